From an optimization exercise on the open Yosys and OpenROAD flow, aimed at small area and a short achievable clock period; shortcuts taken in it are not production practice. Where RTL was checked, it was by simulation tests only, not by an equivalence proof against the original. The runs stand in the order in which they began. Some may have run side by side, so a run need not build on the results above it, and the first need not be the original design. Not every run is shown, and edits may drop behaviour that the tests do not exercise. The RTL of runs 2 and 4 to 6 was laid out without a check of its function. No activity file was given, so power comes from the tool's default toggle rates.

==> flow/design.v <==
`timescale 1ns / 1ps
module full_adder(i_x1,i_x2,i_cin,o_sum,o_carry);
  input  i_x1;                
  input  i_x2;                
  input  i_cin;             
  output o_sum;
  output o_carry;
  wire   w_WIRE_1;
  wire   w_WIRE_2;
  wire   w_WIRE_3;
  assign w_WIRE_1 =  i_x1 ^ i_x2;
  assign w_WIRE_2 =   w_WIRE_1  & i_cin;
  assign w_WIRE_3 = (!w_WIRE_1) & i_x1;
  assign o_sum   =  w_WIRE_1 ^ i_cin;
  assign o_carry =  w_WIRE_2 | w_WIRE_3;
endmodule  
`timescale 1ns / 1ps
module ripple_carry_adder 
  #(parameter WIDTH = 2)
  (
   input [WIDTH-1:0] i_add_term1,
   input [WIDTH-1:0] i_add_term2,
   input                      i_carry_in,
   output [WIDTH:0]  o_result
   );
  wire [WIDTH:0]     w_CARRY;
  wire [WIDTH-1:0]   w_SUM;
   assign w_CARRY[0] = i_carry_in;
  genvar             ii;
  generate 
    for (ii=0; ii<WIDTH; ii=ii+1) 
      begin
        full_adder FA_rca( 
                          .i_x1     (i_add_term1[ii]),
                          .i_x2     (i_add_term2[ii]),
                          .i_cin    (w_CARRY[ii]),
                          .o_sum    (w_SUM[ii]),
                          .o_carry  (w_CARRY[ii+1])
                         );
      end
  endgenerate
  assign o_result = {w_CARRY[WIDTH], w_SUM};    
endmodule  
module compressor_4_2(a,b,c,d,cin,sum,carry,cout);
input	a;
input	b;
input	c;
input	d;
input	cin;				 
output	sum;
output	carry;
output	cout;				 
assign s1  = a  ^ b;
assign s2  = c  ^ d;
assign s3  = s1 ^ s2;
assign sum   = s3 ^ cin;
assign carry = s3 ? cin : d;
assign cout  = s1 ? c : a;
endmodule
`timescale 1ns / 1ps
module compressor_82_42(A,B,C,D,E,F,G,H,Cin0,Cin1,Cin2,Cin3,Cin4,
                        Sum,Carry,Cout0,Cout1,Cout2,Cout3,Cout4);
 input	A;
 input	B;
 input	C;
 input	D;
 input	E;
 input	F;
 input	G;
 input	H;
 input	Cin0;				 
 input	Cin1;				 
 input	Cin2;				 
 input	Cin3;				 
 input	Cin4;				 
 output	Sum;
 output	Carry;
 output	Cout0;				 
 output	Cout1;				 
 output	Cout2;				 
 output	Cout3;				 
 output	Cout4;				 
compressor_4_2	COMP_4_2_0(
                           .a			(E),
                           .b			(F),
                           .c			(G),
                           .d			(H),
                           .cin		    (Cin0),
                           .sum			(Sum_4_2_0),
                           .carry		(Cout3),
                           .cout		(Cout2)
                          );
compressor_4_2	COMP_4_2_1(
                           .a			(A),
                           .b			(B),
                           .c			(C),
                           .d			(D),
                           .cin		    (Cin1),
                           .sum			(Sum_4_2_1),
                           .carry		(Cout1),
                           .cout		(Cout0)
                          );
compressor_4_2	COMP_4_2_2(
                           .a			(Cin2),
                           .b			(Sum_4_2_1),
                           .c			(Cin3),
                           .d			(Sum_4_2_0),
                           .cin		    (Cin4),
                           .sum			(Sum),
                           .carry		(Carry),
                           .cout		(Cout4)
                          );						  
endmodule  
`timescale 1ns / 1ps
module compressor_array_82_42(P0,P1,P2,P3,P4,P5,P6,P7,Sum);
input	[7:0] P0,P1,P2,P3,P4,P5,P6,P7;
output	[10:0] Sum;
wire    [7:0]  S,Carry,Cout0,Cout1,Cout2,Cout3,Cout4;
wire    [10:0] C;
wire    [2:0]  c_sum;
 compressor_82_42 COMPRESSOR_82_42_I0(
								      .A(P0[0]),
								      .B(P1[0]),
								      .C(P2[0]),
								      .D(P3[0]),
								      .E(P4[0]),
								      .F(P5[0]),
								      .G(P6[0]),
									  .H(P7[0]),
								      .Cin0(1'b0),
								      .Cin1(1'b0),
								      .Cin2(1'b0),
								      .Cin3(1'b0),
								      .Cin4(1'b0),
								      .Sum(S[0]),
								      .Carry(Carry[0]),
								      .Cout0(Cout0[0]),
								      .Cout1(Cout1[0]),
								      .Cout2(Cout2[0]),
								      .Cout3(Cout3[0]),
								      .Cout4(Cout4[0])
								    );
genvar i;
generate
begin
 	for(i=1; i<=7; i=i+1) begin 
	compressor_82_42 COMPRESSOR_82_42_I(
  							            .A(P0[i]),
								        .B(P1[i]),
								        .C(P2[i]),
								        .D(P3[i]),
										.E(P4[i]),
										.F(P5[i]),
										.G(P6[i]),
										.H(P7[i]),
										.Cin0(Cout0[i-1]),
										.Cin1(Cout1[i-1]),
										.Cin2(Cout2[i-1]),
										.Cin3(Cout3[i-1]),
										.Cin4(Cout4[i-1]),
										.Sum(S[i]),
										.Carry(Carry[i]),
										.Cout0(Cout0[i]),
										.Cout1(Cout1[i]),
										.Cout2(Cout2[i]),
										.Cout3(Cout3[i]),
										.Cout4(Cout4[i])
										);
	end
end	
endgenerate
full_adder FULL_ADDER_0(
						.i_x1		(Carry[0]),
						.i_x2		(S[1]),
						.i_cin		(1'b0),
						.o_sum		(Sum[1]),
						.o_carry	(C[0])
					   ); 
full_adder FULL_ADDER_1(
						.i_x1		(Carry[1]),
						.i_x2		(S[2]),
						.i_cin		(C[0]),
						.o_sum		(Sum[2]),
						.o_carry	(C[1])
					   );
full_adder FULL_ADDER_2(
						.i_x1		(Carry[2]),
						.i_x2		(S[3]),
						.i_cin		(C[1]),
						.o_sum		(Sum[3]),
						.o_carry	(C[2])
					   );
full_adder FULL_ADDER_3(
						.i_x1		(Carry[3]),
						.i_x2		(S[4]),
						.i_cin		(C[2]),
						.o_sum		(Sum[4]),
						.o_carry	(C[3])
					   );
full_adder FULL_ADDER_4(
						.i_x1		(Carry[4]),
						.i_x2		(S[5]),
						.i_cin		(C[3]),
						.o_sum		(Sum[5]),
						.o_carry	(C[4])
					   );
full_adder FULL_ADDER_5(
						.i_x1		(Carry[5]),
						.i_x2		(S[6]),
						.i_cin		(C[4]),
						.o_sum		(Sum[6]),
						.o_carry	(C[5])
					   );
full_adder FULL_ADDER_6(
						.i_x1		(Carry[6]),
						.i_x2		(S[7]),
						.i_cin		(C[5]),
						.o_sum		(Sum[7]),
						.o_carry	(C[6])
					   ); 
full_adder FULL_ADDER_8(
						.i_x1		(C[6]),
						.i_x2		(Cout0[7]),
						.i_cin		(Cout1[7]),
						.o_sum		(c_sum[0]),
						.o_carry	(C[7])
					   );
full_adder FULL_ADDER_9(
						.i_x1		(Cout2[7]),
						.i_x2		(Cout3[7]),
						.i_cin		(Cout4[7]),
						.o_sum		(c_sum[1]),
						.o_carry	(C[8])
					   );
full_adder FULL_ADDER_10(
						.i_x1		(c_sum[0]),
						.i_x2		(c_sum[1]),
						.i_cin		(Carry[7]),
						.o_sum		(Sum[8]),
						.o_carry	(C[9])
					   );
full_adder FULL_ADDER_11(
						.i_x1		(C[7]),
						.i_x2		(C[9]),
						.i_cin		(C[8]),
						.o_sum		(c_sum[2]),
						.o_carry	(C[10])
					   );
assign Sum[9]  = c_sum[2];
assign Sum[10] = C[10];
assign Sum[0]  = S[0];
endmodule
`timescale 1ns / 1ps
module sad_8_2_arch1(clk,reset,org0,org1,org2,org3,org4,org5,org6,org7,
                               ref0,ref1,ref2,ref3,ref4,ref5,ref6,ref7,final_sum);
input          clk,reset; 
input	[7:0]  ref0,ref1,ref2,ref3,ref4,ref5,ref6,ref7;
input	[7:0]  org0,org1,org2,org3,org4,org5,org6,org7;
output	[15:0] final_sum;
wire	[10:0] sad_sum;
wire    [15:0]  rca_sum;
reg     [15:0]  sum_reg;
reg     [7:0]   sad_0,sad_1,sad_2,sad_3,sad_4,sad_5,sad_6,sad_7;
always @(posedge clk)
begin
  if(reset)
	sad_0 <= 8'd0;  
  else if (org0 > ref0)
	sad_0 <= org0 - ref0;
  else  
	sad_0 <= ref0 - org0;
end      
always @(posedge clk)
begin
  if(reset)
	sad_1 <= 8'd0;  
  else if (org1 > ref1)
	sad_1 <= org1 - ref1;
  else  
	sad_1 <= ref1 - org1;
end      
always @(posedge clk)
begin
  if(reset)
	sad_2 <= 8'd0;  
  else if (org2 > ref2)
	sad_2 <= org2 - ref2;
  else  
	sad_2 <= ref2 - org2;
end      
always @(posedge clk)
begin
  if(reset)
	sad_3 <= 8'd0;  
  else if (org3 > ref3)
	sad_3 <= org3 - ref3;
  else  
	sad_3 <= ref3 - org3;
end      
always @(posedge clk)
begin
  if(reset)
	sad_4 <= 8'd0;  
  else if (org4 > ref4)
	sad_4 <= org4 - ref4;
  else  
	sad_4 <= ref4 - org4;
end      
always @(posedge clk)
begin
  if(reset)
	sad_5 <= 8'd0;  
  else if (org5 > ref5)
	sad_5 <= org5 - ref5;
  else  
	sad_5 <= ref5 - org5;
end      
always @(posedge clk)
begin
  if(reset)
	sad_6 <= 8'd0;  
  else if (org6 > ref6)
	sad_6 <= org6 - ref6;
  else  
	sad_6 <= ref6 - org6;
end      
always @(posedge clk)
begin
  if(reset)
	sad_7 <= 8'd0;  
  else if (org7 > ref7)
	sad_7 <= org7 - ref7;
  else  
	sad_7 <= ref7 - org7;
end    
compressor_array_82_42 COMPRESSOR_ARRAY_82_42(
											  .P0		(sad_0),
											  .P1		(sad_1),
											  .P2		(sad_2),
											  .P3		(sad_3),
											  .P4		(sad_4),
											  .P5		(sad_5),
											  .P6		(sad_6),
											  .P7		(sad_7),
											  .Sum		(sad_sum)
											 ); 
ripple_carry_adder #(.WIDTH(15)) RCA_inst_1_1(
                                              .i_add_term1   ({4'd0,sad_sum}),
                                              .i_add_term2   (sum_reg[14:0]),
   											  .i_carry_in    (1'b0),   
                                              .o_result      (rca_sum)
                                             );	
reg reset_l;											 
always @ (posedge clk)
begin
	reset_l <= reset;
end
always @(posedge clk)
begin
	if(reset_l)
		sum_reg <= 16'd0;
	else
		sum_reg <= rca_sum[15:0];
end
assign final_sum = sum_reg[15:0];
endmodule  
==> flow/run.sh <==
#!/bin/bash
# synth_recipe.tcl (not shown) runs the flow's synth.tcl, then flattens the netlist and writes it again
# the make line also repeats each setting of config.mk as NAME=value (left out here)
make -C /OpenROAD-flow-scripts/flow DESIGN_CONFIG=/design/flow/config.mk WORK_HOME=/design/flow/orfs CLKGATE_MAP_FILE= SYNTH_SCRIPT=/design/flow/synth_recipe.tcl finish
==> flow/config.mk <==
export PLATFORM = sky130hd
export DESIGN_NAME = sad_8_2_arch1
export DESIGN_NICKNAME = sad_8_2_arch1
export VERILOG_FILES = /design/flow/design.v
export SDC_FILE = /design/flow/constraint.sdc
export NUM_CORES = 4
export LEC_CHECK = 0
export CAP_MARGIN = 20
export CORE_MARGIN = 2
export CORE_UTILIZATION = 40
export SLEW_MARGIN = 20
==> flow/constraint.sdc <==
create_clock -name core_clock -period 6.5 [get_ports {clk}]
set_input_delay 1.3000 -clock core_clock [delete_from_list [all_inputs] [get_ports {clk}]]
set_output_delay 1.3000 -clock core_clock [all_outputs]
set_load 0.01 [all_outputs]
==> run notes, run 1 <==
- Status: no timing/DRC/antenna violations
- Longest Clk Path Bufs: 2
- Final Critical Period: 6.00 ns
- Top_reg_cell synth: dfxtp_1
- Post-route cell area: 12100 um^2
- Buf/Inv on CP: 0
- Hold Fails Final Rpt: 0
- Layout cells sized above 1: 0.0553
- Area contributors post-synth: dfxtp_1, ha_1, xnor2_1
- Skew-Pair Late Insertion Delay: about 0.35 ns
- MaxCap Viol Count: 0
- CP required: 6.72 ns
- Critical path's largest stage delay: 0.69 ns
- First-pass GRT wire length: 37500 um
- Hold Crit Start: sum_reg[0]$_SDFF_PP0_
- Comb power frac: 0.778
- 1st-iter DRT viols: 367
- N_diodes: 0
- Root buffer cell: clkbuf_16
- Initial Util: 0.404
- Dpl cells: 1653
- Synthesized cell area: 10100 um^2
- Crit path cell chain: xor3_1 > o22ai_1 > nor3_2 > o211a_1 > o31a_1 > o2111ai_1 > o211ai_1 > or4b_1 > or2_0 > or4_1 > o311a_1 > nand2_1 > a21oi_1 > xnor2_1 > maj3_2 > maj3_1 > ha_1 > ha_1 > ha_1 > ha_1 > nor2b_1
- Synth Register Bits: 81
- Antenna viol nets, final: 0
- Post-synthesis cell type count: 80
- CP arrival: 6.22 ns
- Most used cell, CP: ha_1
- DP Worst Slack: ~0.56 ns
- Reg2reg end: sum_reg[14]$_SDFF_PP0_
- Hold EP: sum_reg[0]$_SDFF_PP0_
- Setup crit end kind: flip-flop
- Slowest CP cell: or4b_1
- Grt total ovfl: 0
- Setup crit start kind: flip-flop
- Global Route Usage Sum: 0.171
- TritonCTS clock tree: done
- Switching Fraction: 0.457
- Hold path depth: 2
- Net count after synthesis: between 1000 and 1500
- FF-to-FF Start: sad_1[3]$_SDFF_PP0_
- Area Overhead vs Synth: 19.8%
- Nets: 1607
- Post-Route WL: 22200 um
- Post-detail-place hpwl: between 15000 and 20000 um
- Port buffer count: 145
- RSZ-0062 raised after global routing: false
- Die H: ~160 um
- FFs w/ async S/R, synth: 0
- Worst rel slew slack: 0.549
- Yosys top cell area share: 0.160
- CP max FO: 10
- F_max: roughly 0.17 GHz
- Average size of a mapped cell: 8.33 um^2
- VDD IR-drop max: approximately 0.65 mV
- Chip width: ~160 um
- Num CTS Buffers: 9
- Placed inst area: 11800 um^2
- Sw power: 0.00260 W
- Vias in the first global route: 8037
- Fin crit share: 0.924
- Sinks on Clock Net: 81
- # rows: 58
- R2R cell count: 21
- CP top delay family: simple AND/OR/NAND/NOR gates
- Leak: between 5 and 6 nW
- WP depth: 21
- CORE AREA: 25000 um^2
- Pwr/cell area: 469 nW/um^2
- Yosys top cell by area: dfxtp_1
- Setup ws final: slightly below 0.5 ns
- Antenna violations before repair: 0
- Residual DRC: 0
- Clk pwr share: 0.095
- Final setup viols: 0
- I/O Pins: between 100 and 150
- Reg clk slew, reported paths: 0.07 ns
- Vias: 8428
- # H-tree levels: 3
- 1st-pass router iterations: 5
- Pin count of the biggest net entering global routing: 66
- Hold-fix buffers at CTS: 0
- R2R Setup Slk: 0.50 ns
- Hold crit path type: reg -> reg
- Max reg flops: 16
- Seq pwr share: 0.128
- WHS: 0.585 ns
- Worst Max-Slew Pin Slew: 0.675 ns
- Kind of critical path: reg -> reg
- Max-slew violations: 0
- Synth warn: 6
- Drt wl/cell: 13.3 um
- Sequential-to-total area share from yosys stat: 0.160
- Number of synthesized flops with an enable pin: 0
- Final TNS setup: 0 ns
- Vias per cell: between 5 and 6
- Worst Skew: about 0.0057 ns
- RD Place Congestion: between 0.8 and 0.9
- Syn Inst Count: 1216
- Pint: 0.00309 W
- Die ar.: 26600 um^2
- Final non-filler cell total: 1669
-- how the worst max path moves through the flow --
stage	from	to	slack [ns]
2_1_floorplan	sad_1[0]$_SDFF_PP0_	sum_reg[14]$_SDFF_PP0_	0.91
3_3_place_gp	sad_1[0]$_SDFF_PP0_	sum_reg[14]$_SDFF_PP0_	0.62
3_5_place_dp	sad_1[0]$_SDFF_PP0_	sum_reg[14]$_SDFF_PP0_	0.56
4_1_cts	sad_1[1]$_SDFF_PP0_	sum_reg[14]$_SDFF_PP0_	0.53
5_1_grt	sad_1[1]$_SDFF_PP0_	sum_reg[14]$_SDFF_PP0_	0.03
6_report	sad_1[3]$_SDFF_PP0_	sum_reg[14]$_SDFF_PP0_	0.50
-- layout make-up --
class	instances	area, um^2
clock buffers	9	225
clock inverters	7	90.1
fillers	2417	12900
inverters	150	563
multi-input cells	940	7720
flip-flops and latches	81	1620
well taps	330	413
repair buffers	152	1500
-- Yosys cell counts, types with 4 or more instances --
cell      instances
o21a_1           12
and4_1            8
a31oi_1           9
inv_1           150
o21bai_1         12
o221ai_1          5
clkbuf_1         24
ha_1            127
xor3_1            6
a21o_1           39
or2_2             6
mux2_2           18
xnor2_1          96
a221o_1           4
maj3_1           25
buf_1             5
nand4_1          11
nand3_1          12
o22ai_1           8
fa_1             16
xor2_1           42
or3_1             8
dfxtp_1          81
buf_4            15
a211oi_1         14
nand3b_1          4
o21ai_0          36
nand2_1          35
o211ai_1          8
a21oi_1          72
nand2b_1          6
o31a_1            5
and2_1            9
nor2_1          109
a221oi_1         16
mux2i_1          35
and3_1            8
o31ai_1           8
nor3_1            9
nor2b_1          36
-- worst min-delay path, delay by kind of cell, from the launching register on --
kind	cells	cell delay (ns)
adders and majority gates	1	0.11
and+or+nand+nor	1	0.10
DFF	1	0.33
-- layout by cell type (no fill, tap or decap), drive strengths merged, types with 10 or more instances in the layout --
cell           netlist  routed
o21bai              13      13
dfxtp               81      81
maj3                28      28
clkdlybuf4s50        0     144
ha                 127     127
a21o                39      39
nor2               109     109
o21ai               38      38
nand2               35      35
a31oi               12      12
mux2i               35      35
mux2                19      19
a211oi              16      16
inv                150     156
nor2b               36      36
nor3                11      11
nand3               12      12
xor2                43      43
o31ai               10      10
nand4               11      11
fa                  16      16
a21oi               74      74
xnor2               99      99
o21a                12      12
a221oi              16      16
-- power by group through the flow --
| stage | clock network, W | registers [W] | logic [W] |
|---|---|---|---|
| 5_1_grt | 0.000574 | 0.000741 | 0.00500 |
| 2_1_floorplan | 0 | 0.000690 | 0.00378 |
| 3_3_place_gp | 0 | 0.000734 | 0.00439 |
| 4_1_cts | 0.000556 | 0.000726 | 0.00444 |
| 6_report | 0.000539 | 0.000726 | 0.00443 |
| 3_5_place_dp | 0 | 0.000737 | 0.00442 |
-- cell families (layout without fill, tap and decap cells) --
logic type / Yosys count / count (layout) / synth area share
AO/OA/AOI/OAI: 286 / 286 / 0.197
AND/OR/NAND/NOR: 275 / 275 / 0.137
buffers and inverters: 195 / 318 / 0.0780
adder cells (fa/ha/maj): 171 / 171 / 0.217
XOR/XNOR: 154 / 154 / 0.155
flip-flops: 81 / 81 / 0.160
multiplexers: 54 / 54 / 0.0561
-- per-layer routing --
metal	track usage	share of wire	vias up
met5	0	0	-
met4	0.0334	0.0070	0
met3	0.0203	0.030	9
met2	0.295	0.47	139
met1	0.230	0.50	3851
li1	-	-	4429
-- what timing repair did --
item / in CTS / in global routing
setup endpoints to repair: 0 / 1
setup buffers: 0 / 0
resized for setup: 0 / 1
-- stage by stage --
stage | util | total power [W]
floorplan | - | 0.00447
global placement | 0.472 | 0.00512
detailed placement | 0.472 | 0.00516
CTS | 0.484 | 0.00572
global route | 0.484 | 0.00632
finish | 0.484 | 0.00569
==> inputs of run 2 (changes only) <==
==> flow/design.v (replaced) <==
module sad_8_2_arch1(clk,reset,org0,org1,org2,org3,org4,org5,org6,org7,
                               ref0,ref1,ref2,ref3,ref4,ref5,ref6,ref7,final_sum);
input          clk,reset;
input   [7:0]  ref0,ref1,ref2,ref3,ref4,ref5,ref6,ref7;
input   [7:0]  org0,org1,org2,org3,org4,org5,org6,org7;
output  [15:0] final_sum;
  wire [7:0] t0, x0; wire c0;
  wire [8:0] k0;
  assign k0[0] = 1'b0;
  genvar j0;
  generate for (j0 = 0; j0 < 8; j0 = j0 + 1) begin : rc0
    assign t0[j0] = org0[j0] ^ ~ref0[j0] ^ k0[j0];
    assign k0[j0+1] = (org0[j0] & ~ref0[j0]) | (k0[j0] & (org0[j0] ^ ~ref0[j0]));
  end endgenerate
  assign c0 = k0[8];
  assign x0 = t0 ^ {8{~c0}};
  wire [7:0] t1, x1; wire c1;
  wire [8:0] k1;
  assign k1[0] = 1'b0;
  genvar j1;
  generate for (j1 = 0; j1 < 8; j1 = j1 + 1) begin : rc1
    assign t1[j1] = org1[j1] ^ ~ref1[j1] ^ k1[j1];
    assign k1[j1+1] = (org1[j1] & ~ref1[j1]) | (k1[j1] & (org1[j1] ^ ~ref1[j1]));
  end endgenerate
  assign c1 = k1[8];
  assign x1 = t1 ^ {8{~c1}};
  wire [7:0] t2, x2; wire c2;
  wire [8:0] k2;
  assign k2[0] = 1'b0;
  genvar j2;
  generate for (j2 = 0; j2 < 8; j2 = j2 + 1) begin : rc2
    assign t2[j2] = org2[j2] ^ ~ref2[j2] ^ k2[j2];
    assign k2[j2+1] = (org2[j2] & ~ref2[j2]) | (k2[j2] & (org2[j2] ^ ~ref2[j2]));
  end endgenerate
  assign c2 = k2[8];
  assign x2 = t2 ^ {8{~c2}};
  wire [7:0] t3, x3; wire c3;
  wire [8:0] k3;
  assign k3[0] = 1'b0;
  genvar j3;
  generate for (j3 = 0; j3 < 8; j3 = j3 + 1) begin : rc3
    assign t3[j3] = org3[j3] ^ ~ref3[j3] ^ k3[j3];
    assign k3[j3+1] = (org3[j3] & ~ref3[j3]) | (k3[j3] & (org3[j3] ^ ~ref3[j3]));
  end endgenerate
  assign c3 = k3[8];
  assign x3 = t3 ^ {8{~c3}};
  wire [7:0] t4, x4; wire c4;
  wire [8:0] k4;
  assign k4[0] = 1'b0;
  genvar j4;
  generate for (j4 = 0; j4 < 8; j4 = j4 + 1) begin : rc4
    assign t4[j4] = org4[j4] ^ ~ref4[j4] ^ k4[j4];
    assign k4[j4+1] = (org4[j4] & ~ref4[j4]) | (k4[j4] & (org4[j4] ^ ~ref4[j4]));
  end endgenerate
  assign c4 = k4[8];
  assign x4 = t4 ^ {8{~c4}};
  wire [7:0] t5, x5; wire c5;
  wire [8:0] k5;
  assign k5[0] = 1'b0;
  genvar j5;
  generate for (j5 = 0; j5 < 8; j5 = j5 + 1) begin : rc5
    assign t5[j5] = org5[j5] ^ ~ref5[j5] ^ k5[j5];
    assign k5[j5+1] = (org5[j5] & ~ref5[j5]) | (k5[j5] & (org5[j5] ^ ~ref5[j5]));
  end endgenerate
  assign c5 = k5[8];
  assign x5 = t5 ^ {8{~c5}};
  wire [7:0] t6, x6; wire c6;
  wire [8:0] k6;
  assign k6[0] = 1'b0;
  genvar j6;
  generate for (j6 = 0; j6 < 8; j6 = j6 + 1) begin : rc6
    assign t6[j6] = org6[j6] ^ ~ref6[j6] ^ k6[j6];
    assign k6[j6+1] = (org6[j6] & ~ref6[j6]) | (k6[j6] & (org6[j6] ^ ~ref6[j6]));
  end endgenerate
  assign c6 = k6[8];
  assign x6 = t6 ^ {8{~c6}};
  wire [7:0] t7, x7; wire c7;
  wire [8:0] k7;
  assign k7[0] = 1'b0;
  genvar j7;
  generate for (j7 = 0; j7 < 8; j7 = j7 + 1) begin : rc7
    assign t7[j7] = org7[j7] ^ ~ref7[j7] ^ k7[j7];
    assign k7[j7+1] = (org7[j7] & ~ref7[j7]) | (k7[j7] & (org7[j7] ^ ~ref7[j7]));
  end endgenerate
  assign c7 = k7[8];
  assign x7 = t7 ^ {8{~c7}};
  wire as1, ac2;
  assign as1 = c0 ^ c1 ^ c2;
  assign ac2 = (c0 & c1) | (c2 & (c0 ^ c1));
  wire as3, ac4;
  assign as3 = c3 ^ c4 ^ c5;
  assign ac4 = (c3 & c4) | (c5 & (c3 ^ c4));
  wire as5, ac6;
  assign as5 = c6 ^ c7 ^ x0[0];
  assign ac6 = (c6 & c7) | (x0[0] & (c6 ^ c7));
  wire as7, ac8;
  assign as7 = x1[0] ^ x2[0] ^ x3[0];
  assign ac8 = (x1[0] & x2[0]) | (x3[0] & (x1[0] ^ x2[0]));
  wire as9, ac10;
  assign as9 = x4[0] ^ x5[0] ^ x6[0];
  assign ac10 = (x4[0] & x5[0]) | (x6[0] & (x4[0] ^ x5[0]));
  wire as11, ac12;
  assign as11 = x7[0] ^ as1 ^ as3;
  assign ac12 = (x7[0] & as1) | (as3 & (x7[0] ^ as1));
  wire as13, ac14;
  assign as13 = as5 ^ as7 ^ as9;
  assign ac14 = (as5 & as7) | (as9 & (as5 ^ as7));
  wire as15, ac16;
  assign as15 = x0[1] ^ x1[1] ^ x2[1];
  assign ac16 = (x0[1] & x1[1]) | (x2[1] & (x0[1] ^ x1[1]));
  wire as17, ac18;
  assign as17 = x3[1] ^ x4[1] ^ x5[1];
  assign ac18 = (x3[1] & x4[1]) | (x5[1] & (x3[1] ^ x4[1]));
  wire as19, ac20;
  assign as19 = x6[1] ^ x7[1] ^ ac2;
  assign ac20 = (x6[1] & x7[1]) | (ac2 & (x6[1] ^ x7[1]));
  wire as21, ac22;
  assign as21 = ac4 ^ ac10 ^ ac6;
  assign ac22 = (ac4 & ac10) | (ac6 & (ac4 ^ ac10));
  wire as23, ac24;
  assign as23 = ac8 ^ as15 ^ as17;
  assign ac24 = (ac8 & as15) | (as17 & (ac8 ^ as15));
  wire as25, ac26;
  assign as25 = ac12 ^ as19 ^ as21;
  assign ac26 = (ac12 & as19) | (as21 & (ac12 ^ as19));
  wire as27, ac28;
  assign as27 = x0[2] ^ x1[2] ^ x2[2];
  assign ac28 = (x0[2] & x1[2]) | (x2[2] & (x0[2] ^ x1[2]));
  wire as29, ac30;
  assign as29 = x3[2] ^ x4[2] ^ x5[2];
  assign ac30 = (x3[2] & x4[2]) | (x5[2] & (x3[2] ^ x4[2]));
  wire as31, ac32;
  assign as31 = x6[2] ^ x7[2] ^ ac16;
  assign ac32 = (x6[2] & x7[2]) | (ac16 & (x6[2] ^ x7[2]));
  wire as33, ac34;
  assign as33 = ac18 ^ as27 ^ as29;
  assign ac34 = (ac18 & as27) | (as29 & (ac18 ^ as27));
  wire as35, ac36;
  assign as35 = ac20 ^ ac22 ^ as31;
  assign ac36 = (ac20 & ac22) | (as31 & (ac20 ^ ac22));
  wire as37, ac38;
  assign as37 = ac24 ^ as33 ^ ac26;
  assign ac38 = (ac24 & as33) | (ac26 & (ac24 ^ as33));
  wire as39, ac40;
  assign as39 = x0[3] ^ x1[3] ^ x2[3];
  assign ac40 = (x0[3] & x1[3]) | (x2[3] & (x0[3] ^ x1[3]));
  wire as41, ac42;
  assign as41 = x3[3] ^ x4[3] ^ x5[3];
  assign ac42 = (x3[3] & x4[3]) | (x5[3] & (x3[3] ^ x4[3]));
  wire as43, ac44;
  assign as43 = x6[3] ^ x7[3] ^ ac28;
  assign ac44 = (x6[3] & x7[3]) | (ac28 & (x6[3] ^ x7[3]));
  wire as45, ac46;
  assign as45 = ac30 ^ as39 ^ as41;
  assign ac46 = (ac30 & as39) | (as41 & (ac30 ^ as39));
  wire as47, ac48;
  assign as47 = ac32 ^ as43 ^ ac34;
  assign ac48 = (ac32 & as43) | (ac34 & (ac32 ^ as43));
  wire as49, ac50;
  assign as49 = as45 ^ ac36 ^ as47;
  assign ac50 = (as45 & ac36) | (as47 & (as45 ^ ac36));
  wire as51, ac52;
  assign as51 = x0[4] ^ x1[4] ^ x2[4];
  assign ac52 = (x0[4] & x1[4]) | (x2[4] & (x0[4] ^ x1[4]));
  wire as53, ac54;
  assign as53 = x3[4] ^ x4[4] ^ x5[4];
  assign ac54 = (x3[4] & x4[4]) | (x5[4] & (x3[4] ^ x4[4]));
  wire as55, ac56;
  assign as55 = x6[4] ^ x7[4] ^ ac40;
  assign ac56 = (x6[4] & x7[4]) | (ac40 & (x6[4] ^ x7[4]));
  wire as57, ac58;
  assign as57 = ac42 ^ as51 ^ as53;
  assign ac58 = (ac42 & as51) | (as53 & (ac42 ^ as51));
  wire as59, ac60;
  assign as59 = ac44 ^ as55 ^ ac46;
  assign ac60 = (ac44 & as55) | (ac46 & (ac44 ^ as55));
  wire as61, ac62;
  assign as61 = as57 ^ ac48 ^ as59;
  assign ac62 = (as57 & ac48) | (as59 & (as57 ^ ac48));
  wire as63, ac64;
  assign as63 = x0[5] ^ x1[5] ^ x2[5];
  assign ac64 = (x0[5] & x1[5]) | (x2[5] & (x0[5] ^ x1[5]));
  wire as65, ac66;
  assign as65 = x3[5] ^ x4[5] ^ x5[5];
  assign ac66 = (x3[5] & x4[5]) | (x5[5] & (x3[5] ^ x4[5]));
  wire as67, ac68;
  assign as67 = x6[5] ^ x7[5] ^ ac52;
  assign ac68 = (x6[5] & x7[5]) | (ac52 & (x6[5] ^ x7[5]));
  wire as69, ac70;
  assign as69 = ac54 ^ as63 ^ as65;
  assign ac70 = (ac54 & as63) | (as65 & (ac54 ^ as63));
  wire as71, ac72;
  assign as71 = ac56 ^ as67 ^ ac58;
  assign ac72 = (ac56 & as67) | (ac58 & (ac56 ^ as67));
  wire as73, ac74;
  assign as73 = as69 ^ ac60 ^ as71;
  assign ac74 = (as69 & ac60) | (as71 & (as69 ^ ac60));
  wire as75, ac76;
  assign as75 = x0[6] ^ x1[6] ^ x2[6];
  assign ac76 = (x0[6] & x1[6]) | (x2[6] & (x0[6] ^ x1[6]));
  wire as77, ac78;
  assign as77 = x3[6] ^ x4[6] ^ x5[6];
  assign ac78 = (x3[6] & x4[6]) | (x5[6] & (x3[6] ^ x4[6]));
  wire as79, ac80;
  assign as79 = x6[6] ^ x7[6] ^ ac64;
  assign ac80 = (x6[6] & x7[6]) | (ac64 & (x6[6] ^ x7[6]));
  wire as81, ac82;
  assign as81 = ac66 ^ as75 ^ as77;
  assign ac82 = (ac66 & as75) | (as77 & (ac66 ^ as75));
  wire as83, ac84;
  assign as83 = ac68 ^ as79 ^ ac70;
  assign ac84 = (ac68 & as79) | (ac70 & (ac68 ^ as79));
  wire as85, ac86;
  assign as85 = as81 ^ ac72 ^ as83;
  assign ac86 = (as81 & ac72) | (as83 & (as81 ^ ac72));
  wire as87, ac88;
  assign as87 = x0[7] ^ x1[7] ^ x2[7];
  assign ac88 = (x0[7] & x1[7]) | (x2[7] & (x0[7] ^ x1[7]));
  wire as89, ac90;
  assign as89 = x3[7] ^ x4[7] ^ x5[7];
  assign ac90 = (x3[7] & x4[7]) | (x5[7] & (x3[7] ^ x4[7]));
  wire as91, ac92;
  assign as91 = x6[7] ^ x7[7] ^ ac76;
  assign ac92 = (x6[7] & x7[7]) | (ac76 & (x6[7] ^ x7[7]));
  wire as93, ac94;
  assign as93 = ac78 ^ as87 ^ as89;
  assign ac94 = (ac78 & as87) | (as89 & (ac78 ^ as87));
  wire as95, ac96;
  assign as95 = ac80 ^ as91 ^ ac82;
  assign ac96 = (ac80 & as91) | (ac82 & (ac80 ^ as91));
  wire as97, ac98;
  assign as97 = as93 ^ ac84 ^ as95;
  assign ac98 = (as93 & ac84) | (as95 & (as93 ^ ac84));
  wire as99, ac100;
  assign as99 = ac88 ^ ac90 ^ ac92;
  assign ac100 = (ac88 & ac90) | (ac92 & (ac88 ^ ac90));
  wire as101, ac102;
  assign as101 = ac94 ^ ac96 ^ as99;
  assign ac102 = (ac94 & ac96) | (as99 & (ac94 ^ ac96));
  reg p0_0, p0_1, p1_0, p1_1, p1_2, p2_0, p2_1, p3_0, p3_1, p4_0, p4_1, p5_0, p5_1, p6_0, p6_1, p7_0, p7_1, p8_0, p8_1, p9_0, p9_1;
  reg reset_l;
  always @(posedge clk) begin
    p0_0 <= as11;
    p0_1 <= as13;
    p1_0 <= ac14;
    p1_1 <= as23;
    p1_2 <= as25;
    p2_0 <= as35;
    p2_1 <= as37;
    p3_0 <= ac38;
    p3_1 <= as49;
    p4_0 <= ac50;
    p4_1 <= as61;
    p5_0 <= ac62;
    p5_1 <= as73;
    p6_0 <= ac74;
    p6_1 <= as85;
    p7_0 <= ac86;
    p7_1 <= as97;
    p8_0 <= ac98;
    p8_1 <= as101;
    p9_0 <= ac100;
    p9_1 <= ac102;
    reset_l <= reset;
  end
  reg [15:0] sum_reg;
  wire bs103, bc104;
  assign bs103 = p0_0 ^ p0_1 ^ sum_reg[0];
  assign bc104 = (p0_0 & p0_1) | (sum_reg[0] & (p0_0 ^ p0_1));
  wire bs105, bc106;
  assign bs105 = p1_0 ^ p1_1 ^ p1_2;
  assign bc106 = (p1_0 & p1_1) | (p1_2 & (p1_0 ^ p1_1));
  wire bs107, bc108;
  assign bs107 = sum_reg[1] ^ bc104 ^ bs105;
  assign bc108 = (sum_reg[1] & bc104) | (bs105 & (sum_reg[1] ^ bc104));
  wire bs109, bc110;
  assign bs109 = p2_0 ^ p2_1 ^ sum_reg[2];
  assign bc110 = (p2_0 & p2_1) | (sum_reg[2] & (p2_0 ^ p2_1));
  wire bs111, bc112;
  assign bs111 = bc106 ^ bs109 ^ bc108;
  assign bc112 = (bc106 & bs109) | (bc108 & (bc106 ^ bs109));
  wire bs113, bc114;
  assign bs113 = p3_0 ^ p3_1 ^ sum_reg[3];
  assign bc114 = (p3_0 & p3_1) | (sum_reg[3] & (p3_0 ^ p3_1));
  wire bs115, bc116;
  assign bs115 = bc110 ^ bs113 ^ bc112;
  assign bc116 = (bc110 & bs113) | (bc112 & (bc110 ^ bs113));
  wire bs117, bc118;
  assign bs117 = p4_0 ^ p4_1 ^ sum_reg[4];
  assign bc118 = (p4_0 & p4_1) | (sum_reg[4] & (p4_0 ^ p4_1));
  wire bs119, bc120;
  assign bs119 = bc114 ^ bs117 ^ bc116;
  assign bc120 = (bc114 & bs117) | (bc116 & (bc114 ^ bs117));
  wire bs121, bc122;
  assign bs121 = p5_0 ^ p5_1 ^ sum_reg[5];
  assign bc122 = (p5_0 & p5_1) | (sum_reg[5] & (p5_0 ^ p5_1));
  wire bs123, bc124;
  assign bs123 = bc118 ^ bs121 ^ bc120;
  assign bc124 = (bc118 & bs121) | (bc120 & (bc118 ^ bs121));
  wire bs125, bc126;
  assign bs125 = p6_0 ^ p6_1 ^ sum_reg[6];
  assign bc126 = (p6_0 & p6_1) | (sum_reg[6] & (p6_0 ^ p6_1));
  wire bs127, bc128;
  assign bs127 = bc122 ^ bs125 ^ bc124;
  assign bc128 = (bc122 & bs125) | (bc124 & (bc122 ^ bs125));
  wire bs129, bc130;
  assign bs129 = p7_0 ^ p7_1 ^ sum_reg[7];
  assign bc130 = (p7_0 & p7_1) | (sum_reg[7] & (p7_0 ^ p7_1));
  wire bs131, bc132;
  assign bs131 = bc126 ^ bs129 ^ bc128;
  assign bc132 = (bc126 & bs129) | (bc128 & (bc126 ^ bs129));
  wire bs133, bc134;
  assign bs133 = p8_0 ^ p8_1 ^ sum_reg[8];
  assign bc134 = (p8_0 & p8_1) | (sum_reg[8] & (p8_0 ^ p8_1));
  wire bs135, bc136;
  assign bs135 = bc130 ^ bs133 ^ bc132;
  assign bc136 = (bc130 & bs133) | (bc132 & (bc130 ^ bs133));
  wire bs137, bc138;
  assign bs137 = p9_0 ^ p9_1 ^ sum_reg[9];
  assign bc138 = (p9_0 & p9_1) | (sum_reg[9] & (p9_0 ^ p9_1));
  wire bs139, bc140;
  assign bs139 = bc134 ^ bs137 ^ bc136;
  assign bc140 = (bc134 & bs137) | (bc136 & (bc134 ^ bs137));
  wire bs141, bc142;
  assign bs141 = sum_reg[10] ^ bc138 ^ bc140;
  assign bc142 = (sum_reg[10] & bc138) | (bc140 & (sum_reg[10] ^ bc138));
  wire [15:0] ra = {1'b0, sum_reg[14], sum_reg[13], sum_reg[12], sum_reg[11], bs141, bs139, bs135, bs131, bs127, bs123, bs119, bs115, bs111, bs107, bs103};
  wire [15:0] rb = {1'b0, 1'b0, 1'b0, 1'b0, bc142, 1'b0, 1'b0, 1'b0, 1'b0, 1'b0, 1'b0, 1'b0, 1'b0, 1'b0, 1'b0, 1'b0};
  wire [15:0] nsum = ra + rb;
  always @(posedge clk)
    if (reset_l) sum_reg <= 16'd0;
    else         sum_reg <= nsum;
  assign final_sum = sum_reg;
endmodule
==> run 2 against run 1 <==
Effect of this change:
- final cell count down 57%
- final area down 43%
- setup slack worse by 0.36 ns
- synthesized cell count down 67%
- flip-flop and latch count down 43
- sequential share of layout area down 2.4 points
- sequential power down 38%
- hold slack worse by 0.032 ns
- largest power group unchanged
==> run notes, run 2 <==
- Pwr/cell area: 366 nW/um^2 (-22%)
- Num CTS Buffers: 5 (-4)
- Register area: 761 um^2 (-53%)
- Antenna violations before repair: 0 (unchanged)
- CP max FO: 8 (-2)
- Number of fill cells in the layout: 993 (-59%)
- Post-Route WL: 9970 um (-55%)
- Net count after synthesis: 671 (-55%)
- Synth cell count leaders: inv_1, fa_1, xnor2_1, dfxtp_1, xor2_1
- Yosys top cell area share: 0.538 (+0.378)
- MaxCap Viol Count: 0 (unchanged)
- Port buffer count: 145 (unchanged)
- Synth warn: 1 (-5)
- Most used cell, CP: fa_2
- Max-slew violations: 0 (unchanged)
- Fin crit share: 0.979 (+0.0557)
- Die ar.: 12600 um^2 (-53%)
- Worst Max-Slew Pin Slew: 0.594 ns (-0.0812 ns)
- CP top delay family: adder cells
- Placed inst area: 6460 um^2 (-45%)
- F_max: 0.157 GHz (-5.7%)
- Critical path's largest stage delay: 0.54 ns (-0.15 ns)
- Post-synthesis cell type count: 15 (-81%)
- Post-detail-place hpwl: 9300 um (-50%)
- Skew-Pair Late Insertion Delay: 0.28 ns (-0.07 ns)
- Average size of a mapped cell: 11.6 um^2 (+39%)
- Synthesized cell area: 4690 um^2 (-54%)
- Commonest non-fill, non-tap cell in the layout: clkdlybuf4s50_1
- Root buffer cell: clkbuf_16
- Setup crit end kind: flip-flop
- Longest Clk Path Bufs: 2 (unchanged)
- Layout cells sized above 1: 0.193 (+0.137)
- I/O Pins: 146 (unchanged)
- Residual DRC: 0 (unchanged)
- Setup crit start kind: input pin
- R2R Setup Slk: 1.44 ns (+0.94 ns)
- Number of synthesized flops with an enable pin: 0 (unchanged)
- Antenna viol nets, final: 0 (unchanged)
- WHS: 0.554 ns (-0.0316 ns)
- Slowest CP cell: fa_1
- Synth Register Bits: 38 (-53%)
- Post-route cell area: 6950 um^2 (-43%)
- Hold crit path type: reg -> reg
- Max reg flops: 16 (unchanged)
- CP arrival: 6.52 ns (+0.30 ns)
- N_diodes: 0 (unchanged)
- Global Route Usage Sum: 0.167 (-0.00404)
- TritonCTS clock tree: done
- Crit path cell chain: clkbuf_2 > inv_2 > ha_4 > fa_2 > fa_2 > fa_2 > fa_2 > fa_2 > fa_2 > fa_2 > buf_8 > xor2_1 > fa_1 > inv_1 > fa_1 > inv_1 > fa_1 > inv_1 > fa_1
- Most frequent cells in the layout: clkdlybuf4s50_1, inv_1, fa_1
- RD Place Congestion: 0.805 (-0.96%)
- Buf/Inv on CP: 6 (+6)
- Sinks on Clock Net: 38 (-53%)
- Yosys top cell by area: fa_1
- Worst Skew: 0.00502 ns (-0.000649 ns)
- # H-tree levels: 2 (-1)
- Status: no timing/DRC/antenna violations
- Vias: 3028 (-64%)
- Nets: 837 (-48%)
- Hold Fails Final Rpt: 0 (unchanged)
- Vias per cell: 4.24 (-16%)
- # rows: 39 (-33%)
- Initial Util: 0.411 (+0.00631)
- Syn Inst Count: 404 (-67%)
- Reg clk slew, reported paths: 0.06 ns (about the same)
- Grt total ovfl: 0 (unchanged)
- RSZ-0062 raised after global routing: true
- Leak: 3.14 nW (-44%)
- Hold-fix buffers at CTS: 0 (unchanged)
- Top-count cell post-synth: inv_1
- 1st-iter DRT viols: 50 (-86%)
- Dpl cells: 700 (-58%)
- Sequential-to-total area share from yosys stat: 0.162 (+0.00206)
- Kind of critical path: in -> reg
- 1st-pass router iterations: 4 (-1)
- Setup ws final: 0.134 ns (-0.362 ns)
- First-pass GRT wire length: 16400 um (-56%)
- CORE AREA: 11400 um^2 (-54%)
- Final setup viols: 0 (unchanged)
- Final Critical Period: 6.37 ns (+0.362 ns)
- VDD IR-drop max: 0.225 mV (-65%)
- DP Worst Slack: -0.731 ns (-1.29 ns)
- Vias in the first global route: 3534 (-56%)
- Die H: 112 um (-31%)
- CP required: 6.65 ns (-0.07 ns)
- Chip width: 112 um (-31%)
- Worst rel slew slack: 0.604 (+0.0545)
- Area of the multi-input gates: 3600 um^2 (-53%)
- Final non-filler cell total: 714 (-57%)
- Area contributors post-synth: fa_1, dfxtp_1, inv_1
- Drt wl/cell: 14.0 um (+4.8%)
- Pin count of the biggest net entering global routing: 17 (-74%)
- Area Overhead vs Synth: 48.1%
- Top_reg_cell synth: dfxtp_1
- FFs w/ async S/R, synth: 0 (unchanged)
## run 2: timing repair
action / in CTS / in global routing
pin swaps: 8 / 30
setup endpoints to repair: 14 / 13
setup buffers: 3 / 3
gates resized for setup: 48 / 48
## run 2: where the power goes
| group | total (W) | switching, W | internal [W] |
|---|---|---|---|
| clock | 0.000269 | 0.0000882 | 0.000181 |
| sequential | 0.000447 | 0.0000595 | 0.000387 |
| combinational | 0.00183 | 0.000894 | 0.000931 |
## run 2: cell type report
class,instances,share of cell area
Clock buffer,6,0.0185
Timing Repair Buffer,168,0.250
Clock inverter,2,0.00540
Tap cell,143,0.0258
Sequential cell,38,0.109
Inverter,134,0.0724
Multi-Input combinational cell,223,0.519
## run 2: layer usage
| metal | global-route usage | vias up | part of all wire |
|---|---|---|---|
| met3 | 0.0302 | 8 | 0.048 |
| met5 | 0 | - | 0 |
| li1 | - | 1416 | - |
| met4 | 0.0260 | 0 | 0.0092 |
| met2 | 0.322 | 78 | 0.58 |
| met1 | 0.196 | 1526 | 0.36 |
## run 2: path summary, 6_finish.rpt
path	start	endpoint	cells past startpoint
worst min-delay path	sum_reg[13]$_SDFF_PP0_	sum_reg[15]$_SDFF_PP0_	1
worst min register to register	sum_reg[13]$_SDFF_PP0_	sum_reg[15]$_SDFF_PP0_	1
worst max register to register	p1_0$_DFF_P_	sum_reg[12]$_SDFF_PP0_	16
worst max-delay path	ref3[0]	p4_1$_DFF_P_	19
## run 2: logic make-up after synthesis
logic type	after synthesis	share of synthesized area
AOI/OAI and AO/OA	1	0.00160
muxes	1	0.00320
adders and majority gates	137	0.567
xor gates and xnor gates	66	0.123
buffers and inverters	143	0.121
and+or+nand+nor	18	0.0216
DFF	38	0.162
## run 2: metrics by stage
stage / power [W] / util / TNS [ns]
floorplan: 0.00171 / - / 0
global placement: 0.00221 / 0.566 / -6.49
detailed placement: 0.00227 / 0.566 / -8.56
CTS: 0.00259 / 0.592 / 0
global route: 0.00294 / 0.608 / -0.189
finish: 0.00254 / 0.608 / 0
## run 2: worst register-to-register path, stage by stage, from the launching register on
cell and delay [ns]:
dfxtp_1 0.31, fa_1 0.47, inv_1 0.08, fa_1 0.17, fa_1 0.16, inv_1 0.05, fa_1 0.37, fa_1 0.38
fa_1 0.39, fa_1 0.38, fa_1 0.39, fa_1 0.40, fa_1 0.40, fa_1 0.38, ha_1 0.21, ha_1 0.27
nor2b_1 0.12
==> inputs of run 3 (changes only) <==
==> flow/design.v (replaced) <==
module sad_8_2_arch1(clk,reset,org0,org1,org2,org3,org4,org5,org6,org7,
                               ref0,ref1,ref2,ref3,ref4,ref5,ref6,ref7,final_sum);
input          clk,reset;
input   [7:0]  ref0,ref1,ref2,ref3,ref4,ref5,ref6,ref7;
input   [7:0]  org0,org1,org2,org3,org4,org5,org6,org7;
output  [15:0] final_sum;
  wire [7:0] x0; wire B0;
  wire [7:0] p0;
  assign p0 = org0 ^ ref0;
  wire q0_G1, q0_P2;
  assign q0_G1 = (~org0[1] & ref0[1]) | (~p0[1] & (~org0[0] & ref0[0]));
  assign q0_P2 = ~p0[1] & ~p0[0];
  wire q0_G3, q0_P4;
  assign q0_G3 = (~org0[3] & ref0[3]) | (~p0[3] & (~org0[2] & ref0[2]));
  assign q0_P4 = ~p0[3] & ~p0[2];
  wire q0_G5, q0_P6;
  assign q0_G5 = (~org0[5] & ref0[5]) | (~p0[5] & (~org0[4] & ref0[4]));
  assign q0_P6 = ~p0[5] & ~p0[4];
  wire q0_G7, q0_P8;
  assign q0_G7 = (~org0[7] & ref0[7]) | (~p0[7] & (~org0[6] & ref0[6]));
  assign q0_P8 = ~p0[7] & ~p0[6];
  wire q0_G9, q0_P10;
  assign q0_G9 = (~org0[2] & ref0[2]) | (~p0[2] & q0_G1);
  assign q0_P10 = ~p0[2] & q0_P2;
  wire q0_G11, q0_P12;
  assign q0_G11 = q0_G3 | (q0_P4 & q0_G1);
  assign q0_P12 = q0_P4 & q0_P2;
  wire q0_G13, q0_P14;
  assign q0_G13 = (~org0[6] & ref0[6]) | (~p0[6] & q0_G5);
  assign q0_P14 = ~p0[6] & q0_P6;
  wire q0_G15, q0_P16;
  assign q0_G15 = q0_G7 | (q0_P8 & q0_G5);
  assign q0_P16 = q0_P8 & q0_P6;
  wire q0_G17, q0_P18;
  assign q0_G17 = (~org0[4] & ref0[4]) | (~p0[4] & q0_G11);
  assign q0_P18 = ~p0[4] & q0_P12;
  wire q0_G19, q0_P20;
  assign q0_G19 = q0_G5 | (q0_P6 & q0_G11);
  assign q0_P20 = q0_P6 & q0_P12;
  wire q0_G21, q0_P22;
  assign q0_G21 = q0_G13 | (q0_P14 & q0_G11);
  assign q0_P22 = q0_P14 & q0_P12;
  wire q0_G23, q0_P24;
  assign q0_G23 = q0_G15 | (q0_P16 & q0_G11);
  assign q0_P24 = q0_P16 & q0_P12;
  wire [8:0] b0 = {q0_G23, q0_G21, q0_G19, q0_G17, q0_G11, q0_G9, q0_G1, (~org0[0] & ref0[0]), 1'b0};
  assign B0 = b0[8];
  assign x0 = p0 ^ b0[7:0] ^ {8{B0}};
  wire [7:0] x1; wire B1;
  wire [7:0] p1;
  assign p1 = org1 ^ ref1;
  wire q1_G25, q1_P26;
  assign q1_G25 = (~org1[1] & ref1[1]) | (~p1[1] & (~org1[0] & ref1[0]));
  assign q1_P26 = ~p1[1] & ~p1[0];
  wire q1_G27, q1_P28;
  assign q1_G27 = (~org1[3] & ref1[3]) | (~p1[3] & (~org1[2] & ref1[2]));
  assign q1_P28 = ~p1[3] & ~p1[2];
  wire q1_G29, q1_P30;
  assign q1_G29 = (~org1[5] & ref1[5]) | (~p1[5] & (~org1[4] & ref1[4]));
  assign q1_P30 = ~p1[5] & ~p1[4];
  wire q1_G31, q1_P32;
  assign q1_G31 = (~org1[7] & ref1[7]) | (~p1[7] & (~org1[6] & ref1[6]));
  assign q1_P32 = ~p1[7] & ~p1[6];
  wire q1_G33, q1_P34;
  assign q1_G33 = (~org1[2] & ref1[2]) | (~p1[2] & q1_G25);
  assign q1_P34 = ~p1[2] & q1_P26;
  wire q1_G35, q1_P36;
  assign q1_G35 = q1_G27 | (q1_P28 & q1_G25);
  assign q1_P36 = q1_P28 & q1_P26;
  wire q1_G37, q1_P38;
  assign q1_G37 = (~org1[6] & ref1[6]) | (~p1[6] & q1_G29);
  assign q1_P38 = ~p1[6] & q1_P30;
  wire q1_G39, q1_P40;
  assign q1_G39 = q1_G31 | (q1_P32 & q1_G29);
  assign q1_P40 = q1_P32 & q1_P30;
  wire q1_G41, q1_P42;
  assign q1_G41 = (~org1[4] & ref1[4]) | (~p1[4] & q1_G35);
  assign q1_P42 = ~p1[4] & q1_P36;
  wire q1_G43, q1_P44;
  assign q1_G43 = q1_G29 | (q1_P30 & q1_G35);
  assign q1_P44 = q1_P30 & q1_P36;
  wire q1_G45, q1_P46;
  assign q1_G45 = q1_G37 | (q1_P38 & q1_G35);
  assign q1_P46 = q1_P38 & q1_P36;
  wire q1_G47, q1_P48;
  assign q1_G47 = q1_G39 | (q1_P40 & q1_G35);
  assign q1_P48 = q1_P40 & q1_P36;
  wire [8:0] b1 = {q1_G47, q1_G45, q1_G43, q1_G41, q1_G35, q1_G33, q1_G25, (~org1[0] & ref1[0]), 1'b0};
  assign B1 = b1[8];
  assign x1 = p1 ^ b1[7:0] ^ {8{B1}};
  wire [7:0] x2; wire B2;
  wire [7:0] p2;
  assign p2 = org2 ^ ref2;
  wire q2_G49, q2_P50;
  assign q2_G49 = (~org2[1] & ref2[1]) | (~p2[1] & (~org2[0] & ref2[0]));
  assign q2_P50 = ~p2[1] & ~p2[0];
  wire q2_G51, q2_P52;
  assign q2_G51 = (~org2[3] & ref2[3]) | (~p2[3] & (~org2[2] & ref2[2]));
  assign q2_P52 = ~p2[3] & ~p2[2];
  wire q2_G53, q2_P54;
  assign q2_G53 = (~org2[5] & ref2[5]) | (~p2[5] & (~org2[4] & ref2[4]));
  assign q2_P54 = ~p2[5] & ~p2[4];
  wire q2_G55, q2_P56;
  assign q2_G55 = (~org2[7] & ref2[7]) | (~p2[7] & (~org2[6] & ref2[6]));
  assign q2_P56 = ~p2[7] & ~p2[6];
  wire q2_G57, q2_P58;
  assign q2_G57 = (~org2[2] & ref2[2]) | (~p2[2] & q2_G49);
  assign q2_P58 = ~p2[2] & q2_P50;
  wire q2_G59, q2_P60;
  assign q2_G59 = q2_G51 | (q2_P52 & q2_G49);
  assign q2_P60 = q2_P52 & q2_P50;
  wire q2_G61, q2_P62;
  assign q2_G61 = (~org2[6] & ref2[6]) | (~p2[6] & q2_G53);
  assign q2_P62 = ~p2[6] & q2_P54;
  wire q2_G63, q2_P64;
  assign q2_G63 = q2_G55 | (q2_P56 & q2_G53);
  assign q2_P64 = q2_P56 & q2_P54;
  wire q2_G65, q2_P66;
  assign q2_G65 = (~org2[4] & ref2[4]) | (~p2[4] & q2_G59);
  assign q2_P66 = ~p2[4] & q2_P60;
  wire q2_G67, q2_P68;
  assign q2_G67 = q2_G53 | (q2_P54 & q2_G59);
  assign q2_P68 = q2_P54 & q2_P60;
  wire q2_G69, q2_P70;
  assign q2_G69 = q2_G61 | (q2_P62 & q2_G59);
  assign q2_P70 = q2_P62 & q2_P60;
  wire q2_G71, q2_P72;
  assign q2_G71 = q2_G63 | (q2_P64 & q2_G59);
  assign q2_P72 = q2_P64 & q2_P60;
  wire [8:0] b2 = {q2_G71, q2_G69, q2_G67, q2_G65, q2_G59, q2_G57, q2_G49, (~org2[0] & ref2[0]), 1'b0};
  assign B2 = b2[8];
  assign x2 = p2 ^ b2[7:0] ^ {8{B2}};
  wire [7:0] x3; wire B3;
  wire [7:0] p3;
  assign p3 = org3 ^ ref3;
  wire q3_G73, q3_P74;
  assign q3_G73 = (~org3[1] & ref3[1]) | (~p3[1] & (~org3[0] & ref3[0]));
  assign q3_P74 = ~p3[1] & ~p3[0];
  wire q3_G75, q3_P76;
  assign q3_G75 = (~org3[3] & ref3[3]) | (~p3[3] & (~org3[2] & ref3[2]));
  assign q3_P76 = ~p3[3] & ~p3[2];
  wire q3_G77, q3_P78;
  assign q3_G77 = (~org3[5] & ref3[5]) | (~p3[5] & (~org3[4] & ref3[4]));
  assign q3_P78 = ~p3[5] & ~p3[4];
  wire q3_G79, q3_P80;
  assign q3_G79 = (~org3[7] & ref3[7]) | (~p3[7] & (~org3[6] & ref3[6]));
  assign q3_P80 = ~p3[7] & ~p3[6];
  wire q3_G81, q3_P82;
  assign q3_G81 = (~org3[2] & ref3[2]) | (~p3[2] & q3_G73);
  assign q3_P82 = ~p3[2] & q3_P74;
  wire q3_G83, q3_P84;
  assign q3_G83 = q3_G75 | (q3_P76 & q3_G73);
  assign q3_P84 = q3_P76 & q3_P74;
  wire q3_G85, q3_P86;
  assign q3_G85 = (~org3[6] & ref3[6]) | (~p3[6] & q3_G77);
  assign q3_P86 = ~p3[6] & q3_P78;
  wire q3_G87, q3_P88;
  assign q3_G87 = q3_G79 | (q3_P80 & q3_G77);
  assign q3_P88 = q3_P80 & q3_P78;
  wire q3_G89, q3_P90;
  assign q3_G89 = (~org3[4] & ref3[4]) | (~p3[4] & q3_G83);
  assign q3_P90 = ~p3[4] & q3_P84;
  wire q3_G91, q3_P92;
  assign q3_G91 = q3_G77 | (q3_P78 & q3_G83);
  assign q3_P92 = q3_P78 & q3_P84;
  wire q3_G93, q3_P94;
  assign q3_G93 = q3_G85 | (q3_P86 & q3_G83);
  assign q3_P94 = q3_P86 & q3_P84;
  wire q3_G95, q3_P96;
  assign q3_G95 = q3_G87 | (q3_P88 & q3_G83);
  assign q3_P96 = q3_P88 & q3_P84;
  wire [8:0] b3 = {q3_G95, q3_G93, q3_G91, q3_G89, q3_G83, q3_G81, q3_G73, (~org3[0] & ref3[0]), 1'b0};
  assign B3 = b3[8];
  assign x3 = p3 ^ b3[7:0] ^ {8{B3}};
  wire [7:0] x4; wire B4;
  wire [7:0] p4;
  assign p4 = org4 ^ ref4;
  wire q4_G97, q4_P98;
  assign q4_G97 = (~org4[1] & ref4[1]) | (~p4[1] & (~org4[0] & ref4[0]));
  assign q4_P98 = ~p4[1] & ~p4[0];
  wire q4_G99, q4_P100;
  assign q4_G99 = (~org4[3] & ref4[3]) | (~p4[3] & (~org4[2] & ref4[2]));
  assign q4_P100 = ~p4[3] & ~p4[2];
  wire q4_G101, q4_P102;
  assign q4_G101 = (~org4[5] & ref4[5]) | (~p4[5] & (~org4[4] & ref4[4]));
  assign q4_P102 = ~p4[5] & ~p4[4];
  wire q4_G103, q4_P104;
  assign q4_G103 = (~org4[7] & ref4[7]) | (~p4[7] & (~org4[6] & ref4[6]));
  assign q4_P104 = ~p4[7] & ~p4[6];
  wire q4_G105, q4_P106;
  assign q4_G105 = (~org4[2] & ref4[2]) | (~p4[2] & q4_G97);
  assign q4_P106 = ~p4[2] & q4_P98;
  wire q4_G107, q4_P108;
  assign q4_G107 = q4_G99 | (q4_P100 & q4_G97);
  assign q4_P108 = q4_P100 & q4_P98;
  wire q4_G109, q4_P110;
  assign q4_G109 = (~org4[6] & ref4[6]) | (~p4[6] & q4_G101);
  assign q4_P110 = ~p4[6] & q4_P102;
  wire q4_G111, q4_P112;
  assign q4_G111 = q4_G103 | (q4_P104 & q4_G101);
  assign q4_P112 = q4_P104 & q4_P102;
  wire q4_G113, q4_P114;
  assign q4_G113 = (~org4[4] & ref4[4]) | (~p4[4] & q4_G107);
  assign q4_P114 = ~p4[4] & q4_P108;
  wire q4_G115, q4_P116;
  assign q4_G115 = q4_G101 | (q4_P102 & q4_G107);
  assign q4_P116 = q4_P102 & q4_P108;
  wire q4_G117, q4_P118;
  assign q4_G117 = q4_G109 | (q4_P110 & q4_G107);
  assign q4_P118 = q4_P110 & q4_P108;
  wire q4_G119, q4_P120;
  assign q4_G119 = q4_G111 | (q4_P112 & q4_G107);
  assign q4_P120 = q4_P112 & q4_P108;
  wire [8:0] b4 = {q4_G119, q4_G117, q4_G115, q4_G113, q4_G107, q4_G105, q4_G97, (~org4[0] & ref4[0]), 1'b0};
  assign B4 = b4[8];
  assign x4 = p4 ^ b4[7:0] ^ {8{B4}};
  wire [7:0] x5; wire B5;
  wire [7:0] p5;
  assign p5 = org5 ^ ref5;
  wire q5_G121, q5_P122;
  assign q5_G121 = (~org5[1] & ref5[1]) | (~p5[1] & (~org5[0] & ref5[0]));
  assign q5_P122 = ~p5[1] & ~p5[0];
  wire q5_G123, q5_P124;
  assign q5_G123 = (~org5[3] & ref5[3]) | (~p5[3] & (~org5[2] & ref5[2]));
  assign q5_P124 = ~p5[3] & ~p5[2];
  wire q5_G125, q5_P126;
  assign q5_G125 = (~org5[5] & ref5[5]) | (~p5[5] & (~org5[4] & ref5[4]));
  assign q5_P126 = ~p5[5] & ~p5[4];
  wire q5_G127, q5_P128;
  assign q5_G127 = (~org5[7] & ref5[7]) | (~p5[7] & (~org5[6] & ref5[6]));
  assign q5_P128 = ~p5[7] & ~p5[6];
  wire q5_G129, q5_P130;
  assign q5_G129 = (~org5[2] & ref5[2]) | (~p5[2] & q5_G121);
  assign q5_P130 = ~p5[2] & q5_P122;
  wire q5_G131, q5_P132;
  assign q5_G131 = q5_G123 | (q5_P124 & q5_G121);
  assign q5_P132 = q5_P124 & q5_P122;
  wire q5_G133, q5_P134;
  assign q5_G133 = (~org5[6] & ref5[6]) | (~p5[6] & q5_G125);
  assign q5_P134 = ~p5[6] & q5_P126;
  wire q5_G135, q5_P136;
  assign q5_G135 = q5_G127 | (q5_P128 & q5_G125);
  assign q5_P136 = q5_P128 & q5_P126;
  wire q5_G137, q5_P138;
  assign q5_G137 = (~org5[4] & ref5[4]) | (~p5[4] & q5_G131);
  assign q5_P138 = ~p5[4] & q5_P132;
  wire q5_G139, q5_P140;
  assign q5_G139 = q5_G125 | (q5_P126 & q5_G131);
  assign q5_P140 = q5_P126 & q5_P132;
  wire q5_G141, q5_P142;
  assign q5_G141 = q5_G133 | (q5_P134 & q5_G131);
  assign q5_P142 = q5_P134 & q5_P132;
  wire q5_G143, q5_P144;
  assign q5_G143 = q5_G135 | (q5_P136 & q5_G131);
  assign q5_P144 = q5_P136 & q5_P132;
  wire [8:0] b5 = {q5_G143, q5_G141, q5_G139, q5_G137, q5_G131, q5_G129, q5_G121, (~org5[0] & ref5[0]), 1'b0};
  assign B5 = b5[8];
  assign x5 = p5 ^ b5[7:0] ^ {8{B5}};
  wire [7:0] x6; wire B6;
  wire [7:0] p6;
  assign p6 = org6 ^ ref6;
  wire q6_G145, q6_P146;
  assign q6_G145 = (~org6[1] & ref6[1]) | (~p6[1] & (~org6[0] & ref6[0]));
  assign q6_P146 = ~p6[1] & ~p6[0];
  wire q6_G147, q6_P148;
  assign q6_G147 = (~org6[3] & ref6[3]) | (~p6[3] & (~org6[2] & ref6[2]));
  assign q6_P148 = ~p6[3] & ~p6[2];
  wire q6_G149, q6_P150;
  assign q6_G149 = (~org6[5] & ref6[5]) | (~p6[5] & (~org6[4] & ref6[4]));
  assign q6_P150 = ~p6[5] & ~p6[4];
  wire q6_G151, q6_P152;
  assign q6_G151 = (~org6[7] & ref6[7]) | (~p6[7] & (~org6[6] & ref6[6]));
  assign q6_P152 = ~p6[7] & ~p6[6];
  wire q6_G153, q6_P154;
  assign q6_G153 = (~org6[2] & ref6[2]) | (~p6[2] & q6_G145);
  assign q6_P154 = ~p6[2] & q6_P146;
  wire q6_G155, q6_P156;
  assign q6_G155 = q6_G147 | (q6_P148 & q6_G145);
  assign q6_P156 = q6_P148 & q6_P146;
  wire q6_G157, q6_P158;
  assign q6_G157 = (~org6[6] & ref6[6]) | (~p6[6] & q6_G149);
  assign q6_P158 = ~p6[6] & q6_P150;
  wire q6_G159, q6_P160;
  assign q6_G159 = q6_G151 | (q6_P152 & q6_G149);
  assign q6_P160 = q6_P152 & q6_P150;
  wire q6_G161, q6_P162;
  assign q6_G161 = (~org6[4] & ref6[4]) | (~p6[4] & q6_G155);
  assign q6_P162 = ~p6[4] & q6_P156;
  wire q6_G163, q6_P164;
  assign q6_G163 = q6_G149 | (q6_P150 & q6_G155);
  assign q6_P164 = q6_P150 & q6_P156;
  wire q6_G165, q6_P166;
  assign q6_G165 = q6_G157 | (q6_P158 & q6_G155);
  assign q6_P166 = q6_P158 & q6_P156;
  wire q6_G167, q6_P168;
  assign q6_G167 = q6_G159 | (q6_P160 & q6_G155);
  assign q6_P168 = q6_P160 & q6_P156;
  wire [8:0] b6 = {q6_G167, q6_G165, q6_G163, q6_G161, q6_G155, q6_G153, q6_G145, (~org6[0] & ref6[0]), 1'b0};
  assign B6 = b6[8];
  assign x6 = p6 ^ b6[7:0] ^ {8{B6}};
  wire [7:0] x7; wire B7;
  wire [7:0] p7;
  assign p7 = org7 ^ ref7;
  wire q7_G169, q7_P170;
  assign q7_G169 = (~org7[1] & ref7[1]) | (~p7[1] & (~org7[0] & ref7[0]));
  assign q7_P170 = ~p7[1] & ~p7[0];
  wire q7_G171, q7_P172;
  assign q7_G171 = (~org7[3] & ref7[3]) | (~p7[3] & (~org7[2] & ref7[2]));
  assign q7_P172 = ~p7[3] & ~p7[2];
  wire q7_G173, q7_P174;
  assign q7_G173 = (~org7[5] & ref7[5]) | (~p7[5] & (~org7[4] & ref7[4]));
  assign q7_P174 = ~p7[5] & ~p7[4];
  wire q7_G175, q7_P176;
  assign q7_G175 = (~org7[7] & ref7[7]) | (~p7[7] & (~org7[6] & ref7[6]));
  assign q7_P176 = ~p7[7] & ~p7[6];
  wire q7_G177, q7_P178;
  assign q7_G177 = (~org7[2] & ref7[2]) | (~p7[2] & q7_G169);
  assign q7_P178 = ~p7[2] & q7_P170;
  wire q7_G179, q7_P180;
  assign q7_G179 = q7_G171 | (q7_P172 & q7_G169);
  assign q7_P180 = q7_P172 & q7_P170;
  wire q7_G181, q7_P182;
  assign q7_G181 = (~org7[6] & ref7[6]) | (~p7[6] & q7_G173);
  assign q7_P182 = ~p7[6] & q7_P174;
  wire q7_G183, q7_P184;
  assign q7_G183 = q7_G175 | (q7_P176 & q7_G173);
  assign q7_P184 = q7_P176 & q7_P174;
  wire q7_G185, q7_P186;
  assign q7_G185 = (~org7[4] & ref7[4]) | (~p7[4] & q7_G179);
  assign q7_P186 = ~p7[4] & q7_P180;
  wire q7_G187, q7_P188;
  assign q7_G187 = q7_G173 | (q7_P174 & q7_G179);
  assign q7_P188 = q7_P174 & q7_P180;
  wire q7_G189, q7_P190;
  assign q7_G189 = q7_G181 | (q7_P182 & q7_G179);
  assign q7_P190 = q7_P182 & q7_P180;
  wire q7_G191, q7_P192;
  assign q7_G191 = q7_G183 | (q7_P184 & q7_G179);
  assign q7_P192 = q7_P184 & q7_P180;
  wire [8:0] b7 = {q7_G191, q7_G189, q7_G187, q7_G185, q7_G179, q7_G177, q7_G169, (~org7[0] & ref7[0]), 1'b0};
  assign B7 = b7[8];
  assign x7 = p7 ^ b7[7:0] ^ {8{B7}};
  wire as193, ac194;
  assign as193 = B0 ^ B1 ^ B2;
  assign ac194 = (B0 & B1) | (B2 & (B0 ^ B1));
  wire as195, ac196;
  assign as195 = B3 ^ B4 ^ B5;
  assign ac196 = (B3 & B4) | (B5 & (B3 ^ B4));
  wire as197, ac198;
  assign as197 = B6 ^ B7 ^ x0[0];
  assign ac198 = (B6 & B7) | (x0[0] & (B6 ^ B7));
  wire as199, ac200;
  assign as199 = x1[0] ^ x2[0] ^ x3[0];
  assign ac200 = (x1[0] & x2[0]) | (x3[0] & (x1[0] ^ x2[0]));
  wire as201, ac202;
  assign as201 = x4[0] ^ x5[0] ^ x6[0];
  assign ac202 = (x4[0] & x5[0]) | (x6[0] & (x4[0] ^ x5[0]));
  wire as203, ac204;
  assign as203 = x7[0] ^ as193 ^ as195;
  assign ac204 = (x7[0] & as193) | (as195 & (x7[0] ^ as193));
  wire as205, ac206;
  assign as205 = as197 ^ as199 ^ as201;
  assign ac206 = (as197 & as199) | (as201 & (as197 ^ as199));
  wire as207, ac208;
  assign as207 = x0[1] ^ x1[1] ^ x2[1];
  assign ac208 = (x0[1] & x1[1]) | (x2[1] & (x0[1] ^ x1[1]));
  wire as209, ac210;
  assign as209 = x3[1] ^ x4[1] ^ x5[1];
  assign ac210 = (x3[1] & x4[1]) | (x5[1] & (x3[1] ^ x4[1]));
  wire as211, ac212;
  assign as211 = x6[1] ^ x7[1] ^ ac194;
  assign ac212 = (x6[1] & x7[1]) | (ac194 & (x6[1] ^ x7[1]));
  wire as213, ac214;
  assign as213 = ac196 ^ ac198 ^ ac200;
  assign ac214 = (ac196 & ac198) | (ac200 & (ac196 ^ ac198));
  wire as215, ac216;
  assign as215 = ac202 ^ as207 ^ as209;
  assign ac216 = (ac202 & as207) | (as209 & (ac202 ^ as207));
  wire as217, ac218;
  assign as217 = ac204 ^ as211 ^ as213;
  assign ac218 = (ac204 & as211) | (as213 & (ac204 ^ as211));
  wire as219, ac220;
  assign as219 = x0[2] ^ x1[2] ^ x2[2];
  assign ac220 = (x0[2] & x1[2]) | (x2[2] & (x0[2] ^ x1[2]));
  wire as221, ac222;
  assign as221 = x3[2] ^ x4[2] ^ x5[2];
  assign ac222 = (x3[2] & x4[2]) | (x5[2] & (x3[2] ^ x4[2]));
  wire as223, ac224;
  assign as223 = x6[2] ^ x7[2] ^ ac208;
  assign ac224 = (x6[2] & x7[2]) | (ac208 & (x6[2] ^ x7[2]));
  wire as225, ac226;
  assign as225 = ac210 ^ as219 ^ as221;
  assign ac226 = (ac210 & as219) | (as221 & (ac210 ^ as219));
  wire as227, ac228;
  assign as227 = ac212 ^ ac214 ^ as223;
  assign ac228 = (ac212 & ac214) | (as223 & (ac212 ^ ac214));
  wire as229, ac230;
  assign as229 = ac216 ^ as225 ^ ac218;
  assign ac230 = (ac216 & as225) | (ac218 & (ac216 ^ as225));
  wire as231, ac232;
  assign as231 = x0[3] ^ x1[3] ^ x2[3];
  assign ac232 = (x0[3] & x1[3]) | (x2[3] & (x0[3] ^ x1[3]));
  wire as233, ac234;
  assign as233 = x3[3] ^ x4[3] ^ x5[3];
  assign ac234 = (x3[3] & x4[3]) | (x5[3] & (x3[3] ^ x4[3]));
  wire as235, ac236;
  assign as235 = x6[3] ^ x7[3] ^ ac220;
  assign ac236 = (x6[3] & x7[3]) | (ac220 & (x6[3] ^ x7[3]));
  wire as237, ac238;
  assign as237 = ac222 ^ as231 ^ as233;
  assign ac238 = (ac222 & as231) | (as233 & (ac222 ^ as231));
  wire as239, ac240;
  assign as239 = ac224 ^ as235 ^ ac226;
  assign ac240 = (ac224 & as235) | (ac226 & (ac224 ^ as235));
  wire as241, ac242;
  assign as241 = as237 ^ ac228 ^ as239;
  assign ac242 = (as237 & ac228) | (as239 & (as237 ^ ac228));
  wire as243, ac244;
  assign as243 = x0[4] ^ x1[4] ^ x2[4];
  assign ac244 = (x0[4] & x1[4]) | (x2[4] & (x0[4] ^ x1[4]));
  wire as245, ac246;
  assign as245 = x3[4] ^ x4[4] ^ x5[4];
  assign ac246 = (x3[4] & x4[4]) | (x5[4] & (x3[4] ^ x4[4]));
  wire as247, ac248;
  assign as247 = x6[4] ^ x7[4] ^ ac232;
  assign ac248 = (x6[4] & x7[4]) | (ac232 & (x6[4] ^ x7[4]));
  wire as249, ac250;
  assign as249 = ac234 ^ as243 ^ as245;
  assign ac250 = (ac234 & as243) | (as245 & (ac234 ^ as243));
  wire as251, ac252;
  assign as251 = ac236 ^ as247 ^ ac238;
  assign ac252 = (ac236 & as247) | (ac238 & (ac236 ^ as247));
  wire as253, ac254;
  assign as253 = as249 ^ ac240 ^ as251;
  assign ac254 = (as249 & ac240) | (as251 & (as249 ^ ac240));
  wire as255, ac256;
  assign as255 = x0[5] ^ x1[5] ^ x2[5];
  assign ac256 = (x0[5] & x1[5]) | (x2[5] & (x0[5] ^ x1[5]));
  wire as257, ac258;
  assign as257 = x3[5] ^ x4[5] ^ x5[5];
  assign ac258 = (x3[5] & x4[5]) | (x5[5] & (x3[5] ^ x4[5]));
  wire as259, ac260;
  assign as259 = x6[5] ^ x7[5] ^ ac244;
  assign ac260 = (x6[5] & x7[5]) | (ac244 & (x6[5] ^ x7[5]));
  wire as261, ac262;
  assign as261 = ac246 ^ as255 ^ as257;
  assign ac262 = (ac246 & as255) | (as257 & (ac246 ^ as255));
  wire as263, ac264;
  assign as263 = ac248 ^ as259 ^ ac250;
  assign ac264 = (ac248 & as259) | (ac250 & (ac248 ^ as259));
  wire as265, ac266;
  assign as265 = as261 ^ ac252 ^ as263;
  assign ac266 = (as261 & ac252) | (as263 & (as261 ^ ac252));
  wire as267, ac268;
  assign as267 = x0[6] ^ x1[6] ^ x2[6];
  assign ac268 = (x0[6] & x1[6]) | (x2[6] & (x0[6] ^ x1[6]));
  wire as269, ac270;
  assign as269 = x3[6] ^ x4[6] ^ x5[6];
  assign ac270 = (x3[6] & x4[6]) | (x5[6] & (x3[6] ^ x4[6]));
  wire as271, ac272;
  assign as271 = x6[6] ^ x7[6] ^ ac256;
  assign ac272 = (x6[6] & x7[6]) | (ac256 & (x6[6] ^ x7[6]));
  wire as273, ac274;
  assign as273 = ac258 ^ as267 ^ as269;
  assign ac274 = (ac258 & as267) | (as269 & (ac258 ^ as267));
  wire as275, ac276;
  assign as275 = ac260 ^ as271 ^ ac262;
  assign ac276 = (ac260 & as271) | (ac262 & (ac260 ^ as271));
  wire as277, ac278;
  assign as277 = as273 ^ ac264 ^ as275;
  assign ac278 = (as273 & ac264) | (as275 & (as273 ^ ac264));
  wire as279, ac280;
  assign as279 = x0[7] ^ x1[7] ^ x2[7];
  assign ac280 = (x0[7] & x1[7]) | (x2[7] & (x0[7] ^ x1[7]));
  wire as281, ac282;
  assign as281 = x3[7] ^ x4[7] ^ x5[7];
  assign ac282 = (x3[7] & x4[7]) | (x5[7] & (x3[7] ^ x4[7]));
  wire as283, ac284;
  assign as283 = x6[7] ^ x7[7] ^ ac268;
  assign ac284 = (x6[7] & x7[7]) | (ac268 & (x6[7] ^ x7[7]));
  wire as285, ac286;
  assign as285 = ac270 ^ as279 ^ as281;
  assign ac286 = (ac270 & as279) | (as281 & (ac270 ^ as279));
  wire as287, ac288;
  assign as287 = ac272 ^ as283 ^ ac274;
  assign ac288 = (ac272 & as283) | (ac274 & (ac272 ^ as283));
  wire as289, ac290;
  assign as289 = as285 ^ ac276 ^ as287;
  assign ac290 = (as285 & ac276) | (as287 & (as285 ^ ac276));
  wire as291, ac292;
  assign as291 = ac280 ^ ac282 ^ ac284;
  assign ac292 = (ac280 & ac282) | (ac284 & (ac280 ^ ac282));
  wire as293, ac294;
  assign as293 = ac286 ^ ac288 ^ as291;
  assign ac294 = (ac286 & ac288) | (as291 & (ac286 ^ ac288));
  reg p0_0, p0_1, p1_0, p1_1, p1_2, p2_0, p2_1, p3_0, p3_1, p4_0, p4_1, p5_0, p5_1, p6_0, p6_1, p7_0, p7_1, p8_0, p8_1, p9_0, p9_1;
  reg reset_l;
  always @(posedge clk) begin
    p0_0 <= as203;
    p0_1 <= as205;
    p1_0 <= ac206;
    p1_1 <= as215;
    p1_2 <= as217;
    p2_0 <= as227;
    p2_1 <= as229;
    p3_0 <= ac230;
    p3_1 <= as241;
    p4_0 <= ac242;
    p4_1 <= as253;
    p5_0 <= ac254;
    p5_1 <= as265;
    p6_0 <= ac266;
    p6_1 <= as277;
    p7_0 <= ac278;
    p7_1 <= as289;
    p8_0 <= ac290;
    p8_1 <= as293;
    p9_0 <= ac292;
    p9_1 <= ac294;
    reset_l <= reset;
  end
  reg [15:0] sum_reg;
  wire bs295, bc296;
  assign bs295 = p0_0 ^ p0_1 ^ sum_reg[0];
  assign bc296 = (p0_0 & p0_1) | (sum_reg[0] & (p0_0 ^ p0_1));
  wire bs297, bc298;
  assign bs297 = p1_0 ^ p1_1 ^ p1_2;
  assign bc298 = (p1_0 & p1_1) | (p1_2 & (p1_0 ^ p1_1));
  wire bs299, bc300;
  assign bs299 = sum_reg[1] ^ bc296 ^ bs297;
  assign bc300 = (sum_reg[1] & bc296) | (bs297 & (sum_reg[1] ^ bc296));
  wire bs301, bc302;
  assign bs301 = p2_0 ^ p2_1 ^ sum_reg[2];
  assign bc302 = (p2_0 & p2_1) | (sum_reg[2] & (p2_0 ^ p2_1));
  wire bs303, bc304;
  assign bs303 = bc298 ^ bs301 ^ bc300;
  assign bc304 = (bc298 & bs301) | (bc300 & (bc298 ^ bs301));
  wire bs305, bc306;
  assign bs305 = p3_0 ^ p3_1 ^ sum_reg[3];
  assign bc306 = (p3_0 & p3_1) | (sum_reg[3] & (p3_0 ^ p3_1));
  wire bs307, bc308;
  assign bs307 = bc302 ^ bs305 ^ bc304;
  assign bc308 = (bc302 & bs305) | (bc304 & (bc302 ^ bs305));
  wire bs309, bc310;
  assign bs309 = p4_0 ^ p4_1 ^ sum_reg[4];
  assign bc310 = (p4_0 & p4_1) | (sum_reg[4] & (p4_0 ^ p4_1));
  wire bs311, bc312;
  assign bs311 = bc306 ^ bs309 ^ bc308;
  assign bc312 = (bc306 & bs309) | (bc308 & (bc306 ^ bs309));
  wire bs313, bc314;
  assign bs313 = p5_0 ^ p5_1 ^ sum_reg[5];
  assign bc314 = (p5_0 & p5_1) | (sum_reg[5] & (p5_0 ^ p5_1));
  wire bs315, bc316;
  assign bs315 = bc310 ^ bs313 ^ bc312;
  assign bc316 = (bc310 & bs313) | (bc312 & (bc310 ^ bs313));
  wire bs317, bc318;
  assign bs317 = p6_0 ^ p6_1 ^ sum_reg[6];
  assign bc318 = (p6_0 & p6_1) | (sum_reg[6] & (p6_0 ^ p6_1));
  wire bs319, bc320;
  assign bs319 = bc314 ^ bs317 ^ bc316;
  assign bc320 = (bc314 & bs317) | (bc316 & (bc314 ^ bs317));
  wire bs321, bc322;
  assign bs321 = p7_0 ^ p7_1 ^ sum_reg[7];
  assign bc322 = (p7_0 & p7_1) | (sum_reg[7] & (p7_0 ^ p7_1));
  wire bs323, bc324;
  assign bs323 = bc318 ^ bs321 ^ bc320;
  assign bc324 = (bc318 & bs321) | (bc320 & (bc318 ^ bs321));
  wire bs325, bc326;
  assign bs325 = p8_0 ^ p8_1 ^ sum_reg[8];
  assign bc326 = (p8_0 & p8_1) | (sum_reg[8] & (p8_0 ^ p8_1));
  wire bs327, bc328;
  assign bs327 = bc322 ^ bs325 ^ bc324;
  assign bc328 = (bc322 & bs325) | (bc324 & (bc322 ^ bs325));
  wire bs329, bc330;
  assign bs329 = p9_0 ^ p9_1 ^ sum_reg[9];
  assign bc330 = (p9_0 & p9_1) | (sum_reg[9] & (p9_0 ^ p9_1));
  wire bs331, bc332;
  assign bs331 = bc326 ^ bs329 ^ bc328;
  assign bc332 = (bc326 & bs329) | (bc328 & (bc326 ^ bs329));
  wire bs333, bc334;
  assign bs333 = sum_reg[10] ^ bc330 ^ bc332;
  assign bc334 = (sum_reg[10] & bc330) | (bc332 & (sum_reg[10] ^ bc330));
  wire [15:0] ra = {1'b0, sum_reg[14], sum_reg[13], sum_reg[12], sum_reg[11], bs333, bs331, bs327, bs323, bs319, bs315, bs311, bs307, bs303, bs299, bs295};
  wire [15:0] rb = {1'b0, 1'b0, 1'b0, 1'b0, bc334, 1'b0, 1'b0, 1'b0, 1'b0, 1'b0, 1'b0, 1'b0, 1'b0, 1'b0, 1'b0, 1'b0};
  wire [15:0] nsum = ra + rb;
  always @(posedge clk)
    if (reset_l) sum_reg <= 16'd0;
    else         sum_reg <= nsum;
  assign final_sum = sum_reg;
endmodule
--- a/flow/config.mk
+++ b/flow/config.mk
@@ -8,4 +8,5 @@
 export CAP_MARGIN = 20
 export CORE_MARGIN = 2
 export CORE_UTILIZATION = 40
+export SETUP_SLACK_MARGIN = 1.5
 export SLEW_MARGIN = 20
==> run 3 against run 2 <==
Effect of this change:
- non-clock buffer count up 11
- still clean
- core utilization shrank 2.0 points
- critical path depth shrank 6
- final area grew 22%
- hold slack improved by 0.0074 ns
- synthesized area rose by 24%
==> run notes, run 3 <==
- Status: no timing/DRC/antenna violations
- Synthesized cell area: 5840 um^2 (+24%)
- Max-slew violations: 0 (unchanged)
- Die ar.: 15600 um^2 (+24%)
- Initial Util: 0.405 (-0.00596)
- TritonCTS clock tree: done
- Area Overhead vs Synth: 45.3%
- Hold Fails Final Rpt: 0 (unchanged)
- Worst Max-Slew Pin Slew: 0.584 ns (-0.00996 ns)
- Yosys top cell area share: 0.326 (-0.212)
- Final TNS setup: 0 ns (unchanged)
- CP arrival: 5.09 ns (-1.43 ns)
- Pint: 0.00156 W (+3.7%)
- Pwr/cell area: 326 nW/um^2 (-11%)
- Slowest CP cell: fa_1
- First-pass GRT wire length: 23300 um (+42%)
- N_diodes: 0 (unchanged)
- Synth cell count leaders: inv_1, fa_1, ha_1, xnor2_1, dfxtp_1
- Number of fill cells in the layout: 1236 (+24%)
- 1st-iter DRT viols: 160 (+220%)
- Vias: 4610 (+52%)
- Layout Utilization: 0.588 (-0.0202)
- Worst Skew: 0.00481 ns (-0.000212 ns)
- Residual DRC: 0 (unchanged)
- Chip width: 125 um (+11%)
- Sw power: 0.00121 W (+16%)
- Leak: 3.96 nW (+26%)
- Max reg flops: 16 (unchanged)
- Seq pwr share: 0.160 (-0.016)
- 1st-pass router iterations: 4 (unchanged)
- I/O Pins: 146 (unchanged)
- Post-synthesis cell type count: 43 (+28)
- Buf/Inv on CP: 4 (-2)
- Antenna violations before repair: 0 (unchanged)
- Kind of critical path: in -> reg
- RSZ-0062 raised after global routing: true
- Crit path cell chain: clkdlybuf4s50_1 > inv_1 > ha_1 > and3_2 > a211oi_4 > o21ai_4 > buf_4 > xnor2_1 > fa_2 > fa_1 > fa_1 > inv_2 > fa_1
- Reg clk slew, reported paths: 0.06 ns (about the same)
- Pin count of the biggest net entering global routing: 17 (unchanged)
- Port buffer count: 145 (unchanged)
- Average size of a mapped cell: 9.64 um^2 (-17%)
- Worst rel slew slack: 0.610 (+0.00665)
- Switching Fraction: 0.437 (+0.0269)
- Vias in the first global route: 5011 (+42%)
- VDD IR-drop max: 0.173 mV (-23%)
- Critical path's largest stage delay: 0.56 ns (+0.02 ns)
- Most used cell, CP: fa_1
- Hold crit path type: reg -> reg
- Setup crit start kind: input pin
- Post-Route WL: 14200 um (+43%)
- CP required: 6.65 ns (about the same)
- Die H: 125 um (+11%)
- Final Critical Period: 4.94 ns (-1.43 ns)
- Clk pwr share: 0.088 (-0.018)
- Global Route Usage Sum: 0.184 (+0.0173)
- Layout cells sized above 1: 0.215 (+0.0225)
- CORE AREA: 14400 um^2 (+26%)
- Setup crit end kind: flip-flop
- Hold-fix buffers at CTS: 0 (unchanged)
- Top-count cell post-synth: inv_1
- Final setup viols: 0 (unchanged)
- Top_reg_cell synth: dfxtp_1
- Nets: 1072 (+28%)
- Sinks on Clock Net: 38 (unchanged)
- Most frequent cells in the layout: inv_1, clkdlybuf4s50_1, fa_1
- FFs w/ async S/R, synth: 0 (unchanged)
- Net count after synthesis: 889 (+32%)
- F_max: 0.202 GHz (+29%)
- MaxCap Viol Count: 0 (unchanged)
- CP top delay family: adder cells
- Area contributors post-synth: fa_1, dfxtp_1, ha_1
- Num CTS Buffers: 5 (unchanged)
- Commonest non-fill, non-tap cell in the layout: inv_1
- Syn Inst Count: 606 (+50%)
- Grt total ovfl: 0 (unchanged)
- Post-detail-place hpwl: 12000 um (+29%)
- Longest Clk Path Bufs: 2 (unchanged)
- Drt wl/cell: 14.6 um (+4.6%)
- RD Place Congestion: 0.981 (+22%)
- # rows: 44 (+13%)
- Root buffer cell: clkbuf_16
- Synth Register Bits: 38 (unchanged)
- Sequential-to-total area share from yosys stat: 0.130 (-0.0319)
- Comb power frac: 0.752 (+0.034)
- Synth warn: 1 (unchanged)
- CP max FO: 7 (-1)
- Antenna viol nets, final: 0 (unchanged)
- Skew-Pair Late Insertion Delay: 0.28 ns (about the same)
- # H-tree levels: 2 (unchanged)
- Yosys top cell by area: fa_1
- Vias per cell: 4.73 (+12%)
- Fin crit share: 0.760 (-0.220)
- Number of synthesized flops with an enable pin: 0 (unchanged)
run 3: cell types whose count changed after synthesis, moves of 7 or more:
| cell | change |
|---|---|
| nor2_1 | +21 |
| ha_1 | +47 |
| a211oi_1 | +10 |
| inv_1 | +17 |
| mux2i_1 | +9 |
| a21oi_1 | +20 |
| nand2_1 | +36 |
| a21o_1 | +7 |
| fa_1 | -31 |
| xor2_1 | +12 |
| buf_4 | -8 |
run 3: what timing repair did:
item | 4_1_cts | 5_1_grt
setup endpoints to repair | 17 | 16
pin swaps | 38 | 66
resized for setup | 67 | 74
setup buffers | 17 | 17
run 3: cell type report:
cell class                 instances  area, um^2  area share
clock inverter                     2        12.5     0.00147
clock buffer                       6         139      0.0164
sequential                        38         761      0.0896
tap                              184         230      0.0271
multi-input combinational        414        5000       0.589
timing repair buffer             179        1780       0.210
inverter                         151         567      0.0668
run 3: worst paths after layout:
| check | start | endpoint | slack, ns | cells after the start |
|---|---|---|---|---|
| worst max-delay path | org2[3] | p3_1$_DFF_P_ | 1.56 | 13 |
| worst min-delay path | sum_reg[13]$_SDFF_PP0_ | sum_reg[15]$_SDFF_PP0_ | 0.56 | 1 |
| worst max register to register | p1_0$_DFF_P_ | sum_reg[12]$_SDFF_PP0_ | 1.78 | 18 |
| worst min register to register | sum_reg[13]$_SDFF_PP0_ | sum_reg[15]$_SDFF_PP0_ | 0.56 | 1 |
run 3: power by group through the flow:
stage | Combinational (W) | Clock (W) | Sequential [W]
after floorplan | 0.00134 | 0 | 0.000449
after global placement | 0.00181 | 0 | 0.000447
after detailed placement | 0.00190 | 0 | 0.000448
after CTS | 0.00203 | 0.000252 | 0.000444
after global routing | 0.00243 | 0.000259 | 0.000456
final | 0.00208 | 0.000244 | 0.000442
run 3: through the flow:
stage / cell area [um^2] / worst slack [ns] / std cells / hold slack, ns / total power, W
floorplan: 5840 / 1.63 / 606 / 0.463 / 0.00179
finish: 8490 / 1.56 / 974 / 0.561 / 0.00276
global placement: 7500 / 0.833 / 932 / 0.521 / 0.00226
CTS: 8050 / 1.46 / 957 / 0.558 / 0.00273
global route: 8490 / 1.44 / 974 / 0.588 / 0.00315
detailed placement: 7500 / 0.739 / 932 / 0.549 / 0.00235
run 3: kinds of logic after synthesis:
logic type	synth area share
buf+inv	0.100
fa+ha+maj	0.450
simple gates	0.0791
compound gates	0.106
xor+xnor	0.111
flops	0.130
mux	0.0231
run 3: layer usage:
metal | up-vias | track usage | share of wire
met3 | 23 | 0.0228 | 0.052
li1 | 2239 | - | -
met1 | 2212 | 0.232 | 0.41
met5 | - | 0 | 0
met4 | 0 | 0.0438 | 0.021
met2 | 136 | 0.336 | 0.52
==> inputs of run 4 (changes only) <==
--- a/flow/design.v
+++ b/flow/design.v
@@ -359,230 +359,389 @@
   assign as203 = x7[0] ^ as193 ^ as195;
   assign ac204 = (x7[0] & as193) | (as195 & (x7[0] ^ as193));
   wire as205, ac206;
-  assign as205 = as197 ^ as199 ^ as201;
-  assign ac206 = (as197 & as199) | (as201 & (as197 ^ as199));
+  assign as205 = x0[1] ^ x1[1] ^ x2[1];
+  assign ac206 = (x0[1] & x1[1]) | (x2[1] & (x0[1] ^ x1[1]));
   wire as207, ac208;
-  assign as207 = x0[1] ^ x1[1] ^ x2[1];
-  assign ac208 = (x0[1] & x1[1]) | (x2[1] & (x0[1] ^ x1[1]));
+  assign as207 = x3[1] ^ x4[1] ^ x5[1];
+  assign ac208 = (x3[1] & x4[1]) | (x5[1] & (x3[1] ^ x4[1]));
   wire as209, ac210;
-  assign as209 = x3[1] ^ x4[1] ^ x5[1];
-  assign ac210 = (x3[1] & x4[1]) | (x5[1] & (x3[1] ^ x4[1]));
+  assign as209 = x6[1] ^ x7[1] ^ ac194;
+  assign ac210 = (x6[1] & x7[1]) | (ac194 & (x6[1] ^ x7[1]));
   wire as211, ac212;
-  assign as211 = x6[1] ^ x7[1] ^ ac194;
-  assign ac212 = (x6[1] & x7[1]) | (ac194 & (x6[1] ^ x7[1]));
+  assign as211 = ac196 ^ ac198 ^ ac200;
+  assign ac212 = (ac196 & ac198) | (ac200 & (ac196 ^ ac198));
   wire as213, ac214;
-  assign as213 = ac196 ^ ac198 ^ ac200;
-  assign ac214 = (ac196 & ac198) | (ac200 & (ac196 ^ ac198));
+  assign as213 = ac202 ^ as205 ^ as207;
+  assign ac214 = (ac202 & as205) | (as207 & (ac202 ^ as205));
   wire as215, ac216;
-  assign as215 = ac202 ^ as207 ^ as209;
-  assign ac216 = (ac202 & as207) | (as209 & (ac202 ^ as207));
+  assign as215 = x0[2] ^ x1[2] ^ x2[2];
+  assign ac216 = (x0[2] & x1[2]) | (x2[2] & (x0[2] ^ x1[2]));
   wire as217, ac218;
-  assign as217 = ac204 ^ as211 ^ as213;
-  assign ac218 = (ac204 & as211) | (as213 & (ac204 ^ as211));
+  assign as217 = x3[2] ^ x4[2] ^ x5[2];
+  assign ac218 = (x3[2] & x4[2]) | (x5[2] & (x3[2] ^ x4[2]));
   wire as219, ac220;
-  assign as219 = x0[2] ^ x1[2] ^ x2[2];
-  assign ac220 = (x0[2] & x1[2]) | (x2[2] & (x0[2] ^ x1[2]));
+  assign as219 = x6[2] ^ x7[2] ^ ac206;
+  assign ac220 = (x6[2] & x7[2]) | (ac206 & (x6[2] ^ x7[2]));
   wire as221, ac222;
-  assign as221 = x3[2] ^ x4[2] ^ x5[2];
-  assign ac222 = (x3[2] & x4[2]) | (x5[2] & (x3[2] ^ x4[2]));
+  assign as221 = ac208 ^ as215 ^ as217;
+  assign ac222 = (ac208 & as215) | (as217 & (ac208 ^ as215));
   wire as223, ac224;
-  assign as223 = x6[2] ^ x7[2] ^ ac208;
-  assign ac224 = (x6[2] & x7[2]) | (ac208 & (x6[2] ^ x7[2]));
+  assign as223 = ac210 ^ ac212 ^ as219;
+  assign ac224 = (ac210 & ac212) | (as219 & (ac210 ^ ac212));
   wire as225, ac226;
-  assign as225 = ac210 ^ as219 ^ as221;
-  assign ac226 = (ac210 & as219) | (as221 & (ac210 ^ as219));
+  assign as225 = x0[3] ^ x1[3] ^ x2[3];
+  assign ac226 = (x0[3] & x1[3]) | (x2[3] & (x0[3] ^ x1[3]));
   wire as227, ac228;
-  assign as227 = ac212 ^ ac214 ^ as223;
-  assign ac228 = (ac212 & ac214) | (as223 & (ac212 ^ ac214));
+  assign as227 = x3[3] ^ x4[3] ^ x5[3];
+  assign ac228 = (x3[3] & x4[3]) | (x5[3] & (x3[3] ^ x4[3]));
   wire as229, ac230;
-  assign as229 = ac216 ^ as225 ^ ac218;
-  assign ac230 = (ac216 & as225) | (ac218 & (ac216 ^ as225));
+  assign as229 = x6[3] ^ x7[3] ^ ac216;
+  assign ac230 = (x6[3] & x7[3]) | (ac216 & (x6[3] ^ x7[3]));
   wire as231, ac232;
-  assign as231 = x0[3] ^ x1[3] ^ x2[3];
-  assign ac232 = (x0[3] & x1[3]) | (x2[3] & (x0[3] ^ x1[3]));
+  assign as231 = ac218 ^ as225 ^ as227;
+  assign ac232 = (ac218 & as225) | (as227 & (ac218 ^ as225));
   wire as233, ac234;
-  assign as233 = x3[3] ^ x4[3] ^ x5[3];
-  assign ac234 = (x3[3] & x4[3]) | (x5[3] & (x3[3] ^ x4[3]));
+  assign as233 = ac220 ^ as229 ^ ac222;
+  assign ac234 = (ac220 & as229) | (ac222 & (ac220 ^ as229));
   wire as235, ac236;
-  assign as235 = x6[3] ^ x7[3] ^ ac220;
-  assign ac236 = (x6[3] & x7[3]) | (ac220 & (x6[3] ^ x7[3]));
+  assign as235 = x0[4] ^ x1[4] ^ x2[4];
+  assign ac236 = (x0[4] & x1[4]) | (x2[4] & (x0[4] ^ x1[4]));
   wire as237, ac238;
-  assign as237 = ac222 ^ as231 ^ as233;
-  assign ac238 = (ac222 & as231) | (as233 & (ac222 ^ as231));
+  assign as237 = x3[4] ^ x4[4] ^ x5[4];
+  assign ac238 = (x3[4] & x4[4]) | (x5[4] & (x3[4] ^ x4[4]));
   wire as239, ac240;
-  assign as239 = ac224 ^ as235 ^ ac226;
-  assign ac240 = (ac224 & as235) | (ac226 & (ac224 ^ as235));
+  assign as239 = x6[4] ^ x7[4] ^ ac226;
+  assign ac240 = (x6[4] & x7[4]) | (ac226 & (x6[4] ^ x7[4]));
   wire as241, ac242;
-  assign as241 = as237 ^ ac228 ^ as239;
-  assign ac242 = (as237 & ac228) | (as239 & (as237 ^ ac228));
+  assign as241 = ac228 ^ as235 ^ as237;
+  assign ac242 = (ac228 & as235) | (as237 & (ac228 ^ as235));
   wire as243, ac244;
-  assign as243 = x0[4] ^ x1[4] ^ x2[4];
-  assign ac244 = (x0[4] & x1[4]) | (x2[4] & (x0[4] ^ x1[4]));
+  assign as243 = ac230 ^ as239 ^ ac232;
+  assign ac244 = (ac230 & as239) | (ac232 & (ac230 ^ as239));
   wire as245, ac246;
-  assign as245 = x3[4] ^ x4[4] ^ x5[4];
-  assign ac246 = (x3[4] & x4[4]) | (x5[4] & (x3[4] ^ x4[4]));
+  assign as245 = x0[5] ^ x1[5] ^ x2[5];
+  assign ac246 = (x0[5] & x1[5]) | (x2[5] & (x0[5] ^ x1[5]));
   wire as247, ac248;
-  assign as247 = x6[4] ^ x7[4] ^ ac232;
-  assign ac248 = (x6[4] & x7[4]) | (ac232 & (x6[4] ^ x7[4]));
+  assign as247 = x3[5] ^ x4[5] ^ x5[5];
+  assign ac248 = (x3[5] & x4[5]) | (x5[5] & (x3[5] ^ x4[5]));
   wire as249, ac250;
-  assign as249 = ac234 ^ as243 ^ as245;
-  assign ac250 = (ac234 & as243) | (as245 & (ac234 ^ as243));
+  assign as249 = x6[5] ^ x7[5] ^ ac236;
+  assign ac250 = (x6[5] & x7[5]) | (ac236 & (x6[5] ^ x7[5]));
   wire as251, ac252;
-  assign as251 = ac236 ^ as247 ^ ac238;
-  assign ac252 = (ac236 & as247) | (ac238 & (ac236 ^ as247));
+  assign as251 = ac238 ^ as245 ^ as247;
+  assign ac252 = (ac238 & as245) | (as247 & (ac238 ^ as245));
   wire as253, ac254;
-  assign as253 = as249 ^ ac240 ^ as251;
-  assign ac254 = (as249 & ac240) | (as251 & (as249 ^ ac240));
+  assign as253 = ac240 ^ as249 ^ ac242;
+  assign ac254 = (ac240 & as249) | (ac242 & (ac240 ^ as249));
   wire as255, ac256;
-  assign as255 = x0[5] ^ x1[5] ^ x2[5];
-  assign ac256 = (x0[5] & x1[5]) | (x2[5] & (x0[5] ^ x1[5]));
+  assign as255 = x0[6] ^ x1[6] ^ x2[6];
+  assign ac256 = (x0[6] & x1[6]) | (x2[6] & (x0[6] ^ x1[6]));
   wire as257, ac258;
-  assign as257 = x3[5] ^ x4[5] ^ x5[5];
-  assign ac258 = (x3[5] & x4[5]) | (x5[5] & (x3[5] ^ x4[5]));
+  assign as257 = x3[6] ^ x4[6] ^ x5[6];
+  assign ac258 = (x3[6] & x4[6]) | (x5[6] & (x3[6] ^ x4[6]));
   wire as259, ac260;
-  assign as259 = x6[5] ^ x7[5] ^ ac244;
-  assign ac260 = (x6[5] & x7[5]) | (ac244 & (x6[5] ^ x7[5]));
+  assign as259 = x6[6] ^ x7[6] ^ ac246;
+  assign ac260 = (x6[6] & x7[6]) | (ac246 & (x6[6] ^ x7[6]));
   wire as261, ac262;
-  assign as261 = ac246 ^ as255 ^ as257;
-  assign ac262 = (ac246 & as255) | (as257 & (ac246 ^ as255));
+  assign as261 = ac248 ^ as255 ^ as257;
+  assign ac262 = (ac248 & as255) | (as257 & (ac248 ^ as255));
   wire as263, ac264;
-  assign as263 = ac248 ^ as259 ^ ac250;
-  assign ac264 = (ac248 & as259) | (ac250 & (ac248 ^ as259));
+  assign as263 = ac250 ^ as259 ^ ac252;
+  assign ac264 = (ac250 & as259) | (ac252 & (ac250 ^ as259));
   wire as265, ac266;
-  assign as265 = as261 ^ ac252 ^ as263;
-  assign ac266 = (as261 & ac252) | (as263 & (as261 ^ ac252));
+  assign as265 = x0[7] ^ x1[7] ^ x2[7];
+  assign ac266 = (x0[7] & x1[7]) | (x2[7] & (x0[7] ^ x1[7]));
   wire as267, ac268;
-  assign as267 = x0[6] ^ x1[6] ^ x2[6];
-  assign ac268 = (x0[6] & x1[6]) | (x2[6] & (x0[6] ^ x1[6]));
+  assign as267 = x3[7] ^ x4[7] ^ x5[7];
+  assign ac268 = (x3[7] & x4[7]) | (x5[7] & (x3[7] ^ x4[7]));
   wire as269, ac270;
-  assign as269 = x3[6] ^ x4[6] ^ x5[6];
-  assign ac270 = (x3[6] & x4[6]) | (x5[6] & (x3[6] ^ x4[6]));
+  assign as269 = x6[7] ^ x7[7] ^ ac256;
+  assign ac270 = (x6[7] & x7[7]) | (ac256 & (x6[7] ^ x7[7]));
   wire as271, ac272;
-  assign as271 = x6[6] ^ x7[6] ^ ac256;
-  assign ac272 = (x6[6] & x7[6]) | (ac256 & (x6[6] ^ x7[6]));
+  assign as271 = ac258 ^ as265 ^ as267;
+  assign ac272 = (ac258 & as265) | (as267 & (ac258 ^ as265));
   wire as273, ac274;
-  assign as273 = ac258 ^ as267 ^ as269;
-  assign ac274 = (ac258 & as267) | (as269 & (ac258 ^ as267));
+  assign as273 = ac260 ^ as269 ^ ac262;
+  assign ac274 = (ac260 & as269) | (ac262 & (ac260 ^ as269));
   wire as275, ac276;
-  assign as275 = ac260 ^ as271 ^ ac262;
-  assign ac276 = (ac260 & as271) | (ac262 & (ac260 ^ as271));
-  wire as277, ac278;
-  assign as277 = as273 ^ ac264 ^ as275;
-  assign ac278 = (as273 & ac264) | (as275 & (as273 ^ ac264));
-  wire as279, ac280;
-  assign as279 = x0[7] ^ x1[7] ^ x2[7];
-  assign ac280 = (x0[7] & x1[7]) | (x2[7] & (x0[7] ^ x1[7]));
-  wire as281, ac282;
-  assign as281 = x3[7] ^ x4[7] ^ x5[7];
-  assign ac282 = (x3[7] & x4[7]) | (x5[7] & (x3[7] ^ x4[7]));
-  wire as283, ac284;
-  assign as283 = x6[7] ^ x7[7] ^ ac268;
-  assign ac284 = (x6[7] & x7[7]) | (ac268 & (x6[7] ^ x7[7]));
-  wire as285, ac286;
-  assign as285 = ac270 ^ as279 ^ as281;
-  assign ac286 = (ac270 & as279) | (as281 & (ac270 ^ as279));
-  wire as287, ac288;
-  assign as287 = ac272 ^ as283 ^ ac274;
-  assign ac288 = (ac272 & as283) | (ac274 & (ac272 ^ as283));
-  wire as289, ac290;
-  assign as289 = as285 ^ ac276 ^ as287;
-  assign ac290 = (as285 & ac276) | (as287 & (as285 ^ ac276));
-  wire as291, ac292;
-  assign as291 = ac280 ^ ac282 ^ ac284;
-  assign ac292 = (ac280 & ac282) | (ac284 & (ac280 ^ ac282));
-  wire as293, ac294;
-  assign as293 = ac286 ^ ac288 ^ as291;
-  assign ac294 = (ac286 & ac288) | (as291 & (ac286 ^ ac288));
-  reg p0_0, p0_1, p1_0, p1_1, p1_2, p2_0, p2_1, p3_0, p3_1, p4_0, p4_1, p5_0, p5_1, p6_0, p6_1, p7_0, p7_1, p8_0, p8_1, p9_0, p9_1;
+  assign as275 = ac266 ^ ac268 ^ ac270;
+  assign ac276 = (ac266 & ac268) | (ac270 & (ac266 ^ ac268));
+  reg p0_0, p0_1, p0_2, p0_3, p1_0, p1_1, p1_2, p1_3, p2_0, p2_1, p2_2, p3_0, p3_1, p3_2, p4_0, p4_1, p4_2, p5_0, p5_1, p5_2, p6_0, p6_1, p6_2, p7_0, p7_1, p7_2, p8_0, p8_1, p8_2, p9_0;
   reg reset_l;
   always @(posedge clk) begin
-    p0_0 <= as203;
-    p0_1 <= as205;
-    p1_0 <= ac206;
-    p1_1 <= as215;
-    p1_2 <= as217;
-    p2_0 <= as227;
-    p2_1 <= as229;
-    p3_0 <= ac230;
-    p3_1 <= as241;
-    p4_0 <= ac242;
-    p4_1 <= as253;
-    p5_0 <= ac254;
-    p5_1 <= as265;
-    p6_0 <= ac266;
-    p6_1 <= as277;
-    p7_0 <= ac278;
-    p7_1 <= as289;
-    p8_0 <= ac290;
-    p8_1 <= as293;
-    p9_0 <= ac292;
-    p9_1 <= ac294;
+    p0_0 <= as197;
+    p0_1 <= as199;
+    p0_2 <= as201;
+    p0_3 <= as203;
+    p1_0 <= ac204;
+    p1_1 <= as209;
+    p1_2 <= as211;
+    p1_3 <= as213;
+    p2_0 <= ac214;
+    p2_1 <= as221;
+    p2_2 <= as223;
+    p3_0 <= as231;
+    p3_1 <= ac224;
+    p3_2 <= as233;
+    p4_0 <= as241;
+    p4_1 <= ac234;
+    p4_2 <= as243;
+    p5_0 <= as251;
+    p5_1 <= ac244;
+    p5_2 <= as253;
+    p6_0 <= as261;
+    p6_1 <= ac254;
+    p6_2 <= as263;
+    p7_0 <= as271;
+    p7_1 <= ac264;
+    p7_2 <= as273;
+    p8_0 <= ac272;
+    p8_1 <= ac274;
+    p8_2 <= as275;
+    p9_0 <= ac276;
     reset_l <= reset;
   end
   reg [15:0] sum_reg;
+  wire bs277, bc278;
+  assign bs277 = p0_0 ^ p0_1 ^ p0_2;
+  assign bc278 = (p0_0 & p0_1) | (p0_2 & (p0_0 ^ p0_1));
+  wire bs279, bc280;
+  assign bs279 = p0_3 ^ sum_reg[0] ^ bs277;
+  assign bc280 = (p0_3 & sum_reg[0]) | (bs277 & (p0_3 ^ sum_reg[0]));
+  wire bs281, bc282;
+  assign bs281 = p1_0 ^ p1_1 ^ p1_2;
+  assign bc282 = (p1_0 & p1_1) | (p1_2 & (p1_0 ^ p1_1));
+  wire bs283, bc284;
+  assign bs283 = p1_3 ^ sum_reg[1] ^ bc278;
+  assign bc284 = (p1_3 & sum_reg[1]) | (bc278 & (p1_3 ^ sum_reg[1]));
+  wire bs285, bc286;
+  assign bs285 = bs281 ^ bc280 ^ bs283;
+  assign bc286 = (bs281 & bc280) | (bs283 & (bs281 ^ bc280));
+  wire bs287, bc288;
+  assign bs287 = p2_0 ^ p2_1 ^ p2_2;
+  assign bc288 = (p2_0 & p2_1) | (p2_2 & (p2_0 ^ p2_1));
+  wire bs289, bc290;
+  assign bs289 = sum_reg[2] ^ bc282 ^ bs287;
+  assign bc290 = (sum_reg[2] & bc282) | (bs287 & (sum_reg[2] ^ bc282));
+  wire bs291, bc292;
+  assign bs291 = bc284 ^ bs289 ^ bc286;
+  assign bc292 = (bc284 & bs289) | (bc286 & (bc284 ^ bs289));
+  wire bs293, bc294;
+  assign bs293 = p3_0 ^ p3_1 ^ p3_2;
+  assign bc294 = (p3_0 & p3_1) | (p3_2 & (p3_0 ^ p3_1));
   wire bs295, bc296;
-  assign bs295 = p0_0 ^ p0_1 ^ sum_reg[0];
-  assign bc296 = (p0_0 & p0_1) | (sum_reg[0] & (p0_0 ^ p0_1));
+  assign bs295 = sum_reg[3] ^ bc288 ^ bs293;
+  assign bc296 = (sum_reg[3] & bc288) | (bs293 & (sum_reg[3] ^ bc288));
   wire bs297, bc298;
-  assign bs297 = p1_0 ^ p1_1 ^ p1_2;
-  assign bc298 = (p1_0 & p1_1) | (p1_2 & (p1_0 ^ p1_1));
+  assign bs297 = bc290 ^ bs295 ^ bc292;
+  assign bc298 = (bc290 & bs295) | (bc292 & (bc290 ^ bs295));
   wire bs299, bc300;
-  assign bs299 = sum_reg[1] ^ bc296 ^ bs297;
-  assign bc300 = (sum_reg[1] & bc296) | (bs297 & (sum_reg[1] ^ bc296));
+  assign bs299 = p4_0 ^ p4_1 ^ p4_2;
+  assign bc300 = (p4_0 & p4_1) | (p4_2 & (p4_0 ^ p4_1));
   wire bs301, bc302;
-  assign bs301 = p2_0 ^ p2_1 ^ sum_reg[2];
-  assign bc302 = (p2_0 & p2_1) | (sum_reg[2] & (p2_0 ^ p2_1));
+  assign bs301 = sum_reg[4] ^ bc294 ^ bs299;
+  assign bc302 = (sum_reg[4] & bc294) | (bs299 & (sum_reg[4] ^ bc294));
   wire bs303, bc304;
-  assign bs303 = bc298 ^ bs301 ^ bc300;
-  assign bc304 = (bc298 & bs301) | (bc300 & (bc298 ^ bs301));
+  assign bs303 = bc296 ^ bs301 ^ bc298;
+  assign bc304 = (bc296 & bs301) | (bc298 & (bc296 ^ bs301));
   wire bs305, bc306;
-  assign bs305 = p3_0 ^ p3_1 ^ sum_reg[3];
-  assign bc306 = (p3_0 & p3_1) | (sum_reg[3] & (p3_0 ^ p3_1));
+  assign bs305 = p5_0 ^ p5_1 ^ p5_2;
+  assign bc306 = (p5_0 & p5_1) | (p5_2 & (p5_0 ^ p5_1));
   wire bs307, bc308;
-  assign bs307 = bc302 ^ bs305 ^ bc304;
-  assign bc308 = (bc302 & bs305) | (bc304 & (bc302 ^ bs305));
+  assign bs307 = sum_reg[5] ^ bc300 ^ bs305;
+  assign bc308 = (sum_reg[5] & bc300) | (bs305 & (sum_reg[5] ^ bc300));
   wire bs309, bc310;
-  assign bs309 = p4_0 ^ p4_1 ^ sum_reg[4];
-  assign bc310 = (p4_0 & p4_1) | (sum_reg[4] & (p4_0 ^ p4_1));
+  assign bs309 = bc302 ^ bs307 ^ bc304;
+  assign bc310 = (bc302 & bs307) | (bc304 & (bc302 ^ bs307));
   wire bs311, bc312;
-  assign bs311 = bc306 ^ bs309 ^ bc308;
-  assign bc312 = (bc306 & bs309) | (bc308 & (bc306 ^ bs309));
+  assign bs311 = p6_0 ^ p6_1 ^ p6_2;
+  assign bc312 = (p6_0 & p6_1) | (p6_2 & (p6_0 ^ p6_1));
   wire bs313, bc314;
-  assign bs313 = p5_0 ^ p5_1 ^ sum_reg[5];
-  assign bc314 = (p5_0 & p5_1) | (sum_reg[5] & (p5_0 ^ p5_1));
+  assign bs313 = sum_reg[6] ^ bc306 ^ bs311;
+  assign bc314 = (sum_reg[6] & bc306) | (bs311 & (sum_reg[6] ^ bc306));
   wire bs315, bc316;
-  assign bs315 = bc310 ^ bs313 ^ bc312;
-  assign bc316 = (bc310 & bs313) | (bc312 & (bc310 ^ bs313));
+  assign bs315 = bc308 ^ bs313 ^ bc310;
+  assign bc316 = (bc308 & bs313) | (bc310 & (bc308 ^ bs313));
   wire bs317, bc318;
-  assign bs317 = p6_0 ^ p6_1 ^ sum_reg[6];
-  assign bc318 = (p6_0 & p6_1) | (sum_reg[6] & (p6_0 ^ p6_1));
+  assign bs317 = p7_0 ^ p7_1 ^ p7_2;
+  assign bc318 = (p7_0 & p7_1) | (p7_2 & (p7_0 ^ p7_1));
   wire bs319, bc320;
-  assign bs319 = bc314 ^ bs317 ^ bc316;
-  assign bc320 = (bc314 & bs317) | (bc316 & (bc314 ^ bs317));
+  assign bs319 = sum_reg[7] ^ bc312 ^ bs317;
+  assign bc320 = (sum_reg[7] & bc312) | (bs317 & (sum_reg[7] ^ bc312));
   wire bs321, bc322;
-  assign bs321 = p7_0 ^ p7_1 ^ sum_reg[7];
-  assign bc322 = (p7_0 & p7_1) | (sum_reg[7] & (p7_0 ^ p7_1));
+  assign bs321 = bc314 ^ bs319 ^ bc316;
+  assign bc322 = (bc314 & bs319) | (bc316 & (bc314 ^ bs319));
   wire bs323, bc324;
-  assign bs323 = bc318 ^ bs321 ^ bc320;
-  assign bc324 = (bc318 & bs321) | (bc320 & (bc318 ^ bs321));
+  assign bs323 = p8_0 ^ p8_1 ^ p8_2;
+  assign bc324 = (p8_0 & p8_1) | (p8_2 & (p8_0 ^ p8_1));
   wire bs325, bc326;
-  assign bs325 = p8_0 ^ p8_1 ^ sum_reg[8];
-  assign bc326 = (p8_0 & p8_1) | (sum_reg[8] & (p8_0 ^ p8_1));
+  assign bs325 = sum_reg[8] ^ bc318 ^ bs323;
+  assign bc326 = (sum_reg[8] & bc318) | (bs323 & (sum_reg[8] ^ bc318));
   wire bs327, bc328;
-  assign bs327 = bc322 ^ bs325 ^ bc324;
-  assign bc328 = (bc322 & bs325) | (bc324 & (bc322 ^ bs325));
+  assign bs327 = bc320 ^ bs325 ^ bc322;
+  assign bc328 = (bc320 & bs325) | (bc322 & (bc320 ^ bs325));
   wire bs329, bc330;
-  assign bs329 = p9_0 ^ p9_1 ^ sum_reg[9];
-  assign bc330 = (p9_0 & p9_1) | (sum_reg[9] & (p9_0 ^ p9_1));
+  assign bs329 = p9_0 ^ sum_reg[9] ^ bc324;
+  assign bc330 = (p9_0 & sum_reg[9]) | (bc324 & (p9_0 ^ sum_reg[9]));
   wire bs331, bc332;
   assign bs331 = bc326 ^ bs329 ^ bc328;
   assign bc332 = (bc326 & bs329) | (bc328 & (bc326 ^ bs329));
   wire bs333, bc334;
   assign bs333 = sum_reg[10] ^ bc330 ^ bc332;
   assign bc334 = (sum_reg[10] & bc330) | (bc332 & (sum_reg[10] ^ bc330));
-  wire [15:0] ra = {1'b0, sum_reg[14], sum_reg[13], sum_reg[12], sum_reg[11], bs333, bs331, bs327, bs323, bs319, bs315, bs311, bs307, bs303, bs299, bs295};
+  wire [15:0] ra = {1'b0, sum_reg[14], sum_reg[13], sum_reg[12], sum_reg[11], bs333, bs331, bs327, bs321, bs315, bs309, bs303, bs297, bs291, bs285, bs279};
   wire [15:0] rb = {1'b0, 1'b0, 1'b0, 1'b0, bc334, 1'b0, 1'b0, 1'b0, 1'b0, 1'b0, 1'b0, 1'b0, 1'b0, 1'b0, 1'b0, 1'b0};
-  wire [15:0] nsum = ra + rb;
+  wire [15:0] sg = ra & rb;
+  wire [15:0] sp = ra ^ rb;
+  wire zG335, zP336;
+  assign zG335 = sg[15] | (sp[15] & sg[14]);
+  assign zP336 = sp[15] & sp[14];
+  wire zG337, zP338;
+  assign zG337 = sg[14] | (sp[14] & sg[13]);
+  assign zP338 = sp[14] & sp[13];
+  wire zG339, zP340;
+  assign zG339 = sg[13] | (sp[13] & sg[12]);
+  assign zP340 = sp[13] & sp[12];
+  wire zG341, zP342;
+  assign zG341 = sg[12] | (sp[12] & sg[11]);
+  assign zP342 = sp[12] & sp[11];
+  wire zG343, zP344;
+  assign zG343 = sg[11] | (sp[11] & sg[10]);
+  assign zP344 = sp[11] & sp[10];
+  wire zG345, zP346;
+  assign zG345 = sg[10] | (sp[10] & sg[9]);
+  assign zP346 = sp[10] & sp[9];
+  wire zG347, zP348;
+  assign zG347 = sg[9] | (sp[9] & sg[8]);
+  assign zP348 = sp[9] & sp[8];
+  wire zG349, zP350;
+  assign zG349 = sg[8] | (sp[8] & sg[7]);
+  assign zP350 = sp[8] & sp[7];
+  wire zG351, zP352;
+  assign zG351 = sg[7] | (sp[7] & sg[6]);
+  assign zP352 = sp[7] & sp[6];
+  wire zG353, zP354;
+  assign zG353 = sg[6] | (sp[6] & sg[5]);
+  assign zP354 = sp[6] & sp[5];
+  wire zG355, zP356;
+  assign zG355 = sg[5] | (sp[5] & sg[4]);
+  assign zP356 = sp[5] & sp[4];
+  wire zG357, zP358;
+  assign zG357 = sg[4] | (sp[4] & sg[3]);
+  assign zP358 = sp[4] & sp[3];
+  wire zG359, zP360;
+  assign zG359 = sg[3] | (sp[3] & sg[2]);
+  assign zP360 = sp[3] & sp[2];
+  wire zG361, zP362;
+  assign zG361 = sg[2] | (sp[2] & sg[1]);
+  assign zP362 = sp[2] & sp[1];
+  wire zG363, zP364;
+  assign zG363 = sg[1] | (sp[1] & sg[0]);
+  assign zP364 = sp[1] & sp[0];
+  wire zG365, zP366;
+  assign zG365 = zG335 | (zP336 & zG339);
+  assign zP366 = zP336 & zP340;
+  wire zG367, zP368;
+  assign zG367 = zG337 | (zP338 & zG341);
+  assign zP368 = zP338 & zP342;
+  wire zG369, zP370;
+  assign zG369 = zG339 | (zP340 & zG343);
+  assign zP370 = zP340 & zP344;
+  wire zG371, zP372;
+  assign zG371 = zG341 | (zP342 & zG345);
+  assign zP372 = zP342 & zP346;
+  wire zG373, zP374;
+  assign zG373 = zG343 | (zP344 & zG347);
+  assign zP374 = zP344 & zP348;
+  wire zG375, zP376;
+  assign zG375 = zG345 | (zP346 & zG349);
+  assign zP376 = zP346 & zP350;
+  wire zG377, zP378;
+  assign zG377 = zG347 | (zP348 & zG351);
+  assign zP378 = zP348 & zP352;
+  wire zG379, zP380;
+  assign zG379 = zG349 | (zP350 & zG353);
+  assign zP380 = zP350 & zP354;
+  wire zG381, zP382;
+  assign zG381 = zG351 | (zP352 & zG355);
+  assign zP382 = zP352 & zP356;
+  wire zG383, zP384;
+  assign zG383 = zG353 | (zP354 & zG357);
+  assign zP384 = zP354 & zP358;
+  wire zG385, zP386;
+  assign zG385 = zG355 | (zP356 & zG359);
+  assign zP386 = zP356 & zP360;
+  wire zG387, zP388;
+  assign zG387 = zG357 | (zP358 & zG361);
+  assign zP388 = zP358 & zP362;
+  wire zG389, zP390;
+  assign zG389 = zG359 | (zP360 & zG363);
+  assign zP390 = zP360 & zP364;
+  wire zG391, zP392;
+  assign zG391 = zG361 | (zP362 & sg[0]);
+  assign zP392 = zP362 & sp[0];
+  wire zG393, zP394;
+  assign zG393 = zG365 | (zP366 & zG373);
+  assign zP394 = zP366 & zP374;
+  wire zG395, zP396;
+  assign zG395 = zG367 | (zP368 & zG375);
+  assign zP396 = zP368 & zP376;
+  wire zG397, zP398;
+  assign zG397 = zG369 | (zP370 & zG377);
+  assign zP398 = zP370 & zP378;
+  wire zG399, zP400;
+  assign zG399 = zG371 | (zP372 & zG379);
+  assign zP400 = zP372 & zP380;
+  wire zG401, zP402;
+  assign zG401 = zG373 | (zP374 & zG381);
+  assign zP402 = zP374 & zP382;
+  wire zG403, zP404;
+  assign zG403 = zG375 | (zP376 & zG383);
+  assign zP404 = zP376 & zP384;
+  wire zG405, zP406;
+  assign zG405 = zG377 | (zP378 & zG385);
+  assign zP406 = zP378 & zP386;
+  wire zG407, zP408;
+  assign zG407 = zG379 | (zP380 & zG387);
+  assign zP408 = zP380 & zP388;
+  wire zG409, zP410;
+  assign zG409 = zG381 | (zP382 & zG389);
+  assign zP410 = zP382 & zP390;
+  wire zG411, zP412;
+  assign zG411 = zG383 | (zP384 & zG391);
+  assign zP412 = zP384 & zP392;
+  wire zG413, zP414;
+  assign zG413 = zG385 | (zP386 & zG363);
+  assign zP414 = zP386 & zP364;
+  wire zG415, zP416;
+  assign zG415 = zG387 | (zP388 & sg[0]);
+  assign zP416 = zP388 & sp[0];
+  wire zG417, zP418;
+  assign zG417 = zG393 | (zP394 & zG409);
+  assign zP418 = zP394 & zP410;
+  wire zG419, zP420;
+  assign zG419 = zG395 | (zP396 & zG411);
+  assign zP420 = zP396 & zP412;
+  wire zG421, zP422;
+  assign zG421 = zG397 | (zP398 & zG413);
+  assign zP422 = zP398 & zP414;
+  wire zG423, zP424;
+  assign zG423 = zG399 | (zP400 & zG415);
+  assign zP424 = zP400 & zP416;
+  wire zG425, zP426;
+  assign zG425 = zG401 | (zP402 & zG389);
+  assign zP426 = zP402 & zP390;
+  wire zG427, zP428;
+  assign zG427 = zG403 | (zP404 & zG391);
+  assign zP428 = zP404 & zP392;
+  wire zG429, zP430;
+  assign zG429 = zG405 | (zP406 & zG363);
+  assign zP430 = zP406 & zP364;
+  wire zG431, zP432;
+  assign zG431 = zG407 | (zP408 & sg[0]);
+  assign zP432 = zP408 & sp[0];
+  wire [15:0] cc = {zG419, zG421, zG423, zG425, zG427, zG429, zG431, zG409, zG411, zG413, zG415, zG389, zG391, zG363, sg[0], 1'b0};
+  wire [15:0] nsum = sp ^ cc;
   always @(posedge clk)
     if (reset_l) sum_reg <= 16'd0;
     else         sum_reg <= nsum;
==> run 4 against run 3 <==
Effect of this change:
- synthesized area is 3.8% higher
- highest routed layer unchanged
- count of clock-buffer cells in the layout is the same
- via count shrank 3.9%
- die area is 3.7% higher
- critical path depth increased by 6
- final area is 6.9% lower
- hold slack got worse by 0.010 ns
- maximum frequency decreased by 6.1%
- non-clock buffer count shrank 34
- register-to-register slack got worse by 0.54 ns
- setup slack worse by 0.32 ns
==> run notes, run 4 <==
- F_max: 0.190 GHz (-6.1%)
- Average size of a mapped cell: 9.65 um^2 (+0.16%)
- Vias per cell: 4.62 (-2.4%)
- Dpl cells: 953 (+2.3%)
- # rows: 44 (unchanged)
- Num CTS Buffers: 5 (unchanged)
- FF-to-FF Start: p0_0$_DFF_P_
- Final TNS setup: 0 ns (unchanged)
- Grt total ovfl: 0 (unchanged)
- Layout cells sized above 1: 0.0645 (-0.151)
- Vias: 4430 (-3.9%)
- Max reg flops: 16 (unchanged)
- Yosys top cell area share: 0.314 (-0.0119)
- Status: no timing/DRC/antenna violations
- Syn Inst Count: 628 (+3.6%)
- VDD IR-drop max: 0.298 mV (+72%)
- Residual DRC: 0 (unchanged)
- Hold Fails Final Rpt: 0 (unchanged)
- Commonest non-fill, non-tap cell in the layout: inv_1
- Pin count of the biggest net entering global routing: 17 (unchanged)
- Final Critical Period: 5.26 ns (+0.320 ns)
- CP required: 6.64 ns (about the same)
- TritonCTS clock tree: done
- Die H: 127 um (+1.8%)
- 1st-iter DRT viols: 109 (-32%)
- 1st-pass router iterations: 4 (unchanged)
- First-pass GRT wire length: 22200 um (-4.6%)
- Reg clk slew, reported paths: 0.06 ns (about the same)
- Synth Register Bits: 47 (+24%)
- Post-route cell area: 7900 um^2 (-6.9%)
- CP max FO: 2 (-5)
- I/O Pins: 146 (unchanged)
- Total power: 0.00289 W (+4.6%)
- Root buffer cell: clkbuf_16
- # Post-CTS Setup Buffers: 0 (-17)
- Chip width: 127 um (+1.8%)
- FFs w/ async S/R, synth: 0 (unchanged)
- Max-slew violations: 0 (unchanged)
- Port buffer count: 145 (unchanged)
- Slowest CP cell: fa_2
- MaxCap Viol Count: 0 (unchanged)
- Post-Route WL: 13000 um (-9.0%)
- Initial Util: 0.414 (+0.00904)
- Number of fill cells in the layout: 1310 (+6.0%)
- Longest Clk Path Bufs: 2 (unchanged)
- Yosys top cell by area: fa_1
- RD Place Congestion: 0.808 (-18%)
- Final setup viols: 0 (unchanged)
- Sequential-to-total area share from yosys stat: 0.155 (+0.0250)
- Area Overhead vs Synth: 30.4%
- Top_reg_cell synth: dfxtp_1
- Worst Max-Slew Pin Slew: 0.592 ns (+0.00820 ns)
- Vias in the first global route: 4820 (-3.8%)
- Hold Crit Start: sum_reg[14]$_SDFF_PP0_
- Antenna viol nets, final: 0 (unchanged)
- WHS: 0.551 ns (-0.0102 ns)
- Skew-Pair Late Insertion Delay: 0.28 ns (about the same)
- Placed inst area: 7760 um^2 (+3.5%)
- Synthesized cell area: 6060 um^2 (+3.8%)
- Net count after synthesis: 911 (+2.5%)
- Post-detail-place hpwl: 11900 um (-1.0%)
- RSZ-0062 raised after global routing: true
- Number of synthesized flops with an enable pin: 0 (unchanged)
- Fin crit share: 0.809 (+0.0493)
- Global Route Usage Sum: 0.171 (-0.0130)
- Antenna violations before repair: 0 (unchanged)
- Sinks on Clock Net: 47 (+24%)
- Top-count cell post-synth: inv_1
- CP arrival: 5.40 ns (+0.31 ns)
- Setup crit start kind: flip-flop
- Setup crit end kind: flip-flop
- CORE AREA: 14600 um^2 (+1.5%)
- Hold-fix buffers at CTS: 0 (unchanged)
- Most used cell, CP: fa_2
- Hold crit path type: reg -> reg
- Final non-filler cell total: 959 (-1.5%)
- Register area: 942 um^2 (+24%)
- Worst Skew: 0.00367 ns (-0.00114 ns)
- Most frequent cells in the layout: inv_1, clkdlybuf4s50_1, fa_1
- Nets: 1059 (-1.2%)
- Die ar.: 16200 um^2 (+3.7%)
- Critical path's largest stage delay: 0.56 ns (about the same)
- Kind of critical path: reg -> reg
- Post-synthesis cell type count: 48 (+12%)
- N_diodes: 0 (unchanged)
- Pwr/cell area: 366 nW/um^2 (+12%)
- Area contributors post-synth: fa_1, dfxtp_1, ha_1
- Drt wl/cell: 13.5 um (-7.6%)
- Worst rel slew slack: 0.605 (-0.00548)
- Synth cell count leaders: inv_1, fa_1, ha_1, xnor2_1, dfxtp_1
- Synth warn: 1 (unchanged)
- Area of the multi-input gates: 4470 um^2 (-10%)
- Crit path cell chain: fa_2 > inv_2 > fa_2 > fa_2 > fa_2 > fa_2 > fa_2 > fa_2 > fa_2 > fa_2 > fa_2 > inv_2 > fa_2 > inv_2 > fa_2 > inv_2 > ha_4 > ha_4 > nor2b_1
- Leak: 3.76 nW (-5.2%)
- # H-tree levels: 2 (unchanged)
- Worst Setup SP: p0_0$_DFF_P_
run 4: cell types whose count changed after synthesis, sizes merged, moves of 3 or more:
cell and change:
nand2 -10, a21oi -4, dfxtp +9, a211oi -4, or2 -3, nor2b -6
xnor2 +3, inv +29
run 4: per-layer routing:
layer | up-vias | wire length (um) | track usage
li1 | 2221 | - | -
met1 | 2098 | 5620 | 0.222
met2 | 103 | 6660 | 0.315
met3 | 8 | 577 | 0.0205
met4 | 0 | 101 | 0.0239
met5 | - | 0 | 0
run 4: through the flow:
stage,worst slack [ns],util
finish,1.24,0.540
global route,1.08,0.540
CTS,1.20,0.540
detailed placement,1.20,0.530
global placement,1.29,0.530
floorplan,1.38,-
run 4: cell families (layout without fill, tap and decap cells):
kind of cell | after synthesis | count (layout) | share of synthesized area
mux | 14 | 14 | 0.0239
fa+ha+maj | 153 | 153 | 0.434
buf+inv | 184 | 331 | 0.118
xor+xnor | 76 | 76 | 0.110
simple gates | 84 | 84 | 0.0659
flops | 47 | 47 | 0.155
compound gates | 70 | 70 | 0.0939
run 4: power by group:
part           total, W  switching (W)  internal [W]
Clock          0.000231      0.0000932      0.000138
Sequential     0.000530      0.0000674      0.000462
Combinational   0.00213        0.00112       0.00101
run 4: repair_timing:
action                                 CTS  global route
pin swaps                                1             1
endpoints found under the hold margin    0             0
gates resized for setup                  4             0
setup endpoints to repair                6             6
run 4: critical path: cells and delay by family (launching register included):
kind | cells | cell delay (ns)
fa+ha+maj | 14 | 4.47
flops | 1 | 0.32
buf+inv | 4 | 0.21
simple gates | 1 | 0.12
run 4: worst paths after layout:
path	slack [ns]	to	cells after the start
worst min register to register	0.55	sum_reg[14]$_SDFF_PP0_	2
worst max-delay path	1.24	sum_reg[12]$_SDFF_PP0_	19
worst max register to register	1.24	sum_reg[12]$_SDFF_PP0_	19
worst min-delay path	0.55	sum_reg[14]$_SDFF_PP0_	2
run 4: layout make-up:
class | instances | share of cell area
Clock buffer | 6 | 0.0163
Tap cell | 184 | 0.0291
Inverter | 180 | 0.0855
Multi-Input combinational cell | 397 | 0.566
Timing Repair Buffer | 145 | 0.184
Sequential cell | 47 | 0.119
==> inputs of run 5 (changes only) <==
==> flow/design.v (replaced) <==
module sad_8_2_arch1(clk,reset,org0,org1,org2,org3,org4,org5,org6,org7,
                               ref0,ref1,ref2,ref3,ref4,ref5,ref6,ref7,final_sum);
input          clk,reset;
input   [7:0]  ref0,ref1,ref2,ref3,ref4,ref5,ref6,ref7;
input   [7:0]  org0,org1,org2,org3,org4,org5,org6,org7;
output  [15:0] final_sum;
  wire [7:0] x0; wire B0;
  wire [7:0] p0;
  assign p0 = org0 ^ ref0;
  wire q0_G1, q0_P2;
  assign q0_G1 = (~org0[1] & ref0[1]) | (~p0[1] & (~org0[0] & ref0[0]));
  assign q0_P2 = ~p0[1] & ~p0[0];
  wire q0_G3, q0_P4;
  assign q0_G3 = (~org0[3] & ref0[3]) | (~p0[3] & (~org0[2] & ref0[2]));
  assign q0_P4 = ~p0[3] & ~p0[2];
  wire q0_G5, q0_P6;
  assign q0_G5 = (~org0[5] & ref0[5]) | (~p0[5] & (~org0[4] & ref0[4]));
  assign q0_P6 = ~p0[5] & ~p0[4];
  wire q0_G7, q0_P8;
  assign q0_G7 = (~org0[7] & ref0[7]) | (~p0[7] & (~org0[6] & ref0[6]));
  assign q0_P8 = ~p0[7] & ~p0[6];
  wire q0_G9, q0_P10;
  assign q0_G9 = (~org0[2] & ref0[2]) | (~p0[2] & q0_G1);
  assign q0_P10 = ~p0[2] & q0_P2;
  wire q0_G11, q0_P12;
  assign q0_G11 = q0_G3 | (q0_P4 & q0_G1);
  assign q0_P12 = q0_P4 & q0_P2;
  wire q0_G13, q0_P14;
  assign q0_G13 = (~org0[6] & ref0[6]) | (~p0[6] & q0_G5);
  assign q0_P14 = ~p0[6] & q0_P6;
  wire q0_G15, q0_P16;
  assign q0_G15 = q0_G7 | (q0_P8 & q0_G5);
  assign q0_P16 = q0_P8 & q0_P6;
  wire q0_G17, q0_P18;
  assign q0_G17 = (~org0[4] & ref0[4]) | (~p0[4] & q0_G11);
  assign q0_P18 = ~p0[4] & q0_P12;
  wire q0_G19, q0_P20;
  assign q0_G19 = q0_G5 | (q0_P6 & q0_G11);
  assign q0_P20 = q0_P6 & q0_P12;
  wire q0_G21, q0_P22;
  assign q0_G21 = q0_G13 | (q0_P14 & q0_G11);
  assign q0_P22 = q0_P14 & q0_P12;
  wire q0_G23, q0_P24;
  assign q0_G23 = q0_G15 | (q0_P16 & q0_G11);
  assign q0_P24 = q0_P16 & q0_P12;
  wire [8:0] b0 = {q0_G23, q0_G21, q0_G19, q0_G17, q0_G11, q0_G9, q0_G1, (~org0[0] & ref0[0]), 1'b0};
  assign B0 = b0[8];
  assign x0 = p0 ^ b0[7:0] ^ {8{B0}};
  wire [7:0] x1; wire B1;
  wire [7:0] p1;
  assign p1 = org1 ^ ref1;
  wire q1_G25, q1_P26;
  assign q1_G25 = (~org1[1] & ref1[1]) | (~p1[1] & (~org1[0] & ref1[0]));
  assign q1_P26 = ~p1[1] & ~p1[0];
  wire q1_G27, q1_P28;
  assign q1_G27 = (~org1[3] & ref1[3]) | (~p1[3] & (~org1[2] & ref1[2]));
  assign q1_P28 = ~p1[3] & ~p1[2];
  wire q1_G29, q1_P30;
  assign q1_G29 = (~org1[5] & ref1[5]) | (~p1[5] & (~org1[4] & ref1[4]));
  assign q1_P30 = ~p1[5] & ~p1[4];
  wire q1_G31, q1_P32;
  assign q1_G31 = (~org1[7] & ref1[7]) | (~p1[7] & (~org1[6] & ref1[6]));
  assign q1_P32 = ~p1[7] & ~p1[6];
  wire q1_G33, q1_P34;
  assign q1_G33 = (~org1[2] & ref1[2]) | (~p1[2] & q1_G25);
  assign q1_P34 = ~p1[2] & q1_P26;
  wire q1_G35, q1_P36;
  assign q1_G35 = q1_G27 | (q1_P28 & q1_G25);
  assign q1_P36 = q1_P28 & q1_P26;
  wire q1_G37, q1_P38;
  assign q1_G37 = (~org1[6] & ref1[6]) | (~p1[6] & q1_G29);
  assign q1_P38 = ~p1[6] & q1_P30;
  wire q1_G39, q1_P40;
  assign q1_G39 = q1_G31 | (q1_P32 & q1_G29);
  assign q1_P40 = q1_P32 & q1_P30;
  wire q1_G41, q1_P42;
  assign q1_G41 = (~org1[4] & ref1[4]) | (~p1[4] & q1_G35);
  assign q1_P42 = ~p1[4] & q1_P36;
  wire q1_G43, q1_P44;
  assign q1_G43 = q1_G29 | (q1_P30 & q1_G35);
  assign q1_P44 = q1_P30 & q1_P36;
  wire q1_G45, q1_P46;
  assign q1_G45 = q1_G37 | (q1_P38 & q1_G35);
  assign q1_P46 = q1_P38 & q1_P36;
  wire q1_G47, q1_P48;
  assign q1_G47 = q1_G39 | (q1_P40 & q1_G35);
  assign q1_P48 = q1_P40 & q1_P36;
  wire [8:0] b1 = {q1_G47, q1_G45, q1_G43, q1_G41, q1_G35, q1_G33, q1_G25, (~org1[0] & ref1[0]), 1'b0};
  assign B1 = b1[8];
  assign x1 = p1 ^ b1[7:0] ^ {8{B1}};
  wire [7:0] x2; wire B2;
  wire [7:0] p2;
  assign p2 = org2 ^ ref2;
  wire q2_G49, q2_P50;
  assign q2_G49 = (~org2[1] & ref2[1]) | (~p2[1] & (~org2[0] & ref2[0]));
  assign q2_P50 = ~p2[1] & ~p2[0];
  wire q2_G51, q2_P52;
  assign q2_G51 = (~org2[3] & ref2[3]) | (~p2[3] & (~org2[2] & ref2[2]));
  assign q2_P52 = ~p2[3] & ~p2[2];
  wire q2_G53, q2_P54;
  assign q2_G53 = (~org2[5] & ref2[5]) | (~p2[5] & (~org2[4] & ref2[4]));
  assign q2_P54 = ~p2[5] & ~p2[4];
  wire q2_G55, q2_P56;
  assign q2_G55 = (~org2[7] & ref2[7]) | (~p2[7] & (~org2[6] & ref2[6]));
  assign q2_P56 = ~p2[7] & ~p2[6];
  wire q2_G57, q2_P58;
  assign q2_G57 = (~org2[2] & ref2[2]) | (~p2[2] & q2_G49);
  assign q2_P58 = ~p2[2] & q2_P50;
  wire q2_G59, q2_P60;
  assign q2_G59 = q2_G51 | (q2_P52 & q2_G49);
  assign q2_P60 = q2_P52 & q2_P50;
  wire q2_G61, q2_P62;
  assign q2_G61 = (~org2[6] & ref2[6]) | (~p2[6] & q2_G53);
  assign q2_P62 = ~p2[6] & q2_P54;
  wire q2_G63, q2_P64;
  assign q2_G63 = q2_G55 | (q2_P56 & q2_G53);
  assign q2_P64 = q2_P56 & q2_P54;
  wire q2_G65, q2_P66;
  assign q2_G65 = (~org2[4] & ref2[4]) | (~p2[4] & q2_G59);
  assign q2_P66 = ~p2[4] & q2_P60;
  wire q2_G67, q2_P68;
  assign q2_G67 = q2_G53 | (q2_P54 & q2_G59);
  assign q2_P68 = q2_P54 & q2_P60;
  wire q2_G69, q2_P70;
  assign q2_G69 = q2_G61 | (q2_P62 & q2_G59);
  assign q2_P70 = q2_P62 & q2_P60;
  wire q2_G71, q2_P72;
  assign q2_G71 = q2_G63 | (q2_P64 & q2_G59);
  assign q2_P72 = q2_P64 & q2_P60;
  wire [8:0] b2 = {q2_G71, q2_G69, q2_G67, q2_G65, q2_G59, q2_G57, q2_G49, (~org2[0] & ref2[0]), 1'b0};
  assign B2 = b2[8];
  assign x2 = p2 ^ b2[7:0] ^ {8{B2}};
  wire [7:0] x3; wire B3;
  wire [7:0] p3;
  assign p3 = org3 ^ ref3;
  wire q3_G73, q3_P74;
  assign q3_G73 = (~org3[1] & ref3[1]) | (~p3[1] & (~org3[0] & ref3[0]));
  assign q3_P74 = ~p3[1] & ~p3[0];
  wire q3_G75, q3_P76;
  assign q3_G75 = (~org3[3] & ref3[3]) | (~p3[3] & (~org3[2] & ref3[2]));
  assign q3_P76 = ~p3[3] & ~p3[2];
  wire q3_G77, q3_P78;
  assign q3_G77 = (~org3[5] & ref3[5]) | (~p3[5] & (~org3[4] & ref3[4]));
  assign q3_P78 = ~p3[5] & ~p3[4];
  wire q3_G79, q3_P80;
  assign q3_G79 = (~org3[7] & ref3[7]) | (~p3[7] & (~org3[6] & ref3[6]));
  assign q3_P80 = ~p3[7] & ~p3[6];
  wire q3_G81, q3_P82;
  assign q3_G81 = (~org3[2] & ref3[2]) | (~p3[2] & q3_G73);
  assign q3_P82 = ~p3[2] & q3_P74;
  wire q3_G83, q3_P84;
  assign q3_G83 = q3_G75 | (q3_P76 & q3_G73);
  assign q3_P84 = q3_P76 & q3_P74;
  wire q3_G85, q3_P86;
  assign q3_G85 = (~org3[6] & ref3[6]) | (~p3[6] & q3_G77);
  assign q3_P86 = ~p3[6] & q3_P78;
  wire q3_G87, q3_P88;
  assign q3_G87 = q3_G79 | (q3_P80 & q3_G77);
  assign q3_P88 = q3_P80 & q3_P78;
  wire q3_G89, q3_P90;
  assign q3_G89 = (~org3[4] & ref3[4]) | (~p3[4] & q3_G83);
  assign q3_P90 = ~p3[4] & q3_P84;
  wire q3_G91, q3_P92;
  assign q3_G91 = q3_G77 | (q3_P78 & q3_G83);
  assign q3_P92 = q3_P78 & q3_P84;
  wire q3_G93, q3_P94;
  assign q3_G93 = q3_G85 | (q3_P86 & q3_G83);
  assign q3_P94 = q3_P86 & q3_P84;
  wire q3_G95, q3_P96;
  assign q3_G95 = q3_G87 | (q3_P88 & q3_G83);
  assign q3_P96 = q3_P88 & q3_P84;
  wire [8:0] b3 = {q3_G95, q3_G93, q3_G91, q3_G89, q3_G83, q3_G81, q3_G73, (~org3[0] & ref3[0]), 1'b0};
  assign B3 = b3[8];
  assign x3 = p3 ^ b3[7:0] ^ {8{B3}};
  wire [7:0] x4; wire B4;
  wire [7:0] p4;
  assign p4 = org4 ^ ref4;
  wire q4_G97, q4_P98;
  assign q4_G97 = (~org4[1] & ref4[1]) | (~p4[1] & (~org4[0] & ref4[0]));
  assign q4_P98 = ~p4[1] & ~p4[0];
  wire q4_G99, q4_P100;
  assign q4_G99 = (~org4[3] & ref4[3]) | (~p4[3] & (~org4[2] & ref4[2]));
  assign q4_P100 = ~p4[3] & ~p4[2];
  wire q4_G101, q4_P102;
  assign q4_G101 = (~org4[5] & ref4[5]) | (~p4[5] & (~org4[4] & ref4[4]));
  assign q4_P102 = ~p4[5] & ~p4[4];
  wire q4_G103, q4_P104;
  assign q4_G103 = (~org4[7] & ref4[7]) | (~p4[7] & (~org4[6] & ref4[6]));
  assign q4_P104 = ~p4[7] & ~p4[6];
  wire q4_G105, q4_P106;
  assign q4_G105 = (~org4[2] & ref4[2]) | (~p4[2] & q4_G97);
  assign q4_P106 = ~p4[2] & q4_P98;
  wire q4_G107, q4_P108;
  assign q4_G107 = q4_G99 | (q4_P100 & q4_G97);
  assign q4_P108 = q4_P100 & q4_P98;
  wire q4_G109, q4_P110;
  assign q4_G109 = (~org4[6] & ref4[6]) | (~p4[6] & q4_G101);
  assign q4_P110 = ~p4[6] & q4_P102;
  wire q4_G111, q4_P112;
  assign q4_G111 = q4_G103 | (q4_P104 & q4_G101);
  assign q4_P112 = q4_P104 & q4_P102;
  wire q4_G113, q4_P114;
  assign q4_G113 = (~org4[4] & ref4[4]) | (~p4[4] & q4_G107);
  assign q4_P114 = ~p4[4] & q4_P108;
  wire q4_G115, q4_P116;
  assign q4_G115 = q4_G101 | (q4_P102 & q4_G107);
  assign q4_P116 = q4_P102 & q4_P108;
  wire q4_G117, q4_P118;
  assign q4_G117 = q4_G109 | (q4_P110 & q4_G107);
  assign q4_P118 = q4_P110 & q4_P108;
  wire q4_G119, q4_P120;
  assign q4_G119 = q4_G111 | (q4_P112 & q4_G107);
  assign q4_P120 = q4_P112 & q4_P108;
  wire [8:0] b4 = {q4_G119, q4_G117, q4_G115, q4_G113, q4_G107, q4_G105, q4_G97, (~org4[0] & ref4[0]), 1'b0};
  assign B4 = b4[8];
  assign x4 = p4 ^ b4[7:0] ^ {8{B4}};
  wire [7:0] x5; wire B5;
  wire [7:0] p5;
  assign p5 = org5 ^ ref5;
  wire q5_G121, q5_P122;
  assign q5_G121 = (~org5[1] & ref5[1]) | (~p5[1] & (~org5[0] & ref5[0]));
  assign q5_P122 = ~p5[1] & ~p5[0];
  wire q5_G123, q5_P124;
  assign q5_G123 = (~org5[3] & ref5[3]) | (~p5[3] & (~org5[2] & ref5[2]));
  assign q5_P124 = ~p5[3] & ~p5[2];
  wire q5_G125, q5_P126;
  assign q5_G125 = (~org5[5] & ref5[5]) | (~p5[5] & (~org5[4] & ref5[4]));
  assign q5_P126 = ~p5[5] & ~p5[4];
  wire q5_G127, q5_P128;
  assign q5_G127 = (~org5[7] & ref5[7]) | (~p5[7] & (~org5[6] & ref5[6]));
  assign q5_P128 = ~p5[7] & ~p5[6];
  wire q5_G129, q5_P130;
  assign q5_G129 = (~org5[2] & ref5[2]) | (~p5[2] & q5_G121);
  assign q5_P130 = ~p5[2] & q5_P122;
  wire q5_G131, q5_P132;
  assign q5_G131 = q5_G123 | (q5_P124 & q5_G121);
  assign q5_P132 = q5_P124 & q5_P122;
  wire q5_G133, q5_P134;
  assign q5_G133 = (~org5[6] & ref5[6]) | (~p5[6] & q5_G125);
  assign q5_P134 = ~p5[6] & q5_P126;
  wire q5_G135, q5_P136;
  assign q5_G135 = q5_G127 | (q5_P128 & q5_G125);
  assign q5_P136 = q5_P128 & q5_P126;
  wire q5_G137, q5_P138;
  assign q5_G137 = (~org5[4] & ref5[4]) | (~p5[4] & q5_G131);
  assign q5_P138 = ~p5[4] & q5_P132;
  wire q5_G139, q5_P140;
  assign q5_G139 = q5_G125 | (q5_P126 & q5_G131);
  assign q5_P140 = q5_P126 & q5_P132;
  wire q5_G141, q5_P142;
  assign q5_G141 = q5_G133 | (q5_P134 & q5_G131);
  assign q5_P142 = q5_P134 & q5_P132;
  wire q5_G143, q5_P144;
  assign q5_G143 = q5_G135 | (q5_P136 & q5_G131);
  assign q5_P144 = q5_P136 & q5_P132;
  wire [8:0] b5 = {q5_G143, q5_G141, q5_G139, q5_G137, q5_G131, q5_G129, q5_G121, (~org5[0] & ref5[0]), 1'b0};
  assign B5 = b5[8];
  assign x5 = p5 ^ b5[7:0] ^ {8{B5}};
  wire [7:0] x6; wire B6;
  wire [7:0] p6;
  assign p6 = org6 ^ ref6;
  wire q6_G145, q6_P146;
  assign q6_G145 = (~org6[1] & ref6[1]) | (~p6[1] & (~org6[0] & ref6[0]));
  assign q6_P146 = ~p6[1] & ~p6[0];
  wire q6_G147, q6_P148;
  assign q6_G147 = (~org6[3] & ref6[3]) | (~p6[3] & (~org6[2] & ref6[2]));
  assign q6_P148 = ~p6[3] & ~p6[2];
  wire q6_G149, q6_P150;
  assign q6_G149 = (~org6[5] & ref6[5]) | (~p6[5] & (~org6[4] & ref6[4]));
  assign q6_P150 = ~p6[5] & ~p6[4];
  wire q6_G151, q6_P152;
  assign q6_G151 = (~org6[7] & ref6[7]) | (~p6[7] & (~org6[6] & ref6[6]));
  assign q6_P152 = ~p6[7] & ~p6[6];
  wire q6_G153, q6_P154;
  assign q6_G153 = (~org6[2] & ref6[2]) | (~p6[2] & q6_G145);
  assign q6_P154 = ~p6[2] & q6_P146;
  wire q6_G155, q6_P156;
  assign q6_G155 = q6_G147 | (q6_P148 & q6_G145);
  assign q6_P156 = q6_P148 & q6_P146;
  wire q6_G157, q6_P158;
  assign q6_G157 = (~org6[6] & ref6[6]) | (~p6[6] & q6_G149);
  assign q6_P158 = ~p6[6] & q6_P150;
  wire q6_G159, q6_P160;
  assign q6_G159 = q6_G151 | (q6_P152 & q6_G149);
  assign q6_P160 = q6_P152 & q6_P150;
  wire q6_G161, q6_P162;
  assign q6_G161 = (~org6[4] & ref6[4]) | (~p6[4] & q6_G155);
  assign q6_P162 = ~p6[4] & q6_P156;
  wire q6_G163, q6_P164;
  assign q6_G163 = q6_G149 | (q6_P150 & q6_G155);
  assign q6_P164 = q6_P150 & q6_P156;
  wire q6_G165, q6_P166;
  assign q6_G165 = q6_G157 | (q6_P158 & q6_G155);
  assign q6_P166 = q6_P158 & q6_P156;
  wire q6_G167, q6_P168;
  assign q6_G167 = q6_G159 | (q6_P160 & q6_G155);
  assign q6_P168 = q6_P160 & q6_P156;
  wire [8:0] b6 = {q6_G167, q6_G165, q6_G163, q6_G161, q6_G155, q6_G153, q6_G145, (~org6[0] & ref6[0]), 1'b0};
  assign B6 = b6[8];
  assign x6 = p6 ^ b6[7:0] ^ {8{B6}};
  wire [7:0] x7; wire B7;
  wire [7:0] p7;
  assign p7 = org7 ^ ref7;
  wire q7_G169, q7_P170;
  assign q7_G169 = (~org7[1] & ref7[1]) | (~p7[1] & (~org7[0] & ref7[0]));
  assign q7_P170 = ~p7[1] & ~p7[0];
  wire q7_G171, q7_P172;
  assign q7_G171 = (~org7[3] & ref7[3]) | (~p7[3] & (~org7[2] & ref7[2]));
  assign q7_P172 = ~p7[3] & ~p7[2];
  wire q7_G173, q7_P174;
  assign q7_G173 = (~org7[5] & ref7[5]) | (~p7[5] & (~org7[4] & ref7[4]));
  assign q7_P174 = ~p7[5] & ~p7[4];
  wire q7_G175, q7_P176;
  assign q7_G175 = (~org7[7] & ref7[7]) | (~p7[7] & (~org7[6] & ref7[6]));
  assign q7_P176 = ~p7[7] & ~p7[6];
  wire q7_G177, q7_P178;
  assign q7_G177 = (~org7[2] & ref7[2]) | (~p7[2] & q7_G169);
  assign q7_P178 = ~p7[2] & q7_P170;
  wire q7_G179, q7_P180;
  assign q7_G179 = q7_G171 | (q7_P172 & q7_G169);
  assign q7_P180 = q7_P172 & q7_P170;
  wire q7_G181, q7_P182;
  assign q7_G181 = (~org7[6] & ref7[6]) | (~p7[6] & q7_G173);
  assign q7_P182 = ~p7[6] & q7_P174;
  wire q7_G183, q7_P184;
  assign q7_G183 = q7_G175 | (q7_P176 & q7_G173);
  assign q7_P184 = q7_P176 & q7_P174;
  wire q7_G185, q7_P186;
  assign q7_G185 = (~org7[4] & ref7[4]) | (~p7[4] & q7_G179);
  assign q7_P186 = ~p7[4] & q7_P180;
  wire q7_G187, q7_P188;
  assign q7_G187 = q7_G173 | (q7_P174 & q7_G179);
  assign q7_P188 = q7_P174 & q7_P180;
  wire q7_G189, q7_P190;
  assign q7_G189 = q7_G181 | (q7_P182 & q7_G179);
  assign q7_P190 = q7_P182 & q7_P180;
  wire q7_G191, q7_P192;
  assign q7_G191 = q7_G183 | (q7_P184 & q7_G179);
  assign q7_P192 = q7_P184 & q7_P180;
  wire [8:0] b7 = {q7_G191, q7_G189, q7_G187, q7_G185, q7_G179, q7_G177, q7_G169, (~org7[0] & ref7[0]), 1'b0};
  assign B7 = b7[8];
  assign x7 = p7 ^ b7[7:0] ^ {8{B7}};
  wire as193, ac194;
  assign as193 = B0 ^ B1 ^ B2;
  assign ac194 = (B0 & B1) | (B2 & (B0 ^ B1));
  wire as195, ac196;
  assign as195 = B3 ^ B4;
  assign ac196 = B3 & B4;
  wire as197, ac198;
  assign as197 = B5 ^ B6 ^ B7;
  assign ac198 = (B5 & B6) | (B7 & (B5 ^ B6));
  wire as199, ac200;
  assign as199 = x0[0] ^ x1[0] ^ x2[0];
  assign ac200 = (x0[0] & x1[0]) | (x2[0] & (x0[0] ^ x1[0]));
  wire as201, ac202;
  assign as201 = ac196 ^ x0[1] ^ x1[1];
  assign ac202 = (ac196 & x0[1]) | (x1[1] & (ac196 ^ x0[1]));
  wire as203, ac204;
  assign as203 = x2[1] ^ x3[1];
  assign ac204 = x2[1] & x3[1];
  wire as205, ac206;
  assign as205 = x0[2] ^ x1[2];
  assign ac206 = x0[2] & x1[2];
  wire as207, ac208;
  assign as207 = x3[0] ^ x4[0] ^ x5[0];
  assign ac208 = (x3[0] & x4[0]) | (x5[0] & (x3[0] ^ x4[0]));
  wire as209, ac210;
  assign as209 = x6[0] ^ x7[0];
  assign ac210 = x6[0] & x7[0];
  wire as211, ac212;
  assign as211 = x4[1] ^ x5[1] ^ x6[1];
  assign ac212 = (x4[1] & x5[1]) | (x6[1] & (x4[1] ^ x5[1]));
  wire as213, ac214;
  assign as213 = x7[1] ^ ac194 ^ ac198;
  assign ac214 = (x7[1] & ac194) | (ac198 & (x7[1] ^ ac194));
  wire as215, ac216;
  assign as215 = as203 ^ ac200;
  assign ac216 = as203 & ac200;
  wire as217, ac218;
  assign as217 = x2[2] ^ x3[2] ^ x4[2];
  assign ac218 = (x2[2] & x3[2]) | (x4[2] & (x2[2] ^ x3[2]));
  wire as219, ac220;
  assign as219 = x5[2] ^ x6[2] ^ x7[2];
  assign ac220 = (x5[2] & x6[2]) | (x7[2] & (x5[2] ^ x6[2]));
  wire as221, ac222;
  assign as221 = ac204 ^ as205 ^ ac202;
  assign ac222 = (ac204 & as205) | (ac202 & (ac204 ^ as205));
  wire as223, ac224;
  assign as223 = x0[3] ^ x1[3] ^ x2[3];
  assign ac224 = (x0[3] & x1[3]) | (x2[3] & (x0[3] ^ x1[3]));
  wire as225, ac226;
  assign as225 = x3[3] ^ x4[3] ^ x5[3];
  assign ac226 = (x3[3] & x4[3]) | (x5[3] & (x3[3] ^ x4[3]));
  wire as227, ac228;
  assign as227 = x6[3] ^ x7[3] ^ ac206;
  assign ac228 = (x6[3] & x7[3]) | (ac206 & (x6[3] ^ x7[3]));
  wire as229, ac230;
  assign as229 = x0[4] ^ x1[4] ^ x2[4];
  assign ac230 = (x0[4] & x1[4]) | (x2[4] & (x0[4] ^ x1[4]));
  wire as231, ac232;
  assign as231 = x3[4] ^ x4[4] ^ x5[4];
  assign ac232 = (x3[4] & x4[4]) | (x5[4] & (x3[4] ^ x4[4]));
  wire as233, ac234;
  assign as233 = x6[4] ^ x7[4];
  assign ac234 = x6[4] & x7[4];
  wire as235, ac236;
  assign as235 = x0[5] ^ x1[5] ^ x2[5];
  assign ac236 = (x0[5] & x1[5]) | (x2[5] & (x0[5] ^ x1[5]));
  wire as237, ac238;
  assign as237 = x3[5] ^ x4[5] ^ x5[5];
  assign ac238 = (x3[5] & x4[5]) | (x5[5] & (x3[5] ^ x4[5]));
  wire as239, ac240;
  assign as239 = x6[5] ^ x7[5];
  assign ac240 = x6[5] & x7[5];
  wire as241, ac242;
  assign as241 = x0[6] ^ x1[6] ^ x2[6];
  assign ac242 = (x0[6] & x1[6]) | (x2[6] & (x0[6] ^ x1[6]));
  wire as243, ac244;
  assign as243 = x3[6] ^ x4[6] ^ x5[6];
  assign ac244 = (x3[6] & x4[6]) | (x5[6] & (x3[6] ^ x4[6]));
  wire as245, ac246;
  assign as245 = x6[6] ^ x7[6];
  assign ac246 = x6[6] & x7[6];
  wire as247, ac248;
  assign as247 = x0[7] ^ x1[7] ^ x2[7];
  assign ac248 = (x0[7] & x1[7]) | (x2[7] & (x0[7] ^ x1[7]));
  wire as249, ac250;
  assign as249 = x3[7] ^ x4[7] ^ x5[7];
  assign ac250 = (x3[7] & x4[7]) | (x5[7] & (x3[7] ^ x4[7]));
  wire as251, ac252;
  assign as251 = x6[7] ^ x7[7];
  assign ac252 = x6[7] & x7[7];
  wire as253, ac254;
  assign as253 = as195 ^ as209 ^ as193;
  assign ac254 = (as195 & as209) | (as193 & (as195 ^ as209));
  wire as255, ac256;
  assign as255 = ac210 ^ ac208 ^ as201;
  assign ac256 = (ac210 & ac208) | (as201 & (ac210 ^ ac208));
  wire as257, ac258;
  assign as257 = as211 ^ as215;
  assign ac258 = as211 & as215;
  wire as259, ac260;
  assign as259 = ac212 ^ as217 ^ as219;
  assign ac260 = (ac212 & as217) | (as219 & (ac212 ^ as217));
  wire as261, ac262;
  assign as261 = ac216 ^ ac214 ^ as221;
  assign ac262 = (ac216 & ac214) | (as221 & (ac216 ^ ac214));
  wire as263, ac264;
  assign as263 = ac218 ^ ac220 ^ as223;
  assign ac264 = (ac218 & ac220) | (as223 & (ac218 ^ ac220));
  wire as265, ac266;
  assign as265 = as225 ^ as227 ^ ac222;
  assign ac266 = (as225 & as227) | (ac222 & (as225 ^ as227));
  wire as267, ac268;
  assign as267 = as233 ^ ac224 ^ ac226;
  assign ac268 = (as233 & ac224) | (ac226 & (as233 ^ ac224));
  wire as269, ac270;
  assign as269 = as229 ^ as231 ^ ac228;
  assign ac270 = (as229 & as231) | (ac228 & (as229 ^ as231));
  wire as271, ac272;
  assign as271 = ac234 ^ as239 ^ ac230;
  assign ac272 = (ac234 & as239) | (ac230 & (ac234 ^ as239));
  wire as273, ac274;
  assign as273 = ac232 ^ as235 ^ as237;
  assign ac274 = (ac232 & as235) | (as237 & (ac232 ^ as235));
  wire as275, ac276;
  assign as275 = ac240 ^ as245 ^ ac236;
  assign ac276 = (ac240 & as245) | (ac236 & (ac240 ^ as245));
  wire as277, ac278;
  assign as277 = ac238 ^ as241 ^ as243;
  assign ac278 = (ac238 & as241) | (as243 & (ac238 ^ as241));
  wire as279, ac280;
  assign as279 = ac246 ^ as251 ^ ac242;
  assign ac280 = (ac246 & as251) | (ac242 & (ac246 ^ as251));
  wire as281, ac282;
  assign as281 = ac244 ^ as247 ^ as249;
  assign ac282 = (ac244 & as247) | (as249 & (ac244 ^ as247));
  wire as283, ac284;
  assign as283 = ac252 ^ ac248;
  assign ac284 = ac252 & ac248;
  wire as285, ac286;
  assign as285 = as197 ^ as199;
  assign ac286 = as197 & as199;
  wire as287, ac288;
  assign as287 = ac254 ^ as213 ^ as257;
  assign ac288 = (ac254 & as213) | (as257 & (ac254 ^ as213));
  wire as289, ac290;
  assign as289 = ac258 ^ ac256 ^ as259;
  assign ac290 = (ac258 & ac256) | (as259 & (ac258 ^ ac256));
  wire as291, ac292;
  assign as291 = ac260 ^ as263 ^ ac262;
  assign ac292 = (ac260 & as263) | (ac262 & (ac260 ^ as263));
  wire as293, ac294;
  assign as293 = as267 ^ ac264 ^ as269;
  assign ac294 = (as267 & ac264) | (as269 & (as267 ^ ac264));
  wire as295, ac296;
  assign as295 = ac268 ^ as271 ^ as273;
  assign ac296 = (ac268 & as271) | (as273 & (ac268 ^ as271));
  wire as297, ac298;
  assign as297 = ac272 ^ as275 ^ ac274;
  assign ac298 = (ac272 & as275) | (ac274 & (ac272 ^ as275));
  wire as299, ac300;
  assign as299 = ac276 ^ as279 ^ ac278;
  assign ac300 = (ac276 & as279) | (ac278 & (ac276 ^ as279));
  wire as301, ac302;
  assign as301 = ac250 ^ as283 ^ ac280;
  assign ac302 = (ac250 & as283) | (ac280 & (ac250 ^ as283));
  reg p0_0, p0_1, p0_2, p1_0, p1_1, p1_2, p2_0, p2_1, p2_2, p3_0, p3_1, p3_2, p4_0, p4_1, p4_2, p5_0, p5_1, p5_2, p6_0, p6_1, p6_2, p7_0, p7_1, p7_2, p8_0, p8_1, p8_2, p9_0, p9_1;
  reg reset_l;
  always @(posedge clk) begin
    p0_0 <= as285;
    p0_1 <= as207;
    p0_2 <= as253;
    p1_0 <= ac286;
    p1_1 <= as287;
    p1_2 <= as255;
    p2_0 <= ac288;
    p2_1 <= as289;
    p2_2 <= as261;
    p3_0 <= ac290;
    p3_1 <= as291;
    p3_2 <= as265;
    p4_0 <= ac292;
    p4_1 <= as293;
    p4_2 <= ac266;
    p5_0 <= ac294;
    p5_1 <= as295;
    p5_2 <= ac270;
    p6_0 <= ac296;
    p6_1 <= as297;
    p6_2 <= as277;
    p7_0 <= ac298;
    p7_1 <= as299;
    p7_2 <= as281;
    p8_0 <= ac300;
    p8_1 <= as301;
    p8_2 <= ac282;
    p9_0 <= ac302;
    p9_1 <= ac284;
    reset_l <= reset;
  end
  reg [15:0] sum_reg;
  wire bs303, bc304;
  assign bs303 = p0_0 ^ p0_1;
  assign bc304 = p0_0 & p0_1;
  wire bs305, bc306;
  assign bs305 = p1_0 ^ p1_1 ^ p1_2;
  assign bc306 = (p1_0 & p1_1) | (p1_2 & (p1_0 ^ p1_1));
  wire bs307, bc308;
  assign bs307 = p2_0 ^ p2_1 ^ p2_2;
  assign bc308 = (p2_0 & p2_1) | (p2_2 & (p2_0 ^ p2_1));
  wire bs309, bc310;
  assign bs309 = p3_0 ^ p3_1 ^ p3_2;
  assign bc310 = (p3_0 & p3_1) | (p3_2 & (p3_0 ^ p3_1));
  wire bs311, bc312;
  assign bs311 = p4_0 ^ p4_1 ^ p4_2;
  assign bc312 = (p4_0 & p4_1) | (p4_2 & (p4_0 ^ p4_1));
  wire bs313, bc314;
  assign bs313 = p5_0 ^ p5_1 ^ p5_2;
  assign bc314 = (p5_0 & p5_1) | (p5_2 & (p5_0 ^ p5_1));
  wire bs315, bc316;
  assign bs315 = p6_0 ^ p6_1 ^ p6_2;
  assign bc316 = (p6_0 & p6_1) | (p6_2 & (p6_0 ^ p6_1));
  wire bs317, bc318;
  assign bs317 = p7_0 ^ p7_1 ^ p7_2;
  assign bc318 = (p7_0 & p7_1) | (p7_2 & (p7_0 ^ p7_1));
  wire bs319, bc320;
  assign bs319 = p8_0 ^ p8_1 ^ p8_2;
  assign bc320 = (p8_0 & p8_1) | (p8_2 & (p8_0 ^ p8_1));
  wire bs321, bc322;
  assign bs321 = p9_0 ^ p9_1;
  assign bc322 = p9_0 & p9_1;
  wire bs323, bc324;
  assign bs323 = p0_2 ^ sum_reg[0];
  assign bc324 = p0_2 & sum_reg[0];
  wire bs325, bc326;
  assign bs325 = sum_reg[1] ^ bc304 ^ bs305;
  assign bc326 = (sum_reg[1] & bc304) | (bs305 & (sum_reg[1] ^ bc304));
  wire bs327, bc328;
  assign bs327 = sum_reg[2] ^ bc306 ^ bs307;
  assign bc328 = (sum_reg[2] & bc306) | (bs307 & (sum_reg[2] ^ bc306));
  wire bs329, bc330;
  assign bs329 = sum_reg[3] ^ bc308 ^ bs309;
  assign bc330 = (sum_reg[3] & bc308) | (bs309 & (sum_reg[3] ^ bc308));
  wire bs331, bc332;
  assign bs331 = sum_reg[4] ^ bc310 ^ bs311;
  assign bc332 = (sum_reg[4] & bc310) | (bs311 & (sum_reg[4] ^ bc310));
  wire bs333, bc334;
  assign bs333 = sum_reg[5] ^ bc312 ^ bs313;
  assign bc334 = (sum_reg[5] & bc312) | (bs313 & (sum_reg[5] ^ bc312));
  wire bs335, bc336;
  assign bs335 = sum_reg[6] ^ bc314 ^ bs315;
  assign bc336 = (sum_reg[6] & bc314) | (bs315 & (sum_reg[6] ^ bc314));
  wire bs337, bc338;
  assign bs337 = sum_reg[7] ^ bc316 ^ bs317;
  assign bc338 = (sum_reg[7] & bc316) | (bs317 & (sum_reg[7] ^ bc316));
  wire bs339, bc340;
  assign bs339 = sum_reg[8] ^ bc318 ^ bs319;
  assign bc340 = (sum_reg[8] & bc318) | (bs319 & (sum_reg[8] ^ bc318));
  wire bs341, bc342;
  assign bs341 = sum_reg[9] ^ bs321 ^ bc320;
  assign bc342 = (sum_reg[9] & bs321) | (bc320 & (sum_reg[9] ^ bs321));
  wire bs343, bc344;
  assign bs343 = sum_reg[10] ^ bc322;
  assign bc344 = sum_reg[10] & bc322;
  wire [15:0] ra = {1'b0, sum_reg[14], sum_reg[13], sum_reg[12], bc344, bc342, bc340, bc338, bc336, bc334, bc332, bc330, bc328, bc326, bc324, bs323};
  wire [15:0] rb = {1'b0, 1'b0, 1'b0, 1'b0, sum_reg[11], bs343, bs341, bs339, bs337, bs335, bs333, bs331, bs329, bs327, bs325, bs303};
  wire [15:0] nsum;
  wire k0;
  assign {k0, nsum[3:0]} = {1'b0, ra[3:0]} + {1'b0, rb[3:0]};
  wire [3:0] s0_1, s1_1; wire c0_1, c1_1, k1;
  assign {c0_1, s0_1} = {1'b0, ra[7:4]} + {1'b0, rb[7:4]};
  assign {c1_1, s1_1} = {1'b0, ra[7:4]} + {1'b0, rb[7:4]} + 1'b1;
  assign nsum[7:4] = k0 ? s1_1 : s0_1;
  assign k1 = k0 ? c1_1 : c0_1;
  wire [3:0] s0_2, s1_2; wire c0_2, c1_2, k2;
  assign {c0_2, s0_2} = {1'b0, ra[11:8]} + {1'b0, rb[11:8]};
  assign {c1_2, s1_2} = {1'b0, ra[11:8]} + {1'b0, rb[11:8]} + 1'b1;
  assign nsum[11:8] = k1 ? s1_2 : s0_2;
  assign k2 = k1 ? c1_2 : c0_2;
  wire [3:0] s0_3, s1_3; wire c0_3, c1_3, k3;
  assign {c0_3, s0_3} = {1'b0, ra[15:12]} + {1'b0, rb[15:12]};
  assign {c1_3, s1_3} = {1'b0, ra[15:12]} + {1'b0, rb[15:12]} + 1'b1;
  assign nsum[15:12] = k2 ? s1_3 : s0_3;
  assign k3 = k2 ? c1_3 : c0_3;
  always @(posedge clk)
    if (reset_l) sum_reg <= 16'd0;
    else         sum_reg <= nsum;
  assign final_sum = sum_reg;
endmodule
==> flow/flow/run.sh (new file) <==
#!/bin/bash
# Own layout flow: the standard flow (standard.sh, unchanged synthesis), with the
# port buffers that global placement inserts made sky130_fd_sc_hd__buf_1 instead of the
# default delay buffer.  Each tool's output goes to a log file in this folder.
set -euo pipefail
export BUFFER_PORTS_ARGS="-buffer_cell sky130_fd_sc_hd__buf_1"
bash standard.sh > standard.log 2>&1
==> flow/standard.sh (new file) <==
#!/bin/bash
# synth_recipe.tcl (not shown) runs the flow's synth.tcl, then flattens the netlist and writes it again
# the make line also repeats each setting of config.mk as NAME=value (left out here)
make -C /OpenROAD-flow-scripts/flow DESIGN_CONFIG=/design/flow/config.mk WORK_HOME=/design/flow/orfs CLKGATE_MAP_FILE= SYNTH_SCRIPT=/design/flow/synth_recipe.tcl "${@:-finish}"
--- a/flow/config.mk
+++ b/flow/config.mk
@@ -8,5 +8,5 @@
 export CAP_MARGIN = 20
 export CORE_MARGIN = 2
 export CORE_UTILIZATION = 40
-export SETUP_SLACK_MARGIN = 1.5
+export SETUP_SLACK_MARGIN = 2.0
 export SLEW_MARGIN = 20
removed: flow/run.sh
==> run 5 against run 4 <==
Effect of this change:
- combinational power up about 50%
- setup slack gained 0.77 ns
- count of clock-buffer cells in the layout is 2 higher
- total power grew 38%
- register-to-register slack improved by 1.6 ns
- final area grew 1.0%
- synthesized area up 7.1%
- sequential share of layout area is 0.39 points lower
- wire length up 3.6%
- still clean
- via count rose by 8.0%
- final cell count up 12%
- die area rose by 6.9%
==> run notes, run 5 <==
- TritonCTS clock tree: done
- Chip width: 131 um (+3.4%)
- Max reg flops: 16 (unchanged)
- F_max: 0.223 GHz (+17%)
- CP required: 6.68 ns (+0.04 ns)
- FFs w/ async S/R, synth: 0 (unchanged)
- Most frequent cells in the layout: inv_1, buf_1, ha_1
- Worst Max-Slew Pin Slew: 0.606 ns (+0.0144 ns)
- Max-slew violations: 0 (unchanged)
- Synth Area in Compound Gates: 0.0933 (-0.000656)
- Fin crit share: 0.691 (-0.118)
- Die ar.: 17300 um^2 (+6.9%)
- Pwr/cell area: 499 nW/um^2 (+37%)
- RD Place Congestion: 0.906 (+12%)
- Num CTS Buffers: 5 (unchanged)
- RSZ-0062 raised after global routing: true
- 1st-iter DRT viols: 153 (+40%)
- Simple-Gate Fraction of Synth Area: 0.0767 (+0.0108)
- Post-synthesis cell type count: 53 (+10%)
- Most used cell, CP: fa_1
- I/O Pins: 146 (unchanged)
- Antenna violations before repair: 0 (unchanged)
- CORE AREA: 15900 um^2 (+8.5%)
- Status: no timing/DRC/antenna violations
- Port buffer count: 145 (unchanged)
- Global Route Usage Sum: 0.161 (-0.0103)
- Final Critical Period: 4.49 ns (-0.769 ns)
- Drt wl/cell: 12.5 um (-7.7%)
- Hold crit path type: reg -> reg
- Mux cell area share after synthesis: 0.0231 (-0.000821)
- Vias: 4785 (+8.0%)
- 1st-pass router iterations: 4 (unchanged)
- Crit path cell chain: buf_1 > inv_1 > ha_1 > inv_1 > fa_1 > nor2b_1 > o21a_1 > o21a_1 > o21ai_1 > nand2b_2 > a31oi_4 > xor2_1 > fa_1 > fa_1 > fa_1 > inv_1
- Skew-Pair Late Insertion Delay: 0.28 ns (about the same)
- Hold-fix buffers at CTS: 0 (unchanged)
- Slowest CP cell: fa_1
- Residual DRC: 0 (unchanged)
- Critical path's largest stage delay: 0.52 ns (-0.04 ns)
- Antenna viol nets, final: 0 (unchanged)
- CP arrival: 4.67 ns (-0.73 ns)
- Register area: 921 um^2 (-2.3%)
- Post-route cell area: 7990 um^2 (+1.0%)
- Number of synthesized flops with an enable pin: 0 (unchanged)
- Synth cell count leaders: inv_1, ha_1, fa_1, xnor2_1, dfxtp_1
- Yosys top cell area share: 0.265 (-0.0486)
- Sinks on Clock Net: 46 (-2.1%)
- Area Overhead vs Synth: 23.0%
- Setup crit end kind: flip-flop
- # rows: 46 (+4.5%)
- VDD IR-drop max: 0.324 mV (+9.0%)
- Synthesized cell area: 6490 um^2 (+7.1%)
- Grt total ovfl: 0 (unchanged)
- Sequential-to-total area share from yosys stat: 0.142 (-0.0134)
- Synth warn: 1 (unchanged)
- WHS: 0.521 ns (-0.0303 ns)
- Area contributors post-synth: fa_1, ha_1, dfxtp_1
- Worst Skew: 0.00545 ns (+0.00178 ns)
- Net count after synthesis: 987 (+8.3%)
- Initial Util: 0.409 (-0.00516)
- Kind of critical path: in -> reg
- Largest family of logic cells by synthesized area: adder cells
- Vias per cell: 4.44 (-3.8%)
- Synth Area in Adders: 0.435 (+0.00124)
- Synth Area in XOR/XNOR: 0.121 (+0.0114)
- Reg clk slew, reported paths: 0.06 ns (about the same)
- Longest Clk Path Bufs: 2 (unchanged)
- Syn Inst Count: 683 (+8.8%)
- Yosys top cell by area: fa_1
- CP max FO: 7 (+5)
- Setup crit start kind: input pin
- Number of fill cells in the layout: 1531 (+17%)
- Leak: 3.88 nW (+3.2%)
- First-pass GRT wire length: 22800 um (+2.7%)
- Die H: 131 um (+3.4%)
- Average size of a mapped cell: 9.51 um^2 (-1.5%)
- Post-detail-place hpwl: 11900 um (+0.15%)
- Final TNS setup: 0 ns (unchanged)
- # H-tree levels: 2 (unchanged)
- Hold Fails Final Rpt: 0 (unchanged)
- MaxCap Viol Count: 0 (unchanged)
- Commonest non-fill, non-tap cell in the layout: inv_1
- Final setup viols: 0 (unchanged)
- Vias in the first global route: 4965 (+3.0%)
- Nets: 1164 (+9.9%)
- Top_reg_cell synth: dfxtp_1
- Post-Route WL: 13400 um (+3.6%)
- Layout cells sized above 1: 0.115 (+0.0505)
- Area of the multi-input gates: 5150 um^2 (+15%)
- Pin count of the biggest net entering global routing: 17 (unchanged)
- Root buffer cell: clkbuf_16
- Synth Register Bits: 46 (-2.1%)
- Placed inst area: 7310 um^2 (-5.9%)
- Top-count cell post-synth: inv_1
- N_diodes: 0 (unchanged)
- Layout Utilization: 0.503 (-0.0370)
- Worst rel slew slack: 0.595 (-0.00962)
## run 5: cell count changes in the layout (fill, tap and decap cells not counted), moves of 7 or more
cell,before,now
o21a_1,1,13
buf_4,0,28
fa_1,83,75
nor2b_1,7,17
nand2_1,26,8
clkdlybuf4s50_1,145,0
a21oi_1,16,23
ha_1,56,81
xnor2_2,1,8
buf_1,0,145
nand2b_1,0,8
## run 5: through the flow
stage | power (W) | cells | setup WS [ns]
after global routing | 0.00458 | 1077 | 1.85
after global placement | 0.00357 | 1038 | 1.61
after floorplan | 0.00301 | 683 | 1.95
final | 0.00399 | 1077 | 2.01
after CTS | 0.00397 | 1053 | 2.00
after detailed placement | 0.00365 | 1038 | 1.57
## run 5: cell type report
type / count / area share
inverter: 182 / 0.0856
clock buffer: 8 / 0.0208
multi-input combinational: 449 / 0.645
tap: 216 / 0.0338
timing repair buffer: 176 / 0.0998
sequential: 46 / 0.115
## run 5: repair_timing
item / 4_1_cts / 5_1_grt
setup endpoints to repair: 6 / 15
pin swaps: 4 / 26
buffers inserted: 7 / 24
gates resized for setup: 9 / 41
## run 5: final timing paths
path	cells after the start	startpoint	to	slack [ns]
setup / recovery	16	org5[0]	p4_1$_DFF_P_	2.01
hold reg to reg	1	sum_reg[13]$_SDFFE_PP0P_	sum_reg[15]$_SDFF_PP0_	0.52
hold / removal	1	sum_reg[13]$_SDFFE_PP0P_	sum_reg[15]$_SDFF_PP0_	0.52
setup reg to reg	13	p4_0$_DFF_P_	sum_reg[13]$_SDFFE_PP0P_	2.80
## run 5: worst max-delay path, delay by kind of cell
family,cells,cell delay [ns]
AO/OA/AOI/OAI,4,0.80
XOR/XNOR,1,0.32
adder cells (fa/ha/maj),5,1.84
AND/OR/NAND/NOR,2,0.21
buffers and inverters,4,0.20
## run 5: kinds of logic after synthesis
family                     count (synthesis)
AOI/OAI and AO/OA                         83
xor gates and xnor gates                  89
adders and majority gates                174
buffers and inverters                    188
DFF                                       46
muxes                                     15
and+or+nand+nor                           88
## run 5: power by group
group / leakage [nW] / switching (W) / total, W / internal, W
logic: 3.41 / 0.00173 / 0.00320 / 0.00148
registers: 0.385 / 0.0000542 / 0.000511 / 0.000456
clock network: 0.0832 / 0.0000984 / 0.000272 / 0.000174
total: 3.88 / 0.00188 / 0.00399 / 0.00211
## run 5: metal layers
layer | part of all wire | global-route usage
met5 | 0 | 0
met4 | 0.011 | 0.0229
met3 | 0.045 | 0.0201
met2 | 0.49 | 0.290
met1 | 0.45 | 0.211
==> inputs of run 6 (changes only) <==
--- a/flow/design.v
+++ b/flow/design.v
@@ -45,7 +45,15 @@
   assign q0_P24 = q0_P16 & q0_P12;
   wire [8:0] b0 = {q0_G23, q0_G21, q0_G19, q0_G17, q0_G11, q0_G9, q0_G1, (~org0[0] & ref0[0]), 1'b0};
   assign B0 = b0[8];
-  assign x0 = p0 ^ b0[7:0] ^ {8{B0}};
+  assign x0[0] = p0[0] ^ b0[0] ^ B0;
+  assign x0[1] = p0[1] ^ b0[1] ^ B0;
+  assign x0[2] = p0[2] ^ b0[2] ^ B0;
+  assign x0[3] = p0[3] ^ b0[3] ^ B0;
+  assign x0[4] = p0[4] ^ b0[4] ^ B0;
+  assign x0[5] = p0[5] ^ b0[5] ^ B0;
+  assign x0[6] = p0[6] ^ b0[6] ^ B0;
+  assign x0[7] = p0[7] ^ b0[7] ^ B0;
+  wire e0 = B0;
   wire [7:0] x1; wire B1;
   wire [7:0] p1;
   assign p1 = org1 ^ ref1;
@@ -87,7 +95,15 @@
   assign q1_P48 = q1_P40 & q1_P36;
   wire [8:0] b1 = {q1_G47, q1_G45, q1_G43, q1_G41, q1_G35, q1_G33, q1_G25, (~org1[0] & ref1[0]), 1'b0};
   assign B1 = b1[8];
-  assign x1 = p1 ^ b1[7:0] ^ {8{B1}};
+  assign x1[0] = p1[0] ^ b1[0] ^ (B1 & (1'b0));
+  assign x1[1] = p1[1] ^ b1[1] ^ B1;
+  assign x1[2] = p1[2] ^ b1[2] ^ B1;
+  assign x1[3] = p1[3] ^ b1[3] ^ B1;
+  assign x1[4] = p1[4] ^ b1[4] ^ B1;
+  assign x1[5] = p1[5] ^ b1[5] ^ B1;
+  assign x1[6] = p1[6] ^ b1[6] ^ B1;
+  assign x1[7] = p1[7] ^ b1[7] ^ B1;
+  wire e1 = B1 & ~(p1[0]);
   wire [7:0] x2; wire B2;
   wire [7:0] p2;
   assign p2 = org2 ^ ref2;
@@ -129,7 +145,15 @@
   assign q2_P72 = q2_P64 & q2_P60;
   wire [8:0] b2 = {q2_G71, q2_G69, q2_G67, q2_G65, q2_G59, q2_G57, q2_G49, (~org2[0] & ref2[0]), 1'b0};
   assign B2 = b2[8];
-  assign x2 = p2 ^ b2[7:0] ^ {8{B2}};
+  assign x2[0] = p2[0] ^ b2[0] ^ (B2 & (1'b0));
+  assign x2[1] = p2[1] ^ b2[1] ^ (B2 & (p2[0]));
+  assign x2[2] = p2[2] ^ b2[2] ^ B2;
+  assign x2[3] = p2[3] ^ b2[3] ^ B2;
+  assign x2[4] = p2[4] ^ b2[4] ^ B2;
+  assign x2[5] = p2[5] ^ b2[5] ^ B2;
+  assign x2[6] = p2[6] ^ b2[6] ^ B2;
+  assign x2[7] = p2[7] ^ b2[7] ^ B2;
+  wire e2 = B2 & ~(p2[0] | p2[1]);
   wire [7:0] x3; wire B3;
   wire [7:0] p3;
   assign p3 = org3 ^ ref3;
@@ -171,7 +195,15 @@
   assign q3_P96 = q3_P88 & q3_P84;
   wire [8:0] b3 = {q3_G95, q3_G93, q3_G91, q3_G89, q3_G83, q3_G81, q3_G73, (~org3[0] & ref3[0]), 1'b0};
   assign B3 = b3[8];
-  assign x3 = p3 ^ b3[7:0] ^ {8{B3}};
+  assign x3[0] = p3[0] ^ b3[0] ^ (B3 & (1'b0));
+  assign x3[1] = p3[1] ^ b3[1] ^ (B3 & (p3[0]));
+  assign x3[2] = p3[2] ^ b3[2] ^ (B3 & (p3[0] | p3[1]));
+  assign x3[3] = p3[3] ^ b3[3] ^ B3;
+  assign x3[4] = p3[4] ^ b3[4] ^ B3;
+  assign x3[5] = p3[5] ^ b3[5] ^ B3;
+  assign x3[6] = p3[6] ^ b3[6] ^ B3;
+  assign x3[7] = p3[7] ^ b3[7] ^ B3;
+  wire e3 = B3 & ~(p3[0] | p3[1] | p3[2]);
   wire [7:0] x4; wire B4;
   wire [7:0] p4;
   assign p4 = org4 ^ ref4;
@@ -213,7 +245,15 @@
   assign q4_P120 = q4_P112 & q4_P108;
   wire [8:0] b4 = {q4_G119, q4_G117, q4_G115, q4_G113, q4_G107, q4_G105, q4_G97, (~org4[0] & ref4[0]), 1'b0};
   assign B4 = b4[8];
-  assign x4 = p4 ^ b4[7:0] ^ {8{B4}};
+  assign x4[0] = p4[0] ^ b4[0] ^ (B4 & (1'b0));
+  assign x4[1] = p4[1] ^ b4[1] ^ (B4 & (p4[0]));
+  assign x4[2] = p4[2] ^ b4[2] ^ (B4 & (p4[0] | p4[1]));
+  assign x4[3] = p4[3] ^ b4[3] ^ (B4 & (p4[0] | p4[1] | p4[2]));
+  assign x4[4] = p4[4] ^ b4[4] ^ B4;
+  assign x4[5] = p4[5] ^ b4[5] ^ B4;
+  assign x4[6] = p4[6] ^ b4[6] ^ B4;
+  assign x4[7] = p4[7] ^ b4[7] ^ B4;
+  wire e4 = B4 & ~(p4[0] | p4[1] | p4[2] | p4[3]);
   wire [7:0] x5; wire B5;
   wire [7:0] p5;
   assign p5 = org5 ^ ref5;
@@ -255,7 +295,15 @@
   assign q5_P144 = q5_P136 & q5_P132;
   wire [8:0] b5 = {q5_G143, q5_G141, q5_G139, q5_G137, q5_G131, q5_G129, q5_G121, (~org5[0] & ref5[0]), 1'b0};
   assign B5 = b5[8];
-  assign x5 = p5 ^ b5[7:0] ^ {8{B5}};
+  assign x5[0] = p5[0] ^ b5[0] ^ (B5 & (1'b0));
+  assign x5[1] = p5[1] ^ b5[1] ^ (B5 & (p5[0]));
+  assign x5[2] = p5[2] ^ b5[2] ^ (B5 & (p5[0] | p5[1]));
+  assign x5[3] = p5[3] ^ b5[3] ^ (B5 & (p5[0] | p5[1] | p5[2]));
+  assign x5[4] = p5[4] ^ b5[4] ^ (B5 & (p5[0] | p5[1] | p5[2] | p5[3]));
+  assign x5[5] = p5[5] ^ b5[5] ^ B5;
+  assign x5[6] = p5[6] ^ b5[6] ^ B5;
+  assign x5[7] = p5[7] ^ b5[7] ^ B5;
+  wire e5 = B5 & ~(p5[0] | p5[1] | p5[2] | p5[3] | p5[4]);
   wire [7:0] x6; wire B6;
   wire [7:0] p6;
   assign p6 = org6 ^ ref6;
@@ -297,7 +345,15 @@
   assign q6_P168 = q6_P160 & q6_P156;
   wire [8:0] b6 = {q6_G167, q6_G165, q6_G163, q6_G161, q6_G155, q6_G153, q6_G145, (~org6[0] & ref6[0]), 1'b0};
   assign B6 = b6[8];
-  assign x6 = p6 ^ b6[7:0] ^ {8{B6}};
+  assign x6[0] = p6[0] ^ b6[0] ^ (B6 & (1'b0));
+  assign x6[1] = p6[1] ^ b6[1] ^ (B6 & (p6[0]));
+  assign x6[2] = p6[2] ^ b6[2] ^ (B6 & (p6[0] | p6[1]));
+  assign x6[3] = p6[3] ^ b6[3] ^ (B6 & (p6[0] | p6[1] | p6[2]));
+  assign x6[4] = p6[4] ^ b6[4] ^ (B6 & (p6[0] | p6[1] | p6[2] | p6[3]));
+  assign x6[5] = p6[5] ^ b6[5] ^ (B6 & (p6[0] | p6[1] | p6[2] | p6[3] | p6[4]));
+  assign x6[6] = p6[6] ^ b6[6] ^ B6;
+  assign x6[7] = p6[7] ^ b6[7] ^ B6;
+  wire e6 = B6 & ~(p6[0] | p6[1] | p6[2] | p6[3] | p6[4] | p6[5]);
   wire [7:0] x7; wire B7;
   wire [7:0] p7;
   assign p7 = org7 ^ ref7;
@@ -339,272 +395,259 @@
   assign q7_P192 = q7_P184 & q7_P180;
   wire [8:0] b7 = {q7_G191, q7_G189, q7_G187, q7_G185, q7_G179, q7_G177, q7_G169, (~org7[0] & ref7[0]), 1'b0};
   assign B7 = b7[8];
-  assign x7 = p7 ^ b7[7:0] ^ {8{B7}};
+  assign x7[0] = p7[0] ^ b7[0] ^ (B7 & (1'b0));
+  assign x7[1] = p7[1] ^ b7[1] ^ (B7 & (p7[0]));
+  assign x7[2] = p7[2] ^ b7[2] ^ (B7 & (p7[0] | p7[1]));
+  assign x7[3] = p7[3] ^ b7[3] ^ (B7 & (p7[0] | p7[1] | p7[2]));
+  assign x7[4] = p7[4] ^ b7[4] ^ (B7 & (p7[0] | p7[1] | p7[2] | p7[3]));
+  assign x7[5] = p7[5] ^ b7[5] ^ (B7 & (p7[0] | p7[1] | p7[2] | p7[3] | p7[4]));
+  assign x7[6] = p7[6] ^ b7[6] ^ (B7 & (p7[0] | p7[1] | p7[2] | p7[3] | p7[4] | p7[5]));
+  assign x7[7] = p7[7] ^ b7[7] ^ B7;
+  wire e7 = B7 & ~(p7[0] | p7[1] | p7[2] | p7[3] | p7[4] | p7[5] | p7[6]);
   wire as193, ac194;
-  assign as193 = B0 ^ B1 ^ B2;
-  assign ac194 = (B0 & B1) | (B2 & (B0 ^ B1));
+  assign as193 = e0 ^ x0[0] ^ x1[0];
+  assign ac194 = (e0 & x0[0]) | (x1[0] & (e0 ^ x0[0]));
   wire as195, ac196;
-  assign as195 = B3 ^ B4;
-  assign ac196 = B3 & B4;
+  assign as195 = x2[0] ^ x3[0];
+  assign ac196 = x2[0] & x3[0];
   wire as197, ac198;
-  assign as197 = B5 ^ B6 ^ B7;
-  assign ac198 = (B5 & B6) | (B7 & (B5 ^ B6));
+  assign as197 = e1 ^ x0[1] ^ x1[1];
+  assign ac198 = (e1 & x0[1]) | (x1[1] & (e1 ^ x0[1]));
   wire as199, ac200;
-  assign as199 = x0[0] ^ x1[0] ^ x2[0];
-  assign ac200 = (x0[0] & x1[0]) | (x2[0] & (x0[0] ^ x1[0]));
+  assign as199 = x2[1] ^ x3[1] ^ x4[1];
+  assign ac200 = (x2[1] & x3[1]) | (x4[1] & (x2[1] ^ x3[1]));
   wire as201, ac202;
-  assign as201 = ac196 ^ x0[1] ^ x1[1];
-  assign ac202 = (ac196 & x0[1]) | (x1[1] & (ac196 ^ x0[1]));
+  assign as201 = x5[1] ^ x6[1];
+  assign ac202 = x5[1] & x6[1];
   wire as203, ac204;
-  assign as203 = x2[1] ^ x3[1];
-  assign ac204 = x2[1] & x3[1];
+  assign as203 = e2 ^ x0[2] ^ x1[2];
+  assign ac204 = (e2 & x0[2]) | (x1[2] & (e2 ^ x0[2]));
   wire as205, ac206;
-  assign as205 = x0[2] ^ x1[2];
-  assign ac206 = x0[2] & x1[2];
+  assign as205 = x2[2] ^ x3[2] ^ x4[2];
+  assign ac206 = (x2[2] & x3[2]) | (x4[2] & (x2[2] ^ x3[2]));
   wire as207, ac208;
-  assign as207 = x3[0] ^ x4[0] ^ x5[0];
-  assign ac208 = (x3[0] & x4[0]) | (x5[0] & (x3[0] ^ x4[0]));
+  assign as207 = x5[2] ^ x6[2] ^ x7[2];
+  assign ac208 = (x5[2] & x6[2]) | (x7[2] & (x5[2] ^ x6[2]));
   wire as209, ac210;
-  assign as209 = x6[0] ^ x7[0];
-  assign ac210 = x6[0] & x7[0];
+  assign as209 = e3 ^ x0[3] ^ x1[3];
+  assign ac210 = (e3 & x0[3]) | (x1[3] & (e3 ^ x0[3]));
   wire as211, ac212;
-  assign as211 = x4[1] ^ x5[1] ^ x6[1];
-  assign ac212 = (x4[1] & x5[1]) | (x6[1] & (x4[1] ^ x5[1]));
+  assign as211 = x2[3] ^ x3[3] ^ x4[3];
+  assign ac212 = (x2[3] & x3[3]) | (x4[3] & (x2[3] ^ x3[3]));
   wire as213, ac214;
-  assign as213 = x7[1] ^ ac194 ^ ac198;
-  assign ac214 = (x7[1] & ac194) | (ac198 & (x7[1] ^ ac194));
+  assign as213 = x5[3] ^ x6[3] ^ x7[3];
+  assign ac214 = (x5[3] & x6[3]) | (x7[3] & (x5[3] ^ x6[3]));
   wire as215, ac216;
-  assign as215 = as203 ^ ac200;
-  assign ac216 = as203 & ac200;
+  assign as215 = e4 ^ x0[4] ^ x1[4];
+  assign ac216 = (e4 & x0[4]) | (x1[4] & (e4 ^ x0[4]));
   wire as217, ac218;
-  assign as217 = x2[2] ^ x3[2] ^ x4[2];
-  assign ac218 = (x2[2] & x3[2]) | (x4[2] & (x2[2] ^ x3[2]));
+  assign as217 = x2[4] ^ x3[4] ^ x4[4];
+  assign ac218 = (x2[4] & x3[4]) | (x4[4] & (x2[4] ^ x3[4]));
   wire as219, ac220;
-  assign as219 = x5[2] ^ x6[2] ^ x7[2];
-  assign ac220 = (x5[2] & x6[2]) | (x7[2] & (x5[2] ^ x6[2]));
+  assign as219 = x5[4] ^ x6[4] ^ x7[4];
+  assign ac220 = (x5[4] & x6[4]) | (x7[4] & (x5[4] ^ x6[4]));
   wire as221, ac222;
-  assign as221 = ac204 ^ as205 ^ ac202;
-  assign ac222 = (ac204 & as205) | (ac202 & (ac204 ^ as205));
+  assign as221 = e5 ^ x0[5] ^ x1[5];
+  assign ac222 = (e5 & x0[5]) | (x1[5] & (e5 ^ x0[5]));
   wire as223, ac224;
-  assign as223 = x0[3] ^ x1[3] ^ x2[3];
-  assign ac224 = (x0[3] & x1[3]) | (x2[3] & (x0[3] ^ x1[3]));
+  assign as223 = x2[5] ^ x3[5] ^ x4[5];
+  assign ac224 = (x2[5] & x3[5]) | (x4[5] & (x2[5] ^ x3[5]));
   wire as225, ac226;
-  assign as225 = x3[3] ^ x4[3] ^ x5[3];
-  assign ac226 = (x3[3] & x4[3]) | (x5[3] & (x3[3] ^ x4[3]));
+  assign as225 = x5[5] ^ x6[5] ^ x7[5];
+  assign ac226 = (x5[5] & x6[5]) | (x7[5] & (x5[5] ^ x6[5]));
   wire as227, ac228;
-  assign as227 = x6[3] ^ x7[3] ^ ac206;
-  assign ac228 = (x6[3] & x7[3]) | (ac206 & (x6[3] ^ x7[3]));
+  assign as227 = e6 ^ x0[6] ^ x1[6];
+  assign ac228 = (e6 & x0[6]) | (x1[6] & (e6 ^ x0[6]));
   wire as229, ac230;
-  assign as229 = x0[4] ^ x1[4] ^ x2[4];
-  assign ac230 = (x0[4] & x1[4]) | (x2[4] & (x0[4] ^ x1[4]));
+  assign as229 = x2[6] ^ x3[6] ^ x4[6];
+  assign ac230 = (x2[6] & x3[6]) | (x4[6] & (x2[6] ^ x3[6]));
   wire as231, ac232;
-  assign as231 = x3[4] ^ x4[4] ^ x5[4];
-  assign ac232 = (x3[4] & x4[4]) | (x5[4] & (x3[4] ^ x4[4]));
+  assign as231 = x5[6] ^ x6[6] ^ x7[6];
+  assign ac232 = (x5[6] & x6[6]) | (x7[6] & (x5[6] ^ x6[6]));
   wire as233, ac234;
-  assign as233 = x6[4] ^ x7[4];
-  assign ac234 = x6[4] & x7[4];
+  assign as233 = e7 ^ x0[7] ^ x1[7];
+  assign ac234 = (e7 & x0[7]) | (x1[7] & (e7 ^ x0[7]));
   wire as235, ac236;
-  assign as235 = x0[5] ^ x1[5] ^ x2[5];
-  assign ac236 = (x0[5] & x1[5]) | (x2[5] & (x0[5] ^ x1[5]));
+  assign as235 = x2[7] ^ x3[7] ^ x4[7];
+  assign ac236 = (x2[7] & x3[7]) | (x4[7] & (x2[7] ^ x3[7]));
   wire as237, ac238;
-  assign as237 = x3[5] ^ x4[5] ^ x5[5];
-  assign ac238 = (x3[5] & x4[5]) | (x5[5] & (x3[5] ^ x4[5]));
+  assign as237 = x5[7] ^ x6[7] ^ x7[7];
+  assign ac238 = (x5[7] & x6[7]) | (x7[7] & (x5[7] ^ x6[7]));
   wire as239, ac240;
-  assign as239 = x6[5] ^ x7[5];
-  assign ac240 = x6[5] & x7[5];
+  assign as239 = x4[0] ^ x5[0] ^ x6[0];
+  assign ac240 = (x4[0] & x5[0]) | (x6[0] & (x4[0] ^ x5[0]));
   wire as241, ac242;
-  assign as241 = x0[6] ^ x1[6] ^ x2[6];
-  assign ac242 = (x0[6] & x1[6]) | (x2[6] & (x0[6] ^ x1[6]));
+  assign as241 = x7[1] ^ ac196 ^ as201;
+  assign ac242 = (x7[1] & ac196) | (as201 & (x7[1] ^ ac196));
   wire as243, ac244;
-  assign as243 = x3[6] ^ x4[6] ^ x5[6];
-  assign ac244 = (x3[6] & x4[6]) | (x5[6] & (x3[6] ^ x4[6]));
+  assign as243 = ac194 ^ as197;
+  assign ac244 = ac194 & as197;
   wire as245, ac246;
-  assign as245 = x6[6] ^ x7[6];
-  assign ac246 = x6[6] & x7[6];
+  assign as245 = ac202 ^ ac198 ^ ac200;
+  assign ac246 = (ac202 & ac198) | (ac200 & (ac202 ^ ac198));
   wire as247, ac248;
-  assign as247 = x0[7] ^ x1[7] ^ x2[7];
-  assign ac248 = (x0[7] & x1[7]) | (x2[7] & (x0[7] ^ x1[7]));
+  assign as247 = as203 ^ as205 ^ as207;
+  assign ac248 = (as203 & as205) | (as207 & (as203 ^ as205));
   wire as249, ac250;
-  assign as249 = x3[7] ^ x4[7] ^ x5[7];
-  assign ac250 = (x3[7] & x4[7]) | (x5[7] & (x3[7] ^ x4[7]));
+  assign as249 = ac204 ^ ac206 ^ ac208;
+  assign ac250 = (ac204 & ac206) | (ac208 & (ac204 ^ ac206));
   wire as251, ac252;
-  assign as251 = x6[7] ^ x7[7];
-  assign ac252 = x6[7] & x7[7];
+  assign as251 = as209 ^ as211 ^ as213;
+  assign ac252 = (as209 & as211) | (as213 & (as209 ^ as211));
   wire as253, ac254;
-  assign as253 = as195 ^ as209 ^ as193;
-  assign ac254 = (as195 & as209) | (as193 & (as195 ^ as209));
+  assign as253 = ac210 ^ ac212 ^ ac214;
+  assign ac254 = (ac210 & ac212) | (ac214 & (ac210 ^ ac212));
   wire as255, ac256;
-  assign as255 = ac210 ^ ac208 ^ as201;
-  assign ac256 = (ac210 & ac208) | (as201 & (ac210 ^ ac208));
+  assign as255 = as215 ^ as217 ^ as219;
+  assign ac256 = (as215 & as217) | (as219 & (as215 ^ as217));
   wire as257, ac258;
-  assign as257 = as211 ^ as215;
-  assign ac258 = as211 & as215;
+  assign as257 = ac216 ^ ac218 ^ ac220;
+  assign ac258 = (ac216 & ac218) | (ac220 & (ac216 ^ ac218));
   wire as259, ac260;
-  assign as259 = ac212 ^ as217 ^ as219;
-  assign ac260 = (ac212 & as217) | (as219 & (ac212 ^ as217));
+  assign as259 = as221 ^ as223 ^ as225;
+  assign ac260 = (as221 & as223) | (as225 & (as221 ^ as223));
   wire as261, ac262;
-  assign as261 = ac216 ^ ac214 ^ as221;
-  assign ac262 = (ac216 & ac214) | (as221 & (ac216 ^ ac214));
+  assign as261 = ac222 ^ ac224 ^ ac226;
+  assign ac262 = (ac222 & ac224) | (ac226 & (ac222 ^ ac224));
   wire as263, ac264;
-  assign as263 = ac218 ^ ac220 ^ as223;
-  assign ac264 = (ac218 & ac220) | (as223 & (ac218 ^ ac220));
+  assign as263 = as227 ^ as229 ^ as231;
+  assign ac264 = (as227 & as229) | (as231 & (as227 ^ as229));
   wire as265, ac266;
-  assign as265 = as225 ^ as227 ^ ac222;
-  assign ac266 = (as225 & as227) | (ac222 & (as225 ^ as227));
+  assign as265 = ac228 ^ ac230 ^ ac232;
+  assign ac266 = (ac228 & ac230) | (ac232 & (ac228 ^ ac230));
   wire as267, ac268;
-  assign as267 = as233 ^ ac224 ^ ac226;
-  assign ac268 = (as233 & ac224) | (ac226 & (as233 ^ ac224));
+  assign as267 = as233 ^ as235 ^ as237;
+  assign ac268 = (as233 & as235) | (as237 & (as233 ^ as235));
   wire as269, ac270;
-  assign as269 = as229 ^ as231 ^ ac228;
-  assign ac270 = (as229 & as231) | (ac228 & (as229 ^ as231));
+  assign as269 = ac234 ^ ac236;
+  assign ac270 = ac234 & ac236;
   wire as271, ac272;
-  assign as271 = ac234 ^ as239 ^ ac230;
-  assign ac272 = (ac234 & as239) | (ac230 & (ac234 ^ as239));
+  assign as271 = x7[0] ^ as195;
+  assign ac272 = x7[0] & as195;
   wire as273, ac274;
-  assign as273 = ac232 ^ as235 ^ as237;
-  assign ac274 = (ac232 & as235) | (as237 & (ac232 ^ as235));
+  assign as273 = ac240 ^ as199 ^ as241;
+  assign ac274 = (ac240 & as199) | (as241 & (ac240 ^ as199));
   wire as275, ac276;
-  assign as275 = ac240 ^ as245 ^ ac236;
-  assign ac276 = (ac240 & as245) | (ac236 & (ac240 ^ as245));
+  assign as275 = ac244 ^ ac242 ^ as245;
+  assign ac276 = (ac244 & ac242) | (as245 & (ac244 ^ ac242));
   wire as277, ac278;
-  assign as277 = ac238 ^ as241 ^ as243;
-  assign ac278 = (ac238 & as241) | (as243 & (ac238 ^ as241));
+  assign as277 = ac246 ^ as249 ^ ac248;
+  assign ac278 = (ac246 & as249) | (ac248 & (ac246 ^ as249));
   wire as279, ac280;
-  assign as279 = ac246 ^ as251 ^ ac242;
-  assign ac280 = (ac246 & as251) | (ac242 & (ac246 ^ as251));
+  assign as279 = ac250 ^ as253 ^ ac252;
+  assign ac280 = (ac250 & as253) | (ac252 & (ac250 ^ as253));
   wire as281, ac282;
-  assign as281 = ac244 ^ as247 ^ as249;
-  assign ac282 = (ac244 & as247) | (as249 & (ac244 ^ as247));
+  assign as281 = ac254 ^ as257 ^ ac256;
+  assign ac282 = (ac254 & as257) | (ac256 & (ac254 ^ as257));
   wire as283, ac284;
-  assign as283 = ac252 ^ ac248;
-  assign ac284 = ac252 & ac248;
+  assign as283 = ac258 ^ as261 ^ ac260;
+  assign ac284 = (ac258 & as261) | (ac260 & (ac258 ^ as261));
   wire as285, ac286;
-  assign as285 = as197 ^ as199;
-  assign ac286 = as197 & as199;
+  assign as285 = ac262 ^ as265 ^ ac264;
+  assign ac286 = (ac262 & as265) | (ac264 & (ac262 ^ as265));
   wire as287, ac288;
-  assign as287 = ac254 ^ as213 ^ as257;
-  assign ac288 = (ac254 & as213) | (as257 & (ac254 ^ as213));
-  wire as289, ac290;
-  assign as289 = ac258 ^ ac256 ^ as259;
-  assign ac290 = (ac258 & ac256) | (as259 & (ac258 ^ ac256));
-  wire as291, ac292;
-  assign as291 = ac260 ^ as263 ^ ac262;
-  assign ac292 = (ac260 & as263) | (ac262 & (ac260 ^ as263));
-  wire as293, ac294;
-  assign as293 = as267 ^ ac264 ^ as269;
-  assign ac294 = (as267 & ac264) | (as269 & (as267 ^ ac264));
-  wire as295, ac296;
-  assign as295 = ac268 ^ as271 ^ as273;
-  assign ac296 = (ac268 & as271) | (as273 & (ac268 ^ as271));
-  wire as297, ac298;
-  assign as297 = ac272 ^ as275 ^ ac274;
-  assign ac298 = (ac272 & as275) | (ac274 & (ac272 ^ as275));
-  wire as299, ac300;
-  assign as299 = ac276 ^ as279 ^ ac278;
-  assign ac300 = (ac276 & as279) | (ac278 & (ac276 ^ as279));
-  wire as301, ac302;
-  assign as301 = ac250 ^ as283 ^ ac280;
-  assign ac302 = (ac250 & as283) | (ac280 & (ac250 ^ as283));
+  assign as287 = ac238 ^ as269 ^ ac266;
+  assign ac288 = (ac238 & as269) | (ac266 & (ac238 ^ as269));
   reg p0_0, p0_1, p0_2, p1_0, p1_1, p1_2, p2_0, p2_1, p2_2, p3_0, p3_1, p3_2, p4_0, p4_1, p4_2, p5_0, p5_1, p5_2, p6_0, p6_1, p6_2, p7_0, p7_1, p7_2, p8_0, p8_1, p8_2, p9_0, p9_1;
   reg reset_l;
   always @(posedge clk) begin
-    p0_0 <= as285;
-    p0_1 <= as207;
-    p0_2 <= as253;
-    p1_0 <= ac286;
-    p1_1 <= as287;
-    p1_2 <= as255;
-    p2_0 <= ac288;
-    p2_1 <= as289;
-    p2_2 <= as261;
-    p3_0 <= ac290;
-    p3_1 <= as291;
-    p3_2 <= as265;
-    p4_0 <= ac292;
-    p4_1 <= as293;
-    p4_2 <= ac266;
-    p5_0 <= ac294;
-    p5_1 <= as295;
-    p5_2 <= ac270;
-    p6_0 <= ac296;
-    p6_1 <= as297;
-    p6_2 <= as277;
-    p7_0 <= ac298;
-    p7_1 <= as299;
-    p7_2 <= as281;
-    p8_0 <= ac300;
-    p8_1 <= as301;
-    p8_2 <= ac282;
-    p9_0 <= ac302;
-    p9_1 <= ac284;
+    p0_0 <= as271;
+    p0_1 <= as193;
+    p0_2 <= as239;
+    p1_0 <= ac272;
+    p1_1 <= as273;
+    p1_2 <= as243;
+    p2_0 <= ac274;
+    p2_1 <= as275;
+    p2_2 <= as247;
+    p3_0 <= ac276;
+    p3_1 <= as277;
+    p3_2 <= as251;
+    p4_0 <= ac278;
+    p4_1 <= as279;
+    p4_2 <= as255;
+    p5_0 <= ac280;
+    p5_1 <= as281;
+    p5_2 <= as259;
+    p6_0 <= ac282;
+    p6_1 <= as283;
+    p6_2 <= as263;
+    p7_0 <= ac284;
+    p7_1 <= as285;
+    p7_2 <= as267;
+    p8_0 <= ac286;
+    p8_1 <= as287;
+    p8_2 <= ac268;
+    p9_0 <= ac288;
+    p9_1 <= ac270;
     reset_l <= reset;
   end
   reg [15:0] sum_reg;
+  wire bs289, bc290;
+  assign bs289 = p0_0 ^ p0_1;
+  assign bc290 = p0_0 & p0_1;
+  wire bs291, bc292;
+  assign bs291 = p1_0 ^ p1_1 ^ p1_2;
+  assign bc292 = (p1_0 & p1_1) | (p1_2 & (p1_0 ^ p1_1));
+  wire bs293, bc294;
+  assign bs293 = p2_0 ^ p2_1 ^ p2_2;
+  assign bc294 = (p2_0 & p2_1) | (p2_2 & (p2_0 ^ p2_1));
+  wire bs295, bc296;
+  assign bs295 = p3_0 ^ p3_1 ^ p3_2;
+  assign bc296 = (p3_0 & p3_1) | (p3_2 & (p3_0 ^ p3_1));
+  wire bs297, bc298;
+  assign bs297 = p4_0 ^ p4_1 ^ p4_2;
+  assign bc298 = (p4_0 & p4_1) | (p4_2 & (p4_0 ^ p4_1));
+  wire bs299, bc300;
+  assign bs299 = p5_0 ^ p5_1 ^ p5_2;
+  assign bc300 = (p5_0 & p5_1) | (p5_2 & (p5_0 ^ p5_1));
+  wire bs301, bc302;
+  assign bs301 = p6_0 ^ p6_1 ^ p6_2;
+  assign bc302 = (p6_0 & p6_1) | (p6_2 & (p6_0 ^ p6_1));
   wire bs303, bc304;
-  assign bs303 = p0_0 ^ p0_1;
-  assign bc304 = p0_0 & p0_1;
+  assign bs303 = p7_0 ^ p7_1 ^ p7_2;
+  assign bc304 = (p7_0 & p7_1) | (p7_2 & (p7_0 ^ p7_1));
   wire bs305, bc306;
-  assign bs305 = p1_0 ^ p1_1 ^ p1_2;
-  assign bc306 = (p1_0 & p1_1) | (p1_2 & (p1_0 ^ p1_1));
+  assign bs305 = p8_0 ^ p8_1 ^ p8_2;
+  assign bc306 = (p8_0 & p8_1) | (p8_2 & (p8_0 ^ p8_1));
   wire bs307, bc308;
-  assign bs307 = p2_0 ^ p2_1 ^ p2_2;
-  assign bc308 = (p2_0 & p2_1) | (p2_2 & (p2_0 ^ p2_1));
+  assign bs307 = p9_0 ^ p9_1;
+  assign bc308 = p9_0 & p9_1;
   wire bs309, bc310;
-  assign bs309 = p3_0 ^ p3_1 ^ p3_2;
-  assign bc310 = (p3_0 & p3_1) | (p3_2 & (p3_0 ^ p3_1));
+  assign bs309 = p0_2 ^ sum_reg[0];
+  assign bc310 = p0_2 & sum_reg[0];
   wire bs311, bc312;
-  assign bs311 = p4_0 ^ p4_1 ^ p4_2;
-  assign bc312 = (p4_0 & p4_1) | (p4_2 & (p4_0 ^ p4_1));
+  assign bs311 = sum_reg[1] ^ bc290 ^ bs291;
+  assign bc312 = (sum_reg[1] & bc290) | (bs291 & (sum_reg[1] ^ bc290));
   wire bs313, bc314;
-  assign bs313 = p5_0 ^ p5_1 ^ p5_2;
-  assign bc314 = (p5_0 & p5_1) | (p5_2 & (p5_0 ^ p5_1));
+  assign bs313 = sum_reg[2] ^ bc292 ^ bs293;
+  assign bc314 = (sum_reg[2] & bc292) | (bs293 & (sum_reg[2] ^ bc292));
   wire bs315, bc316;
-  assign bs315 = p6_0 ^ p6_1 ^ p6_2;
-  assign bc316 = (p6_0 & p6_1) | (p6_2 & (p6_0 ^ p6_1));
+  assign bs315 = sum_reg[3] ^ bc294 ^ bs295;
+  assign bc316 = (sum_reg[3] & bc294) | (bs295 & (sum_reg[3] ^ bc294));
   wire bs317, bc318;
-  assign bs317 = p7_0 ^ p7_1 ^ p7_2;
-  assign bc318 = (p7_0 & p7_1) | (p7_2 & (p7_0 ^ p7_1));
+  assign bs317 = sum_reg[4] ^ bc296 ^ bs297;
+  assign bc318 = (sum_reg[4] & bc296) | (bs297 & (sum_reg[4] ^ bc296));
   wire bs319, bc320;
-  assign bs319 = p8_0 ^ p8_1 ^ p8_2;
-  assign bc320 = (p8_0 & p8_1) | (p8_2 & (p8_0 ^ p8_1));
+  assign bs319 = sum_reg[5] ^ bc298 ^ bs299;
+  assign bc320 = (sum_reg[5] & bc298) | (bs299 & (sum_reg[5] ^ bc298));
   wire bs321, bc322;
-  assign bs321 = p9_0 ^ p9_1;
-  assign bc322 = p9_0 & p9_1;
+  assign bs321 = sum_reg[6] ^ bc300 ^ bs301;
+  assign bc322 = (sum_reg[6] & bc300) | (bs301 & (sum_reg[6] ^ bc300));
   wire bs323, bc324;
-  assign bs323 = p0_2 ^ sum_reg[0];
-  assign bc324 = p0_2 & sum_reg[0];
+  assign bs323 = sum_reg[7] ^ bc302 ^ bs303;
+  assign bc324 = (sum_reg[7] & bc302) | (bs303 & (sum_reg[7] ^ bc302));
   wire bs325, bc326;
-  assign bs325 = sum_reg[1] ^ bc304 ^ bs305;
-  assign bc326 = (sum_reg[1] & bc304) | (bs305 & (sum_reg[1] ^ bc304));
+  assign bs325 = sum_reg[8] ^ bc304 ^ bs305;
+  assign bc326 = (sum_reg[8] & bc304) | (bs305 & (sum_reg[8] ^ bc304));
   wire bs327, bc328;
-  assign bs327 = sum_reg[2] ^ bc306 ^ bs307;
-  assign bc328 = (sum_reg[2] & bc306) | (bs307 & (sum_reg[2] ^ bc306));
+  assign bs327 = sum_reg[9] ^ bs307 ^ bc306;
+  assign bc328 = (sum_reg[9] & bs307) | (bc306 & (sum_reg[9] ^ bs307));
   wire bs329, bc330;
-  assign bs329 = sum_reg[3] ^ bc308 ^ bs309;
-  assign bc330 = (sum_reg[3] & bc308) | (bs309 & (sum_reg[3] ^ bc308));
-  wire bs331, bc332;
-  assign bs331 = sum_reg[4] ^ bc310 ^ bs311;
-  assign bc332 = (sum_reg[4] & bc310) | (bs311 & (sum_reg[4] ^ bc310));
-  wire bs333, bc334;
-  assign bs333 = sum_reg[5] ^ bc312 ^ bs313;
-  assign bc334 = (sum_reg[5] & bc312) | (bs313 & (sum_reg[5] ^ bc312));
-  wire bs335, bc336;
-  assign bs335 = sum_reg[6] ^ bc314 ^ bs315;
-  assign bc336 = (sum_reg[6] & bc314) | (bs315 & (sum_reg[6] ^ bc314));
-  wire bs337, bc338;
-  assign bs337 = sum_reg[7] ^ bc316 ^ bs317;
-  assign bc338 = (sum_reg[7] & bc316) | (bs317 & (sum_reg[7] ^ bc316));
-  wire bs339, bc340;
-  assign bs339 = sum_reg[8] ^ bc318 ^ bs319;
-  assign bc340 = (sum_reg[8] & bc318) | (bs319 & (sum_reg[8] ^ bc318));
-  wire bs341, bc342;
-  assign bs341 = sum_reg[9] ^ bs321 ^ bc320;
-  assign bc342 = (sum_reg[9] & bs321) | (bc320 & (sum_reg[9] ^ bs321));
-  wire bs343, bc344;
-  assign bs343 = sum_reg[10] ^ bc322;
-  assign bc344 = sum_reg[10] & bc322;
-  wire [15:0] ra = {1'b0, sum_reg[14], sum_reg[13], sum_reg[12], bc344, bc342, bc340, bc338, bc336, bc334, bc332, bc330, bc328, bc326, bc324, bs323};
-  wire [15:0] rb = {1'b0, 1'b0, 1'b0, 1'b0, sum_reg[11], bs343, bs341, bs339, bs337, bs335, bs333, bs331, bs329, bs327, bs325, bs303};
+  assign bs329 = sum_reg[10] ^ bc308;
+  assign bc330 = sum_reg[10] & bc308;
+  wire [15:0] ra = {1'b0, sum_reg[14], sum_reg[13], sum_reg[12], bc330, bc328, bc326, bc324, bc322, bc320, bc318, bc316, bc314, bc312, bc310, bs309};
+  wire [15:0] rb = {1'b0, 1'b0, 1'b0, 1'b0, sum_reg[11], bs329, bs327, bs325, bs323, bs321, bs319, bs317, bs315, bs313, bs311, bs289};
   wire [15:0] nsum;
   wire k0;
   assign {k0, nsum[3:0]} = {1'b0, ra[3:0]} + {1'b0, rb[3:0]};
==> run 6 against run 5 <==
Effect of this change:
- setup slack improved by 0.088 ns
- clock power rose by 7%
- core utilization fell by 0.24 points
- total power fell by 7.1%
- global-route usage rose by 0.47 points
- non-clock buffer count fell by 19
- sequential share of layout area barely moved
- critical endpoint is now p5_1$_DFF_P_
==> run notes, run 6 <==
- R2R cell count: 13 (unchanged)
- Antenna violations before repair: 0 (unchanged)
- Root buffer cell: clkbuf_16
- Crit path cell chain: buf_1 > inv_1 > ha_2 > inv_2 > fa_2 > nor2b_2 > o21a_1 > o21a_1 > o21ai_4 > a32oi_2 > buf_6 > o21ai_4 > xnor2_2 > fa_2 > fa_2 > fa_1
- Setup crit start kind: input pin
- Critical Path End: p5_1$_DFF_P_
- TritonCTS clock tree: done
- RD Place Congestion: 0.869 (-4.1%)
- CP top delay family: adder cells
- Top-count cell post-synth: inv_1
- Syn Inst Count: 730 (+6.9%)
- Longest Clk Path Bufs: 2 (unchanged)
- Leak: 3.86 nW (-0.37%)
- Final Critical Period: 4.40 ns (-0.0882 ns)
- Reg2reg end: sum_reg[14]$_SDFFE_PP0P_
- Post-Route WL: 14000 um (+4.4%)
- MaxCap Viol Count: 0 (unchanged)
- Synth warn: 1 (unchanged)
- Top_reg_cell synth: dfxtp_1
- Yosys top cell area share: 0.261 (-0.00452)
- WP depth: 16 (unchanged)
- Synthesized cell area: 6610 um^2 (+1.7%)
- Pin count of the biggest net entering global routing: 19 (+2)
- Fin crit share: 0.677 (-0.0136)
- Kind of critical path: in -> reg
- CP max FO: 6 (-1)
- Layout cells sized above 1: 0.102 (-0.0130)
- Worst rel slew slack: 0.593 (-0.00233)
- Global Route Usage Sum: 0.166 (+0.00472)
- Hold Fails Final Rpt: 0 (unchanged)
- 1st-iter DRT viols: 135 (-12%)
- Final non-filler cell total: 1108 (+2.9%)
- CP required: 6.66 ns (-0.02 ns)
- Final setup viols: 0 (unchanged)
- VDD IR-drop max: 0.394 mV (+22%)
- Pwr/cell area: 463 nW/um^2 (-7.3%)
- Vias in the first global route: 5084 (+2.4%)
- Port buffer count: 145 (unchanged)
- Critical path's largest stage delay: 0.49 ns (-0.03 ns)
- Nets: 1193 (+2.5%)
- First-pass GRT wire length: 23600 um (+3.1%)
- Hold crit path type: reg -> reg
- F_max: 0.227 GHz (+2.0%)
- Die H: 133 um (+0.84%)
- Vias: 4979 (+4.1%)
- Worst Skew: 0.00655 ns (+0.00110 ns)
- Post-detail-place hpwl: 12500 um (+4.8%)
- 1st-pass router iterations: 5 (+1)
- Post-synthesis cell type count: 44 (-17%)
- Vias per cell: 4.49 (+1.1%)
- Antenna viol nets, final: 0 (unchanged)
- CP arrival: 4.56 ns (-0.11 ns)
- I/O Pins: 146 (unchanged)
- Sequential-to-total area share from yosys stat: 0.139 (-0.00242)
- Dpl cells: 1088 (+4.8%)
- # H-tree levels: 2 (unchanged)
- FF-to-FF Start: p4_0$_DFF_P_
- Worst Setup SP: org5[0]
- Average size of a mapped cell: 9.05 um^2 (-4.8%)
- Status: no timing/DRC/antenna violations
- Num CTS Buffers: 5 (unchanged)
- FFs w/ async S/R, synth: 0 (unchanged)
- Most used cell, CP: fa_2
- Commonest non-fill, non-tap cell in the layout: inv_1
- Slowest CP cell: fa_2
- Skew-Pair Late Insertion Delay: 0.28 ns (about the same)
- # rows: 46 (unchanged)
- Area Overhead vs Synth: 21.2%
- Buf/Inv on CP: 4 (unchanged)
- Max-slew violations: 0 (unchanged)
- N_diodes: 0 (unchanged)
- Drt wl/cell: 12.7 um (+1.5%)
- Die ar.: 17600 um^2 (+1.7%)
- Initial Util: 0.413 (+0.00410)
- Number of fill cells in the layout: 1594 (+4.1%)
- Setup crit end kind: flip-flop
- Layout Utilization: 0.500 (-0.00236)
- Final TNS setup: 0 ns (unchanged)
- Residual DRC: 0 (unchanged)
- Grt total ovfl: 0 (unchanged)
- Sinks on Clock Net: 46 (unchanged)
- R2R Setup Slk: 2.70 ns (-0.10 ns)
- CORE AREA: 16000 um^2 (+0.72%)
- Most frequent cells in the layout: inv_1, buf_1, ha_1
- Worst Max-Slew Pin Slew: 0.610 ns (+0.00349 ns)
- Synth Register Bits: 46 (unchanged)
- RSZ-0062 raised after global routing: true
- Max reg flops: 16 (unchanged)
- Yosys top cell by area: fa_1
- Synth cell count leaders: inv_1, fa_1, ha_1, xnor2_1, dfxtp_1
- Area contributors post-synth: fa_1, ha_1, dfxtp_1
- Number of synthesized flops with an enable pin: 0 (unchanged)
- Net count after synthesis: 1032 (+4.6%)
- Reg clk slew, reported paths: 0.06 ns (about the same)
- Chip width: 133 um (+0.84%)
==> run 6: worst min-delay path, delay by kind of cell (launching register included) <==
| family | cells | cell delay, ns |
|---|---|---|
| flip-flops | 1 | 0.34 |
| multiplexers | 1 | 0.06 |
| AND/OR/NAND/NOR | 1 | 0.07 |
==> run 6: worst min-delay path by stage <==
stage / start / end / slack, ns / cells past startpoint
floorplan: sum_reg[13]$_SDFFE_PP0P_ / sum_reg[13]$_SDFFE_PP0P_ / 0.52 / 2
global placement: sum_reg[13]$_SDFFE_PP0P_ / sum_reg[13]$_SDFFE_PP0P_ / 0.51 / 2
detailed placement: sum_reg[13]$_SDFFE_PP0P_ / sum_reg[13]$_SDFFE_PP0P_ / 0.51 / 2
CTS: sum_reg[13]$_SDFFE_PP0P_ / sum_reg[13]$_SDFFE_PP0P_ / 0.52 / 2
global route: sum_reg[12]$_SDFFE_PP0P_ / sum_reg[15]$_SDFF_PP0_ / 0.55 / 1
finish: sum_reg[13]$_SDFFE_PP0P_ / sum_reg[13]$_SDFFE_PP0P_ / 0.51 / 2
==> run 6: report_power, final <==
part	total, W	internal, W	leakage (nW)	switching, W
clock	0.000291	0.000182	0.0842	0.000109
combinational	0.00292	0.00134	3.39	0.00158
sequential	0.000498	0.000443	0.385	0.0000542
total	0.00370	0.00196	3.86	0.00174
==> run 6: cells by family after synthesis <==
| group | count (synthesis) | share of synthesized area |
|---|---|---|
| multiplexers | 17 | 0.0277 |
| flip-flops | 46 | 0.139 |
| AO/OA/AOI/OAI | 95 | 0.0917 |
| AND/OR/NAND/NOR | 124 | 0.0968 |
| XOR/XNOR | 83 | 0.111 |
| adder cells (fa/ha/maj) | 172 | 0.424 |
| buffers and inverters | 193 | 0.110 |
==> run 6: metrics by stage <==
stage | instance area [um^2] | hold slack [ns] | setup slack (ns) | power [W]
floorplan | 6640 | 0.516 | 2.00 | 0.00280
global placement | 7440 | 0.509 | 1.48 | 0.00330
detailed placement | 7440 | 0.514 | 1.46 | 0.00335
CTS | 7690 | 0.524 | 1.99 | 0.00368
global route | 8010 | 0.554 | 1.95 | 0.00429
finish | 8010 | 0.515 | 2.10 | 0.00370
==> run 6: layout make-up <==
type	count	area [um^2]	share of cell area
multi-input cells	491	5270	0.658
flip-flops and latches	46	921	0.115
inverters	190	713	0.0891
repair buffers	157	667	0.0833
well taps	216	270	0.0338
clock buffers	5	125	0.0156
clock inverters	3	43.8	0.00547
==> run 6: layer usage <==
metal	wire (um)	GRT usage	vias up	part of all wire
met4	240	0.0418	0	0.017
li1	-	-	2588	-
met3	429	0.0165	16	0.031
met2	7100	0.299	91	0.51
met5	0	0	-	0
met1	6250	0.212	2284	0.45
==> run 6: repair_timing <==
action	4_1_cts	5_1_grt
setup endpoints to repair	11	14
hold buffers	0	0
setup buffers	6	6
pin swaps	7	31
resized for setup	9	65
==> inputs of run 7 (changes only) <==
==> flow/design.v: back to that of run 3 <==
--- a/flow/config.mk
+++ b/flow/config.mk
@@ -8,5 +8,5 @@
 export CAP_MARGIN = 20
 export CORE_MARGIN = 2
 export CORE_UTILIZATION = 40
-export SETUP_SLACK_MARGIN = 2.0
+export SETUP_SLACK_MARGIN = 1.5
 export SLEW_MARGIN = 20
==> run 7 against run 6 <==
Effect of this change:
- synthesized area shrank 12%
- sequential share of layout area is 0.47 points lower
- first-iteration DRC count rose by 16%
- synthesized cell count fell by 17%
- global-route usage grew 0.71 points
- critical endpoint is now p6_1$_DFF_P_
- largest power group unchanged
- final cell count shrank 15%
- critical path depth increased by 1
- combinational power is 38% lower
- clock skew decreased by 0.0022 ns
- via count fell by 11%
- maximum frequency is 8.5% lower
- still clean
==> run notes, run 7 <==
- Setup crit end kind: flip-flop
- Drt wl/cell: 13.6 um (+7.3%)
- Post-Route WL: 12800 um (-8.4%)
- CORE AREA: 14400 um^2 (-9.9%)
- Net count after synthesis: 889 (-14%)
- Top_reg_cell synth: dfxtp_1
- VDD IR-drop max: 0.162 mV (-59%)
- Max-slew violations: 0 (unchanged)
- Placed inst area: 6590 um^2 (-11%)
- Num CTS Buffers: 5 (unchanged)
- Leak: 3.24 nW (-16%)
- Die H: 125 um (-5.8%)
- R2R cell count: 19 (+6)
- Worst Max-Slew Pin Slew: 0.592 ns (-0.0178 ns)
- 1st-iter DRT viols: 157 (+16%)
- Final Critical Period: 4.81 ns (+0.407 ns)
- GRT busiest layer: met2
- Post-synthesis cell type count: 43 (-2.3%)
- Most frequent cells in the layout: inv_1, buf_1, fa_1
- Met1 GRT Util: 0.222 (+0.0107)
- # H-tree levels: 2 (unchanged)
- Max reg flops: 16 (unchanged)
- MaxCap Viol Count: 0 (unchanged)
- CP max FO: 3 (-3)
- Chip width: 125 um (-5.8%)
- # rows: 44 (-4.3%)
- Vias per cell: 4.66 (+3.7%)
- Root buffer cell: clkbuf_16
- Hold-fix buffers at CTS: 0 (unchanged)
- Yosys top cell by area: fa_1
- Pwr/cell area: 372 nW/um^2 (-20%)
- Skew-Pair Late Insertion Delay: 0.27 ns (about the same)
- CP arrival: 4.96 ns (+0.40 ns)
- Number of fill cells in the layout: 1407 (-12%)
- RSZ-0062 raised after global routing: false
- Antenna violations before repair: 0 (unchanged)
- Post-detail-place hpwl: 11600 um (-7.5%)
- Number of synthesized flops with an enable pin: 0 (unchanged)
- CP required: 6.66 ns (about the same)
- Longest Clk Path Bufs: 2 (unchanged)
- Pint: 0.00144 W (-27%)
- Die ar.: 15600 um^2 (-11%)
- Hold crit path type: reg -> reg
- Hold Crit Start: sum_reg[14]$_SDFF_PP0_
- Synth warn: 1 (unchanged)
- FFs w/ async S/R, synth: 0 (unchanged)
- Setup crit start kind: input pin
- Hold path depth: 2 (unchanged)
- Fin crit share: 0.740 (+0.0626)
- Hold Fails Final Rpt: 0 (unchanged)
- Pin count of the biggest net entering global routing: 17 (-2)
- Sinks on Clock Net: 38 (-17%)
- I/O Pins: 146 (unchanged)
- Sequential-to-total area share from yosys stat: 0.130 (-0.00914)
- 1st-pass router iterations: 4 (-1)
- Kind of critical path: in -> reg
- First-pass GRT wire length: 22000 um (-6.6%)
- R2R Setup Slk: 1.73 ns (-0.97 ns)
- Clk pwr share: 0.122 (+0.044)
- Comb power frac: 0.706 (-0.081)
- FF-to-FF Start: p1_0$_DFF_P_
- Antenna viol nets, final: 0 (unchanged)
- Commonest non-fill, non-tap cell in the layout: inv_1
- Reg2reg end: sum_reg[13]$_SDFF_PP0_
- Layout cells sized above 1: 0.0682 (-0.0338)
- Met3 GRT Util: 0.0219 (+0.00543)
- Worst rel slew slack: 0.605 (+0.0119)
- Residual DRC: 0 (unchanged)
- F_max: 0.208 GHz (-8.5%)
- Switching Fraction: 0.439 (-0.0313)
- Synth cell count leaders: inv_1, fa_1, ha_1, xnor2_1, dfxtp_1
- Yosys top cell area share: 0.326 (+0.0650)
- Area contributors post-synth: fa_1, dfxtp_1, ha_1
- TritonCTS clock tree: done
- RD Place Congestion: 0.949 (+9.2%)
- Top-count cell post-synth: inv_1
- Reg clk slew, reported paths: 0.06 ns (about the same)
- Nets: 1044 (-12%)
- Layout Utilization: 0.478 (-0.0225)
- Worst Skew: 0.00430 ns (-0.00224 ns)
- Grt total ovfl: 0 (unchanged)
- Average size of a mapped cell: 9.64 um^2 (+6.5%)
- Synthesized cell area: 5840 um^2 (-12%)
- Syn Inst Count: 606 (-17%)
- Register area: 761 um^2 (-17%)
- Hold EP: sum_reg[14]$_SDFF_PP0_
- Post-route cell area: 6890 um^2 (-14%)
- Met2 GRT Util: 0.311 (+0.0111)
- N_diodes: 0 (unchanged)
- Total power: 0.00256 W (-31%)
- Final TNS setup: 0 ns (unchanged)
- Area Overhead vs Synth: 18.0%
- Port buffer count: 145 (unchanged)
- Initial Util: 0.405 (-0.00797)
- Global Route Usage Sum: 0.173 (+0.00714)
- Synth Register Bits: 38 (-17%)
- Final setup viols: 0 (unchanged)
- Sw power: 0.00112 W (-35%)
- Status: no timing/DRC/antenna violations
- Vias in the first global route: 4823 (-5.1%)
- Vias: 4408 (-11%)
- Area of the multi-input gates: 4550 um^2 (-14%)
- Seq pwr share: 0.172 (+0.038)
-- run 7: worst max path at each step --
stage / to / startpoint / slack, ns / cells past startpoint
floorplan: p7_1$_DFF_P_ / org3[0] / 1.63 / 14
global placement: p4_1$_DFF_P_ / org0[0] / 1.27 / 17
detailed placement: p4_1$_DFF_P_ / org0[0] / 1.16 / 17
CTS: sum_reg[13]$_SDFF_PP0_ / p1_0$_DFF_P_ / 1.47 / 19
global route: p7_1$_DFF_P_ / org0[0] / 1.50 / 17
finish: p6_1$_DFF_P_ / ref2[0] / 1.69 / 17
-- run 7: logic make-up (layout without fill, tap and decap cells) --
logic type | after synthesis | after routing | synth area share
buf+inv | 154 | 310 | 0.100
fa+ha+maj | 153 | 153 | 0.450
simple gates | 99 | 99 | 0.0791
compound gates | 75 | 75 | 0.106
xor+xnor | 74 | 74 | 0.111
flops | 38 | 38 | 0.130
mux | 13 | 13 | 0.0231
-- run 7: power by group through the flow --
stage          sequential (W)  combinational (W)  clock [W]
2_1_floorplan        0.000449            0.00134          0
3_3_place_gp         0.000445            0.00171          0
3_5_place_dp         0.000446            0.00180          0
4_1_cts              0.000442            0.00183   0.000318
5_1_grt              0.000456            0.00219   0.000326
6_report             0.000440            0.00181   0.000312
-- run 7: final cells by class --
class	count	share of cell area
clock buffer	5	0.0182
multi-input combinational	414	0.660
sequential	38	0.110
tap	184	0.0334
timing repair buffer	151	0.0855
clock inverter	3	0.00999
inverter	151	0.0822
-- run 7: per-layer routing --
layer	vias to the layer above	share of wire
met3	19	0.048
li1	2193	-
met2	130	0.49
met1	2066	0.44
met5	-	0
met4	0	0.023
-- run 7: what timing repair did --
action	4_1_cts	5_1_grt
resized for setup	5	10
buffers inserted	0	6
pin swaps	0	8
endpoints found under the setup margin	8	10
gates cloned	0	0
-- run 7: per-stage QoR --
stage / std cells / setup slack, ns / hold WS [ns]
after floorplan: 606 / 1.63 / 0.463
after global placement: 932 / 1.27 / 0.509
after detailed placement: 932 / 1.16 / 0.549
after CTS: 940 / 1.47 / 0.560
after global routing: 946 / 1.50 / 0.585
final: 946 / 1.69 / 0.551
-- run 7: worst max-delay path, stage by stage --
cell and delay, ns:
buf_1 0.15, ha_1 0.17, inv_1 0.04, fa_1 0.35, inv_1 0.10, a21o_1 0.17
a21oi_1 0.09, fa_1 0.40, xor2_2 0.17, xnor2_1 0.15, fa_1 0.49, inv_1 0.06
fa_1 0.37, inv_1 0.08, fa_1 0.40, inv_1 0.08, fa_1 0.39

-- re-timing with driven ports --
No port has a modelled driver above. Below, the same layouts with a new extraction and two added sets of constraints. Step 1 (the two cells are an assumption about what drives the block):
set clk [get_ports {clk}]
set_driving_cell -lib_cell sky130_fd_sc_hd__clkbuf_16 $clk
set_driving_cell -lib_cell sky130_fd_sc_hd__buf_2 [delete_from_list [all_inputs] $clk]
Step 2, shift: input delay + t, output delay - t, t = (earliest + latest rising clock arrival at the registers) / 2. This alone moves slack from input paths to output paths. Slacks: ideal ports / drivers / drivers and shift; pairs: ideal ports / drivers.
run	t (ns)	slack for setup (ns)	clock arrival spread, ns
run 1	0.392	0.496 / 0.496 / 0.496	0.006 / 0.005
run 2	0.305	0.134 / 0.133 / -0.172	0.005 / 0.005
run 3	0.308	1.561 / 1.569 / 1.261	0.005 / 0.005
run 4	0.310	1.241 / 1.241 / 1.241	0.004 / 0.004
run 5	0.311	2.010 / 2.017 / 1.705	0.005 / 0.005
run 6	0.317	2.098 / 2.111 / 1.794	0.009 / 0.009
run 7	0.304	1.691 / 1.696 / 1.391	0.005 / 0.005
Met with ideal ports but missed after step 2: setup timing in run 2. For run 2, which loses most, drivers alone change the setup slack by -0.001 ns; drivers and shift together by -0.306 ns.
